This design comes from an exercise in tuning for small area on the open sky130 flow, not from production work.
At most, simulation tests tie the RTL to the original design; equivalence was not proved.
Runs are listed by start time; runs that overlapped did not see each other's results, and the first one shown may already differ from the original design.
Not every run is shown, and edits may drop behaviour that the tests do not exercise.
Function not checked in runs 1, 2 and 4 to 8: the RTL went through the layout flow alone.
Power figures rest on the tool's default switching activity, not on a simulated workload.

File: design/flow/design.v
`default_nettype	none
module	seqcordic #(
		localparam	IW=16,	 
				OW=16,	 
				WW=19,	 
				PW=32	 
	) (
		input	wire				i_clk, i_reset, i_stb,
		input	wire	signed	[(IW-1):0]	i_xval, i_yval,
		input	wire		[(PW-1):0]	i_phase,
		output	wire				o_busy,
		output	reg				o_done,
		output	reg	signed	[(OW-1):0]	o_xval, o_yval
	);
	wire	signed [(WW-1):0]	e_xval, e_yval;
	assign	e_xval = { {i_xval[(IW-1)]}, i_xval, {(WW-IW-1){1'b0}} };
	assign	e_yval = { {i_yval[(IW-1)]}, i_yval, {(WW-IW-1){1'b0}} };
	reg	signed	[(WW-1):0]	xv, prex, yv, prey;
	reg		[(PW-1):0]	ph, preph;
	reg				idle, pre_valid;
	reg		[4:0]		state;
	always @(posedge i_clk)
	case(i_phase[(PW-1):(PW-3)])
	3'b000: begin	 
		prex  <=  e_xval;
		prey  <=  e_yval;
		preph <= i_phase;
		end
	3'b001: begin	 
		prex  <= -e_yval;
		prey  <=  e_xval;
		preph <= i_phase - 32'h40000000;
		end
	3'b010: begin	 
		prex  <= -e_yval;
		prey  <=  e_xval;
		preph <= i_phase - 32'h40000000;
		end
	3'b011: begin	 
		prex  <= -e_xval;
		prey  <= -e_yval;
		preph <= i_phase - 32'h80000000;
		end
	3'b100: begin	 
		prex  <= -e_xval;
		prey  <= -e_yval;
		preph <= i_phase - 32'h80000000;
		end
	3'b101: begin	 
		prex  <=  e_yval;
		prey  <= -e_xval;
		preph <= i_phase - 32'hc0000000;
		end
	3'b110: begin	 
		prex  <=  e_yval;
		prey  <= -e_xval;
		preph <= i_phase - 32'hc0000000;
		end
	3'b111: begin	 
		prex  <=  e_xval;
		prey  <=  e_yval;
		preph <= i_phase;
		end
	endcase
	reg	[31:0]	cordic_angle [0:31];
	reg	[31:0]	cangle;
	initial	cordic_angle[ 0] = 32'h12e4_051d;  
	initial	cordic_angle[ 1] = 32'h09fb_385b;  
	initial	cordic_angle[ 2] = 32'h0511_11d4;  
	initial	cordic_angle[ 3] = 32'h028b_0d43;  
	initial	cordic_angle[ 4] = 32'h0145_d7e1;  
	initial	cordic_angle[ 5] = 32'h00a2_f61e;  
	initial	cordic_angle[ 6] = 32'h0051_7c55;  
	initial	cordic_angle[ 7] = 32'h0028_be53;  
	initial	cordic_angle[ 8] = 32'h0014_5f2e;  
	initial	cordic_angle[ 9] = 32'h000a_2f98;  
	initial	cordic_angle[10] = 32'h0005_17cc;  
	initial	cordic_angle[11] = 32'h0002_8be6;  
	initial	cordic_angle[12] = 32'h0001_45f3;  
	initial	cordic_angle[13] = 32'h0000_a2f9;  
	initial	cordic_angle[14] = 32'h0000_517c;  
	initial	cordic_angle[15] = 32'h0000_28be;  
	initial	cordic_angle[16] = 32'h0000_145f;  
	initial	cordic_angle[17] = 32'h0000_0a2f;  
	initial	cordic_angle[18] = 32'h0000_0517;  
	initial	cordic_angle[19] = 32'h0000_028b;  
	initial	cordic_angle[20] = 32'h0000_0145;  
	initial	cordic_angle[21] = 32'h0000_00a2;  
	initial	cordic_angle[22] = 32'h0000_0051;  
	initial	cordic_angle[23] = 32'h0000_0028;  
	initial	cordic_angle[24] = 32'h0000_0014;  
	initial	cordic_angle[25] = 32'h0000_000a;  
	initial	cordic_angle[26] = 32'h0000_0005;  
	initial	cordic_angle[27] = 32'h0000_0002;  
	initial	cordic_angle[28] = 32'h0000_0001;  
	initial	cordic_angle[29] = 32'h0000_0000;  
	initial	cordic_angle[30] = 32'h0000_0000;  
	initial	cordic_angle[31] = 32'h0000_0000;  
	always @(posedge i_clk)
	if (i_reset)
		idle <= 1'b1;
	else if ((i_stb)&&(idle))
		idle <= 1'b0;
	else if (state == 18)
		idle <= 1'b1;
	always @(posedge i_clk)
	if (i_reset)
		pre_valid <= 1'b0;
	else
		pre_valid <= (i_stb)&&(idle);
	always @(posedge i_clk)
		cangle <= cordic_angle[state];
	always @(posedge i_clk)
	if (i_reset)
		state <= 0;
	else if (idle)
		state <= 0;
	else if (state == 18)
		state <= 0;
	else
		state <= state + 1;
	always @(posedge i_clk)
	if (pre_valid)
	begin
		xv <= prex;
		yv <= prey;
		ph <= preph;
	end else if (ph[PW-1])
	begin
		xv <= xv + (yv >>> state);
		yv <= yv - (xv >>> state);
		ph <= ph + (cangle);
	end else begin
		xv <= xv - (yv >>> state);
		yv <= yv + (xv >>> state);
		ph <= ph - (cangle);
	end
	wire	[(WW-1):0]	final_xv, final_yv;
	assign	final_xv = xv + $signed({{(OW){1'b0}},
				xv[(WW-OW)],
				{(WW-OW-1){!xv[WW-OW]}} });
	assign	final_yv = yv + $signed({{(OW){1'b0}},
				yv[(WW-OW)],
				{(WW-OW-1){!yv[WW-OW]}} });
	always @(posedge i_clk)
	if (i_reset)
		o_done <= 1'b0;
	else
		o_done <= (state >= 18);
	always @(posedge i_clk)
	if (state >= 18)
	begin
		o_xval <= final_xv[WW-1:WW-OW];
		o_yval <= final_yv[WW-1:WW-OW];
	end
	assign	o_busy = !idle;
	/*verilator lint_off UNUSED*/
	wire	[(2*WW-2*OW-1):0] unused_val;
	assign	unused_val = { final_xv[WW-OW-1:0], final_yv[WW-OW-1:0] };
	/*verilator lint_on UNUSED*/
endmodule
`default_nettype	none
module	seqpolar #(
		localparam	IW=16,	 
				OW=16, 
				WW=24,	 
				PW=32	 
	) (
		input	wire				i_clk, i_reset, i_stb,
		input	wire	signed	[(IW-1):0]	i_xval, i_yval,
		output	wire				o_busy,
		output	reg				o_done,
		output	reg	signed	[(OW-1):0]	o_mag,
		output	reg		[(PW-1):0]	o_phase
	);
	wire	signed [(WW-1):0]	e_xval, e_yval;
	assign	e_xval = { {(2){i_xval[(IW-1)]}}, i_xval, {(WW-IW-2){1'b0}} };
	assign	e_yval = { {(2){i_yval[(IW-1)]}}, i_yval, {(WW-IW-2){1'b0}} };
	reg	signed	[(WW-1):0]	xv, yv, prex, prey;
	reg		[(PW-1):0]	ph, preph;
	reg		idle, pre_valid;
	reg	[4:0]	state;
	wire		last_state;
	always @(posedge i_clk)
	case({i_xval[IW-1], i_yval[IW-1]})
	2'b01: begin  
		prex <=  e_xval - e_yval;
		prey <=  e_xval + e_yval;
		preph <= 32'he0000000;
		end
	2'b10: begin  
		prex <= -e_xval + e_yval;
		prey <= -e_xval - e_yval;
		preph <= 32'h60000000;
		end
	2'b11: begin  
		prex <= -e_xval - e_yval;
		prey <=  e_xval - e_yval;
		preph <= 32'ha0000000;
		end
	default: begin  
		prex <=  e_xval + e_yval;
		prey <= -e_xval + e_yval;
		preph <= 32'h20000000;
		end
	endcase
	reg	[31:0]	cordic_angle [0:31];
	reg	[31:0]	cangle;
	initial	cordic_angle[ 0] = 32'h12e4_051d;  
	initial	cordic_angle[ 1] = 32'h09fb_385b;  
	initial	cordic_angle[ 2] = 32'h0511_11d4;  
	initial	cordic_angle[ 3] = 32'h028b_0d43;  
	initial	cordic_angle[ 4] = 32'h0145_d7e1;  
	initial	cordic_angle[ 5] = 32'h00a2_f61e;  
	initial	cordic_angle[ 6] = 32'h0051_7c55;  
	initial	cordic_angle[ 7] = 32'h0028_be53;  
	initial	cordic_angle[ 8] = 32'h0014_5f2e;  
	initial	cordic_angle[ 9] = 32'h000a_2f98;  
	initial	cordic_angle[10] = 32'h0005_17cc;  
	initial	cordic_angle[11] = 32'h0002_8be6;  
	initial	cordic_angle[12] = 32'h0001_45f3;  
	initial	cordic_angle[13] = 32'h0000_a2f9;  
	initial	cordic_angle[14] = 32'h0000_517c;  
	initial	cordic_angle[15] = 32'h0000_28be;  
	initial	cordic_angle[16] = 32'h0000_145f;  
	initial	cordic_angle[17] = 32'h0000_0a2f;  
	initial	cordic_angle[18] = 32'h0000_0517;  
	initial	cordic_angle[19] = 32'h0000_028b;  
	initial	cordic_angle[20] = 32'h0000_0145;  
	initial	cordic_angle[21] = 32'h0000_00a2;  
	initial	cordic_angle[22] = 32'h0000_0051;  
	initial	cordic_angle[23] = 32'h0000_0028;  
	initial	cordic_angle[24] = 32'h0000_0014;  
	initial	cordic_angle[25] = 32'h0000_000a;  
	initial	cordic_angle[26] = 32'h0000_0005;  
	initial	cordic_angle[27] = 32'h0000_0002;  
	initial	cordic_angle[28] = 32'h0000_0001;  
	initial	cordic_angle[29] = 32'h0000_0000;  
	initial	cordic_angle[30] = 32'h0000_0000;  
	initial	cordic_angle[31] = 32'h0000_0000;  
	assign	last_state = (state >= 30);
	always @(posedge i_clk)
	if (i_reset)
		idle <= 1'b1;
	else if ((i_stb)&&(idle))
		idle <= 1'b0;
	else if (last_state)
		idle <= 1'b1;
	always @(posedge i_clk)
	if (i_reset)
		pre_valid <= 1'b0;
	else
		pre_valid <= (i_stb)&&(idle);
	always @(posedge i_clk)
	if (i_reset)
		state <= 0;
	else if (idle)
		state <= 0;
	else if (last_state)
		state <= 0;
	else
		state <= state + 1;
	always @(posedge i_clk)
		cangle <= cordic_angle[state[4:0]];
	always @(posedge i_clk)
	if (pre_valid)
	begin
		xv <= prex;
		yv <= prey;
		ph <= preph;
	end else if (yv[(WW-1)])  
	begin
		xv <= xv - (yv>>>state);
		yv <= yv + (xv>>>state);
		ph <= ph - cangle;
	end else begin
		xv <= xv + (yv>>>state);
		yv <= yv - (xv>>>state);
		ph <= ph + cangle;
	end
	always @(posedge i_clk)
	if (i_reset)
		o_done <= 1'b0;
	else
		o_done <= (last_state);
	wire	[(WW-1):0]	final_mag;
	assign	final_mag = xv + $signed({{(OW){1'b0}},
				xv[(WW-OW)],
				{(WW-OW-1){!xv[WW-OW]}} });
	always @(posedge i_clk)
	if (last_state)
		o_mag   <= final_mag[(WW-1):(WW-OW)];
	always @(posedge i_clk)
	if (i_reset)
		o_phase <= 0;
	else if (last_state)
		o_phase <= ph;
	assign	o_busy = !idle;
	/*verilator lint_off UNUSED*/
	wire	 unused_val;
	assign	unused_val = &{ 1'b0,  final_mag[WW-1],
			final_mag[(WW-OW-1):0] };
	/*verilator lint_on UNUSED*/
endmodule
`default_nettype	none
module	dblcordicpll #(
		parameter	IW = 16,  
				PW = 32,  
				OW = IW,  
		parameter [0:0]	OPT_TRACK_FREQUENCY = 1'b1,
		parameter [0:0]	OPT_FILTER = 1'b1
	) (
		input	wire				i_clk,
		input	wire				i_reset,
		input	wire				i_ld,
		input	wire		[PW-1:0]	i_step,
		input	wire				i_ce,
		input	wire	signed	[IW-1:0]	i_input,
		input	wire	[4:0]			i_lgcoeff,
		output	wire	[OW-1:0]		o_err
	);
	reg	[PW-1:0]		r_phase, r_step;
	wire				pm_busy, pm_done;
	wire	signed	[IW-1:0]	pm_sin, pm_cos;
	wire				fil_ce;
	reg	signed	[IW-1:0]	fil_sin, fil_cos;
	wire				pd_busy, pd_done;
	wire	[IW-1:0]		pd_mag;
	wire	signed [PW-1:0]		pd_phase;
	reg	[4:0]			log_gamma;
	reg	signed [PW-1:0]		phase_correction;
	seqcordic
	phasemultiply (i_clk, i_reset, i_ce, {(IW){1'b0}}, i_input,
			~r_phase, pm_busy, pm_done, pm_cos, pm_sin);
	generate if (OPT_FILTER && OPT_TRACK_FREQUENCY)
	begin : TRACKING_SIN_COS
		reg		[2:0]		shift_ce;
		reg	signed	[IW-1:0]	diff_sin, diff_cos,
						tripl_sin, tripl_cos;
		reg	[5:0]			log_alpha;
		always @(*)
			log_alpha = i_lgcoeff - 1;
		always @(posedge i_clk)
		if (i_reset)
			shift_ce <= 0;
		else
			shift_ce <= { shift_ce[1:0], pm_done };
		always @(posedge i_clk)
		if (pm_done)
		begin
			diff_sin <= pm_sin - fil_sin;
			diff_cos <= pm_cos - fil_cos;
		end
		always @(posedge i_clk)
		if (shift_ce[0])
		begin
			tripl_sin <= diff_sin + (diff_sin >>> 1);
			tripl_cos <= diff_cos + (diff_cos >>> 1);
		end
		always @(posedge i_clk)
		if (i_reset)
		begin
			fil_sin <= 0;
			fil_cos <= 0;
		end else if (shift_ce[1])
		begin
			fil_sin <= fil_sin + (tripl_sin >>> log_alpha);
			fil_cos <= fil_cos + (tripl_cos >>> log_alpha);
		end
		assign	fil_ce = shift_ce[2];
	end else if (OPT_FILTER)
	begin : FILTER_SIN_COS
		reg		[1:0]		shift_ce;
		reg	signed	[IW-1:0]	diff_sin, diff_cos;
		reg	[5:0]			log_alpha;
		always @(*)
			log_alpha = i_lgcoeff - 2;
		always @(posedge i_clk)
		if (i_reset)
			shift_ce <= 0;
		else
			shift_ce <= { shift_ce[0], pm_done };
		always @(posedge i_clk)
		if (pm_done)
		begin
			diff_sin <= pm_sin - fil_sin;
			diff_cos <= pm_cos - fil_cos;
		end
		always @(posedge i_clk)
		if (i_reset)
		begin
			fil_sin <= 0;
			fil_cos <= 0;
		end else if (shift_ce[0])
		begin
			fil_sin <= fil_sin + (diff_sin >>> log_alpha);
			fil_cos <= fil_cos + (diff_cos >>> log_alpha);
		end
		assign	fil_ce = shift_ce[1];
	end else begin : OTHER
		assign	fil_ce  = pm_done;
		always @(*)
			fil_sin = pm_sin;
		always @(*)
			fil_cos = pm_cos;
	end endgenerate
	seqpolar
	phasedet(i_clk, i_reset, fil_ce, fil_cos, fil_sin, pd_busy,
			pd_done, pd_mag, pd_phase);
	always @(*)
		log_gamma = i_lgcoeff;
	generate if (OPT_TRACK_FREQUENCY)
	begin : FREQ_CORRECTION
		reg	[5:0]			log_beta;
		reg	signed [PW-1:0]		freq_correction;
		always @(*)
			log_beta = { i_lgcoeff, 1'b0 } + 2;
		always @(*)
			freq_correction = pd_phase >>> log_beta;
		always @(posedge i_clk)
		if (i_reset)
			r_step <= 0;
		else if (i_ld)
			r_step <= i_step;
		else if (pd_done)
			r_step <= r_step - freq_correction;
	end else begin : PHASE_CORRECTION_ONLY
		always @(posedge i_clk)
		if (i_reset)
			r_step <= 0;
		else if (i_ld)
			r_step <= i_step;
	end endgenerate
	assign	o_err = pd_phase[PW-1:PW-OW];
	always @(*)
		phase_correction = pd_phase >>> log_gamma;
	always @(posedge i_clk)
	if (i_reset)
		r_phase <= 0;
	else if (pd_done)
		r_phase <= r_phase + r_step - phase_correction;
	/*verilator lint_off UNUSED*/
	wire	unused;
	assign	unused = &{ 1'b0, pm_busy, pd_busy, pd_mag };
	/*verilator lint_on UNUSED*/
endmodule
File: design/flow/run.sh
#!/bin/bash
# synth_recipe.tcl (not shown) runs the flow's synth.tcl, then flattens the netlist and writes it again
# the make line also repeats each setting of config.mk as NAME=value (left out here)
make -C /OpenROAD-flow-scripts/flow DESIGN_CONFIG=/design/flow/config.mk WORK_HOME=/design/flow/orfs CLKGATE_MAP_FILE= SYNTH_SCRIPT=/design/flow/synth_recipe.tcl finish
File: design/flow/config.mk
export PLATFORM = sky130hd
export DESIGN_NAME = dblcordicpll
export DESIGN_NICKNAME = dblcordicpll
export VERILOG_FILES = /design/flow/design.v
export SDC_FILE = /design/flow/constraint.sdc
export NUM_CORES = 4
export LEC_CHECK = 0
export CAP_MARGIN = 20
export CORE_MARGIN = 2
export CORE_UTILIZATION = 40
export SLEW_MARGIN = 20
File: design/flow/constraint.sdc
create_clock -name core_clock -period 10.0 [get_ports {i_clk}]
set_input_delay 2.0000 -clock core_clock [delete_from_list [all_inputs] [get_ports {i_clk}]]
set_output_delay 2.0000 -clock core_clock [all_outputs]
set_load 0.01 [all_outputs]
==> results.py, run 1 <==
metrics = {
    "outcome": {
        "status": "no timing/DRC/antenna violations",
    },
    "grt": {
        "grt_util_all_layers_pct": 22.8,
        "globalRouteOverflowTotal": 0,
        "first_global_vias": 41300,
        "number_of_antenna_violations_at_the_first_check_in_global_routing": 1,
        "grt_start_max_net_pins": 80,
        "grt_pass1_wl_microns": 233000,
    },
    "power_and_ir_drop": {
        "power_frac_clock_pct": 17.7,
        "post-layout-total-power_w": 0.0144,
        "power.internal_w": 0.00802,
        "p_sw_share_pct": 44.1,
        "power_per_cell_area_mw_per_mm2": 268,
        "sequential_share_of_power_pct": 23.3,
        "power.ir.vdd_worst_mv": 0.165,
        "p_leak_nw": 21.8,
        "netSwitchingPower_w": 0.00633,
        "share_comb_of_total_power_pct": 59.0,
    },
    "final_layout": {
        "ff_latch_area_sq_mm": 0.0121,
        "nNetsFinal": 6559,
        "multi_input_area_sq_mm": 0.0345,
        "layout-area-overhead-vs-synth_pct": 8.23,
        "share_of_the_core_filled_with_cells_in_the_final_layout_pct": 43.8,
        "finalNonFillerCells": 7724,
        "share_of_layout_cells_above_drive_strength_1_pct": 6.87,
        "num-fill-cells": 12100,
    },
    "timing": {
        "min_period_ps": 8080,
        "timing.final.crit_share_pct": 80.8,
        "max_freq_mhz": 124,
        "timing.final.setup_violations": 0,
        "worst_clock_skew_ps": 42.5,
        "finalHoldViolations": 0,
        "timing.setup.tns_ps": 0,
        "worst_margin_pin_slew_ps": 1050,
        "grt_setup_unrepaired": "no",
        "final-max-slew-violation-count": 0,
        "holdWs_ps": 391,
        "max-slew-margin-rel_pct": 29.4,
    },
    "setup_path": {
        "timing.critical_path.from_type": "primary input",
        "criticalPathCategory": "primary input to register",
        "setup.worst_path.end_class": "register",
        "cp.required_ps": 10540,
        "worst_ep_arrival_time_ps": 8620,
        "critical_path.max_fanout": 48,
    },
    "synthesis": {
        "synthesis.instances": 6167,
        "synth_sequential_area_ratio_pct": 24.3,
        "synth.top_cells.by_count": "649 x nor2_1, 640 x nand2_1, 516 x a21oi_1",
        "synth.distinct_cells": 100,
        "yosys.area.top_type_share_pct": 18.5,
        "async_reset_ff_share_pct": 0,
        "syn-cell-area_sq_mm": 0.0494,
        "top_ff_cell_synth": "dfxtp_1",
        "yosys.cell_count.top_type": "nor2_1",
        "yosysWarningCount": 3,
        "synth_enable_flop_cells": 96,
        "synth_top_cells_by_area": "dfxtp_1 19%, ha_1 10%, edfxtp_1 5.8%, a21oi_1 5.2%, xnor2_1 5.1%",
        "synthDominantAreaCellType": "dfxtp_1",
        "syn_area_per_cell_sq_um": 8.02,
        "synthesis.nets": 6680,
        "synth_seq_cells": 553,
    },
    "clocking": {
        "max-clock-path-buffers": 3,
        "clk-insertion-delay-late_ps": 680,
        "cts-htree-levels": 3,
        "cts.root.buffer_cell": "clkbuf_16",
        "clock_sinks": 553,
        "num_cts_buffers": 69,
        "postCtsHoldBufs": 0,
        "clk_pin_slew_worst_paths_ps": 60,
        "cts-resized-gates": 0,
        "postCtsSetupBuffers": 0,
        "cts_tree": "yes",
    },
    "worst_hold_path": {
        "worstHoldPathType": "register to register",
    },
    "placement": {
        "globalplace.congestion": 0.933,
        "dp_hpwl_microns": 112000,
        "portBuffers": 72,
        "placed_cells": 7599,
    },
    "route": {
        "drc": 0,
        "drt_iter0_markers": 3924,
        "drtAntennaViolNets": 0,
        "detail_route.vias_per_cell": 5.73,
        "drt_pass1_iterations": 6,
        "wl_microns": 147000,
        "route.vias.total": 44300,
        "detail_route.wl_per_cell_microns": 19.1,
    },
    "floorplan": {
        "die_x_extent_microns": 356,
        "fp.dieArea_sq_mm": 0.126,
        "ios": 73,
        "die_height_microns": 356,
        "initial_core_util_pct": 40.5,
        "core_sq_mm": 0.122,
        "placementRows": 128,
    },
    "flow_run": {
        "drv_cap": 0,
    },
}
==> stage by stage <==
step | area (sq um) | setup slack [ps]
5_1_grt | 53500 | 1330
2_1_floorplan | 49400 | 2290
3_5_place_dp | 51200 | 1360
6_report | 53500 | 1920
3_3_place_gp | 51200 | 1420
4_1_cts | 53500 | 2090
==> per-layer routing <==
layer,share of wire (%),GRT usage [%],vias to the layer above
li1,-,-,21800
met1,47,32.6,21000
met2,44,35.9,1341
met3,5.7,2.92,201
met4,2.4,6.03,0
met5,0,0,-
==> flip-flops by register name (all words and copies together), names as in the netlist, 17 cells and up <==
register              count
phasedet.o_phase         32
phasedet.ph              32
phasemultiply.ph         32
r_phase                  32
r_step                   32
phasemultiply.preph      31
phasedet.cangle          29
phasemultiply.cangle     29
phasedet.xv              24
phasedet.yv              24
phasemultiply.xv         19
phasemultiply.yv         19
phasedet.prex            18
phasedet.prey            17
phasemultiply.prex       17
phasemultiply.prey       17
==> logic make-up (layout without fill, tap and decap cells) <==
| family | after synthesis | in the layout | synth area share (%) |
|---|---|---|---|
| xor+xnor | 444 | 444 | 7.87 |
| simple gates | 1894 | 1894 | 17.2 |
| buf+inv | 710 | 641 | 5.96 |
| compound gates | 1726 | 1726 | 21.9 |
| flops | 553 | 553 | 24.3 |
| fa+ha+maj | 456 | 456 | 12.3 |
| mux | 384 | 384 | 10.5 |
| other cells | 0 | 1 | 0 |
==> power groups by stage <==
stage	Clock, W	Combinational, W	Sequential [W]
floorplan	0	0.00684	0.00306
global placement	0	0.00823	0.00336
detailed placement	0	0.00836	0.00336
CTS	0.00261	0.00842	0.00332
global route	0.00270	0.00959	0.00338
finish	0.00255	0.00846	0.00334
==> critical path: stages <==
cell      delay (ps)
buf_4            420
clkinv_1         700
ha_2            1150
inv_1            650
nand2_1          340
nor2_1           140
mux2_2           300
a221oi_1         270
ha_1             230
nand3_1          170
a211o_1          310
a31o_2           220
a21boi_0         560
a31oi_1          220
o211ai_1         320
a21oi_1          130
xnor2_1          140
a211oi_1         230
nor3_1            60
==> layout by cell type (no fill, tap or decap), types with 57 or more instances in the layout <==
cell type and n:
a211oi_1 65, a21o_1 108, a21oi_1 515, a31oi_1 77, buf_4 63, clkbuf_16 71, clkdlybuf4s50_1 68, dfxtp_1 444
edfxtp_1 96, ha_1 407, inv_1 375, mux2_2 74, mux2i_1 212, mux4_2 87, nand2_1 640, nand2b_1 57
nand3_1 110, nor2_1 648, nor2b_1 85, nor3_1 114, o21ai_0 444, xnor2_1 286, xor2_1 155
==> final timing paths <==
| check | endpoint | slack, ps | depth (start not counted) | start |
|---|---|---|---|---|
| setup / recovery | r_step[30]$_SDFFE_PP0P_ | 1920 | 19 | i_lgcoeff[0] |
| hold / removal | phasedet.yv[21]$_DFF_P_ | 390 | 2 | phasedet.prey[21]$_DFF_P_ |
| setup reg to reg | phasedet.xv[23]$_DFF_P_ | 2570 | 22 | phasedet.state[0]$_SDFF_PP0_ |
| hold reg to reg | phasedet.yv[21]$_DFF_P_ | 390 | 2 | phasedet.prey[21]$_DFF_P_ |
==> cell type report <==
| class | instances | area share (%) |
|---|---|---|
| Multi-Input combinational cell | 4904 | 64.5 |
| Clock buffer | 86 | 3.58 |
| Tap cell | 1625 | 3.80 |
| Clock inverter | 37 | 0.692 |
| Sequential cell | 553 | 22.5 |
| Inverter | 384 | 2.69 |
| Timing Repair Buffer | 134 | 2.20 |
| Antenna cell | 1 | 0.00468 |
==> inputs of run 2 (changes only) <==
==> design/flow/design.v (replaced) <==
`default_nettype	none
module	seqcordic (
		input	wire			i_clk, i_reset, i_stb,
		input	wire	signed	[15:0]	i_yval,
		input	wire		[31:0]	i_nphase,	 
		output	reg			o_done,
		output	reg	[4:0]		o_cnt,
		output	reg	signed	[18:0]	o_xv, o_yv
	);
	reg	signed	[29:0]	ph;
	wire	[29:0]		cangle;
	wire			idle, load, dir;
	wire	[2:0]		q;
	wire			swap, neg;
	wire	[16:0]		ny;
	wire	[18:0]		ey, xs, ys, xn, yn;
	wire	[29:0]		phn;
	assign	idle = (o_cnt == 0);
	assign	load = i_stb && idle;
	assign	q    = i_nphase[31:29];
	assign	swap = q[1] ^ q[0];
	assign	neg  = q[2] ^ (q[1] | q[0]);
	cneg #(17) negy({ i_yval[15], i_yval }, neg, ny);
	assign	ey   = { ny, 2'b00 };
	assign	cangle =
		  ({(30){o_cnt == 5'd1}} & 30'h12e4051d)
		| ({(30){o_cnt == 5'd2}} & 30'h9fb385b)
		| ({(30){o_cnt == 5'd3}} & 30'h51111d4)
		| ({(30){o_cnt == 5'd4}} & 30'h28b0d43)
		| ({(30){o_cnt == 5'd5}} & 30'h145d7e1)
		| ({(30){o_cnt == 5'd6}} & 30'ha2f61e)
		| ({(30){o_cnt == 5'd7}} & 30'h517c55)
		| ({(30){o_cnt == 5'd8}} & 30'h28be53)
		| ({(30){o_cnt == 5'd9}} & 30'h145f2e)
		| ({(30){o_cnt == 5'd10}} & 30'ha2f98)
		| ({(30){o_cnt == 5'd11}} & 30'h517cc)
		| ({(30){o_cnt == 5'd12}} & 30'h28be6)
		| ({(30){o_cnt == 5'd13}} & 30'h145f3)
		| ({(30){o_cnt == 5'd14}} & 30'ha2f9)
		| ({(30){o_cnt == 5'd15}} & 30'h517c)
		| ({(30){o_cnt == 5'd16}} & 30'h28be)
		| ({(30){o_cnt == 5'd17}} & 30'h145f);
	assign	xs = o_xv >>> o_cnt;
	assign	ys = o_yv >>> o_cnt;
	assign	dir = ph[29];
	add_csel #(19, 10) ax(o_xv, ys ^ {(19){!dir}}, !dir, xn);
	add_csel #(19, 10) ay(o_yv, xs ^ {(19){ dir}},  dir, yn);
	add_bk #(30) ap(ph, cangle ^ {(30){!dir}}, !dir, phn);
	always @(posedge i_clk)
	if (load)
	begin
		o_xv <= swap ? ey : 19'h0;
		o_yv <= swap ? 19'h0 : ey;
		ph   <= i_nphase[29:0];
	end else begin
		o_xv <= xn;
		o_yv <= yn;
		ph   <= phn;
	end
	always @(posedge i_clk)
	if (i_reset)
		o_cnt <= 0;
	else if (idle)
		o_cnt <= { 4'h0, i_stb };
	else if (o_cnt == 19)
		o_cnt <= 0;
	else
		o_cnt <= o_cnt + 1;
	always @(posedge i_clk)
	if (i_reset)
		o_done <= 1'b0;
	else
		o_done <= (o_cnt == 19);
endmodule
module	add_rip #(parameter N = 16) (
		input	wire	[N-1:0]	i_a, i_b,
		input	wire		i_c,
		output	wire	[N-1:0]	o_s,
		output	wire		o_c
	);
	wire	[N:0]	c;
	genvar	k;
	assign	c[0] = i_c;
	generate for(k=0; k<N; k=k+1)
	begin : CARRY
		assign	c[k+1] = (i_a[k] & i_b[k]) | (c[k] & (i_a[k] ^ i_b[k]));
	end endgenerate
	assign	o_s = i_a ^ i_b ^ c[N-1:0];
	assign	o_c = c[N];
endmodule
module	add_csel #(parameter N = 24, L = 12) (
		input	wire	[N-1:0]	i_a, i_b,
		input	wire		i_c,
		output	wire	[N-1:0]	o_s
	);
	wire	[L-1:0]		sl;
	wire	[N-L-1:0]	s0, s1;
	wire			cl, c0, c1;
	add_rip #(L)   lo(i_a[L-1:0], i_b[L-1:0], i_c,  sl, cl);
	add_rip #(N-L) h0(i_a[N-1:L], i_b[N-1:L], 1'b0, s0, c0);
	add_rip #(N-L) h1(i_a[N-1:L], i_b[N-1:L], 1'b1, s1, c1);
	assign	o_s = { cl ? s1 : s0, sl };
endmodule
module	cneg #(parameter N = 17) (
		input	wire	[N-1:0]	i_v,
		input	wire		i_n,
		output	wire	[N-1:0]	o_v
	);
	wire	[N-1:0]	p;
	wire	[N:0]	c;
	genvar	k;
	assign	p = i_v ^ {(N){i_n}};
	assign	c[0] = i_n;
	generate for(k=0; k<N; k=k+1)
	begin : CARRY
		assign	c[k+1] = c[k] & p[k];
	end endgenerate
	assign	o_v = p ^ c[N-1:0];
endmodule
module	add_bk #(parameter N = 32) (
		input	wire	[N-1:0]	i_a, i_b,
		input	wire		i_c,
		output	wire	[N-1:0]	o_s
	);
	localparam	L = $clog2(N);
	wire	[N-1:0]		g0, p0;
	genvar	l, k;
	assign	g0 = (i_a & i_b) | ({ {(N-1){1'b0}}, i_c } & (i_a ^ i_b));
	assign	p0 = i_a ^ i_b;
	generate for(l=0; l<2*L-1; l=l+1)
	begin : LVL
		localparam	D = (l < L) ? (1<<l) : (1<<(2*L-2-l));
		wire	[N-1:0]	gi, pi, g, p;
		if (l == 0)
		begin : FIRST
			assign	gi = g0;
			assign	pi = p0;
		end else begin : NEXT
			assign	gi = LVL[l-1].g;
			assign	pi = LVL[l-1].p;
		end
		for(k=0; k<N; k=k+1)
		begin : BIT
			if ((l < L) ? ((k % (2*D)) == (2*D-1))
				: ((k >= 3*D-1) && (((k - (3*D-1)) % (2*D)) == 0)))
			begin : NODE_G
				assign	g[k] = gi[k] | (pi[k] & gi[k-D]);
				assign	p[k] = pi[k] & pi[k-D];
			end else begin : PASS_G
				assign	g[k] = gi[k];
				assign	p[k] = pi[k];
			end
		end
	end endgenerate
	assign	o_s = p0 ^ { LVL[2*L-2].g[N-2:0], i_c };
endmodule
`default_nettype	none
module	seqpolar (
		input	wire			i_clk, i_reset, i_stb,
		input	wire	signed	[15:0]	i_xval, i_yval,
		output	reg			o_done,
		output	reg		[31:0]	o_phase
	);
	reg		[22:0]	xv;
	reg	signed	[23:0]	yv;
	reg		[31:0]	ph;
	wire		[31:0]	cangle;
	reg			idle, dir0, phc;
	reg		[4:0]	state;
	wire			pre_valid, last_state, below, nx, pm, cl, ch;
	wire		[16:0]	ax, ay;
	wire	signed	[23:0]	ys, xs, yn;
	wire		[22:0]	xn;
	wire		[15:0]	pl, phh;
	assign	pre_valid  = !idle && (state == 0);
	assign	last_state = (state >= 30);
	assign	nx = i_xval[15];
	cneg #(17) negx({ i_xval[15], i_xval }, nx, ax);
	cneg #(17) negy({ i_yval[15], i_yval }, nx, ay);
	always @(posedge i_clk)
	if (i_reset)
		idle <= 1'b1;
	else if ((i_stb)&&(idle))
		idle <= 1'b0;
	else if (last_state)
		idle <= 1'b1;
	always @(posedge i_clk)
	if (i_reset)
		state <= 0;
	else if (idle)
		state <= 0;
	else if (last_state)
		state <= 0;
	else
		state <= state + 1;
	assign	cangle =
		  ({(32){state == 5'd0}} & 32'h20000000)
		| ({(32){state == 5'd1}} & 32'h12e4051d)
		| ({(32){state == 5'd2}} & 32'h9fb385b)
		| ({(32){state == 5'd3}} & 32'h51111d4)
		| ({(32){state == 5'd4}} & 32'h28b0d43)
		| ({(32){state == 5'd5}} & 32'h145d7e1)
		| ({(32){state == 5'd6}} & 32'ha2f61e)
		| ({(32){state == 5'd7}} & 32'h517c55)
		| ({(32){state == 5'd8}} & 32'h28be53)
		| ({(32){state == 5'd9}} & 32'h145f2e)
		| ({(32){state == 5'd10}} & 32'ha2f98)
		| ({(32){state == 5'd11}} & 32'h517cc)
		| ({(32){state == 5'd12}} & 32'h28be6)
		| ({(32){state == 5'd13}} & 32'h145f3)
		| ({(32){state == 5'd14}} & 32'ha2f9)
		| ({(32){state == 5'd15}} & 32'h517c)
		| ({(32){state == 5'd16}} & 32'h28be)
		| ({(32){state == 5'd17}} & 32'h145f)
		| ({(32){state == 5'd18}} & 32'ha2f)
		| ({(32){state == 5'd19}} & 32'h517)
		| ({(32){state == 5'd20}} & 32'h28b)
		| ({(32){state == 5'd21}} & 32'h145)
		| ({(32){state == 5'd22}} & 32'ha2)
		| ({(32){state == 5'd23}} & 32'h51)
		| ({(32){state == 5'd24}} & 32'h28)
		| ({(32){state == 5'd25}} & 32'h14)
		| ({(32){state == 5'd26}} & 32'ha)
		| ({(32){state == 5'd27}} & 32'h5)
		| ({(32){state == 5'd28}} & 32'h2)
		| ({(32){state == 5'd29}} & 32'h1);
	assign	below = pre_valid ? dir0 : yv[23];
	assign	xs = { 1'b0, xv } >> state;
	assign	ys = yv >>> state;
	add_csel #(23, 12) axv(xv, ys[22:0] ^ {(23){ below}},  below, xn);
	add_csel #(24, 12) ayv(yv, xs ^ {(24){!below}}, !below, yn);
	assign	pm = below && !last_state;
	add_rip #(16) apl(ph[15:0],  cangle[15:0]  ^ {(16){pm}}, pm,  pl, cl);
	add_rip #(16) aph(ph[31:16], cangle[31:16] ^ {(16){pm}}, phc, phh, ch);
	always @(posedge i_clk)
	if ((i_stb)&&(idle))
	begin
		xv   <= { ax, 6'h0 };
		yv   <= { ay[16], ay, 6'h0 };
		ph   <= { nx, 31'h0 };
		phc  <= 1'b0;
		dir0 <= i_xval[15] ^ i_yval[15];
	end else begin
		xv  <= xn;
		yv  <= yn;
		ph  <= { phh, pl };
		phc <= cl;
	end
	always @(posedge i_clk)
	if (i_reset)
		o_done <= 1'b0;
	else
		o_done <= last_state;
	always @(posedge i_clk)
	if (i_reset)
		o_phase <= 0;
	else if (last_state)
		o_phase <= { phh, pl };
endmodule
`default_nettype	none
module	dblcordicpll (
		input	wire			i_clk,
		input	wire			i_reset,
		input	wire			i_ld,
		input	wire	[31:0]		i_step,
		input	wire			i_ce,
		input	wire	signed	[15:0]	i_input,
		input	wire	[4:0]		i_lgcoeff,
		output	wire	[15:0]		o_err
	);
	reg	[31:0]		r_phase, r_step;
	wire			pm_done;
	wire	[4:0]		pm_cnt;
	wire	[18:0]		pm_xv, pm_yv;
	reg	[15:0]		fil_sin, fil_cos, tripl_sin, tripl_cos;
	reg	[2:0]		shift_ce;
	wire			pd_done;
	wire	[31:0]		pd_phase;
	seqcordic
	phasemultiply(i_clk, i_reset, i_ce, i_input, ~r_phase,
			pm_done, pm_cnt, pm_xv, pm_yv);
	wire	[15:0]	ts, tc;
	tripler	tsin(pm_yv, fil_sin, ts);
	tripler	tcos(pm_xv, fil_cos, tc);
	always @(posedge i_clk)
	if (pm_cnt == 18)
	begin
		tripl_sin <= ts;
		tripl_cos <= tc;
	end
	always @(posedge i_clk)
	if (i_reset)
		shift_ce <= 0;
	else
		shift_ce <= { shift_ce[1:0], pm_done };
	wire		lsat = (i_lgcoeff == 0) || i_lgcoeff[4];
	wire	[16:0]	dsin = { tripl_sin, 1'b0 }, dcos = { tripl_cos, 1'b0 };
	wire	[16:0]	hsin = $signed(dsin) >>> i_lgcoeff[3:0];
	wire	[16:0]	hcos = $signed(dcos) >>> i_lgcoeff[3:0];
	wire	[15:0]	usin = lsat ? {(16){tripl_sin[15]}} : hsin[15:0];
	wire	[15:0]	ucos = lsat ? {(16){tripl_cos[15]}} : hcos[15:0];
	wire	[15:0]	nfsin, nfcos;
	add_csel #(16, 8) afs(fil_sin, usin, 1'b0, nfsin);
	add_csel #(16, 8) afc(fil_cos, ucos, 1'b0, nfcos);
	always @(posedge i_clk)
	if (i_reset)
	begin
		fil_sin <= 0;
		fil_cos <= 0;
	end else if (shift_ce[1])
	begin
		fil_sin <= nfsin;
		fil_cos <= nfcos;
	end
	seqpolar
	phasedet(i_clk, i_reset, shift_ce[2], fil_cos, fil_sin,
			pd_done, pd_phase);
	wire	[5:0]	log_beta = { i_lgcoeff, 1'b0 } + 6'd2;
	reg	[5:0]	sj;
	reg	[4:0]	scnt;
	reg		sact, sb;
	wire	[5:0]	sidx = sact ? sj : log_beta;
	wire		sf = sidx[5] ? pd_phase[31] : pd_phase[sidx[4:0]];
	wire		sbin = sact && sb;
	wire		sdiff = r_step[0] ^ sf ^ sbin;
	wire		sbout = (!r_step[0] && (sf || sbin)) || (sf && sbin);
	always @(posedge i_clk)
	if (i_reset)
		r_step <= 0;
	else if (i_ld)
		r_step <= i_step;
	else if (pd_done || sact)
		r_step <= { sdiff, r_step[31:1] };
	always @(posedge i_clk)
	if (i_reset || i_ld)
		sact <= 1'b0;
	else if (pd_done)
		sact <= 1'b1;
	else if (scnt == 31)
		sact <= 1'b0;
	always @(posedge i_clk)
	begin
		sb <= sbout;
		sj <= (sidx[5]) ? sidx : (sidx + 1);
		scnt <= (sact) ? (scnt + 1) : 5'd1;
	end
	wire	signed	[31:0]	phase_correction;
	wire	[31:0]		npc, csa_s, pnew;
	wire	[32:0]		csa_c;
	assign	phase_correction = $signed(pd_phase) >>> i_lgcoeff;
	assign	npc   = ~phase_correction;
	assign	csa_s = r_phase ^ r_step ^ npc;
	assign	csa_c = { (r_phase & r_step) | (r_phase & npc) | (r_step & npc), 1'b1 };
	assign	pnew = csa_s + csa_c[31:0];
	always @(posedge i_clk)
	if (i_reset)
		r_phase <= 0;
	else if (pd_done)
		r_phase <= pnew;
	assign	o_err = pd_phase[31:16];
endmodule
module	tripler (
		input	wire	[18:0]	i_v,
		input	wire	[15:0]	i_f,
		output	wire	[15:0]	o_t
	);
	wire	[15:0]	r, d;
	wire		c0, c1, c2;
	add_rip #(16) ar(i_v[18:3], 16'h0, i_v[2] & (i_v[3] | i_v[1] | i_v[0]),
			r, c0);
	add_rip #(16) ad(r, ~i_f, 1'b1, d, c1);
	add_rip #(16) at(d, { d[15], d[15:1] }, 1'b0, o_t, c2);
endmodule
module	add_csel4 #(parameter N = 32, B = 8) (
		input	wire	[N-1:0]	i_a, i_b,
		output	wire	[N-1:0]	o_s
	);
	wire	[B-1:0]	s0, s1a, s1b, s2a, s2b, s3a, s3b;
	wire		c0, c1a, c1b, c2a, c2b, c3a, c3b, c1, c2;
	add_rip #(B) b0 (i_a[B-1:0],     i_b[B-1:0],     1'b0, s0,  c0);
	add_rip #(B) b1a(i_a[2*B-1:B],   i_b[2*B-1:B],   1'b0, s1a, c1a);
	add_rip #(B) b1b(i_a[2*B-1:B],   i_b[2*B-1:B],   1'b1, s1b, c1b);
	add_rip #(B) b2a(i_a[3*B-1:2*B], i_b[3*B-1:2*B], 1'b0, s2a, c2a);
	add_rip #(B) b2b(i_a[3*B-1:2*B], i_b[3*B-1:2*B], 1'b1, s2b, c2b);
	add_rip #(B) b3a(i_a[4*B-1:3*B], i_b[4*B-1:3*B], 1'b0, s3a, c3a);
	add_rip #(B) b3b(i_a[4*B-1:3*B], i_b[4*B-1:3*B], 1'b1, s3b, c3b);
	assign	c1 = c0 ? c1b : c1a;
	assign	c2 = c1 ? c2b : c2a;
	assign	o_s = { c2 ? s3b : s3a, c1 ? s2b : s2a, c0 ? s1b : s1a, s0 };
endmodule
==> run 2 against run 1 <==
  * Hold slack gained 24 ps
  * Sequential share of layout area down 2.0 points
  * Final area down 35%
  * Combinational power is 28% lower
  * Largest power group unchanged
  * Final cell count fell by 38%
  * Still clean on timing, DRC and antenna
  * Largest cell class unchanged
  * Via count decreased by 41%
  * Core utilization increased by 0.14 points
  * Critical endpoint is now phasedet.yv[22]$_DFF_P_
  * Global-route usage is 1.3 points lower
==> results.py, run 2 <==
metrics = {
    "synthesis": {
        "syn-cell-area_sq_mm": 0.0318,
        "synth_top_cells_by_area": "dfxtp_1 19%, fa_1 12%, ha_1 8.1%, mux2i_1 5.9%, a21oi_1 5.7%",
        "synthDominantAreaCellType": "dfxtp_1",
        "yosysWarningCount": 3,
        "synth_enable_flop_cells": 33,
        "synth.top_cells.by_count": "388 x nor2_1, 366 x inv_1, 363 x a21oi_1",
        "synthesis.instances": 3821,
        "synth_seq_cells": 338,
        "synth_sequential_area_ratio_pct": 22.3,
        "async_reset_ff_share_pct": 0,
        "yosys.cell_count.top_type": "nor2_1",
        "synth.distinct_cells": 77,
        "top_ff_cell_synth": "dfxtp_1",
        "syn_area_per_cell_sq_um": 8.32,
        "yosys.area.top_type_share_pct": 19.2,
        "synthesis.nets": 4278,
    },
    "power_and_ir_drop": {
        "power.ir.vdd_worst_mv": 0.142,
        "power_per_cell_area_mw_per_mm2": 286,
        "p_leak_nw": 14.9,
        "post-layout-total-power_w": 0.00991,
    },
    "placement": {
        "dp_hpwl_microns": 66000,
        "place_area_sq_mm": 0.0333,
        "globalplace.congestion": 0.906,
        "portBuffers": 72,
    },
    "route": {
        "drt_iter0_markers": 2076,
        "detail_route.wl_per_cell_microns": 18.1,
        "detail_route.vias_per_cell": 5.40,
        "drc": 0,
        "drtAntennaViolNets": 0,
        "drt_pass1_iterations": 7,
        "route.vias.total": 26000,
        "wl_microns": 87200,
    },
    "timing": {
        "timing.setup.tns_ps": 0,
        "min_period_ps": 9320,
        "final-max-slew-violation-count": 0,
        "finalHoldViolations": 0,
        "timing.final.setup_violations": 0,
        "holdWs_ps": 415,
        "max_freq_mhz": 107,
        "max-slew-margin-rel_pct": 30.5,
        "timing.final.crit_share_pct": 93.2,
        "worst_clock_skew_ps": 32.4,
        "grt_setup_unrepaired": "no",
        "worst_margin_pin_slew_ps": 1040,
    },
    "setup_path": {
        "worst-r2r-setup-slack_ps": 680,
        "crit_cells": 30,
        "timing.critical_path.from_type": "register",
        "critical_path.slowest_cell": "mux2i_4",
        "setup.worst_path.end_class": "register",
        "timing.rr.end": "phasedet.yv[22]$_DFF_P_",
        "worst-r2r-cell-count": 30,
        "setup.worst_path.end": "phasedet.yv[22]$_DFF_P_",
        "crit_path_frequent_cell": "fa_1",
        "worst_r2r_startpoint": "phasedet.state[3]$_SDFF_PP0_",
        "worst_ep_arrival_time_ps": 9810,
        "crit_family": "adder cells",
        "crit_path_start": "phasedet.state[3]$_SDFF_PP0_",
        "criticalPathCategory": "register to register",
        "timing.critical_path.slowest_cell_delay_ps": 610,
        "critical_path.max_fanout": 15,
        "count_of_buffering_cells_on_the_critical_path_with_inverters_included": 3,
        "cp.required_ps": 10490,
    },
    "clocking": {
        "cts.root.buffer_cell": "clkbuf_16",
        "clk_pin_slew_worst_paths_ps": 60,
        "cts_tree": "yes",
        "clk-insertion-delay-late_ps": 590,
        "cts-htree-levels": 2,
        "num_cts_buffers": 42,
        "max-clock-path-buffers": 3,
        "postCtsHoldBufs": 0,
        "clock_sinks": 338,
    },
    "grt": {
        "gr-usage-met3_pct": 2.80,
        "groute.layer.met1.usage_pct": 29.0,
        "global_route.peak_usage_layer": "met2",
        "globalRouteOverflowTotal": 0,
        "grt_util_all_layers_pct": 21.4,
        "number_of_antenna_violations_at_the_first_check_in_global_routing": 2,
        "first_global_vias": 25500,
        "grt_start_max_net_pins": 79,
        "grt_pass1_wl_microns": 141000,
        "grt_util_met2_pct": 35.3,
    },
    "final_layout": {
        "num-fill-cells": 7977,
        "design_area_sq_mm": 0.0346,
        "mostFrequentLayoutCells": "386 x nor2_1, 365 x inv_1, 363 x a21oi_1, 332 x nand2_1, 293 x dfxtp_1",
        "share_of_layout_cells_above_drive_strength_1_pct": 7.68,
        "layout-area-overhead-vs-synth_pct": 8.97,
        "nNetsFinal": 4191,
        "final_common_cell": "nor2_1",
    },
    "floorplan": {
        "initial_core_util_pct": 40.3,
        "fp.dieArea_sq_mm": 0.0817,
        "core_sq_mm": 0.0789,
        "die_x_extent_microns": 286,
        "die_height_microns": 286,
        "placementRows": 103,
        "ios": 73,
    },
    "worst_hold_path": {
        "holdPathStages": 1,
        "worstHoldPathType": "register to register",
    },
    "outcome": {
        "status": "no timing/DRC/antenna violations",
    },
    "flow_run": {
        "drv_cap": 0,
    },
}
## run 2: cell count changes in the layout (fill, tap and decap cells not counted), sizes merged, moves of 146 or more
| cell | change |
|---|---|
| a21oi | -153 |
| dfxtp | -152 |
| fa | +146 |
| ha | -202 |
| nand2 | -307 |
| nor2 | -260 |
| o21ai | -200 |
## run 2: worst reg2reg max path: cells and delay by family (launching register included)
family / cells / cell delay (ps)
compound gates: 8 / 1710
fa+ha+maj: 12 / 5010
buf+inv: 3 / 440
flops: 1 / 310
mux: 2 / 900
simple gates: 5 / 840
## run 2: power by group
part / leakage [nW] / internal, W / switching, W / total, W
clock: 0.662 / 0.000906 / 0.000643 / 0.00155
combinational: 11.4 / 0.00282 / 0.00332 / 0.00613
sequential: 2.83 / 0.00190 / 0.000335 / 0.00223
total: 14.9 / 0.00562 / 0.00429 / 0.00991
## run 2: final cells by class
type                       instances  area, sq um  share of cell area, %
clock inverter                    18          198                  0.571
inverter                         375         1410                   4.06
clock buffer                      57         1180                   3.40
tap                             1050         1310                   3.79
antenna                            1         2.50                0.00722
timing repair buffer             139         1200                   3.46
multi-input combinational       2838        22200                   64.2
sequential                       338         7110                   20.5
## run 2: metrics by stage
stage | util (%) | instances | setup WS [ps]
after detailed placement | 42.2 | 4740 | 572
after CTS | 43.9 | 4815 | 565
after global routing | 43.9 | 4816 | 99.9
after floorplan | - | 3821 | 762
final | 43.9 | 4816 | 683
after global placement | 42.2 | 4740 | 687
## run 2: cell families (layout without fill, tap and decap cells)
kind of cell / Yosys count / count (layout) / synth area share [%]
compound gates: 897 / 897 / 16.6
xor+xnor: 295 / 295 / 8.13
fa+ha+maj: 400 / 400 / 20.3
buf+inv: 645 / 589 / 7.91
flops: 338 / 338 / 22.3
mux: 293 / 293 / 11.8
other cells: 0 / 1 / 0
simple gates: 953 / 953 / 12.9
## run 2: layer usage
layer | up-vias | routed length, microns
li1 | 12700 | -
met1 | 12400 | 38700
met2 | 736 | 40800
met3 | 157 | 4820
met4 | 2 | 2910
met5 | - | 8
## run 2: what timing repair did
item	CTS	global route
buffers inserted	0	0
setup endpoints to repair	0	3
resized for setup	0	1
## run 2: how the worst min path moves through the flow
stage | end | from
global route | scnt[0]$_SDFF_PN1_ | scnt[0]$_SDFF_PN1_
global placement | scnt[0]$_SDFF_PN1_ | scnt[0]$_SDFF_PN1_
finish | scnt[0]$_SDFF_PN1_ | scnt[0]$_SDFF_PN1_
floorplan | scnt[0]$_SDFF_PN1_ | scnt[0]$_SDFF_PN1_
detailed placement | scnt[0]$_SDFF_PN1_ | scnt[0]$_SDFF_PN1_
CTS | scnt[0]$_SDFF_PN1_ | scnt[0]$_SDFF_PN1_
==> inputs of run 3 (changes only) <==
--- a/design/flow/design.v
+++ b/design/flow/design.v
@@ -47,3 +47,3 @@
 	add_csel #(19, 10) ay(o_yv, xs ^ {(19){ dir}},  dir, yn);
-	add_bk #(30) ap(ph, cangle ^ {(30){!dir}}, !dir, phn);
+	add_bk #(30, 5) ap(ph, cangle ^ {(30){!dir}}, !dir, phn);
 	always @(posedge i_clk)
@@ -119,3 +119,3 @@
 endmodule
-module	add_bk #(parameter N = 32) (
+module	add_bk #(parameter N = 32, L = 5) (
 		input	wire	[N-1:0]	i_a, i_b,
@@ -124,3 +124,2 @@
 	);
-	localparam	L = $clog2(N);
 	wire	[N-1:0]		g0, p0;
--- a/design/flow/config.mk
+++ b/design/flow/config.mk
@@ -7,2 +7,3 @@
 export LEC_CHECK = 0
+export ABC_AREA = 1
 export CAP_MARGIN = 20
==> run 3 against run 2 <==
  * Sequential power is 4% lower
  * Area after synthesis shrank 3.1%
  * Final cell count increased by 9.2%
  * Combinational power fell by 8.0%
  * Clock-buffer cell count increased by 8
  * Critical endpoint is now phasedet.ph[31]$_DFF_P_
  * Highest routed layer is now met4
  * Largest power group unchanged
==> results.py, run 3 <==
metrics = {
    "outcome": {
        "status": "no timing/DRC/antenna violations",
    },
    "setup_path": {
        "timing.rr.end": "phasedet.ph[31]$_DFF_P_",
        "critical_path.slowest_cell": "fa_1",
        "count_of_buffering_cells_on_the_critical_path_with_inverters_included": 6,
        "worst_r2r_startpoint": "phasedet.state[1]$_SDFF_PP0_",
        "crit_path_frequent_cell": "fa_1",
        "timing.critical_path.from_type": "register",
        "worst-r2r-setup-slack_ps": 670,
        "setup.worst_path.end_class": "register",
        "timing.critical_path.slowest_cell_delay_ps": 460,
        "criticalPathCategory": "register to register",
        "worst_ep_arrival_time_ps": 9760,
        "crit_family": "adder cells",
        "cp.required_ps": 10430,
        "worst-r2r-cell-count": 32,
        "critical_path.max_fanout": 44,
    },
    "route": {
        "detail_route.vias_per_cell": 5.17,
        "drt_pass1_iterations": 6,
        "drt_iter0_markers": 2066,
        "drtAntennaViolNets": 0,
        "wl_microns": 93200,
        "drc": 0,
        "detail_route.wl_per_cell_microns": 17.7,
        "route.vias.total": 27200,
    },
    "final_layout": {
        "final_common_cell": "nand2_1",
        "mostFrequentLayoutCells": "786 x nand2_1, 617 x inv_1, 553 x o21ai_0, 301 x dfxtp_1, 287 x nor2_1",
        "share_of_layout_cells_above_drive_strength_1_pct": 5.20,
        "nNetsFinal": 4652,
        "layout-area-overhead-vs-synth_pct": 9.44,
        "diodes": 0,
    },
    "clocking": {
        "cts-resized-gates": 0,
        "cts.root.buffer_cell": "clkbuf_16",
        "clk_pin_slew_worst_paths_ps": 60,
        "clock_sinks": 338,
        "postCtsSetupBuffers": 0,
        "num_cts_buffers": 43,
        "max-clock-path-buffers": 3,
        "clk-insertion-delay-late_ps": 590,
        "postCtsHoldBufs": 0,
        "cts-htree-levels": 2,
        "cts_tree": "yes",
    },
    "power_and_ir_drop": {
        "power.ir.vdd_worst_mv": 0.117,
        "p_leak_nw": 16.4,
        "power_per_cell_area_mw_per_mm2": 279,
    },
    "worst_hold_path": {
        "holdCritStartpoint": "shift_ce[0]$_SDFF_PP0_",
        "worst_hold_path.endpoint": "shift_ce[1]$_SDFF_PP0_",
        "worstHoldPathType": "register to register",
        "holdPathStages": 2,
    },
    "grt": {
        "number_of_antenna_violations_at_the_first_check_in_global_routing": 1,
        "grt_start_max_net_pins": 76,
        "grt_util_all_layers_pct": 23.7,
        "grt_pass1_wl_microns": 147000,
        "first_global_vias": 26200,
        "globalRouteOverflowTotal": 0,
    },
    "synthesis": {
        "yosysWarningCount": 3,
        "yosys.area.top_type_share_pct": 19.8,
        "yosys.cell_count.top_type": "nand2_1",
        "synthDominantAreaCellType": "dfxtp_1",
        "synth.distinct_cells": 69,
        "syn-cell-area_sq_mm": 0.0308,
        "synth.top_cells.by_count": "786 x nand2_1, 618 x inv_1, 553 x o21ai_0",
        "synth_enable_flop_cells": 33,
        "synth_sequential_area_ratio_pct": 23.1,
        "top_ff_cell_synth": "dfxtp_1",
        "synthesis.nets": 4696,
        "synth_seq_cells": 338,
        "synth_top_cells_by_area": "dfxtp_1 20%, fa_1 13%, nand2_1 9.6%, o21ai_0 9.0%, ha_1 8.4%",
        "async_reset_ff_share_pct": 0,
        "synthesis.instances": 4239,
        "syn_area_per_cell_sq_um": 7.26,
    },
    "floorplan": {
        "placementRows": 101,
        "core_sq_mm": 0.0761,
        "initial_core_util_pct": 40.5,
        "die_x_extent_microns": 281,
        "die_height_microns": 281,
        "fp.dieArea_sq_mm": 0.0792,
        "ios": 73,
    },
    "timing": {
        "timing.final.crit_share_pct": 93.3,
        "grt_setup_unrepaired": "no",
        "timing.setup.tns_ps": 0,
        "finalHoldViolations": 0,
        "max_freq_mhz": 107,
        "fin_ws_ps": 674,
        "timing.final.setup_violations": 0,
        "max-slew-margin-rel_pct": 32.2,
        "worst_margin_pin_slew_ps": 1020,
        "worst_clock_skew_ps": 28.9,
        "min_period_ps": 9330,
        "final-max-slew-violation-count": 0,
    },
    "placement": {
        "dpl_worst_slack_ps": 726,
        "dp_hpwl_microns": 73300,
        "portBuffers": 72,
        "globalplace.congestion": 0.937,
    },
    "flow_run": {
        "drv_cap": 0,
    },
}
-- run 3: cell types whose count changed after synthesis, sizes merged, moves of 53 or more --
| cell | delta |
|---|---|
| o21ai | +323 |
| nand2 | +455 |
| mux2i | -151 |
| mux4 | -61 |
| xnor2 | -116 |
| clkbuf | -53 |
| nor2 | -79 |
| a21oi | -160 |
| inv | +277 |
| nand3 | +79 |
| a211oi | -71 |
| xor2 | +83 |
-- run 3: stage by stage --
step / power, W / hold WS (ps) / cell area [sq um] / std cells / util, %
2_1_floorplan: 0.00647 / 384 / 30800 / 4239 / -
3_3_place_gp: 0.00773 / 393 / 32200 / 5180 / 42.4
3_5_place_dp: 0.00781 / 398 / 32200 / 5180 / 42.4
4_1_cts: 0.00950 / 407 / 33700 / 5258 / 44.3
5_1_grt: 0.0105 / 432 / 33700 / 5258 / 44.3
6_report: 0.00940 / 405 / 33700 / 5258 / 44.3
-- run 3: tightest hold or removal path: cells and delay by family (launching register included) --
kind	cells	cell delay, ps
DFF	1	290
buffers and inverters	1	40
and+or+nand+nor	1	30
-- run 3: worst max-delay path by stage --
stage | end | start | slack [ps] | cells past startpoint
2_1_floorplan | phasedet.xv[22]$_SDFF_PP0_ | phasedet.state[1]$_SDFF_PP0_ | 1080 | 48
3_3_place_gp | phasedet.ph[31]$_DFF_P_ | phasedet.state[1]$_SDFF_PP0_ | 800 | 32
3_5_place_dp | phasedet.ph[31]$_DFF_P_ | phasedet.state[1]$_SDFF_PP0_ | 730 | 32
4_1_cts | phasedet.ph[31]$_DFF_P_ | phasedet.state[1]$_SDFF_PP0_ | 650 | 32
5_1_grt | phasedet.ph[31]$_DFF_P_ | phasedet.state[1]$_SDFF_PP0_ | 140 | 32
6_report | phasedet.ph[31]$_DFF_P_ | phasedet.state[1]$_SDFF_PP0_ | 670 | 32
-- run 3: cells by family (layout without fill, tap and decap cells) --
family / after synthesis / in the layout / share of synthesized area [%]
AND/OR/NAND/NOR: 1340 / 1340 / 18.1
AO/OA/AOI/OAI: 993 / 993 / 17.9
buffers and inverters: 870 / 859 / 11.3
adder cells (fa/ha/maj): 400 / 400 / 21.0
flip-flops: 338 / 338 / 23.1
XOR/XNOR: 262 / 262 / 7.50
multiplexers: 36 / 36 / 1.17
-- run 3: layout make-up --
class / count / area, sq um
inverters: 649 / 2440
clock inverters: 13 / 153
well taps: 1030 / 1290
multi-input cells: 3031 / 20200
flip-flops and latches: 338 / 7100
clock buffers: 65 / 1310
fillers: 7895 / 42400
repair buffers: 132 / 1170
-- run 3: power breakdown --
group,internal [W],total (W),leakage (nW),switching [W]
Sequential,0.00187,0.00213,2.82,0.000259
Clock,0.000981,0.00163,0.719,0.000651
Combinational,0.00235,0.00564,12.9,0.00328
Total,0.00521,0.00940,16.4,0.00419
-- run 3: routing by layer --
| layer | wire (microns) | track usage [%] |
|---|---|---|
| met5 | 0 | 0 |
| met4 | 3180 | 8.02 |
| met3 | 5390 | 3.57 |
| met1 | 42900 | 32.5 |
| met2 | 41800 | 38.1 |
==> inputs of run 4 (changes only) <==
--- a/design/flow/design.v
+++ b/design/flow/design.v
@@ -42,3 +42,3 @@
 		| ({(30){o_cnt == 5'd17}} & 30'h145f);
-	assign	xs = o_xv >>> o_cnt;
+	assign	xs = (o_cnt == 18) ? 19'sh0 : (o_xv >>> o_cnt);
 	assign	ys = o_yv >>> o_cnt;
@@ -163,3 +163,3 @@
 	reg		[22:0]	xv;
-	reg	signed	[23:0]	yv;
+	reg		[27:0]	yh;
 	reg		[31:0]	ph;
@@ -170,3 +170,5 @@
 	wire		[16:0]	ax, ay;
-	wire	signed	[23:0]	ys, xs, yn;
+	wire		[27:0]	ys, yr, xm;
+	wire		[22:0]	tmask;
+	genvar			k;
 	wire		[22:0]	xn;
@@ -225,7 +227,11 @@
 		| ({(32){state == 5'd29}} & 32'h1);
-	assign	below = pre_valid ? dir0 : yv[23];
-	assign	xs = { 1'b0, xv } >> state;
-	assign	ys = yv >>> state;
+	assign	below = pre_valid ? dir0 : yh[27];
+	assign	ys = $signed(yh) >>> { state, 1'b0 };
+	generate for(k=0; k<23; k=k+1)
+	begin : TMASK
+		assign	tmask[k] = (state <= k);
+	end endgenerate
+	assign	xm = { 5'h0, xv & tmask };
 	add_csel #(23, 12) axv(xv, ys[22:0] ^ {(23){ below}},  below, xn);
-	add_csel #(24, 12) ayv(yv, xs ^ {(24){!below}}, !below, yn);
+	add_csel #(28, 14) ayv(yh, xm ^ {(28){!below}}, !below, yr);
 	assign	pm = below && !last_state;
@@ -237,3 +243,3 @@
 		xv   <= { ax, 6'h0 };
-		yv   <= { ay[16], ay, 6'h0 };
+		yh   <= { {(5){ay[16]}}, ay, 6'h0 };
 		ph   <= { nx, 31'h0 };
@@ -243,3 +249,3 @@
 		xv  <= xn;
-		yv  <= yn;
+		yh  <= { yr[27], yr[25:0], 1'b0 };
 		ph  <= { phh, pl };
@@ -280,11 +286,11 @@
 			pm_done, pm_cnt, pm_xv, pm_yv);
-	wire	[15:0]	ts, tc;
-	tripler	tsin(pm_yv, fil_sin, ts);
-	tripler	tcos(pm_xv, fil_cos, tc);
+	wire		tsel = (pm_cnt == 19);
+	wire	[15:0]	tr;
+	tripler	trip(tsel ? pm_yv : pm_xv, tsel ? fil_sin : fil_cos, tr);
 	always @(posedge i_clk)
 	if (pm_cnt == 18)
-	begin
-		tripl_sin <= ts;
-		tripl_cos <= tc;
-	end
+		tripl_cos <= tr;
+	always @(posedge i_clk)
+	if (tsel)
+		tripl_sin <= tr;
 	always @(posedge i_clk)
@@ -294,23 +300,25 @@
 		shift_ce <= { shift_ce[1:0], pm_done };
-	wire		lsat = (i_lgcoeff == 0) || i_lgcoeff[4];
-	wire	[16:0]	dsin = { tripl_sin, 1'b0 }, dcos = { tripl_cos, 1'b0 };
-	wire	[16:0]	hsin = $signed(dsin) >>> i_lgcoeff[3:0];
-	wire	[16:0]	hcos = $signed(dcos) >>> i_lgcoeff[3:0];
-	wire	[15:0]	usin = lsat ? {(16){tripl_sin[15]}} : hsin[15:0];
-	wire	[15:0]	ucos = lsat ? {(16){tripl_cos[15]}} : hcos[15:0];
-	wire	[15:0]	nfsin, nfcos;
-	add_csel #(16, 8) afs(fil_sin, usin, 1'b0, nfsin);
-	add_csel #(16, 8) afc(fil_cos, ucos, 1'b0, nfcos);
+	reg	[4:0]	lg_d;
+	always @(posedge i_clk)
+		lg_d <= i_lgcoeff;
+	wire	[4:0]	lgf = shift_ce[1] ? i_lgcoeff : lg_d;
+	wire	[15:0]	tsrc = shift_ce[1] ? tripl_cos : tripl_sin;
+	wire	[15:0]	fsrc = shift_ce[1] ? fil_cos : fil_sin;
+	wire		lsat = (lgf == 0) || lgf[4];
+	wire	[16:0]	hsrc = $signed({ tsrc, 1'b0 }) >>> lgf[3:0];
+	wire	[15:0]	usrc = lsat ? {(16){tsrc[15]}} : hsrc[15:0];
+	wire	[15:0]	nfil;
+	add_csel #(16, 8) afil(fsrc, usrc, 1'b0, nfil);
 	always @(posedge i_clk)
 	if (i_reset)
-	begin
-		fil_sin <= 0;
 		fil_cos <= 0;
-	end else if (shift_ce[1])
-	begin
-		fil_sin <= nfsin;
-		fil_cos <= nfcos;
-	end
+	else if (shift_ce[1])
+		fil_cos <= nfil;
+	always @(posedge i_clk)
+	if (i_reset)
+		fil_sin <= 0;
+	else if (shift_ce[2])
+		fil_sin <= nfil;
 	seqpolar
-	phasedet(i_clk, i_reset, shift_ce[2], fil_cos, fil_sin,
+	phasedet(i_clk, i_reset, shift_ce[2], fil_cos, nfil,
 			pd_done, pd_phase);
@@ -352,3 +360,3 @@
 	assign	csa_c = { (r_phase & r_step) | (r_phase & npc) | (r_step & npc), 1'b1 };
-	assign	pnew = csa_s + csa_c[31:0];
+	add_bk #(32, 5) aph(csa_s, csa_c[31:0], 1'b0, pnew);
 	always @(posedge i_clk)
==> run 4 against run 3 <==
  * Largest cell class unchanged
  * Critical path depth rose by 2
  * Synthesized cell count fell by 8.3%
  * Register-to-register slack improved by 150 ps
  * Hold slack got worse by 3.8 ps
  * Non-clock buffer count rose by 2
  * Highest routed layer unchanged
  * Final area fell by 6.2%
  * Critical path type is now primary input to register
  * Global-route usage fell by 1.2 points
==> results.py, run 4 <==
metrics = {
    "worst_hold_path": {
        "worstHoldPathType": "register to register",
        "holdCritStartpoint": "phasemultiply.o_done$_SDFF_PP0_",
    },
    "clocking": {
        "clk_pin_slew_worst_paths_ps": 60,
        "max-clock-path-buffers": 3,
        "num_cts_buffers": 44,
        "clock_sinks": 346,
        "cts_tree": "yes",
        "cts.root.buffer_cell": "clkbuf_16",
        "postCtsSetupBuffers": 0,
        "clk-insertion-delay-late_ps": 590,
        "postCtsHoldBufs": 0,
        "cts-resized-gates": 0,
        "cts-htree-levels": 2,
    },
    "floorplan": {
        "placementRows": 98,
        "die_x_extent_microns": 272,
        "core_sq_mm": 0.0712,
        "initial_core_util_pct": 40.3,
        "ios": 73,
        "fp.dieArea_sq_mm": 0.0739,
        "die_height_microns": 272,
    },
    "synthesis": {
        "synth_enable_flop_cells": 33,
        "synthesis.nets": 4301,
        "async_reset_ff_share_pct": 0,
        "synth_sequential_area_ratio_pct": 25.3,
        "synthesis.instances": 3889,
        "syn_area_per_cell_sq_um": 7.38,
        "yosys.cell_count.top_type": "nand2_1",
        "synth.distinct_cells": 61,
        "yosys.area.top_type_share_pct": 21.8,
        "synth_seq_cells": 346,
        "synthDominantAreaCellType": "dfxtp_1",
        "top_ff_cell_synth": "dfxtp_1",
        "synth_top_cells_by_area": "dfxtp_1 22%, fa_1 12%, o21ai_0 9.5%, nand2_1 9.4%, ha_1 7.9%",
        "yosysWarningCount": 3,
        "synth.top_cells.by_count": "720 x nand2_1, 557 x inv_1, 543 x o21ai_0",
        "syn-cell-area_sq_mm": 0.0287,
    },
    "setup_path": {
        "worst_r2r_startpoint": "phasedet.state[0]$_SDFF_PP0_",
        "crit_path_frequent_cell": "fa_1",
        "setup.worst_path.end_class": "register",
        "critical_path.slowest_cell": "clkdlybuf4s50_1",
        "criticalPathCategory": "primary input to register",
        "timing.critical_path.slowest_cell_delay_ps": 520,
        "critical_path.max_fanout": 12,
        "worst_ep_arrival_time_ps": 9660,
        "cp.required_ps": 10450,
        "timing.critical_path.from_type": "primary input",
        "crit_path_start": "i_lgcoeff[3]",
    },
    "timing": {
        "final-max-slew-violation-count": 0,
        "min_period_ps": 9210,
        "max-slew-margin-rel_pct": 44.0,
        "finalHoldViolations": 0,
        "grt_setup_unrepaired": "no",
        "fin_ws_ps": 793,
        "timing.setup.tns_ps": 0,
        "worst_clock_skew_ps": 32.4,
        "timing.final.crit_share_pct": 92.1,
        "timing.final.setup_violations": 0,
        "max_freq_mhz": 109,
        "worst_margin_pin_slew_ps": 839,
    },
    "grt": {
        "global_route.peak_usage_layer": "met2",
        "grt_util_met2_pct": 36.0,
        "globalRouteOverflowTotal": 0,
        "number_of_antenna_violations_at_the_first_check_in_global_routing": 0,
        "groute.layer.met1.usage_pct": 32.2,
        "first_global_vias": 24300,
        "grt_util_all_layers_pct": 22.5,
        "grt_pass1_wl_microns": 133000,
        "gr-usage-met3_pct": 2.31,
        "grt_start_max_net_pins": 85,
    },
    "final_layout": {
        "mostFrequentLayoutCells": "720 x nand2_1, 554 x inv_1, 543 x o21ai_0, 309 x dfxtp_1, 248 x nor2_1",
        "share_of_layout_cells_above_drive_strength_1_pct": 5.52,
        "nNetsFinal": 4274,
        "final_common_cell": "nand2_1",
        "diodes": 0,
        "layout-area-overhead-vs-synth_pct": 10.2,
    },
    "power_and_ir_drop": {
        "sequential_share_of_power_pct": 23.0,
        "netSwitchingPower_w": 0.00411,
        "power.ir.vdd_worst_mv": 0.218,
        "power_frac_clock_pct": 17.3,
        "share_comb_of_total_power_pct": 59.7,
        "power.internal_w": 0.00521,
        "power_per_cell_area_mw_per_mm2": 295,
        "p_leak_nw": 14.7,
        "p_sw_share_pct": 44.1,
    },
    "placement": {
        "portBuffers": 72,
        "dpl_worst_slack_ps": 230,
        "dp_hpwl_microns": 64700,
        "globalplace.congestion": 0.973,
    },
    "route": {
        "wl_microns": 83200,
        "detail_route.vias_per_cell": 5.15,
        "drt_iter0_markers": 2084,
        "drt_pass1_iterations": 5,
        "detail_route.wl_per_cell_microns": 17.2,
        "drtAntennaViolNets": 0,
        "route.vias.total": 25000,
        "drc": 0,
    },
    "outcome": {
        "status": "no timing/DRC/antenna violations",
    },
    "flow_run": {
        "drv_cap": 0,
    },
}
==> run 4: cell families (layout without fill, tap and decap cells) <==
kind of cell	count (synthesis)	after routing	synth area share [%]
compound gates	932	932	18.2
xor+xnor	257	257	7.85
fa+ha+maj	355	355	20.0
buf+inv	787	795	10.8
flops	346	346	25.3
mux	30	30	1.05
simple gates	1182	1182	16.8
==> run 4: area by class of cell <==
class	count	area, sq um
clock buffer	56	1230
fill	7280	39600
clock inverter	25	224
timing repair buffer	134	1180
multi-input combinational	2756	18400
sequential	346	7260
inverter	580	2180
tap	950	1190
==> run 4: path summary, 6_finish.rpt <==
check,endpoint,slack [ps],cells after the start
worst max-delay path,phasedet.yh[25]$_DFF_P_,790,34
worst min-delay path,shift_ce[0]$_SDFF_PP0_,400,2
worst max register to register,phasedet.xv[22]$_SDFF_PP0_,820,38
worst min register to register,shift_ce[0]$_SDFF_PP0_,400,2
==> run 4: per-layer routing <==
metal | part of all wire [%] | routed length, microns | vias to the layer above
met3 | 5.2 | 4320 | 115
met4 | 2.4 | 1970 | 0
met1 | 48 | 39800 | 11600
met5 | 0 | 0 | -
met2 | 45 | 37100 | 680
li1 | - | - | 12600
==> run 4: power by group through the flow <==
stage,sequential (W),combinational [W],clock [W]
global route,0.00218,0.00648,0.00171
finish,0.00214,0.00556,0.00161
global placement,0.00217,0.00550,0
CTS,0.00214,0.00563,0.00166
detailed placement,0.00217,0.00558,0
floorplan,0.00206,0.00439,0
==> run 4: critical path, delay by kind of cell <==
| kind | cells | cell delay (ps) |
|---|---|---|
| adder cells (fa/ha/maj) | 11 | 4040 |
| buffers and inverters | 8 | 1280 |
| AND/OR/NAND/NOR | 5 | 570 |
| AO/OA/AOI/OAI | 9 | 1560 |
| XOR/XNOR | 1 | 180 |
==> run 4: metrics by stage <==
stage	hold slack, ps	utilization (%)	instances	instance area [sq um]	total power (W)
final	402	44.4	4847	31600	0.00932
after CTS	403	44.4	4847	31600	0.00943
after detailed placement	392	42.3	4766	30200	0.00775
after floorplan	383	-	3889	28700	0.00645
after global routing	435	44.4	4847	31600	0.0104
after global placement	382	42.3	4765	30200	0.00767
==> inputs of run 5 (changes only) <==
--- a/design/flow/config.mk
+++ b/design/flow/config.mk
@@ -10,3 +10,3 @@
 export CORE_MARGIN = 2
-export CORE_UTILIZATION = 40
+export CORE_UTILIZATION = 65
 export SLEW_MARGIN = 20
==> run 5 against run 4 <==
  * Final cell count decreased by 7.8%
  * Clock-buffer cell count shrank 2
  * Clock power decreased by 3%
  * Critical endpoint is now tripl_sin[14]$_DFFE_PP_
==> results.py, run 5 <==
metrics = {
    "power_and_ir_drop": {
        "sequential_share_of_power_pct": 22.4,
        "post-layout-total-power_w": 0.00955,
        "p_leak_nw": 14.7,
        "netSwitchingPower_w": 0.00432,
        "power_per_cell_area_mw_per_mm2": 307,
        "power.internal_w": 0.00523,
        "power_frac_clock_pct": 16.4,
        "share_comb_of_total_power_pct": 61.2,
        "p_sw_share_pct": 45.2,
        "power.ir.vdd_worst_mv": 0.336,
    },
    "grt": {
        "first_global_vias": 26600,
        "grt_pass1_wl_microns": 138000,
        "globalRouteOverflowTotal": 0,
        "grt_start_max_net_pins": 92,
        "grt_util_all_layers_pct": 37.0,
        "number_of_antenna_violations_at_the_first_check_in_global_routing": 1,
    },
    "route": {
        "wl_microns": 85700,
        "detail_route.vias_per_cell": 5.94,
        "drt_iter0_markers": 2556,
        "drtAntennaViolNets": 0,
        "drt_pass1_iterations": 8,
        "drc": 0,
        "route.vias.total": 26500,
        "detail_route.wl_per_cell_microns": 19.2,
    },
    "flow_run": {
        "drv_cap": 0,
    },
    "setup_path": {
        "cp.required_ps": 10450,
        "critical_path.slowest_cell": "fa_1",
        "setup.worst_path.end": "tripl_sin[14]$_DFFE_PP_",
        "worst-r2r-cell-count": 31,
        "criticalPathCategory": "register to register",
        "timing.critical_path.slowest_cell_delay_ps": 540,
        "critical_path.max_fanout": 18,
        "worst-r2r-setup-slack_ps": 540,
        "timing.rr.end": "tripl_sin[14]$_DFFE_PP_",
        "setup.worst_path.end_class": "register",
        "crit_path_frequent_cell": "fa_1",
        "timing.critical_path.from_type": "register",
        "worst_r2r_startpoint": "phasemultiply.o_cnt[2]$_SDFF_PP0_",
        "worst_ep_arrival_time_ps": 9910,
        "crit_path_start": "phasemultiply.o_cnt[2]$_SDFF_PP0_",
    },
    "placement": {
        "globalplace.congestion": 0.966,
        "portBuffers": 72,
        "dpl_worst_slack_ps": 21.4,
        "dp_hpwl_microns": 65000,
        "place_area_sq_mm": 0.0297,
        "placed_cells": 4394,
    },
    "final_layout": {
        "finalNonFillerCells": 4469,
        "mostFrequentLayoutCells": "720 x nand2_1, 554 x inv_1, 543 x o21ai_0, 309 x dfxtp_1, 248 x nor2_1",
        "design_area_sq_mm": 0.0311,
        "final_common_cell": "nand2_1",
        "diodes": 0,
        "share_of_layout_cells_above_drive_strength_1_pct": 5.20,
        "nNetsFinal": 4264,
        "layout-area-overhead-vs-synth_pct": 8.31,
    },
    "synthesis": {
        "synth.top_cells.by_count": "720 x nand2_1, 557 x inv_1, 543 x o21ai_0",
        "yosysWarningCount": 3,
        "syn_area_per_cell_sq_um": 7.38,
        "async_reset_ff_share_pct": 0,
        "yosys.area.top_type_share_pct": 21.8,
        "synth.distinct_cells": 61,
        "synth_top_cells_by_area": "dfxtp_1 22%, fa_1 12%, o21ai_0 9.5%, nand2_1 9.4%, ha_1 7.9%",
        "synth_enable_flop_cells": 33,
        "top_ff_cell_synth": "dfxtp_1",
        "yosys.cell_count.top_type": "nand2_1",
        "synthesis.instances": 3889,
        "synth_seq_cells": 346,
        "synth_sequential_area_ratio_pct": 25.3,
        "synthesis.nets": 4301,
        "syn-cell-area_sq_mm": 0.0287,
        "synthDominantAreaCellType": "dfxtp_1",
    },
    "clocking": {
        "max-clock-path-buffers": 3,
        "postCtsSetupBuffers": 0,
        "cts_tree": "yes",
        "cts.root.buffer_cell": "clkbuf_16",
        "num_cts_buffers": 40,
        "clock_sinks": 346,
        "clk-insertion-delay-late_ps": 580,
        "clk_pin_slew_worst_paths_ps": 60,
        "cts-htree-levels": 2,
    },
    "floorplan": {
        "initial_core_util_pct": 66.2,
        "die_height_microns": 214,
        "core_sq_mm": 0.0434,
        "ios": 73,
        "placementRows": 76,
        "die_x_extent_microns": 214,
        "fp.dieArea_sq_mm": 0.0458,
    },
    "timing": {
        "fin_ws_ps": 541,
        "max-slew-margin-rel_pct": 39.7,
        "timing.final.setup_violations": 0,
        "timing.setup.tns_ps": 0,
        "grt_setup_unrepaired": "no",
        "max_freq_mhz": 106,
        "min_period_ps": 9460,
        "timing.final.crit_share_pct": 94.6,
        "worst_margin_pin_slew_ps": 905,
        "worst_clock_skew_ps": 24.9,
        "finalHoldViolations": 0,
        "final-max-slew-violation-count": 0,
    },
    "worst_hold_path": {
        "worstHoldPathType": "register to register",
    },
    "outcome": {
        "status": "no timing/DRC/antenna violations",
    },
}
[run 5: final cells by class]
| class | count | area, sq um |
|---|---|---|
| Clock buffer | 54 | 1150 |
| Clock inverter | 20 | 231 |
| Tap cell | 585 | 732 |
| Sequential cell | 346 | 7260 |
| Fill cell | 3367 | 12300 |
| Timing Repair Buffer | 128 | 1160 |
| Inverter | 580 | 2180 |
| Multi-Input combinational cell | 2756 | 18400 |
[run 5: what timing repair did]
item / in CTS / in global routing
endpoints found under the setup margin: 0 / 1
resized for setup: 0 / 1
hold buffers: 0 / 0
hold endpoints to repair: 0 / 0
[run 5: logic make-up after synthesis]
logic type	Yosys count	synth area share [%]
simple gates	1182	16.8
compound gates	932	18.2
buf+inv	787	10.8
fa+ha+maj	355	20.0
flops	346	25.3
xor+xnor	257	7.85
mux	30	1.05
[run 5: power by group through the flow]
| stage | sequential [W] | combinational [W] | clock, W |
|---|---|---|---|
| floorplan | 0.00206 | 0.00439 | 0 |
| global placement | 0.00214 | 0.00528 | 0 |
| detailed placement | 0.00215 | 0.00573 | 0 |
| CTS | 0.00213 | 0.00581 | 0.00157 |
| global route | 0.00216 | 0.00661 | 0.00163 |
| finish | 0.00214 | 0.00584 | 0.00156 |
[run 5: how the worst min path moves through the flow]
| stage | start | to | slack (ps) | cells after the start |
|---|---|---|---|---|
| 3_5_place_dp | shift_ce[0]$_SDFF_PP0_ | shift_ce[1]$_SDFF_PP0_ | 390 | 2 |
| 3_3_place_gp | shift_ce[0]$_SDFF_PP0_ | shift_ce[1]$_SDFF_PP0_ | 390 | 2 |
| 5_1_grt | shift_ce[0]$_SDFF_PP0_ | shift_ce[1]$_SDFF_PP0_ | 420 | 2 |
| 6_report | shift_ce[0]$_SDFF_PP0_ | shift_ce[1]$_SDFF_PP0_ | 400 | 2 |
| 2_1_floorplan | scnt[0]$_SDFF_PN1_ | scnt[0]$_SDFF_PN1_ | 380 | 1 |
| 4_1_cts | shift_ce[0]$_SDFF_PP0_ | shift_ce[1]$_SDFF_PP0_ | 400 | 2 |
[run 5: layer usage]
metal | global-route usage [%] | wire length, microns
met5 | 0 | 0
met4 | 18.6 | 4480
met3 | 4.96 | 5830
met2 | 63.5 | 41100
met1 | 46.0 | 34300
[run 5: through the flow]
stage	util, %	hold slack, ps
finish	71.7	399
global route	71.7	418
CTS	71.6	399
detailed placement	68.5	390
global placement	68.4	386
floorplan	-	383
[run 5: worst max-delay path: cells and delay by family (launching register included)]
kind                     cells  cell delay (ps)
adder cells (fa/ha/maj)     18             7060
AND/OR/NAND/NOR              5              880
buffers and inverters        6              530
AO/OA/AOI/OAI                2              510
flip-flops                   1              340
==> inputs of run 6 (changes only) <==
--- a/design/flow/design.v
+++ b/design/flow/design.v
@@ -163,3 +163,3 @@
 	reg		[22:0]	xv;
-	reg		[27:0]	yh;
+	reg		[27:4]	yh;
 	reg		[31:0]	ph;
@@ -170,3 +170,4 @@
 	wire		[16:0]	ax, ay;
-	wire		[27:0]	ys, yr, xm;
+	wire		[27:0]	ys, xm;
+	wire		[27:3]	yr;
 	wire		[22:0]	tmask;
@@ -228,3 +229,3 @@
 	assign	below = pre_valid ? dir0 : yh[27];
-	assign	ys = $signed(yh) >>> { state, 1'b0 };
+	assign	ys = $signed({ yh, 4'h0 }) >>> { state, 1'b0 };
 	generate for(k=0; k<23; k=k+1)
@@ -235,3 +236,3 @@
 	add_csel #(23, 12) axv(xv, ys[22:0] ^ {(23){ below}},  below, xn);
-	add_csel #(28, 14) ayv(yh, xm ^ {(28){!below}}, !below, yr);
+	add_csel #(25, 12) ayv({ yh, 1'b0 }, xm[27:3] ^ {(25){!below}}, !below, yr);
 	assign	pm = below && !last_state;
@@ -243,3 +244,3 @@
 		xv   <= { ax, 6'h0 };
-		yh   <= { {(5){ay[16]}}, ay, 6'h0 };
+		yh   <= { {(5){ay[16]}}, ay, 2'h0 };
 		ph   <= { nx, 31'h0 };
@@ -249,3 +250,3 @@
 		xv  <= xn;
-		yh  <= { yr[27], yr[25:0], 1'b0 };
+		yh  <= { yr[27], yr[25:3] };
 		ph  <= { phh, pl };
--- a/design/flow/config.mk
+++ b/design/flow/config.mk
@@ -10,3 +10,5 @@
 export CORE_MARGIN = 2
-export CORE_UTILIZATION = 65
+export CORE_UTILIZATION = 40
+export CTS_BUF_LIST = sky130_fd_sc_hd__clkbuf_2 sky130_fd_sc_hd__clkbuf_4
+export CTS_CLUSTER_SIZE = 30
 export SLEW_MARGIN = 20
==> run 6 against run 5 <==
  * Still clean on timing, DRC and antenna
  * Sequential cell count is 3 lower
  * Synthesized cell count shrank 2.0%
  * Clock-buffer cell count increased by 90
  * Area after synthesis decreased by 1.6%
  * Combinational power fell by 11%
  * Sequential power about the same
  * Setup slack better by 78 ps
  * First-iteration DRC count down 24%
  * Wire length fell by 4.5%
  * Maximum frequency increased by 0.83%
  * Final area decreased by 0.24%
  * Register-to-register slack better by 80 ps
==> results.py, run 6 <==
metrics = {
    "flow_run": {
        "drv_cap": 0,
    },
    "route": {
        "drtAntennaViolNets": 0,
        "wl_microns": 81900,
        "drt_pass1_iterations": 7,
        "drc": 0,
        "route.vias.total": 24900,
        "detail_route.wl_per_cell_microns": 16.9,
        "drt_iter0_markers": 1947,
        "detail_route.vias_per_cell": 5.12,
    },
    "setup_path": {
        "timing.critical_path.slowest_cell_delay_ps": 560,
        "timing.critical_path.from_type": "register",
        "criticalPathCategory": "register to register",
        "crit_path_frequent_cell": "fa_1",
        "worst_ep_arrival_time_ps": 10070,
        "setup.worst_path.end_class": "register",
        "critical_path.max_fanout": 23,
        "cp.required_ps": 10690,
        "critical_path.slowest_cell": "o32ai_1",
    },
    "timing": {
        "min_period_ps": 9380,
        "grt_setup_unrepaired": "no",
        "timing.final.crit_share_pct": 93.8,
        "max-slew-margin-rel_pct": 33.5,
        "timing.final.setup_violations": 0,
        "timing.setup.tns_ps": 0,
        "worst_margin_pin_slew_ps": 997,
        "final-max-slew-violation-count": 0,
        "max_freq_mhz": 107,
        "worst_clock_skew_ps": 72.2,
        "finalHoldViolations": 0,
    },
    "synthesis": {
        "post_synthesis_xor_xnor_area_fraction_pct": 7.63,
        "synth.top_cells.by_count": "657 x nand2_1, 561 x o21ai_0, 557 x inv_1",
        "synthesis.instances": 3812,
        "yosys.area_share.simple_pct": 16.0,
        "syn-cell-area_sq_mm": 0.0282,
        "synth.distinct_cells": 57,
        "synth_area_in_adders_pct": 20.2,
        "synthesis.nets": 4222,
        "synth_top_cells_by_area": "dfxtp_1 22%, fa_1 12%, o21ai_0 9.9%, nand2_1 8.7%, ha_1 8.0%",
        "yosysWarningCount": 3,
        "combinational_family_with_the_most_area_after_synthesis": "adder cells",
        "synth_sequential_area_ratio_pct": 25.5,
        "synthDominantAreaCellType": "dfxtp_1",
        "synth_area_in_compound_gates_pct": 18.3,
        "synth_enable_flop_cells": 33,
        "top_ff_cell_synth": "dfxtp_1",
        "syn_area_per_cell_sq_um": 7.41,
        "yosys.area.top_type_share_pct": 22.0,
        "synth_seq_cells": 343,
        "synth_mux_area_share_pct": 1.49,
        "yosys.cell_count.top_type": "nand2_1",
        "async_reset_ff_share_pct": 0,
    },
    "grt": {
        "globalRouteOverflowTotal": 0,
        "grt_pass1_wl_microns": 132000,
        "grt_start_max_net_pins": 98,
        "grt_util_all_layers_pct": 22.4,
        "first_global_vias": 24000,
        "number_of_antenna_violations_at_the_first_check_in_global_routing": 5,
    },
    "clocking": {
        "postCtsHoldBufs": 0,
        "clk_pin_slew_worst_paths_ps": 60,
        "cts_tree": "yes",
        "cts.root.buffer_cell": "clkbuf_4",
        "cts-htree-levels": 3,
        "num_cts_buffers": 103,
        "max-clock-path-buffers": 3,
        "clk-insertion-delay-late_ps": 890,
        "cts-resized-gates": 0,
        "clock_sinks": 343,
        "postCtsSetupBuffers": 0,
    },
    "power_and_ir_drop": {
        "post-layout-total-power_w": 0.00868,
        "p_leak_nw": 14.7,
        "power.ir.vdd_worst_mv": 0.163,
        "power_per_cell_area_mw_per_mm2": 280,
    },
    "floorplan": {
        "placementRows": 97,
        "core_sq_mm": 0.0699,
        "die_height_microns": 270,
        "initial_core_util_pct": 40.4,
        "fp.dieArea_sq_mm": 0.0727,
        "die_x_extent_microns": 270,
        "ios": 73,
    },
    "final_layout": {
        "num-fill-cells": 7326,
        "layout-area-overhead-vs-synth_pct": 9.80,
        "share_of_layout_cells_above_drive_strength_1_pct": 7.43,
        "final_common_cell": "nand2_1",
        "nNetsFinal": 4256,
        "ff_latch_area_sq_mm": 0.00720,
        "mostFrequentLayoutCells": "657 x nand2_1, 561 x o21ai_0, 554 x inv_1, 306 x dfxtp_1, 240 x nor2_1",
        "multi_input_area_sq_mm": 0.0180,
    },
    "placement": {
        "globalplace.congestion": 0.949,
        "portBuffers": 72,
        "dp_hpwl_microns": 63000,
    },
    "outcome": {
        "status": "no timing/DRC/antenna violations",
    },
    "worst_hold_path": {
        "worstHoldPathType": "register to register",
    },
}
run 6: cell count changes after synthesis, moves of 12 or more:
cell,change
a211oi_1,-26
o211ai_1,+13
nand3_1,-13
nand2_2,+18
xor2_1,-12
nand2_1,-63
buf_1,-18
o21ai_0,+18
a21oi_1,+12
run 6: path summary, 6_finish.rpt:
path	slack [ps]	end	depth (start not counted)	from
min	410	shift_ce[0]$_SDFF_PP0_	2	phasemultiply.o_done$_SDFF_PP0_
max reg2reg	620	tripl_cos[14]$_DFFE_PP_	30	phasemultiply.o_cnt[4]$_SDFF_PP0_
max	620	tripl_cos[14]$_DFFE_PP_	30	phasemultiply.o_cnt[4]$_SDFF_PP0_
min reg2reg	410	shift_ce[0]$_SDFF_PP0_	2	phasemultiply.o_done$_SDFF_PP0_
run 6: critical path, delay by kind of cell, from the launching register on:
family,cells,cell delay [ps]
compound gates,2,640
fa+ha+maj,18,6750
buf+inv,7,1000
simple gates,3,520
flops,1,310
run 6: power breakdown:
| part | switching (W) | internal, W | total [W] | leakage, nW |
|---|---|---|---|---|
| sequential | 0.000230 | 0.00188 | 0.00211 | 2.86 |
| clock | 0.000650 | 0.000708 | 0.00136 | 0.750 |
| combinational | 0.00300 | 0.00222 | 0.00522 | 11.1 |
run 6: cell type report:
type	count	share of cell area (%)
sequential	343	23.2
inverter	572	6.93
tap	940	3.79
timing repair buffer	137	3.92
clock inverter	30	0.585
clock buffer	144	3.49
antenna	2	0.0161
multi-input combinational	2689	58.0
run 6: routing by layer:
metal | vias to the layer above | global-route usage, % | share of wire (%)
met2 | 680 | 35.8 | 45
met5 | - | 0 | 0.027
met3 | 134 | 2.97 | 4.7
li1 | 12500 | - | -
met1 | 11600 | 31.4 | 48
met4 | 4 | 6.73 | 2.5
run 6: cells by family after synthesis:
group | count (synthesis)
AO/OA/AOI/OAI | 947
XOR/XNOR | 246
adder cells (fa/ha/maj) | 353
buffers and inverters | 780
flip-flops | 343
multiplexers | 42
AND/OR/NAND/NOR | 1101
run 6: through the flow:
step           std cells  hold slack [ps]  cell area (sq um)  utilization [%]  worst slack (ps)
2_1_floorplan       3812              383              28200                -              1060
3_3_place_gp        4681              382              29700             42.5               300
3_5_place_dp        4681              389              29700             42.5               310
4_1_cts             4855              409              31000             44.3               706
5_1_grt             4857              421              31000             44.3               299
6_report            4857              407              31000             44.3               619
==> inputs of run 7 (changes only) <==
--- a/design/flow/config.mk
+++ b/design/flow/config.mk
@@ -11,4 +11,3 @@
 export CORE_UTILIZATION = 40
-export CTS_BUF_LIST = sky130_fd_sc_hd__clkbuf_2 sky130_fd_sc_hd__clkbuf_4
-export CTS_CLUSTER_SIZE = 30
+export CTS_BUF_LIST = sky130_fd_sc_hd__clkbuf_4
 export SLEW_MARGIN = 20
==> run 7 against run 6 <==
  * Clock power about the same
  * Critical path type unchanged
  * Sequential share of layout area unchanged
  * Non-clock buffer count unchanged
  * Die area unchanged
  * Clock skew unchanged
  * Sequential power about the same
  * Global-route usage unchanged
  * Final area unchanged
  * Clock-buffer cell count unchanged
  * First-iteration DRC count unchanged
  * Via count unchanged
  * Hold slack unchanged
==> results.py, run 7 <==
metrics = {
    "floorplan": {
        "initial_core_util_pct": 40.4,
        "die_x_extent_microns": 270,
        "ios": 73,
        "die_height_microns": 270,
        "fp.dieArea_sq_mm": 0.0727,
        "core_sq_mm": 0.0699,
        "placementRows": 97,
    },
    "synthesis": {
        "synth_seq_cells": 343,
        "syn_area_per_cell_sq_um": 7.41,
        "yosysWarningCount": 3,
        "synthesis.nets": 4222,
        "synthDominantAreaCellType": "dfxtp_1",
        "async_reset_ff_share_pct": 0,
        "synth.distinct_cells": 57,
        "synth_top_cells_by_area": "dfxtp_1 22%, fa_1 12%, o21ai_0 9.9%, nand2_1 8.7%, ha_1 8.0%",
        "top_ff_cell_synth": "dfxtp_1",
        "syn-cell-area_sq_mm": 0.0282,
        "synth_sequential_area_ratio_pct": 25.5,
        "yosys.area.top_type_share_pct": 22.0,
        "synth_enable_flop_cells": 33,
        "yosys.cell_count.top_type": "nand2_1",
        "synthesis.instances": 3812,
        "synth.top_cells.by_count": "657 x nand2_1, 561 x o21ai_0, 557 x inv_1",
    },
    "clocking": {
        "cts.root.buffer_cell": "clkbuf_4",
        "clk_pin_slew_worst_paths_ps": 60,
        "cts_tree": "yes",
        "clock_sinks": 343,
        "postCtsHoldBufs": 0,
        "cts-htree-levels": 3,
        "max-clock-path-buffers": 3,
        "postCtsSetupBuffers": 0,
        "num_cts_buffers": 103,
        "cts-resized-gates": 0,
        "clk-insertion-delay-late_ps": 890,
    },
    "timing": {
        "timing.final.crit_share_pct": 93.8,
        "worst_clock_skew_ps": 72.2,
        "final-max-slew-violation-count": 0,
        "grt_setup_unrepaired": "no",
        "timing.final.setup_violations": 0,
        "max-slew-margin-rel_pct": 33.5,
        "max_freq_mhz": 107,
        "min_period_ps": 9380,
        "timing.setup.tns_ps": 0,
        "finalHoldViolations": 0,
        "worst_margin_pin_slew_ps": 997,
    },
    "route": {
        "wl_microns": 81900,
        "drt_pass1_iterations": 7,
        "detail_route.wl_per_cell_microns": 16.9,
        "drt_iter0_markers": 1947,
        "drc": 0,
        "detail_route.vias_per_cell": 5.12,
        "route.vias.total": 24900,
        "drtAntennaViolNets": 0,
    },
    "setup_path": {
        "cp.required_ps": 10690,
        "timing.critical_path.from_type": "register",
        "crit_path_frequent_cell": "fa_1",
        "timing.critical_path.slowest_cell_delay_ps": 560,
        "setup.worst_path.end_class": "register",
        "critical_path.max_fanout": 23,
        "critical_path.slowest_cell": "o32ai_1",
        "worst_ep_arrival_time_ps": 10070,
        "criticalPathCategory": "register to register",
    },
    "power_and_ir_drop": {
        "power_frac_clock_pct": 15.6,
        "sequential_share_of_power_pct": 24.3,
        "power.ir.vdd_worst_mv": 0.163,
        "share_comb_of_total_power_pct": 60.1,
        "p_leak_nw": 14.7,
        "power.internal_w": 0.00481,
        "p_sw_share_pct": 44.7,
        "netSwitchingPower_w": 0.00388,
        "power_per_cell_area_mw_per_mm2": 280,
    },
    "grt": {
        "grt_util_all_layers_pct": 22.4,
        "grt_start_max_net_pins": 98,
        "first_global_vias": 24000,
        "number_of_antenna_violations_at_the_first_check_in_global_routing": 5,
        "globalRouteOverflowTotal": 0,
        "grt_pass1_wl_microns": 132000,
    },
    "final_layout": {
        "num-fill-cells": 7326,
        "design_area_sq_mm": 0.0310,
        "share_of_layout_cells_above_drive_strength_1_pct": 7.43,
        "ff_latch_area_sq_mm": 0.00720,
        "share_of_the_core_filled_with_cells_in_the_final_layout_pct": 44.3,
        "multi_input_area_sq_mm": 0.0180,
        "layout-area-overhead-vs-synth_pct": 9.80,
        "final_common_cell": "nand2_1",
        "mostFrequentLayoutCells": "657 x nand2_1, 561 x o21ai_0, 554 x inv_1, 306 x dfxtp_1, 240 x nor2_1",
        "nNetsFinal": 4256,
    },
    "placement": {
        "dp_hpwl_microns": 63000,
        "portBuffers": 72,
        "place_area_sq_mm": 0.0297,
        "globalplace.congestion": 0.949,
    },
    "flow_run": {
        "drv_cap": 0,
    },
    "worst_hold_path": {
        "worstHoldPathType": "register to register",
    },
    "outcome": {
        "status": "no timing/DRC/antenna violations",
    },
}
## run 7: cell counts after synthesis
Identical to the previous run, type by type.
## run 7: power groups by stage
stage	sequential [W]	combinational, W	clock [W]
3_3_place_gp	0.00213	0.00513	0
5_1_grt	0.00215	0.00609	0.00147
6_report	0.00211	0.00522	0.00136
3_5_place_dp	0.00213	0.00524	0
4_1_cts	0.00211	0.00528	0.00140
2_1_floorplan	0.00203	0.00410	0
## run 7: final cells by class
cell class,instances,area share (%)
sequential,343,23.2
timing repair buffer,137,3.92
multi-input combinational,2689,58.0
inverter,572,6.93
clock buffer,144,3.49
clock inverter,30,0.585
tap,940,3.79
antenna,2,0.0161
## run 7: worst max-delay path: cells and delay by family, from the launching register on
kind	cells	cell delay, ps
fa+ha+maj	18	6750
flops	1	310
buf+inv	7	1000
simple gates	3	520
compound gates	2	640
## run 7: worst paths after layout
| check | from | to | slack, ps | cells past startpoint |
|---|---|---|---|---|
| worst min register to register | phasemultiply.o_done$_SDFF_PP0_ | shift_ce[0]$_SDFF_PP0_ | 410 | 2 |
| worst max-delay path | phasemultiply.o_cnt[4]$_SDFF_PP0_ | tripl_cos[14]$_DFFE_PP_ | 620 | 30 |
| worst max register to register | phasemultiply.o_cnt[4]$_SDFF_PP0_ | tripl_cos[14]$_DFFE_PP_ | 620 | 30 |
| worst min-delay path | phasemultiply.o_done$_SDFF_PP0_ | shift_ce[0]$_SDFF_PP0_ | 410 | 2 |
## run 7: layer usage
metal | wire length (microns) | global-route usage, % | vias up
met5 | 22 | 0 | -
met4 | 2070 | 6.73 | 4
met3 | 3810 | 2.97 | 134
met2 | 36600 | 35.8 | 680
met1 | 39400 | 31.4 | 11600
li1 | - | - | 12500
## run 7: metrics by stage
| step | std cells | setup WS [ps] | hold WS [ps] | total power, W |
|---|---|---|---|---|
| final | 4857 | 619 | 407 | 0.00868 |
| after global routing | 4857 | 299 | 421 | 0.00971 |
| after detailed placement | 4681 | 310 | 389 | 0.00737 |
| after floorplan | 3812 | 1060 | 383 | 0.00613 |
| after CTS | 4855 | 706 | 409 | 0.00878 |
| after global placement | 4681 | 300 | 382 | 0.00726 |
## run 7: cell families after synthesis
group | count (synthesis) | synth area share [%]
mux | 42 | 1.49
xor+xnor | 246 | 7.63
fa+ha+maj | 353 | 20.2
compound gates | 947 | 18.3
buf+inv | 780 | 10.9
simple gates | 1101 | 16.0
flops | 343 | 25.5
==> inputs of run 8 (changes only) <==
--- a/design/flow/config.mk
+++ b/design/flow/config.mk
@@ -11,3 +11,3 @@
 export CORE_UTILIZATION = 40
-export CTS_BUF_LIST = sky130_fd_sc_hd__clkbuf_4
+export CTS_BUF_LIST = sky130_fd_sc_hd__clkbuf_8
 export SLEW_MARGIN = 20
==> run 8 against run 7 <==
  * Still clean on timing, DRC and antenna
  * Clock power increased by 15%
  * Total power is 2.3% higher
  * Setup slack better by 66 ps
  * Wire length down 0.11%
  * Critical path depth unchanged
  * Die area unchanged
  * Largest power group unchanged
==> results.py, run 8 <==
metrics = {
    "clocking": {
        "clk-insertion-delay-late_ps": 670,
        "clock_sinks": 343,
        "cts-htree-levels": 3,
        "cts-resized-gates": 0,
        "postCtsSetupBuffers": 0,
        "max-clock-path-buffers": 3,
        "postCtsHoldBufs": 0,
        "cts.root.buffer_cell": "clkbuf_8",
        "num_cts_buffers": 70,
        "clk_pin_slew_worst_paths_ps": 60,
        "cts_tree": "yes",
    },
    "floorplan": {
        "initial_core_util_pct": 40.4,
        "core_sq_mm": 0.0699,
        "die_height_microns": 270,
        "ios": 73,
        "die_x_extent_microns": 270,
        "placementRows": 97,
        "fp.dieArea_sq_mm": 0.0727,
    },
    "setup_path": {
        "crit_path_frequent_cell": "fa_1",
        "timing.critical_path.from_type": "register",
        "critical_path.max_fanout": 23,
        "timing.critical_path.slowest_cell_delay_ps": 550,
        "critical_path.slowest_cell": "o32ai_1",
        "worst-r2r-cell-count": 30,
        "worst_ep_arrival_time_ps": 9840,
        "cp.required_ps": 10520,
        "crit_path_start": "phasemultiply.o_cnt[4]$_SDFF_PP0_",
        "criticalPathCategory": "register to register",
        "setup.worst_path.end_class": "register",
        "worst_r2r_startpoint": "phasemultiply.o_cnt[4]$_SDFF_PP0_",
    },
    "route": {
        "drc": 0,
        "wl_microns": 81800,
        "detail_route.vias_per_cell": 5.14,
        "drtAntennaViolNets": 0,
        "route.vias.total": 24700,
        "drt_iter0_markers": 2035,
        "detail_route.wl_per_cell_microns": 17.0,
        "drt_pass1_iterations": 6,
    },
    "power_and_ir_drop": {
        "p_leak_nw": 14.8,
        "power_per_cell_area_mw_per_mm2": 285,
        "power.ir.vdd_worst_mv": 0.176,
    },
    "final_layout": {
        "nNetsFinal": 4223,
        "num-fill-cells": 7305,
        "design_area_sq_mm": 0.0312,
        "finalNonFillerCells": 4810,
        "share_of_the_core_filled_with_cells_in_the_final_layout_pct": 44.7,
        "mostFrequentLayoutCells": "657 x nand2_1, 577 x inv_1, 561 x o21ai_0, 306 x dfxtp_1, 240 x nor2_1",
        "final_common_cell": "nand2_1",
        "layout-area-overhead-vs-synth_pct": 10.6,
        "share_of_layout_cells_above_drive_strength_1_pct": 6.20,
    },
    "synthesis": {
        "async_reset_ff_share_pct": 0,
        "syn_area_per_cell_sq_um": 7.41,
        "synthesis.nets": 4222,
        "synth_top_cells_by_area": "dfxtp_1 22%, fa_1 12%, o21ai_0 9.9%, nand2_1 8.7%, ha_1 8.0%",
        "synth_enable_flop_cells": 33,
        "yosys.area.top_type_share_pct": 22.0,
        "synth.top_cells.by_count": "657 x nand2_1, 561 x o21ai_0, 557 x inv_1",
        "top_ff_cell_synth": "dfxtp_1",
        "synthDominantAreaCellType": "dfxtp_1",
        "synthesis.instances": 3812,
        "yosys.cell_count.top_type": "nand2_1",
        "syn-cell-area_sq_mm": 0.0282,
        "synth.distinct_cells": 57,
        "synth_seq_cells": 343,
        "synth_sequential_area_ratio_pct": 25.5,
        "yosysWarningCount": 3,
    },
    "timing": {
        "max_freq_mhz": 107,
        "min_period_ps": 9310,
        "max-slew-margin-rel_pct": 34.5,
        "timing.final.crit_share_pct": 93.1,
        "timing.final.setup_violations": 0,
        "grt_setup_unrepaired": "no",
        "worst_clock_skew_ps": 39.6,
        "finalHoldViolations": 0,
        "final-max-slew-violation-count": 0,
        "timing.setup.tns_ps": 0,
        "worst_margin_pin_slew_ps": 982,
        "fin_ws_ps": 685,
    },
    "placement": {
        "dp_hpwl_microns": 63000,
        "portBuffers": 72,
        "globalplace.congestion": 0.949,
        "placed_cells": 4681,
        "dpl_worst_slack_ps": 310,
        "place_area_sq_mm": 0.0297,
    },
    "grt": {
        "first_global_vias": 23700,
        "globalRouteOverflowTotal": 0,
        "grt_pass1_wl_microns": 131000,
        "groute.layer.met1.usage_pct": 31.8,
        "gr-usage-met3_pct": 2.87,
        "grt_start_max_net_pins": 98,
        "grt_util_all_layers_pct": 22.4,
        "number_of_antenna_violations_at_the_first_check_in_global_routing": 2,
        "grt_util_met2_pct": 35.5,
        "global_route.peak_usage_layer": "met2",
    },
    "worst_hold_path": {
        "holdPathStages": 2,
        "holdCritStartpoint": "shift_ce[0]$_SDFF_PP0_",
        "worstHoldPathType": "register to register",
    },
    "flow_run": {
        "drv_cap": 0,
    },
    "outcome": {
        "status": "no timing/DRC/antenna violations",
    },
}
[run 8: changes by cell type in the layout (fill, tap and decap cells not counted), moves of 2 or more]
cell        delta
clkinv_1      -18
clkinvlp_4     +3
inv_6          +2
bufinv_16      +2
clkbuf_8      +83
inv_1         +23
clkbuf_4     -144
clkinv_8       +3
[run 8: power by group]
part           total [W]  switching [W]  internal, W
Clock            0.00157       0.000697     0.000871
Combinational    0.00521        0.00299      0.00222
Sequential       0.00211       0.000229      0.00188
[run 8: cells by family (layout without fill, tap and decap cells)]
group                    after synthesis  count (layout)  share of synthesized area (%)
other                                  0               1                              0
AND/OR/NAND/NOR                     1101            1101                           16.0
flip-flops                           343             343                           25.5
adder cells (fa/ha/maj)              353             353                           20.2
AO/OA/AOI/OAI                        947             947                           18.3
buffers and inverters                780             837                           10.9
multiplexers                          42              42                           1.49
XOR/XNOR                             246             246                           7.63
[run 8: area by class of cell]
type                    count  area [sq um]  share of cell area, %
multi-input cells        2689         18000                   57.6
clock inverters            45           355                   1.14
inverters                 572          2150                   6.87
clock buffers              83          1140                   3.66
repair buffers            137          1220                   3.89
diodes                      1          2.50                0.00801
flip-flops and latches    343          7200                   23.1
well taps                 940          1180                   3.77
[run 8: per-layer routing]
metal	share of wire (%)	vias to the layer above	routed length, microns
li1	-	12400	-
met1	48	11500	39400
met2	44	658	36400
met3	4.8	142	3930
met4	2.6	0	2130
met5	0	-	0
[run 8: final timing paths]
path	endpoint	slack (ps)
min reg2reg	shift_ce[1]$_SDFF_PP0_	400
min	shift_ce[1]$_SDFF_PP0_	400
max reg2reg	tripl_cos[14]$_DFFE_PP_	690
max	tripl_cos[14]$_DFFE_PP_	690
[run 8: critical path: cells and delay by family, from the launching register on]
kind,cells,cell delay [ps]
AOI/OAI and AO/OA,2,630
adders and majority gates,18,6750
buffers and inverters,7,1000
DFF,1,300
and+or+nand+nor,3,520
[run 8: metrics by stage]
stage	hold slack, ps	power (W)
2_1_floorplan	383	0.00613
4_1_cts	392	0.00899
5_1_grt	421	0.00991
6_report	399	0.00889
3_5_place_dp	389	0.00737
3_3_place_gp	382	0.00726
==> inputs of run 9 (changes only) <==
--- a/design/flow/design.v
+++ b/design/flow/design.v
@@ -10,2 +10,3 @@
 	reg	signed	[29:0]	ph;
+	reg			phc;
 	wire	[29:0]		cangle;
@@ -17,2 +18,3 @@
 	wire	[29:0]		phn;
+	wire			pcl, pch;
 	assign	idle = (o_cnt == 0);
@@ -44,6 +46,7 @@
 	assign	ys = o_yv >>> o_cnt;
-	assign	dir = ph[29];
+	assign	dir = ph[29] ^ (phc && (&ph[28:16]));
 	add_csel #(19, 10) ax(o_xv, ys ^ {(19){!dir}}, !dir, xn);
 	add_csel #(19, 10) ay(o_yv, xs ^ {(19){ dir}},  dir, yn);
-	add_bk #(30, 5) ap(ph, cangle ^ {(30){!dir}}, !dir, phn);
+	add_rip #(16) apl(ph[15:0],  cangle[15:0]  ^ {(16){!dir}}, !dir, phn[15:0],  pcl);
+	add_rip #(14) aph(ph[29:16], cangle[29:16] ^ {(14){!dir}}, phc,  phn[29:16], pch);
 	always @(posedge i_clk)
@@ -54,2 +57,3 @@
 		ph   <= i_nphase[29:0];
+		phc  <= 1'b0;
 	end else begin
@@ -58,2 +62,3 @@
 		ph   <= phn;
+		phc  <= pcl;
 	end
--- a/design/flow/config.mk
+++ b/design/flow/config.mk
@@ -11,3 +11,5 @@
 export CORE_UTILIZATION = 40
-export CTS_BUF_LIST = sky130_fd_sc_hd__clkbuf_8
+export CTS_BUF_LIST = sky130_fd_sc_hd__clkbuf_16
+export CTS_CLUSTER_DIAMETER = 60
+export CTS_CLUSTER_SIZE = 20
 export SLEW_MARGIN = 20
==> run 9 against run 8 <==
  * Still clean on timing, DRC and antenna
  * Wire length decreased by 2.1%
  * Global-route usage about the same
  * Via count decreased by 3.3%
  * Final area decreased by 2.2%
  * Core utilization decreased by 0.28 points
  * Setup slack got worse by 150 ps
  * Largest cell class unchanged
  * Highest routed layer is now met5
==> results.py, run 9 <==
metrics = {
    "outcome": {
        "status": "no timing/DRC/antenna violations",
    },
    "synthesis": {
        "synth_sequential_area_ratio_pct": 25.9,
        "synth.distinct_cells": 62,
        "synth_top_cells_by_area": "dfxtp_1 22%, fa_1 13%, o21ai_0 9.1%, nand2_1 8.5%, ha_1 7.0%",
        "syn_area_per_cell_sq_um": 7.49,
        "synthesis.instances": 3721,
        "yosysWarningCount": 3,
        "synthesis.nets": 4118,
        "synth_seq_cells": 344,
        "async_reset_ff_share_pct": 0,
        "top_ff_cell_synth": "dfxtp_1",
        "synth.top_cells.by_count": "628 x nand2_1, 509 x o21ai_0, 501 x inv_1",
        "synth_enable_flop_cells": 33,
        "yosys.area.top_type_share_pct": 22.4,
        "yosys.cell_count.top_type": "nand2_1",
        "syn-cell-area_sq_mm": 0.0279,
        "synthDominantAreaCellType": "dfxtp_1",
    },
    "timing": {
        "max_freq_mhz": 106,
        "worst_margin_pin_slew_ps": 1020,
        "worst_clock_skew_ps": 25.2,
        "timing.final.crit_share_pct": 94.6,
        "max-slew-margin-rel_pct": 31.8,
        "grt_setup_unrepaired": "no",
        "min_period_ps": 9460,
        "timing.setup.tns_ps": 0,
        "finalHoldViolations": 0,
        "timing.final.setup_violations": 0,
        "final-max-slew-violation-count": 0,
    },
    "floorplan": {
        "core_sq_mm": 0.0688,
        "placementRows": 96,
        "die_x_extent_microns": 268,
        "die_height_microns": 268,
        "initial_core_util_pct": 40.5,
        "fp.dieArea_sq_mm": 0.0718,
        "ios": 73,
    },
    "route": {
        "drc": 0,
        "drt_iter0_markers": 1615,
        "wl_microns": 80100,
        "drtAntennaViolNets": 0,
        "route.vias.total": 23900,
        "drt_pass1_iterations": 6,
        "detail_route.wl_per_cell_microns": 17.2,
        "detail_route.vias_per_cell": 5.14,
    },
    "setup_path": {
        "timing.critical_path.slowest_cell_delay_ps": 520,
        "crit_path_frequent_cell": "fa_1",
        "critical_path.max_fanout": 14,
        "crit_path_start": "phasemultiply.o_cnt[3]$_SDFF_PP0_",
        "criticalPathCategory": "register to register",
        "setup.worst_path.end_class": "register",
        "worst_ep_arrival_time_ps": 9910,
        "critical_path.slowest_cell": "fa_1",
        "cp.required_ps": 10440,
        "worst-r2r-cell-count": 31,
        "worst-r2r-setup-slack_ps": 540,
        "timing.critical_path.from_type": "register",
        "timing.rr.end": "tripl_cos[14]$_DFFE_PP_",
        "setup.worst_path.end": "tripl_cos[14]$_DFFE_PP_",
        "worst_r2r_startpoint": "phasemultiply.o_cnt[3]$_SDFF_PP0_",
    },
    "power_and_ir_drop": {
        "power.ir.vdd_worst_mv": 0.137,
        "power_frac_clock_pct": 17.0,
        "p_sw_share_pct": 44.1,
        "p_leak_nw": 14.1,
        "netSwitchingPower_w": 0.00372,
        "power_per_cell_area_mw_per_mm2": 276,
        "sequential_share_of_power_pct": 24.8,
        "share_comb_of_total_power_pct": 58.2,
        "post-layout-total-power_w": 0.00844,
        "power.internal_w": 0.00471,
    },
    "grt": {
        "number_of_antenna_violations_at_the_first_check_in_global_routing": 4,
        "first_global_vias": 23100,
        "grt_start_max_net_pins": 105,
        "grt_util_all_layers_pct": 22.4,
        "globalRouteOverflowTotal": 0,
        "grt_pass1_wl_microns": 127000,
    },
    "clocking": {
        "clock_sinks": 344,
        "clk-insertion-delay-late_ps": 580,
        "max-clock-path-buffers": 3,
        "cts-resized-gates": 0,
        "cts_tree": "yes",
        "num_cts_buffers": 37,
        "postCtsHoldBufs": 0,
        "cts-htree-levels": 2,
        "postCtsSetupBuffers": 0,
        "clk_pin_slew_worst_paths_ps": 70,
        "cts.root.buffer_cell": "clkbuf_16",
    },
    "final_layout": {
        "num-fill-cells": 7093,
        "finalNonFillerCells": 4648,
        "layout-area-overhead-vs-synth_pct": 9.71,
        "mostFrequentLayoutCells": "627 x nand2_1, 509 x o21ai_0, 499 x inv_1, 309 x dfxtp_1, 235 x nor2_1",
        "nNetsFinal": 4082,
        "final_common_cell": "nand2_1",
        "share_of_layout_cells_above_drive_strength_1_pct": 6.35,
    },
    "placement": {
        "globalplace.congestion": 0.950,
        "portBuffers": 72,
        "placed_cells": 4577,
        "dp_hpwl_microns": 62300,
    },
    "flow_run": {
        "drv_cap": 0,
    },
    "worst_hold_path": {
        "worstHoldPathType": "register to register",
    },
}
-- run 9: cell types whose count changed in the layout (fill, tap and decap cells not counted), moves of 30 or more --
cell and change:
clkbuf_8 -83, clkbuf_16 +39, inv_1 -78, o21ai_0 -52
inv_2 +36, nand2_1 -30
-- run 9: worst min path at each step --
stage,startpoint,endpoint,slack (ps),cells past startpoint
floorplan,scnt[0]$_SDFF_PN1_,scnt[0]$_SDFF_PN1_,380,1
global placement,shift_ce[0]$_SDFF_PP0_,shift_ce[1]$_SDFF_PP0_,380,2
detailed placement,shift_ce[0]$_SDFF_PP0_,shift_ce[1]$_SDFF_PP0_,390,2
CTS,shift_ce[0]$_SDFF_PP0_,shift_ce[1]$_SDFF_PP0_,410,2
global route,shift_ce[0]$_SDFF_PP0_,shift_ce[1]$_SDFF_PP0_,420,2
finish,shift_ce[0]$_SDFF_PP0_,shift_ce[1]$_SDFF_PP0_,410,2
-- run 9: critical path, delay by kind of cell, from the launching register on --
kind                       cells  cell delay (ps)
AOI/OAI and AO/OA              2              590
adders and majority gates     18             6640
buffers and inverters          6              560
DFF                            1              380
and+or+nand+nor                5             1160
-- run 9: final cells by class --
cell class              count  area [sq um]  area share [%]
repair buffers            132          1170            3.82
well taps                 931          1160            3.81
inverters                 551          2070            6.77
multi-input cells        2619         17700            57.9
diodes                      3          7.51          0.0246
flip-flops and latches    344          7220            23.6
clock buffers              39           976            3.19
clock inverters            29           275           0.901
-- run 9: cell families (layout without fill, tap and decap cells) --
family,Yosys count,count (layout),synth area share [%]
AND/OR/NAND/NOR,1078,1078,16.1
AO/OA/AOI/OAI,918,918,17.9
buffers and inverters,758,751,10.7
flip-flops,344,344,25.9
adder cells (fa/ha/maj),340,340,20.3
XOR/XNOR,236,236,7.42
multiplexers,47,47,1.69
other,0,3,0
-- run 9: power groups by stage --
stage / Combinational, W / Sequential (W) / Clock, W
6_report: 0.00491 / 0.00210 / 0.00143
5_1_grt: 0.00573 / 0.00214 / 0.00152
4_1_cts: 0.00499 / 0.00210 / 0.00147
3_5_place_dp: 0.00496 / 0.00212 / 0
3_3_place_gp: 0.00486 / 0.00212 / 0
2_1_floorplan: 0.00389 / 0.00204 / 0
-- run 9: metrics by stage --
step	utilization [%]	area (sq um)	hold slack (ps)	worst slack, ps
after detailed placement	42.6	29300	385	544
after floorplan	-	27900	384	1010
after CTS	44.4	30600	406	502
after global routing	44.4	30600	420	162
after global placement	42.6	29300	382	629
final	44.4	30600	405	536
-- run 9: routing by layer --
layer,track usage [%],routed length [microns]
met3,2.60,3910
met2,37.2,36800
met5,0,13
met1,30.8,37600
met4,5.95,1760
==> inputs of run 10 (changes only) <==
--- a/design/flow/config.mk
+++ b/design/flow/config.mk
@@ -11,5 +11,5 @@
 export CORE_UTILIZATION = 40
-export CTS_BUF_LIST = sky130_fd_sc_hd__clkbuf_16
-export CTS_CLUSTER_DIAMETER = 60
-export CTS_CLUSTER_SIZE = 20
+export CTS_BUF_LIST = sky130_fd_sc_hd__clkbuf_8
+export CTS_CLUSTER_DIAMETER = 50
+export CTS_CLUSTER_SIZE = 12
 export SLEW_MARGIN = 20
==> run 10 against run 9 <==
  * Non-clock buffer count unchanged
  * Clock skew increased by 23 ps
  * Maximum frequency increased by 0.11%
  * Critical path type unchanged
  * Largest power group unchanged
  * Core utilization decreased by 0.12 points
  * Via count decreased by 0.30%
  * Sequential share of layout area increased by 0.064 points
  * Critical endpoint is now tripl_sin[14]$_DFFE_PP_
==> results.py, run 10 <==
metrics = {
    "grt": {
        "grt_pass1_wl_microns": 128000,
        "globalRouteOverflowTotal": 0,
        "first_global_vias": 23300,
        "grt_start_max_net_pins": 105,
        "grt_util_all_layers_pct": 22.5,
        "number_of_antenna_violations_at_the_first_check_in_global_routing": 6,
    },
    "route": {
        "detail_route.wl_per_cell_microns": 17.2,
        "route.vias.total": 23800,
        "wl_microns": 80300,
        "drtAntennaViolNets": 0,
        "drt_pass1_iterations": 6,
        "drc": 0,
        "detail_route.vias_per_cell": 5.10,
        "drt_iter0_markers": 1583,
    },
    "synthesis": {
        "synth.distinct_cells": 62,
        "synthDominantAreaCellType": "dfxtp_1",
        "synth_sequential_area_ratio_pct": 25.9,
        "async_reset_ff_share_pct": 0,
        "syn-cell-area_sq_mm": 0.0279,
        "synthesis.instances": 3721,
        "synthesis.nets": 4118,
        "synth.top_cells.by_count": "628 x nand2_1, 509 x o21ai_0, 501 x inv_1",
        "syn_area_per_cell_sq_um": 7.49,
        "synth_top_cells_by_area": "dfxtp_1 22%, fa_1 13%, o21ai_0 9.1%, nand2_1 8.5%, ha_1 7.0%",
        "yosysWarningCount": 3,
        "synth_enable_flop_cells": 33,
        "yosys.area.top_type_share_pct": 22.4,
        "yosys.cell_count.top_type": "nand2_1",
        "synth_seq_cells": 344,
        "top_ff_cell_synth": "dfxtp_1",
    },
    "clocking": {
        "cts-htree-levels": 2,
        "clock_sinks": 344,
        "cts-resized-gates": 0,
        "cts.root.buffer_cell": "clkbuf_8",
        "clk-insertion-delay-late_ps": 680,
        "postCtsSetupBuffers": 0,
        "num_cts_buffers": 50,
        "postCtsHoldBufs": 0,
        "clk_pin_slew_worst_paths_ps": 80,
        "max-clock-path-buffers": 3,
        "cts_tree": "yes",
    },
    "setup_path": {
        "crit_path_start": "phasemultiply.o_cnt[3]$_SDFF_PP0_",
        "setup.worst_path.end_class": "register",
        "cp.required_ps": 10550,
        "worst-r2r-setup-slack_ps": 550,
        "crit_family": "adder cells",
        "critical_path.slowest_cell": "nor2_2",
        "crit_path_frequent_cell": "fa_1",
        "timing.critical_path.slowest_cell_delay_ps": 470,
        "critical_path.max_fanout": 14,
        "count_of_buffering_cells_on_the_critical_path_with_inverters_included": 8,
        "timing.critical_path.from_type": "register",
        "criticalPathCategory": "register to register",
        "worst_ep_arrival_time_ps": 10000,
        "worst_r2r_startpoint": "phasemultiply.o_cnt[3]$_SDFF_PP0_",
    },
    "timing": {
        "finalHoldViolations": 0,
        "min_period_ps": 9450,
        "final-max-slew-violation-count": 0,
        "holdWs_ps": 398,
        "worst_clock_skew_ps": 47.9,
        "timing.final.crit_share_pct": 94.5,
        "max-slew-margin-rel_pct": 31.8,
        "worst_margin_pin_slew_ps": 1020,
        "grt_setup_unrepaired": "no",
        "timing.final.setup_violations": 0,
        "timing.setup.tns_ps": 0,
        "max_freq_mhz": 106,
    },
    "power_and_ir_drop": {
        "post-layout-total-power_w": 0.00836,
        "power.ir.vdd_worst_mv": 0.132,
        "power_per_cell_area_mw_per_mm2": 274,
        "p_leak_nw": 14.0,
    },
    "floorplan": {
        "placementRows": 96,
        "ios": 73,
        "die_height_microns": 268,
        "die_x_extent_microns": 268,
        "core_sq_mm": 0.0688,
        "fp.dieArea_sq_mm": 0.0718,
        "initial_core_util_pct": 40.5,
    },
    "flow_run": {
        "drv_cap": 0,
    },
    "worst_hold_path": {
        "holdCritStartpoint": "shift_ce[0]$_SDFF_PP0_",
        "worstHoldPathType": "register to register",
    },
    "final_layout": {
        "nNetsFinal": 4095,
        "final_common_cell": "nand2_1",
        "mostFrequentLayoutCells": "627 x nand2_1, 509 x o21ai_0, 503 x inv_1, 309 x dfxtp_1, 235 x nor2_1",
        "share_of_the_core_filled_with_cells_in_the_final_layout_pct": 44.3,
        "layout-area-overhead-vs-synth_pct": 9.41,
        "share_of_layout_cells_above_drive_strength_1_pct": 6.90,
    },
    "placement": {
        "dp_hpwl_microns": 62300,
        "globalplace.congestion": 0.950,
        "portBuffers": 72,
    },
    "outcome": {
        "status": "no timing/DRC/antenna violations",
    },
}
run 10: where the power goes:
| part | internal [W] | total (W) | switching, W | leakage, nW |
|---|---|---|---|---|
| registers | 0.00189 | 0.00210 | 0.000209 | 2.87 |
| clock network | 0.000690 | 0.00135 | 0.000658 | 0.604 |
| logic | 0.00208 | 0.00492 | 0.00284 | 10.6 |
| total | 0.00466 | 0.00836 | 0.00370 | 14.0 |
run 10: worst reg2reg max path, delay by kind of cell, from the launching register on:
family / cells / cell delay [ps]
adders and majority gates: 18 / 6540
buffers and inverters: 8 / 700
DFF: 1 / 380
and+or+nand+nor: 4 / 1260
AOI/OAI and AO/OA: 2 / 460
run 10: cell type report:
type	count	area (sq um)
diodes	5	12.5
clock buffers	55	757
clock inverters	37	407
fillers	7117	38300
inverters	551	2070
multi-input cells	2619	17700
flip-flops and latches	344	7220
well taps	931	1160
repair buffers	132	1170
run 10: path summary, 6_finish.rpt:
check / end / cells after the start
setup / recovery: tripl_sin[14]$_DFFE_PP_ / 32
hold / removal: shift_ce[1]$_SDFF_PP0_ / 2
setup reg to reg: tripl_sin[14]$_DFFE_PP_ / 32
hold reg to reg: shift_ce[1]$_SDFF_PP0_ / 2
run 10: cells by family after synthesis:
group | count (synthesis) | share of synthesized area, %
AO/OA/AOI/OAI | 918 | 17.9
multiplexers | 47 | 1.69
adder cells (fa/ha/maj) | 340 | 20.3
AND/OR/NAND/NOR | 1078 | 16.1
XOR/XNOR | 236 | 7.42
buffers and inverters | 758 | 10.7
flip-flops | 344 | 25.9
run 10: per-stage QoR:
step                setup WS (ps)  cells  area (sq um)
floorplan                    1010   3721         27900
global placement              629   4577         29300
detailed placement            544   4577         29300
CTS                           528   4669         30500
global route                  174   4674         30500
finish                        547   4674         30500
run 10: layer usage:
metal  vias to the layer above  GRT usage, %  wire, microns
li1                      12000             -              -
met1                     11100          30.7          37800
met2                       558          37.1          36700
met3                       123          2.98           3880
met4                         2          6.61           1890
met5                         -             0             13
==> inputs of run 11 (changes only) <==
==> design/flow/flow/run.sh (new file) <==
#!/bin/bash
# Layout flow: the standard layout (standard.sh: ORFS's synthesis and
# layout, unchanged), except that the input and output port buffers that
# global placement inserts (buffer_ports) use sky130_fd_sc_hd__buf_1 instead
# of the cell buffer_ports would pick by itself.
#
# make's output goes to make.log in this folder; each ORFS step keeps its own
# full log under orfs/logs/.
set -euo pipefail
export BUFFER_PORTS_ARGS="-buffer_cell sky130_fd_sc_hd__buf_1"
bash standard.sh finish > make.log 2>&1
==> design/flow/standard.sh (new file) <==
#!/bin/bash
# synth_recipe.tcl (not shown) runs the flow's synth.tcl, then flattens the netlist and writes it again
# the make line also repeats each setting of config.mk as NAME=value (left out here)
make -C /OpenROAD-flow-scripts/flow DESIGN_CONFIG=/design/flow/config.mk WORK_HOME=/design/flow/orfs CLKGATE_MAP_FILE= SYNTH_SCRIPT=/design/flow/synth_recipe.tcl "${@:-finish}"
removed: design/flow/run.sh
==> run 11 against run 10 <==
  * Still clean on timing, DRC and antenna
  * Sequential share of layout area up 0.36 points
  * Clock-buffer cell count unchanged
  * Total power down 0.46%
  * Clock skew down 15 ps
  * Critical path depth down 1
  * Clock power about the same
  * Core utilization down 0.67 points
  * Die area unchanged
==> results.py, run 11 <==
metrics = {
    "outcome": {
        "status": "no timing/DRC/antenna violations",
    },
    "synthesis": {
        "async_reset_ff_share_pct": 0,
        "synthesis.instances": 3721,
        "synth_seq_cells": 344,
        "syn-cell-area_sq_mm": 0.0279,
        "synthesis.nets": 4118,
        "synth_top_cells_by_area": "dfxtp_1 22%, fa_1 13%, o21ai_0 9.1%, nand2_1 8.5%, ha_1 7.0%",
        "syn_area_per_cell_sq_um": 7.49,
        "synth.top_cells.by_count": "628 x nand2_1, 509 x o21ai_0, 501 x inv_1",
        "synth_area_in_adders_pct": 20.3,
        "synth_sequential_area_ratio_pct": 25.9,
        "combinational_family_with_the_most_area_after_synthesis": "adder cells",
        "yosys.cell_count.top_type": "nand2_1",
        "post_synthesis_xor_xnor_area_fraction_pct": 7.42,
        "yosysWarningCount": 3,
        "top_ff_cell_synth": "dfxtp_1",
        "yosys.area_share.simple_pct": 16.1,
        "synth_enable_flop_cells": 33,
        "synth_area_in_compound_gates_pct": 17.9,
        "synthDominantAreaCellType": "dfxtp_1",
        "synth_mux_area_share_pct": 1.69,
        "yosys.area.top_type_share_pct": 22.4,
        "synth.distinct_cells": 62,
    },
    "grt": {
        "groute.layer.met1.usage_pct": 30.8,
        "grt_util_met2_pct": 35.6,
        "grt_util_all_layers_pct": 22.2,
        "grt_pass1_wl_microns": 126000,
        "globalRouteOverflowTotal": 0,
        "first_global_vias": 22700,
        "grt_start_max_net_pins": 85,
        "gr-usage-met3_pct": 3.08,
        "number_of_antenna_violations_at_the_first_check_in_global_routing": 9,
        "global_route.peak_usage_layer": "met2",
    },
    "route": {
        "detail_route.wl_per_cell_microns": 16.9,
        "detail_route.vias_per_cell": 5.09,
        "drc": 0,
        "drtAntennaViolNets": 0,
        "route.vias.total": 23800,
        "drt_iter0_markers": 1641,
        "drt_pass1_iterations": 6,
        "wl_microns": 79100,
    },
    "timing": {
        "timing.final.crit_share_pct": 93.7,
        "worst_margin_pin_slew_ps": 889,
        "max_freq_mhz": 107,
        "min_period_ps": 9370,
        "holdWs_ps": 412,
        "final-max-slew-violation-count": 0,
        "timing.setup.tns_ps": 0,
        "grt_setup_unrepaired": "no",
        "timing.final.setup_violations": 0,
        "max-slew-margin-rel_pct": 40.8,
        "finalHoldViolations": 0,
        "worst_clock_skew_ps": 33.0,
    },
    "clocking": {
        "cts-resized-gates": 0,
        "clock_sinks": 344,
        "cts_tree": "yes",
        "num_cts_buffers": 51,
        "cts.root.buffer_cell": "clkbuf_8",
        "clk_pin_slew_worst_paths_ps": 80,
        "postCtsSetupBuffers": 0,
        "clk-insertion-delay-late_ps": 670,
        "max-clock-path-buffers": 3,
        "cts-htree-levels": 2,
        "postCtsHoldBufs": 0,
    },
    "setup_path": {
        "worst_ep_arrival_time_ps": 9910,
        "cp.required_ps": 10540,
        "criticalPathCategory": "register to register",
        "crit_path_frequent_cell": "fa_1",
        "worst-r2r-setup-slack_ps": 630,
        "setup.worst_path.end_class": "register",
        "timing.critical_path.from_type": "register",
        "critical_path.max_fanout": 19,
        "timing.critical_path.slowest_cell_delay_ps": 520,
        "critical_path.slowest_cell": "dfxtp_1",
    },
    "final_layout": {
        "share_of_layout_cells_above_drive_strength_1_pct": 6.94,
        "share_of_the_core_filled_with_cells_in_the_final_layout_pct": 43.6,
        "final_common_cell": "nand2_1",
        "layout-area-overhead-vs-synth_pct": 7.76,
        "design_area_sq_mm": 0.0300,
        "nNetsFinal": 4093,
        "mostFrequentLayoutCells": "627 x nand2_1, 509 x o21ai_0, 501 x inv_1, 309 x dfxtp_1, 235 x nor2_1",
    },
    "worst_hold_path": {
        "worstHoldPathType": "register to register",
    },
    "placement": {
        "globalplace.congestion": 0.977,
        "place_area_sq_mm": 0.0288,
        "dp_hpwl_microns": 61300,
        "portBuffers": 72,
    },
    "power_and_ir_drop": {
        "power_frac_clock_pct": 16.2,
        "post-layout-total-power_w": 0.00832,
        "sequential_share_of_power_pct": 25.1,
        "netSwitchingPower_w": 0.00368,
        "power.internal_w": 0.00465,
        "p_leak_nw": 13.8,
        "power_per_cell_area_mw_per_mm2": 277,
        "p_sw_share_pct": 44.2,
        "power.ir.vdd_worst_mv": 0.131,
        "share_comb_of_total_power_pct": 58.7,
    },
    "floorplan": {
        "fp.dieArea_sq_mm": 0.0718,
        "die_height_microns": 268,
        "placementRows": 96,
        "core_sq_mm": 0.0688,
        "die_x_extent_microns": 268,
        "initial_core_util_pct": 40.5,
        "ios": 73,
    },
    "flow_run": {
        "drv_cap": 0,
    },
}
run 11: cell counts after synthesis:
No cell type changed its count.
run 11: area by class of cell:
type | count | area, sq um
Antenna cell | 8 | 20.0
Clock buffer | 55 | 757
Clock inverter | 36 | 403
Fill cell | 7241 | 38800
Inverter | 551 | 2070
Multi-Input combinational cell | 2619 | 17700
Sequential cell | 344 | 7220
Tap cell | 931 | 1160
Timing Repair Buffer | 129 | 703
run 11: kinds of logic (layout without fill, tap and decap cells):
kind of cell               after synthesis  count (layout)
xor gates and xnor gates               236             236
buffers and inverters                  758             771
DFF                                    344             344
muxes                                   47              47
other                                    0               8
and+or+nand+nor                       1078            1078
AOI/OAI and AO/OA                      918             918
adders and majority gates              340             340
run 11: power groups by stage:
stage / logic (W) / clock network [W] / registers, W
floorplan: 0.00389 / 0 / 0.00204
global placement: 0.00483 / 0 / 0.00212
detailed placement: 0.00492 / 0 / 0.00212
CTS: 0.00496 / 0.00140 / 0.00209
global route: 0.00572 / 0.00145 / 0.00213
finish: 0.00489 / 0.00135 / 0.00209
run 11: critical path, delay by kind of cell, from the launching register on:
kind	cells	cell delay [ps]
AOI/OAI and AO/OA	2	410
adders and majority gates	18	6620
buffers and inverters	6	560
DFF	1	520
and+or+nand+nor	5	1160
run 11: worst paths after layout:
path | start | to | cells past startpoint
setup / recovery | phasemultiply.o_cnt[3]$_SDFF_PP0_ | tripl_cos[14]$_DFFE_PP_ | 31
hold / removal | phasemultiply.o_done$_SDFF_PP0_ | shift_ce[0]$_SDFF_PP0_ | 2
setup reg to reg | phasemultiply.o_cnt[3]$_SDFF_PP0_ | tripl_cos[14]$_DFFE_PP_ | 31
hold reg to reg | phasemultiply.o_done$_SDFF_PP0_ | shift_ce[0]$_SDFF_PP0_ | 2
run 11: routing by layer:
layer  up-vias  wire length [microns]  part of all wire [%]
met2       562                  35900                    45
li1      12000                      -                     -
met3       120                   4000                   5.1
met4         0                   2280                   2.9
met1     11100                  36900                    47
met5         -                      0                     0
run 11: through the flow:
| step | setup slack, ps | cells |
|---|---|---|
| floorplan | 1010 | 3721 |
| global placement | 780 | 4573 |
| detailed placement | 654 | 4573 |
| CTS | 646 | 4664 |
| global route | 65.6 | 4673 |
| finish | 633 | 4673 |
==> inputs of run 12 (changes only) <==
==> design/flow/flow/run.sh (replaced) <==
#!/bin/bash
# Layout flow: the standard layout (standard.sh: ORFS's synthesis and
# layout, unchanged) with two changes:
#  1. after the standard synthesis, its combinational cells are mapped a second
#     time by ABC, with ORFS's own area script and the platform's don't-use
#     list; every flip-flop, adder cell (fa/ha) and tie cell of the standard
#     synthesis is kept as it is, with its instance name and cell type;
#  2. the port buffers that global placement inserts (buffer_ports) use
#     sky130_fd_sc_hd__buf_1.
# Each tool's output goes to a log of its own in this folder (make_synth.log,
# yosys_reabc.log, make.log); ORFS keeps each step's log under orfs/logs/.
set -euo pipefail
export BUFFER_PORTS_ARGS="-buffer_cell sky130_fd_sc_hd__buf_1"
R=$PWD/orfs/results/$FLOW_PLATFORM/dblcordicpll/base
LIB=$FLOW_HOME/platforms/$FLOW_PLATFORM/lib/sky130_fd_sc_hd__tt_025C_1v80.lib
YOSYS=$FLOW_HOME/../tools/install/yosys/bin/yosys

bash standard.sh synth > make_synth.log 2>&1

cp "$R/1_2_yosys.v" "$R/1_2_yosys_standard.v"
KEEP=$(grep -oE '^\s*sky130_fd_sc_hd__(fa_|ha_|conb)\w*' "$R/1_2_yosys_standard.v" | sort -u | tr -d ' ' | tr '\n' ' ')
{
  echo "read_liberty -ignore_miss_func $LIB"
  echo "read_verilog $R/1_2_yosys_standard.v"
  echo "hierarchy -top $FLOW_TOP"
  echo "blackbox $KEEP"
  echo "flatten"
  echo "opt_clean -purge"
  echo -n "abc -liberty $LIB -script $PWD/flow/reabc.abc -D 10.0"
  for c in $(cat "$PWD/flow/dont_use.txt"); do echo -n " -dont_use $c"; done
  echo
  echo "opt_clean -purge"
  echo "setundef -zero"
  echo "hilomap -singleton -hicell sky130_fd_sc_hd__conb_1 HI -locell sky130_fd_sc_hd__conb_1 LO"
  echo "splitnets"
  echo "opt_clean -purge"
  echo "stat -liberty $LIB"
  echo "write_verilog -noattr -nohex -nodec $R/1_2_yosys.v"
} > reabc.ys
"$YOSYS" -s reabc.ys > yosys_reabc.log 2>&1
{
  echo "read_liberty -lib $LIB"
  echo "read_verilog $R/1_2_yosys.v"
  echo "hierarchy -check -top $FLOW_TOP"
  echo "check -assert"
} > reabc_check.ys
"$YOSYS" -s reabc_check.ys > yosys_reabc_check.log 2>&1

bash standard.sh finish > make.log 2>&1
==> design/flow/flow/dont_use.txt (new file) <==
sky130_fd_sc_hd__lpflow_bleeder_1
sky130_fd_sc_hd__lpflow_clkbufkapwr_1
sky130_fd_sc_hd__lpflow_clkbufkapwr_16
sky130_fd_sc_hd__lpflow_clkbufkapwr_2
sky130_fd_sc_hd__lpflow_clkbufkapwr_4
sky130_fd_sc_hd__lpflow_clkbufkapwr_8
sky130_fd_sc_hd__lpflow_clkinvkapwr_1
sky130_fd_sc_hd__lpflow_clkinvkapwr_16
sky130_fd_sc_hd__lpflow_clkinvkapwr_2
sky130_fd_sc_hd__lpflow_clkinvkapwr_4
sky130_fd_sc_hd__lpflow_clkinvkapwr_8
sky130_fd_sc_hd__lpflow_decapkapwr_12
sky130_fd_sc_hd__lpflow_decapkapwr_3
sky130_fd_sc_hd__lpflow_decapkapwr_4
sky130_fd_sc_hd__lpflow_decapkapwr_6
sky130_fd_sc_hd__lpflow_decapkapwr_8
sky130_fd_sc_hd__lpflow_inputiso0n_1
sky130_fd_sc_hd__lpflow_inputiso0p_1
sky130_fd_sc_hd__lpflow_inputiso1n_1
sky130_fd_sc_hd__lpflow_inputiso1p_1
sky130_fd_sc_hd__lpflow_inputisolatch_1
sky130_fd_sc_hd__lpflow_isobufsrc_1
sky130_fd_sc_hd__lpflow_isobufsrc_16
sky130_fd_sc_hd__lpflow_isobufsrc_2
sky130_fd_sc_hd__lpflow_isobufsrc_4
sky130_fd_sc_hd__lpflow_isobufsrc_8
sky130_fd_sc_hd__lpflow_isobufsrckapwr_16
sky130_fd_sc_hd__lpflow_lsbuf_lh_hl_isowell_tap_1
sky130_fd_sc_hd__lpflow_lsbuf_lh_hl_isowell_tap_2
sky130_fd_sc_hd__lpflow_lsbuf_lh_hl_isowell_tap_4
sky130_fd_sc_hd__lpflow_lsbuf_lh_isowell_4
sky130_fd_sc_hd__lpflow_lsbuf_lh_isowell_tap_1
sky130_fd_sc_hd__lpflow_lsbuf_lh_isowell_tap_2
sky130_fd_sc_hd__lpflow_lsbuf_lh_isowell_tap_4
sky130_fd_sc_hd__probe_p_8
sky130_fd_sc_hd__probec_p_8
==> design/flow/flow/reabc.abc (new file) <==
strash
dch
map -B 0.9
topo
stime -c
buffer -c
upsize -c
dnsize -c
==> run 12 against run 11 <==
  * The run now fails in 1_synth
==> results.py, run 12 <==
metrics = {
    "outcome": {
        "status": "did not finish",
        "haltStage": "1_synth",
        "first-error": "[ERROR STA-0171] /design/flow/orfs/results/sky130hd/dblcordicpll/base/1_2_yosys.v line 2797, syntax error",
    },
    "synthesis": {
        "yosysWarningCount": 3,
    },
}
==> inputs of run 13 (changes only) <==
--- a/design/flow/flow/run.sh
+++ b/design/flow/flow/run.sh
@@ -40,2 +40,5 @@
 "$YOSYS" -s reabc.ys > yosys_reabc.log 2>&1
+# Yosys declares the nets that the (unknown to it) flip-flops drive as reg;
+# they are plain nets
+sed -i -E 's/^(\s*)reg /\1wire /' "$R/1_2_yosys.v"
 {
==> run 13 against run 12 <==
  * The run again fails in 1_synth
==> results.py, run 13 <==
metrics = {
    "outcome": {
        "status": "did not finish",
        "haltStage": "1_synth",
        "first-error": "[ERROR STA-0171] /design/flow/orfs/results/sky130hd/dblcordicpll/base/1_2_yosys.v line 19664, syntax error",
    },
    "synthesis": {
        "yosysWarningCount": 3,
    },
}
==> inputs of run 14 (changes only) <==
--- a/design/flow/flow/run.sh
+++ b/design/flow/flow/run.sh
@@ -20,3 +20,3 @@
 cp "$R/1_2_yosys.v" "$R/1_2_yosys_standard.v"
-KEEP=$(grep -oE '^\s*sky130_fd_sc_hd__(fa_|ha_|conb)\w*' "$R/1_2_yosys_standard.v" | sort -u | tr -d ' ' | tr '\n' ' ')
+KEEP=$(grep -oE '^\s*sky130_fd_sc_hd__(df|edf|sdf|dl|fa_|ha_|conb)\w*' "$R/1_2_yosys_standard.v" | sort -u | tr -d ' ' | tr '\n' ' ')
 {
==> run 14 against run 13 <==
  * The run now finishes clean
==> results.py, run 14 <==
metrics = {
    "clocking": {
        "cts.root.buffer_cell": "clkbuf_8",
        "clock_sinks": 344,
        "cts_tree": "yes",
        "cts-htree-levels": 2,
        "max-clock-path-buffers": 3,
        "postCtsHoldBufs": 0,
        "clk-insertion-delay-late_ps": 660,
        "num_cts_buffers": 48,
        "clk_pin_slew_worst_paths_ps": 70,
    },
    "route": {
        "wl_microns": 81300,
        "drc": 0,
        "drt_pass1_iterations": 5,
        "drt_iter0_markers": 1623,
        "route.vias.total": 23800,
        "detail_route.vias_per_cell": 5.20,
        "detail_route.wl_per_cell_microns": 17.7,
        "drtAntennaViolNets": 0,
    },
    "power_and_ir_drop": {
        "power_per_cell_area_mw_per_mm2": 283,
        "power.ir.vdd_worst_mv": 0.119,
        "p_leak_nw": 13.6,
    },
    "worst_hold_path": {
        "worstHoldPathType": "register to register",
    },
    "final_layout": {
        "layout-area-overhead-vs-synth_pct": 8.65,
        "multi_input_area_sq_mm": 0.0174,
        "finalNonFillerCells": 4580,
        "ff_latch_area_sq_mm": 0.00722,
        "nNetsFinal": 4067,
        "final_common_cell": "nand2_1",
        "num-fill-cells": 6976,
        "mostFrequentLayoutCells": "655 x nand2_1, 451 x inv_1, 411 x o21ai_0, 308 x dfxtp_1, 235 x nor2_1",
        "share_of_layout_cells_above_drive_strength_1_pct": 8.26,
    },
    "timing": {
        "timing.setup.tns_ps": 0,
        "max_freq_mhz": 107,
        "grt_setup_unrepaired": "no",
        "max-slew-margin-rel_pct": 27.1,
        "worst_clock_skew_ps": 26.9,
        "final-max-slew-violation-count": 0,
        "finalHoldViolations": 0,
        "timing.final.crit_share_pct": 93.7,
        "timing.final.setup_violations": 0,
        "min_period_ps": 9370,
        "worst_margin_pin_slew_ps": 1090,
    },
    "setup_path": {
        "crit_path_frequent_cell": "fa_1",
        "timing.critical_path.slowest_cell_delay_ps": 550,
        "cp.required_ps": 10510,
        "setup.worst_path.end_class": "register",
        "criticalPathCategory": "register to register",
        "critical_path.slowest_cell": "fa_1",
        "critical_path.max_fanout": 15,
        "worst_ep_arrival_time_ps": 9870,
        "timing.critical_path.from_type": "register",
    },
    "synthesis": {
        "synthesis.instances": 3603,
        "yosysWarningCount": 3,
        "syn-cell-area_sq_mm": 0.0272,
        "synthesis.nets": 4000,
        "syn_area_per_cell_sq_um": 7.56,
    },
    "placement": {
        "portBuffers": 72,
        "globalplace.congestion": 0.945,
        "dp_hpwl_microns": 62900,
        "placed_cells": 4493,
    },
    "flow_run": {
        "drv_cap": 0,
    },
    "grt": {
        "number_of_antenna_violations_at_the_first_check_in_global_routing": 3,
        "grt_pass1_wl_microns": 129000,
        "grt_util_all_layers_pct": 23.2,
        "first_global_vias": 23100,
        "globalRouteOverflowTotal": 0,
        "grt_start_max_net_pins": 80,
    },
    "floorplan": {
        "die_x_extent_microns": 265,
        "ios": 73,
        "fp.dieArea_sq_mm": 0.0702,
        "placementRows": 95,
        "die_height_microns": 265,
        "initial_core_util_pct": 40.5,
        "core_sq_mm": 0.0673,
    },
    "outcome": {
        "status": "no timing/DRC/antenna violations",
    },
}
run 14: final cells by class:
class,instances,share of cell area [%]
multi-input combinational,2576,58.7
sequential,344,24.4
inverter,581,7.55
tap,873,3.69
clock buffer,51,2.37
timing repair buffer,119,2.12
clock inverter,34,1.14
antenna,2,0.0169
run 14: power breakdown:
part | switching, W | internal [W] | total (W) | leakage [nW]
logic | 0.00290 | 0.00213 | 0.00502 | 10.2
clock network | 0.000652 | 0.000600 | 0.00125 | 0.524
registers | 0.000220 | 0.00189 | 0.00211 | 2.87
run 14: metrics by stage:
| step | util (%) | hold WS, ps | cell area (sq um) | worst slack, ps | power [W] |
|---|---|---|---|---|---|
| after floorplan | - | 376 | 27200 | 361 | 0.00599 |
| after global placement | 42.4 | 390 | 28500 | 698 | 0.00707 |
| after detailed placement | 42.4 | 388 | 28500 | 633 | 0.00715 |
| after CTS | 44.0 | 402 | 29600 | 591 | 0.00847 |
| after global routing | 44.0 | 428 | 29600 | 15.8 | 0.00931 |
| final | 44.0 | 401 | 29600 | 634 | 0.00838 |
run 14: what timing repair did:
item | 4_1_cts | 5_1_grt
setup endpoints to repair | 0 | 1
setup buffers | 0 | 0
endpoints found under the hold margin | 0 | 0
resized for setup | 0 | 1
run 14: routing by layer:
layer  up-vias  routed length [microns]  global-route usage (%)
li1      11900                        -                       -
met1     11200                    37700                    31.6
met2       563                    36800                    37.7
met3       150                     4030                    3.50
met4         2                     2730                    7.67
met5         -                       11                       0
run 14: final timing paths:
check             depth (start not counted)  slack (ps)                    endpoint                          from
setup / recovery                         41         630  phasedet.xv[22]$_SDFF_PP0_  phasedet.state[0]$_SDFF_PP0_
hold / removal                            2         400      shift_ce[1]$_SDFF_PP0_        shift_ce[0]$_SDFF_PP0_
setup reg to reg                         41         630  phasedet.xv[22]$_SDFF_PP0_  phasedet.state[0]$_SDFF_PP0_
hold reg to reg                           2         400      shift_ce[1]$_SDFF_PP0_        shift_ce[0]$_SDFF_PP0_
run 14: worst max-delay path, delay by kind of cell (launching register included):
| kind | cells | cell delay (ps) |
|---|---|---|
| buf+inv | 7 | 620 |
| flops | 1 | 410 |
| compound gates | 7 | 1070 |
| xor+xnor | 4 | 720 |
| fa+ha+maj | 13 | 5350 |
| simple gates | 10 | 1030 |
==> inputs of run 15 (changes only) <==
--- a/design/flow/design.v
+++ b/design/flow/design.v
@@ -47,4 +47,4 @@
 	assign	dir = ph[29] ^ (phc && (&ph[28:16]));
-	add_csel #(19, 10) ax(o_xv, ys ^ {(19){!dir}}, !dir, xn);
-	add_csel #(19, 10) ay(o_yv, xs ^ {(19){ dir}},  dir, yn);
+	add_csel #(19, 12) ax(o_xv, ys ^ {(19){!dir}}, !dir, xn);
+	add_csel #(19, 12) ay(o_yv, xs ^ {(19){ dir}},  dir, yn);
 	add_rip #(16) apl(ph[15:0],  cangle[15:0]  ^ {(16){!dir}}, !dir, phn[15:0],  pcl);
@@ -311,3 +311,2 @@
 	wire	[15:0]	tsrc = shift_ce[1] ? tripl_cos : tripl_sin;
-	wire	[15:0]	fsrc = shift_ce[1] ? fil_cos : fil_sin;
 	wire		lsat = (lgf == 0) || lgf[4];
@@ -316,15 +315,15 @@
 	wire	[15:0]	nfil;
-	add_csel #(16, 8) afil(fsrc, usrc, 1'b0, nfil);
+	add_csel #(16, 8) afil(fil_cos, usrc, 1'b0, nfil);
 	always @(posedge i_clk)
 	if (i_reset)
+	begin
 		fil_cos <= 0;
-	else if (shift_ce[1])
-		fil_cos <= nfil;
-	always @(posedge i_clk)
-	if (i_reset)
 		fil_sin <= 0;
-	else if (shift_ce[2])
+	end else if (shift_ce[1] || shift_ce[2])
+	begin
+		fil_cos <= fil_sin;
 		fil_sin <= nfil;
+	end
 	seqpolar
-	phasedet(i_clk, i_reset, shift_ce[2], fil_cos, nfil,
+	phasedet(i_clk, i_reset, shift_ce[2], fil_sin, nfil,
 			pd_done, pd_phase);
==> run 15 against run 14 <==
  * Final area is 0.37% higher
  * Critical endpoint is now tripl_cos[14]$_DFFE_PP_
  * Non-clock buffer count is 5 higher
  * Via count is 1.1% lower
  * Clock skew is 12 ps higher
  * Core utilization is 0.24 points higher
  * First-iteration DRC count is 21% higher
  * Global-route usage is 0.085 points higher
  * Largest power group unchanged
  * Critical path type unchanged
  * Area after synthesis is 0.38% lower
  * Combinational power is 4.6% lower
  * Total power is 0.98% lower
  * Die area is 0.37% lower
  * Setup slack worse by 16 ps
  * Still clean
==> results.py, run 15 <==
metrics = {
    "clocking": {
        "postCtsSetupBuffers": 0,
        "cts.root.buffer_cell": "clkbuf_8",
        "postCtsHoldBufs": 0,
        "cts-htree-levels": 2,
        "num_cts_buffers": 57,
        "cts_tree": "yes",
        "clk_pin_slew_worst_paths_ps": 70,
        "cts-resized-gates": 0,
        "clock_sinks": 344,
        "max-clock-path-buffers": 3,
        "clk-insertion-delay-late_ps": 680,
    },
    "timing": {
        "timing.setup.tns_ps": 0,
        "timing.final.setup_violations": 0,
        "grt_setup_unrepaired": "no",
        "min_period_ps": 9380,
        "timing.final.crit_share_pct": 93.8,
        "fin_ws_ps": 618,
        "max_freq_mhz": 107,
        "finalHoldViolations": 0,
        "worst_clock_skew_ps": 38.5,
        "worst_margin_pin_slew_ps": 1020,
        "max-slew-margin-rel_pct": 31.4,
        "final-max-slew-violation-count": 0,
    },
    "final_layout": {
        "final_common_cell": "nand2_1",
        "nNetsFinal": 4071,
        "ff_latch_area_sq_mm": 0.00722,
        "share_of_layout_cells_above_drive_strength_1_pct": 5.51,
        "mostFrequentLayoutCells": "611 x nand2_1, 604 x inv_1, 514 x o21ai_0, 309 x dfxtp_1, 256 x nor2_1",
        "layout-area-overhead-vs-synth_pct": 9.46,
        "finalNonFillerCells": 4592,
        "num-fill-cells": 6970,
        "multi_input_area_sq_mm": 0.0171,
    },
    "setup_path": {
        "worst-r2r-setup-slack_ps": 620,
        "timing.critical_path.slowest_cell_delay_ps": 480,
        "setup.worst_path.end_class": "register",
        "cp.required_ps": 10530,
        "count_of_buffering_cells_on_the_critical_path_with_inverters_included": 10,
        "critical_path.max_fanout": 23,
        "timing.critical_path.from_type": "register",
        "crit_path_frequent_cell": "fa_1",
        "worst_ep_arrival_time_ps": 9910,
        "critical_path.slowest_cell": "fa_1",
        "worst_r2r_startpoint": "phasemultiply.o_cnt[4]$_SDFF_PP0_",
        "criticalPathCategory": "register to register",
        "crit_path_start": "phasemultiply.o_cnt[4]$_SDFF_PP0_",
        "crit_family": "adder cells",
    },
    "route": {
        "wl_microns": 81200,
        "drtAntennaViolNets": 0,
        "route.vias.total": 23500,
        "drt_iter0_markers": 1956,
        "detail_route.wl_per_cell_microns": 17.7,
        "drc": 0,
        "drt_pass1_iterations": 7,
        "detail_route.vias_per_cell": 5.13,
    },
    "grt": {
        "grt_start_max_net_pins": 82,
        "grt_pass1_wl_microns": 129000,
        "grt_util_all_layers_pct": 23.3,
        "number_of_antenna_violations_at_the_first_check_in_global_routing": 1,
        "first_global_vias": 23000,
        "globalRouteOverflowTotal": 0,
    },
    "placement": {
        "dp_hpwl_microns": 63500,
        "portBuffers": 72,
        "globalplace.congestion": 0.988,
        "dpl_worst_slack_ps": 556,
        "placed_cells": 4488,
    },
    "power_and_ir_drop": {
        "power_per_cell_area_mw_per_mm2": 279,
        "p_sw_share_pct": 44.6,
        "power_frac_clock_pct": 17.2,
        "netSwitchingPower_w": 0.00370,
        "share_comb_of_total_power_pct": 57.7,
        "p_leak_nw": 13.9,
        "post-layout-total-power_w": 0.00830,
        "power.ir.vdd_worst_mv": 0.227,
        "sequential_share_of_power_pct": 25.1,
        "power.internal_w": 0.00460,
    },
    "worst_hold_path": {
        "holdCritStartpoint": "shift_ce[0]$_SDFF_PP0_",
        "worstHoldPathType": "register to register",
    },
    "floorplan": {
        "die_height_microns": 264,
        "ios": 73,
        "die_x_extent_microns": 264,
        "initial_core_util_pct": 40.4,
        "placementRows": 95,
        "core_sq_mm": 0.0672,
        "fp.dieArea_sq_mm": 0.0699,
    },
    "flow_run": {
        "drv_cap": 0,
    },
    "outcome": {
        "status": "no timing/DRC/antenna violations",
    },
    "synthesis": {
        "synthesis.instances": 3603,
        "syn_area_per_cell_sq_um": 7.53,
        "synthesis.nets": 4000,
        "yosysWarningCount": 3,
        "syn-cell-area_sq_mm": 0.0271,
    },
}
==> run 15: through the flow <==
step | hold slack, ps | utilization (%) | instance area [sq um]
finish | 405 | 44.2 | 29700
global route | 441 | 44.2 | 29700
CTS | 414 | 44.2 | 29700
detailed placement | 398 | 42.3 | 28400
global placement | 399 | 42.3 | 28400
floorplan | 384 | - | 27100
==> run 15: worst paths after layout <==
| kind | end | cells after the start |
|---|---|---|
| worst min-delay path | shift_ce[1]$_SDFF_PP0_ | 2 |
| worst max-delay path | tripl_cos[14]$_DFFE_PP_ | 33 |
| worst min register to register | shift_ce[1]$_SDFF_PP0_ | 2 |
| worst max register to register | tripl_cos[14]$_DFFE_PP_ | 33 |
==> run 15: per-layer routing <==
metal | wire length (microns) | part of all wire (%) | vias to the layer above | track usage [%]
met3 | 4610 | 5.7 | 146 | 3.52
met4 | 2970 | 3.7 | 0 | 8.55
met1 | 38100 | 47 | 10900 | 32.2
met5 | 0 | 0 | - | 0
li1 | - | - | 11800 | -
met2 | 35600 | 44 | 689 | 36.8
==> run 15: worst min-delay path, stage by stage (launching register included) <==
cell     delay [ps]
dfxtp_1         300
inv_1            40
nor2_1           30
==> run 15: layout make-up <==
cell class	instances	area share, %
diodes	1	0.00843
clock buffers	59	2.73
clock inverters	44	1.50
inverters	614	7.81
multi-input cells	2533	57.7
flip-flops and latches	344	24.3
well taps	873	3.68
repair buffers	124	2.24
==> run 15: power by group through the flow <==
stage / logic [W] / registers, W / clock network (W)
after floorplan: 0.00366 / 0.00204 / 0
after global placement: 0.00472 / 0.00211 / 0
after detailed placement: 0.00477 / 0.00211 / 0
after CTS: 0.00483 / 0.00208 / 0.00147
after global routing: 0.00559 / 0.00212 / 0.00152
final: 0.00479 / 0.00208 / 0.00143
==> inputs of run 16 (changes only) <==
--- a/design/flow/design.v
+++ b/design/flow/design.v
@@ -47,4 +47,4 @@
 	assign	dir = ph[29] ^ (phc && (&ph[28:16]));
-	add_csel #(19, 12) ax(o_xv, ys ^ {(19){!dir}}, !dir, xn);
-	add_csel #(19, 12) ay(o_yv, xs ^ {(19){ dir}},  dir, yn);
+	add_csel #(19, 10) ax(o_xv, ys ^ {(19){!dir}}, !dir, xn);
+	add_csel #(19, 10) ay(o_yv, xs ^ {(19){ dir}},  dir, yn);
 	add_rip #(16) apl(ph[15:0],  cangle[15:0]  ^ {(16){!dir}}, !dir, phn[15:0],  pcl);
@@ -311,2 +311,3 @@
 	wire	[15:0]	tsrc = shift_ce[1] ? tripl_cos : tripl_sin;
+	wire	[15:0]	fsrc = shift_ce[1] ? fil_cos : fil_sin;
 	wire		lsat = (lgf == 0) || lgf[4];
@@ -315,15 +316,15 @@
 	wire	[15:0]	nfil;
-	add_csel #(16, 8) afil(fil_cos, usrc, 1'b0, nfil);
+	add_csel #(16, 8) afil(fsrc, usrc, 1'b0, nfil);
 	always @(posedge i_clk)
 	if (i_reset)
-	begin
 		fil_cos <= 0;
+	else if (shift_ce[1])
+		fil_cos <= nfil;
+	always @(posedge i_clk)
+	if (i_reset)
 		fil_sin <= 0;
-	end else if (shift_ce[1] || shift_ce[2])
-	begin
-		fil_cos <= fil_sin;
+	else if (shift_ce[2])
 		fil_sin <= nfil;
-	end
 	seqpolar
-	phasedet(i_clk, i_reset, shift_ce[2], fil_sin, nfil,
+	phasedet(i_clk, i_reset, shift_ce[2], fil_cos, nfil,
 			pd_done, pd_phase);
--- a/design/flow/config.mk
+++ b/design/flow/config.mk
@@ -12,4 +12,4 @@
 export CTS_BUF_LIST = sky130_fd_sc_hd__clkbuf_8
-export CTS_CLUSTER_DIAMETER = 50
-export CTS_CLUSTER_SIZE = 12
+export CTS_CLUSTER_DIAMETER = 60
+export CTS_CLUSTER_SIZE = 16
 export SLEW_MARGIN = 20
==> run 16 against run 15 <==
  * Clock skew shrank 12 ps
  * Sequential share of layout area grew 0.30 points
  * Via count up 0.75%
  * Critical path type unchanged
  * Critical endpoint is now phasedet.xv[22]$_SDFF_PP0_
  * Largest power group unchanged
==> results.py, run 16 <==
metrics = {
    "grt": {
        "grt_util_all_layers_pct": 23.1,
        "number_of_antenna_violations_at_the_first_check_in_global_routing": 2,
        "globalRouteOverflowTotal": 0,
        "grt_start_max_net_pins": 80,
        "first_global_vias": 23000,
        "grt_pass1_wl_microns": 129000,
    },
    "power_and_ir_drop": {
        "power.ir.vdd_worst_mv": 0.139,
        "p_leak_nw": 13.5,
        "post-layout-total-power_w": 0.00817,
        "power_per_cell_area_mw_per_mm2": 278,
    },
    "clocking": {
        "clk_pin_slew_worst_paths_ps": 100,
        "num_cts_buffers": 38,
        "postCtsHoldBufs": 0,
        "cts-htree-levels": 2,
        "cts.root.buffer_cell": "clkbuf_8",
        "cts_tree": "yes",
        "clock_sinks": 344,
        "max-clock-path-buffers": 3,
        "clk-insertion-delay-late_ps": 650,
    },
    "route": {
        "wl_microns": 81100,
        "drt_iter0_markers": 1816,
        "drtAntennaViolNets": 0,
        "route.vias.total": 23700,
        "detail_route.wl_per_cell_microns": 17.8,
        "drc": 0,
        "detail_route.vias_per_cell": 5.20,
        "drt_pass1_iterations": 8,
    },
    "final_layout": {
        "num-fill-cells": 6991,
        "layout-area-overhead-vs-synth_pct": 7.70,
        "share_of_layout_cells_above_drive_strength_1_pct": 7.81,
        "design_area_sq_mm": 0.0293,
        "final_common_cell": "nand2_1",
        "mostFrequentLayoutCells": "655 x nand2_1, 451 x inv_1, 411 x o21ai_0, 308 x dfxtp_1, 235 x nor2_1",
        "nNetsFinal": 4057,
    },
    "timing": {
        "finalHoldViolations": 0,
        "max-slew-margin-rel_pct": 29.1,
        "timing.setup.tns_ps": 0,
        "timing.final.setup_violations": 0,
        "worst_margin_pin_slew_ps": 1060,
        "grt_setup_unrepaired": "no",
        "final-max-slew-violation-count": 0,
        "max_freq_mhz": 106,
        "min_period_ps": 9410,
        "worst_clock_skew_ps": 26.3,
        "timing.final.crit_share_pct": 94.1,
    },
    "worst_hold_path": {
        "holdCritStartpoint": "shift_ce[0]$_SDFF_PP0_",
        "worstHoldPathType": "register to register",
        "holdPathStages": 2,
    },
    "outcome": {
        "status": "no timing/DRC/antenna violations",
    },
    "setup_path": {
        "critical_path.slowest_cell": "fa_1",
        "critical_path.max_fanout": 35,
        "crit_family": "adder cells",
        "worst-r2r-setup-slack_ps": 590,
        "crit_path_frequent_cell": "fa_1",
        "worst_r2r_startpoint": "phasedet.state[0]$_SDFF_PP0_",
        "crit_cells": 42,
        "timing.critical_path.slowest_cell_delay_ps": 560,
        "cp.required_ps": 10490,
        "crit_path_start": "phasedet.state[0]$_SDFF_PP0_",
        "setup.worst_path.end_class": "register",
        "worst-r2r-cell-count": 42,
        "timing.critical_path.from_type": "register",
        "criticalPathCategory": "register to register",
        "count_of_buffering_cells_on_the_critical_path_with_inverters_included": 6,
        "worst_ep_arrival_time_ps": 9900,
    },
    "placement": {
        "place_area_sq_mm": 0.0285,
        "globalplace.congestion": 0.945,
        "dp_hpwl_microns": 62900,
        "portBuffers": 72,
    },
    "floorplan": {
        "initial_core_util_pct": 40.5,
        "die_x_extent_microns": 265,
        "placementRows": 95,
        "ios": 73,
        "die_height_microns": 265,
        "fp.dieArea_sq_mm": 0.0702,
        "core_sq_mm": 0.0673,
    },
    "flow_run": {
        "drv_cap": 0,
    },
    "synthesis": {
        "synthesis.instances": 3603,
        "yosysWarningCount": 3,
        "syn-cell-area_sq_mm": 0.0272,
        "syn_area_per_cell_sq_um": 7.56,
        "synthesis.nets": 4000,
    },
}
-- run 16: routing by layer --
metal	global-route usage, %	wire (microns)	share of wire (%)	vias up
met5	0	11	0.014	-
met1	31.7	37500	46	11200
met4	5.97	1950	2.4	2
met3	3.04	3940	4.9	109
met2	38.5	37700	47	549
li1	-	-	-	11900
-- run 16: metrics by stage --
stage,cells,hold WS [ps],util (%),worst slack [ps]
2_1_floorplan,3603,376,-,361
3_3_place_gp,4493,390,42.4,698
3_5_place_dp,4493,388,42.4,633
4_1_cts,4561,406,43.6,560
5_1_grt,4562,433,43.6,0.687
6_report,4562,404,43.6,591
-- run 16: final cells by class --
type / instances / area [sq um] / area share, %
Multi-Input combinational cell: 2576 / 17400 / 59.2
Sequential cell: 344 / 7220 / 24.6
Inverter: 581 / 2240 / 7.62
Tap cell: 873 / 1090 / 3.72
Timing Repair Buffer: 119 / 628 / 2.14
Clock buffer: 39 / 537 / 1.83
Clock inverter: 29 / 253 / 0.862
Antenna cell: 1 / 2.50 / 0.00853
-- run 16: timing repair --
item | CTS | global route
resized for setup | 0 | 1
setup endpoints to repair | 0 | 1
buffers inserted | 0 | 0
-- run 16: worst paths after layout --
kind                                                    to
worst min-delay path                shift_ce[1]$_SDFF_PP0_
worst max register to register  phasedet.xv[22]$_SDFF_PP0_
worst min register to register      shift_ce[1]$_SDFF_PP0_
worst max-delay path            phasedet.xv[22]$_SDFF_PP0_
-- run 16: worst reg2reg max path, delay by kind of cell (launching register included) --
kind | cells | cell delay (ps)
compound gates | 11 | 1590
buf+inv | 6 | 730
xor+xnor | 3 | 500
simple gates | 10 | 830
flops | 1 | 540
fa+ha+maj | 12 | 5060
-- run 16: report_power, final --
group / internal [W] / switching, W / total [W]
Clock: 0.000421 / 0.000615 / 0.00104
Combinational: 0.00213 / 0.00290 / 0.00502
Sequential: 0.00188 / 0.000221 / 0.00211
==> inputs of run 17 (changes only) <==
==> design/flow/flow/reabc.abc (replaced) <==
strash
dch
map -B 0.9
topo
stime -c
==> run 17 against run 16 <==
  * Final area is 0.31% higher
  * Wire length decreased by 2.4%
  * Clock skew grew 16 ps
  * Core utilization grew 1.2 points
  * Non-clock buffer count rose by 26
  * Hold slack improved by 1.2 ps
  * Still clean
  * Largest cell class unchanged
==> results.py, run 17 <==
metrics = {
    "outcome": {
        "status": "no timing/DRC/antenna violations",
    },
    "floorplan": {
        "placementRows": 94,
        "ios": 73,
        "die_height_microns": 262,
        "die_x_extent_microns": 262,
        "fp.dieArea_sq_mm": 0.0686,
        "initial_core_util_pct": 40.5,
        "core_sq_mm": 0.0657,
    },
    "placement": {
        "globalplace.congestion": 0.971,
        "placed_cells": 4510,
        "portBuffers": 72,
        "dp_hpwl_microns": 62100,
    },
    "power_and_ir_drop": {
        "netSwitchingPower_w": 0.00360,
        "p_leak_nw": 12.0,
        "power_frac_clock_pct": 13.7,
        "sequential_share_of_power_pct": 26.4,
        "p_sw_share_pct": 45.0,
        "power.ir.vdd_worst_mv": 0.116,
        "share_comb_of_total_power_pct": 60.0,
        "power_per_cell_area_mw_per_mm2": 272,
        "post-layout-total-power_w": 0.00799,
        "power.internal_w": 0.00440,
    },
    "final_layout": {
        "share_of_layout_cells_above_drive_strength_1_pct": 5.09,
        "layout-area-overhead-vs-synth_pct": 10.6,
        "final_common_cell": "nand2_1",
        "finalNonFillerCells": 4580,
        "nNetsFinal": 4083,
        "num-fill-cells": 6735,
        "share_of_the_core_filled_with_cells_in_the_final_layout_pct": 44.7,
        "mostFrequentLayoutCells": "675 x nand2_1, 574 x clkinv_1, 544 x o21ai_0, 307 x dfxtp_1, 237 x nor2_1",
    },
    "route": {
        "detail_route.vias_per_cell": 5.18,
        "drt_pass1_iterations": 5,
        "drtAntennaViolNets": 0,
        "drt_iter0_markers": 1617,
        "route.vias.total": 23700,
        "detail_route.wl_per_cell_microns": 17.3,
        "wl_microns": 79100,
        "drc": 0,
    },
    "timing": {
        "max_freq_mhz": 107,
        "final-max-slew-violation-count": 0,
        "finalHoldViolations": 0,
        "grt_setup_unrepaired": "no",
        "worst_clock_skew_ps": 42.3,
        "timing.final.setup_violations": 0,
        "max-slew-margin-rel_pct": 33.9,
        "min_period_ps": 9370,
        "worst_margin_pin_slew_ps": 992,
        "timing.final.crit_share_pct": 93.7,
    },
    "clocking": {
        "postCtsHoldBufs": 0,
        "num_cts_buffers": 38,
        "clk-insertion-delay-late_ps": 660,
        "clk_pin_slew_worst_paths_ps": 100,
        "cts_tree": "yes",
        "cts.root.buffer_cell": "clkbuf_8",
        "cts-htree-levels": 2,
        "max-clock-path-buffers": 3,
        "clock_sinks": 344,
    },
    "grt": {
        "gr-usage-met3_pct": 3.07,
        "grt_start_max_net_pins": 80,
        "first_global_vias": 22700,
        "number_of_antenna_violations_at_the_first_check_in_global_routing": 2,
        "global_route.peak_usage_layer": "met2",
        "grt_util_met2_pct": 37.2,
        "grt_util_all_layers_pct": 23.1,
        "grt_pass1_wl_microns": 125000,
        "groute.layer.met1.usage_pct": 32.2,
        "globalRouteOverflowTotal": 0,
    },
    "setup_path": {
        "criticalPathCategory": "register to register",
        "crit_path_frequent_cell": "fa_1",
        "crit_path_start": "phasedet.state[1]$_SDFF_PP0_",
        "timing.rr.end": "phasedet.ph[31]$_DFF_P_",
        "timing.critical_path.from_type": "register",
        "setup.worst_path.end": "phasedet.ph[31]$_DFF_P_",
        "setup.worst_path.end_class": "register",
        "timing.critical_path.slowest_cell_delay_ps": 470,
        "critical_path.slowest_cell": "fa_1",
        "worst-r2r-cell-count": 31,
        "cp.required_ps": 10530,
        "worst_ep_arrival_time_ps": 9900,
        "worst_r2r_startpoint": "phasedet.state[1]$_SDFF_PP0_",
        "critical_path.max_fanout": 24,
        "worst-r2r-setup-slack_ps": 630,
    },
    "synthesis": {
        "syn-cell-area_sq_mm": 0.0266,
        "synthesis.instances": 3501,
        "yosysWarningCount": 3,
        "syn_area_per_cell_sq_um": 7.60,
        "synthesis.nets": 3898,
    },
    "flow_run": {
        "drv_cap": 0,
    },
    "worst_hold_path": {
        "worstHoldPathType": "register to register",
    },
}
run 17: worst min-delay path by stage:
stage	start	end	slack, ps	cells past startpoint
global route	shift_ce[0]$_SDFF_PP0_	shift_ce[1]$_SDFF_PP0_	410	2
floorplan	scnt[0]$_SDFF_PN1_	scnt[0]$_SDFF_PN1_	380	1
global placement	shift_ce[0]$_SDFF_PP0_	shift_ce[1]$_SDFF_PP0_	380	2
finish	shift_ce[0]$_SDFF_PP0_	shift_ce[1]$_SDFF_PP0_	400	2
CTS	shift_ce[0]$_SDFF_PP0_	shift_ce[1]$_SDFF_PP0_	410	2
detailed placement	shift_ce[0]$_SDFF_PP0_	shift_ce[1]$_SDFF_PP0_	400	2
run 17: cell type report:
type / instances / area, sq um / area share, %
tap: 864 / 1080 / 3.67
antenna: 2 / 5.00 / 0.0170
timing repair buffer: 145 / 826 / 2.81
multi-input combinational: 2576 / 17200 / 58.6
clock buffer: 40 / 551 / 1.87
inverter: 581 / 2190 / 7.43
clock inverter: 28 / 300 / 1.02
sequential: 344 / 7220 / 24.5
run 17: timing repair:
action / in CTS / in global routing
resized for setup: 0 / 3
endpoints found under the setup margin: 0 / 2
buffers inserted: 0 / 0
run 17: per-stage QoR:
| stage | cell area [sq um] | TNS [ps] | hold WS, ps | setup WS, ps |
|---|---|---|---|---|
| 2_1_floorplan | 26600 | -96.9 | 376 | -96.9 |
| 3_3_place_gp | 28500 | 0 | 382 | 701 |
| 3_5_place_dp | 28500 | 0 | 396 | 555 |
| 4_1_cts | 29400 | 0 | 410 | 504 |
| 5_1_grt | 29400 | 0 | 413 | 12.7 |
| 6_report | 29400 | 0 | 405 | 627 |
run 17: critical path, delay by kind of cell (launching register included):
kind,cells,cell delay [ps]
fa+ha+maj,16,6730
xor+xnor,3,560
simple gates,4,570
flops,1,360
buf+inv,7,960
compound gates,1,80
run 17: per-layer routing:
layer,vias to the layer above,wire [microns]
met1,11000,37000
met2,628,35800
met5,-,0
met3,106,4140
li1,12000,-
met4,0,2190
run 17: power groups by stage:
stage / Clock [W] / Combinational (W) / Sequential (W)
finish: 0.00109 / 0.00479 / 0.00211
detailed placement: 0 / 0.00482 / 0.00213
global placement: 0 / 0.00475 / 0.00214
CTS: 0.00113 / 0.00484 / 0.00211
global route: 0.00118 / 0.00562 / 0.00215
floorplan: 0 / 0.00373 / 0.00207
==> inputs of run 18 (changes only) <==
--- a/design/flow/design.v
+++ b/design/flow/design.v
@@ -47,4 +47,4 @@
 	assign	dir = ph[29] ^ (phc && (&ph[28:16]));
-	add_csel #(19, 10) ax(o_xv, ys ^ {(19){!dir}}, !dir, xn);
-	add_csel #(19, 10) ay(o_yv, xs ^ {(19){ dir}},  dir, yn);
+	add_csel #(19, 12) ax(o_xv, ys ^ {(19){!dir}}, !dir, xn);
+	add_csel #(19, 12) ay(o_yv, xs ^ {(19){ dir}},  dir, yn);
 	add_rip #(16) apl(ph[15:0],  cangle[15:0]  ^ {(16){!dir}}, !dir, phn[15:0],  pcl);
@@ -311,3 +311,2 @@
 	wire	[15:0]	tsrc = shift_ce[1] ? tripl_cos : tripl_sin;
-	wire	[15:0]	fsrc = shift_ce[1] ? fil_cos : fil_sin;
 	wire		lsat = (lgf == 0) || lgf[4];
@@ -316,15 +315,15 @@
 	wire	[15:0]	nfil;
-	add_csel #(16, 8) afil(fsrc, usrc, 1'b0, nfil);
+	add_csel #(16, 8) afil(fil_cos, usrc, 1'b0, nfil);
 	always @(posedge i_clk)
 	if (i_reset)
+	begin
 		fil_cos <= 0;
-	else if (shift_ce[1])
-		fil_cos <= nfil;
-	always @(posedge i_clk)
-	if (i_reset)
 		fil_sin <= 0;
-	else if (shift_ce[2])
+	end else if (shift_ce[1] || shift_ce[2])
+	begin
+		fil_cos <= fil_sin;
 		fil_sin <= nfil;
+	end
 	seqpolar
-	phasedet(i_clk, i_reset, shift_ce[2], fil_cos, nfil,
+	phasedet(i_clk, i_reset, shift_ce[2], fil_sin, nfil,
 			pd_done, pd_phase);
==> design/flow/flow/reabc.abc (replaced) <==
strash
dch
map -B 0.9
topo
stime -c
buffer -c
upsize -c
dnsize -c
==> run 18 against run 17 <==
  * Combinational power about the same
  * Sequential cell count did not move
  * Critical path depth is 2 higher
  * Die area up 1.9%
  * Largest cell class unchanged
  * Register-to-register slack lost 20 ps
  * Non-clock buffer count shrank 21
  * Still clean
  * Sequential share of layout area is 0.096 points higher
  * Total power down 0.26%
  * Clock power about the same
  * Highest routed layer unchanged
  * Core utilization decreased by 1.1 points
==> results.py, run 18 <==
metrics = {
    "grt": {
        "grt_pass1_wl_microns": 128000,
        "first_global_vias": 22700,
        "number_of_antenna_violations_at_the_first_check_in_global_routing": 1,
        "grt_util_all_layers_pct": 23.1,
        "grt_start_max_net_pins": 82,
        "globalRouteOverflowTotal": 0,
    },
    "timing": {
        "max-slew-margin-rel_pct": 29.8,
        "worst_margin_pin_slew_ps": 1050,
        "holdWs_ps": 413,
        "worst_clock_skew_ps": 45.9,
        "timing.final.setup_violations": 0,
        "timing.final.crit_share_pct": 93.9,
        "min_period_ps": 9390,
        "final-max-slew-violation-count": 0,
        "max_freq_mhz": 106,
        "timing.setup.tns_ps": 0,
        "grt_setup_unrepaired": "no",
        "finalHoldViolations": 0,
    },
    "outcome": {
        "status": "no timing/DRC/antenna violations",
    },
    "route": {
        "detail_route.vias_per_cell": 5.13,
        "drtAntennaViolNets": 0,
        "drt_iter0_markers": 2006,
        "drc": 0,
        "drt_pass1_iterations": 6,
        "route.vias.total": 23400,
        "wl_microns": 80700,
        "detail_route.wl_per_cell_microns": 17.7,
    },
    "floorplan": {
        "die_x_extent_microns": 264,
        "ios": 73,
        "initial_core_util_pct": 40.4,
        "core_sq_mm": 0.0672,
        "fp.dieArea_sq_mm": 0.0699,
        "placementRows": 95,
        "die_height_microns": 264,
    },
    "synthesis": {
        "synthesis.instances": 3603,
        "syn_area_per_cell_sq_um": 7.53,
        "yosysWarningCount": 3,
        "syn-cell-area_sq_mm": 0.0271,
        "synthesis.nets": 4000,
    },
    "setup_path": {
        "worst-r2r-cell-count": 33,
        "crit_path_start": "phasemultiply.o_cnt[4]$_SDFF_PP0_",
        "criticalPathCategory": "register to register",
        "timing.critical_path.from_type": "register",
        "setup.worst_path.end": "tripl_cos[14]$_DFFE_PP_",
        "worst_r2r_startpoint": "phasemultiply.o_cnt[4]$_SDFF_PP0_",
        "setup.worst_path.end_class": "register",
        "timing.critical_path.slowest_cell_delay_ps": 480,
        "critical_path.max_fanout": 23,
        "worst-r2r-setup-slack_ps": 610,
        "critical_path.slowest_cell": "fa_1",
        "timing.rr.end": "tripl_cos[14]$_DFFE_PP_",
        "cp.required_ps": 10490,
        "crit_path_frequent_cell": "fa_1",
        "worst_ep_arrival_time_ps": 9880,
    },
    "worst_hold_path": {
        "worstHoldPathType": "register to register",
        "holdPathStages": 2,
        "holdCritStartpoint": "shift_ce[0]$_SDFF_PP0_",
    },
    "placement": {
        "portBuffers": 72,
        "globalplace.congestion": 0.988,
        "dp_hpwl_microns": 63500,
        "placed_cells": 4488,
        "place_area_sq_mm": 0.0284,
    },
    "clocking": {
        "num_cts_buffers": 39,
        "cts.root.buffer_cell": "clkbuf_8",
        "clock_sinks": 344,
        "postCtsHoldBufs": 0,
        "max-clock-path-buffers": 3,
        "cts-htree-levels": 2,
        "clk_pin_slew_worst_paths_ps": 100,
        "cts_tree": "yes",
        "clk-insertion-delay-late_ps": 650,
    },
    "final_layout": {
        "design_area_sq_mm": 0.0293,
        "layout-area-overhead-vs-synth_pct": 8.02,
        "mostFrequentLayoutCells": "611 x nand2_1, 604 x inv_1, 514 x o21ai_0, 309 x dfxtp_1, 256 x nor2_1",
        "final_common_cell": "nand2_1",
        "share_of_layout_cells_above_drive_strength_1_pct": 4.72,
        "finalNonFillerCells": 4560,
        "num-fill-cells": 6982,
        "nNetsFinal": 4053,
    },
    "power_and_ir_drop": {
        "power.ir.vdd_worst_mv": 0.234,
        "power_per_cell_area_mw_per_mm2": 272,
        "p_leak_nw": 13.7,
    },
    "flow_run": {
        "drv_cap": 0,
    },
}
run 18: through the flow:
stage,total power [W],setup slack (ps),utilization [%]
floorplan,0.00571,619,-
global placement,0.00683,699,42.3
detailed placement,0.00688,556,42.3
CTS,0.00805,525,43.6
global route,0.00889,40.4,43.6
finish,0.00797,606,43.6
run 18: per-layer routing:
layer / vias up / track usage (%) / routed length (microns)
li1: 11800 / - / -
met1: 10900 / 32.1 / 38200
met2: 635 / 36.6 / 35300
met3: 130 / 3.28 / 4270
met4: 0 / 8.17 / 2970
met5: - / 0 / 0
run 18: worst max-delay path: cells and delay by family (launching register included):
family	cells	cell delay (ps)
buffers and inverters	10	980
AOI/OAI and AO/OA	2	440
adders and majority gates	18	6600
DFF	1	310
and+or+nand+nor	3	920
run 18: how the worst min path moves through the flow:
stage / endpoint / slack, ps
floorplan: scnt[0]$_SDFF_PN1_ / 380
global route: shift_ce[0]$_SDFF_PP0_ / 450
finish: shift_ce[1]$_SDFF_PP0_ / 410
detailed placement: shift_ce[1]$_SDFF_PP0_ / 400
CTS: shift_ce[1]$_SDFF_PP0_ / 410
global placement: shift_ce[0]$_SDFF_PP0_ / 400
run 18: power breakdown:
| part | internal [W] | switching, W |
|---|---|---|
| registers | 0.00188 | 0.000203 |
| logic | 0.00200 | 0.00279 |
| clock network | 0.000465 | 0.000637 |
| total | 0.00435 | 0.00363 |
run 18: area by class of cell:
type / instances / area (sq um) / share of cell area (%)
multi-input combinational: 2533 / 17100 / 58.5
clock inverter: 31 / 315 / 1.08
antenna: 1 / 2.50 / 0.00854
timing repair buffer: 124 / 664 / 2.27
sequential: 344 / 7220 / 24.6
clock buffer: 40 / 551 / 1.88
tap: 873 / 1090 / 3.73
inverter: 614 / 2320 / 7.92
run 18: what timing repair did:
item | CTS | global route
endpoints found under the setup margin | 0 | 2
gates resized for setup | 0 | 1
setup buffers | 0 | 0
==> inputs of run 19 (changes only) <==
--- a/design/flow/config.mk
+++ b/design/flow/config.mk
@@ -13,3 +13,3 @@
 export CTS_CLUSTER_DIAMETER = 60
-export CTS_CLUSTER_SIZE = 16
+export CTS_CLUSTER_SIZE = 18
 export SLEW_MARGIN = 20
==> run 19 against run 18 <==
  * Still clean
  * Via count about the same
  * Final area decreased by 0.12%
  * Final cell count about the same
  * Clock skew decreased by 5.9 ps
  * Core utilization decreased by 0.050 points
  * Total power decreased by 0.40%
  * Critical path depth unchanged
  * Maximum frequency about the same
  * Largest power group unchanged
  * Highest routed layer unchanged
==> results.py, run 19 <==
metrics = {
    "route": {
        "drc": 0,
        "wl_microns": 80800,
        "drtAntennaViolNets": 0,
        "route.vias.total": 23400,
        "detail_route.vias_per_cell": 5.14,
        "detail_route.wl_per_cell_microns": 17.7,
        "drt_iter0_markers": 2042,
        "drt_pass1_iterations": 6,
    },
    "clocking": {
        "cts.root.buffer_cell": "clkbuf_8",
        "clk-insertion-delay-late_ps": 650,
        "clock_sinks": 344,
        "max-clock-path-buffers": 3,
        "clk_pin_slew_worst_paths_ps": 100,
        "num_cts_buffers": 38,
        "cts_tree": "yes",
        "cts-htree-levels": 2,
    },
    "grt": {
        "grt_pass1_wl_microns": 128000,
        "number_of_antenna_violations_at_the_first_check_in_global_routing": 1,
        "globalRouteOverflowTotal": 0,
        "grt_util_all_layers_pct": 23.1,
        "first_global_vias": 22700,
        "grt_start_max_net_pins": 82,
    },
    "final_layout": {
        "mostFrequentLayoutCells": "611 x nand2_1, 602 x inv_1, 514 x o21ai_0, 309 x dfxtp_1, 256 x nor2_1",
        "nNetsFinal": 4052,
        "final_common_cell": "nand2_1",
        "share_of_layout_cells_above_drive_strength_1_pct": 4.70,
        "design_area_sq_mm": 0.0293,
        "num-fill-cells": 6979,
        "layout-area-overhead-vs-synth_pct": 7.89,
    },
    "setup_path": {
        "criticalPathCategory": "register to register",
        "critical_path.max_fanout": 23,
        "critical_path.slowest_cell": "fa_1",
        "timing.critical_path.from_type": "register",
        "worst_r2r_startpoint": "phasemultiply.o_cnt[4]$_SDFF_PP0_",
        "timing.critical_path.slowest_cell_delay_ps": 480,
        "timing.rr.end": "tripl_cos[14]$_DFFE_PP_",
        "setup.worst_path.end_class": "register",
        "worst_ep_arrival_time_ps": 9900,
        "crit_path_frequent_cell": "fa_1",
        "count_of_buffering_cells_on_the_critical_path_with_inverters_included": 10,
        "crit_family": "adder cells",
        "worst-r2r-setup-slack_ps": 600,
        "cp.required_ps": 10490,
        "worst-r2r-cell-count": 33,
    },
    "worst_hold_path": {
        "holdCritStartpoint": "shift_ce[0]$_SDFF_PP0_",
        "holdPathStages": 2,
        "worstHoldPathType": "register to register",
        "worst_hold_path.endpoint": "shift_ce[1]$_SDFF_PP0_",
    },
    "timing": {
        "worst_clock_skew_ps": 40.0,
        "timing.final.crit_share_pct": 94.0,
        "worst_margin_pin_slew_ps": 1050,
        "timing.final.setup_violations": 0,
        "min_period_ps": 9400,
        "finalHoldViolations": 0,
        "grt_setup_unrepaired": "no",
        "max_freq_mhz": 106,
        "holdWs_ps": 414,
        "max-slew-margin-rel_pct": 29.5,
        "fin_ws_ps": 596,
        "final-max-slew-violation-count": 0,
        "timing.setup.tns_ps": 0,
    },
    "floorplan": {
        "core_sq_mm": 0.0672,
        "placementRows": 95,
        "ios": 73,
        "initial_core_util_pct": 40.4,
        "die_height_microns": 264,
        "fp.dieArea_sq_mm": 0.0699,
        "die_x_extent_microns": 264,
    },
    "placement": {
        "place_area_sq_mm": 0.0284,
        "portBuffers": 72,
        "globalplace.congestion": 0.988,
        "dpl_worst_slack_ps": 556,
        "dp_hpwl_microns": 63500,
    },
    "power_and_ir_drop": {
        "p_sw_share_pct": 45.8,
        "sequential_share_of_power_pct": 26.2,
        "power.internal_w": 0.00430,
        "power_frac_clock_pct": 13.5,
        "power_per_cell_area_mw_per_mm2": 271,
        "power.ir.vdd_worst_mv": 0.235,
        "netSwitchingPower_w": 0.00364,
        "share_comb_of_total_power_pct": 60.3,
        "p_leak_nw": 13.7,
        "post-layout-total-power_w": 0.00794,
    },
    "synthesis": {
        "synthesis.nets": 4000,
        "synthesis.instances": 3603,
        "syn-cell-area_sq_mm": 0.0271,
        "yosysWarningCount": 3,
        "syn_area_per_cell_sq_um": 7.53,
    },
    "flow_run": {
        "drv_cap": 0,
    },
    "outcome": {
        "status": "no timing/DRC/antenna violations",
    },
}
[run 19: cell types whose count changed in the layout (fill, tap and decap cells not counted), sizes merged]
cell      before  now
clkinv        15   17
bufinv         2    0
clkinvlp       5    3
[run 19: metal layers]
layer  up-vias  GRT usage (%)  part of all wire (%)
li1      11800              -                     -
met1     10900           32.1                    47
met2       633           36.5                    44
met3       135           3.43                   5.3
met4         0           8.31                   3.7
met5         -              0                     0
[run 19: power groups by stage]
stage,combinational (W),clock [W],sequential (W)
2_1_floorplan,0.00366,0,0.00204
3_3_place_gp,0.00472,0,0.00211
3_5_place_dp,0.00477,0,0.00211
4_1_cts,0.00483,0.00111,0.00208
5_1_grt,0.00559,0.00115,0.00212
6_report,0.00479,0.00107,0.00208
[run 19: timing repair]
| action | in CTS | in global routing |
|---|---|---|
| buffers inserted | 0 | 0 |
| hold buffers | 0 | 0 |
| gates resized for setup | 0 | 1 |
| setup endpoints to repair | 0 | 2 |
[run 19: final cells by class]
class                      instances  area, sq um  area share [%]
antenna                            1         2.50         0.00855
clock buffer                      40          551            1.88
clock inverter                    29          282           0.962
inverter                         614         2320            7.93
multi-input combinational       2533        17100            58.5
sequential                       344         7220            24.7
tap                              873         1090            3.73
timing repair buffer             124          664            2.27
[run 19: worst max-delay path by stage]
stage | cells after the start | from | endpoint
floorplan | 41 | phasedet.state[1]$_SDFF_PP0_ | phasedet.xv[22]$_SDFF_PP0_
global placement | 30 | phasemultiply.o_cnt[0]$_SDFF_PP0_ | tripl_cos[14]$_DFFE_PP_
detailed placement | 30 | phasemultiply.o_cnt[0]$_SDFF_PP0_ | tripl_cos[14]$_DFFE_PP_
CTS | 30 | phasemultiply.o_cnt[0]$_SDFF_PP0_ | tripl_cos[14]$_DFFE_PP_
global route | 31 | phasemultiply.o_cnt[1]$_SDFF_PP0_ | tripl_sin[14]$_DFFE_PP_
finish | 33 | phasemultiply.o_cnt[4]$_SDFF_PP0_ | tripl_cos[14]$_DFFE_PP_
[run 19: tightest hold or removal path, cell delays in order, from the launching register on]
cell,delay (ps)
dfxtp_1,310
inv_1,40
nor2_1,30
[run 19: per-stage QoR]
stage,util (%),cells
after global routing,43.6,4558
after detailed placement,42.3,4488
after floorplan,-,3603
final,43.6,4558
after CTS,43.6,4557
after global placement,42.3,4488

-- separate check: timing with driven ports --
Ports are ideal in the flow. The routed layouts listed here were re-timed in OpenROAD.
Step 1 sets driving cells, clkbuf_16 on the clock port and buf_2 on the other inputs (assumed; they add their load-dependent delay and slew).
Step 2 also shifts input and output timing later by t, the mid clock arrival at the registers, as if the neighbouring blocks saw the same clock.
a / b / c = ideal / step 1 / step 2; a / b = the first two.
run	t (ns)	slack for setup (ns)	hold slack, ns	cell pins on the clock port's net
run 1	0.733	1.921 / 1.956 / 1.223	0.391 / 0.391 / 0.391	1
run 2	0.633	0.683 / 0.683 / 0.683	0.415 / 0.415 / 0.415	1
run 3	0.637	0.674 / 0.674 / 0.674	0.405 / 0.405 / 0.405	1
run 4	0.639	0.793 / 0.823 / 0.195	0.402 / 0.402 / 0.402	1
run 5	0.634	0.541 / 0.541 / -0.028	0.399 / 0.399 / 0.399	1
run 6	0.914	0.619 / 0.619 / 0.293	0.407 / 0.407 / 0.407	1
run 7	0.914	0.619 / 0.619 / 0.293	0.407 / 0.407 / 0.407	1
run 8	0.716	0.685 / 0.685 / 0.243	0.399 / 0.399 / 0.399	1
run 9	0.629	0.536 / 0.536 / 0.536	0.405 / 0.405 / 0.405	1
run 10	0.716	0.547 / 0.547 / 0.547	0.398 / 0.398 / 0.398	1
run 11	0.712	0.633 / 0.633 / 0.633	0.412 / 0.412 / 0.412	1
run 14	0.701	0.634 / 0.634 / 0.634	0.401 / 0.401 / 0.401	1
run 15	0.719	0.618 / 0.618 / 0.557	0.405 / 0.405 / 0.405	1
run 16	0.693	0.591 / 0.591 / 0.591	0.404 / 0.404 / 0.404	1
run 17	0.695	0.627 / 0.627 / 0.627	0.405 / 0.405 / 0.405	1
run 18	0.689	0.606 / 0.606 / 0.564	0.413 / 0.413 / 0.413	1
run 19	0.692	0.596 / 0.596 / 0.564	0.414 / 0.414 / 0.414	1
With both steps, setup timing fails in run 5, where it was met with ideal ports. For run 1, which loses most, drivers alone change the setup slack by +0.035 ns; drivers and shift together by -0.698 ns.
